This design comes from an exercise in tuning for small area, a short achievable clock period and few clock cycles on the open sky130 flow, not from production work. In this exercise RTL edits were held to simulation tests only and were not proved equivalent to the original. The runs stand in the order in which they began. Some may have run side by side, so a run need not build on the results above it, and the first need not be the original design. Not every run is shown, and edits may drop behaviour that the tests do not exercise. Power and IR drop assume default switching activity.

**flow/design.v**
```verilog
module ysyx_23060025 (
	input				clock,
	input				reset,
	input				io_interrupt,
	input				io_master_awready,
	output				io_master_awvalid,
	output		[31:0]	io_master_awaddr,
	output		[3:0]	io_master_awid,
	output		[7:0]	io_master_awlen,
	output		[2:0]	io_master_awsize,
	output		[1:0]	io_master_awburst,
	input				io_master_wready,
	output				io_master_wvalid,
	output		[31:0]	io_master_wdata,
	output		[3:0]	io_master_wstrb,
	output				io_master_wlast,
	output				io_master_bready,
	input				io_master_bvalid,
	input		[1:0]	io_master_bresp,
	input		[3:0]	io_master_bid,
	input				io_master_arready,
	output				io_master_arvalid,
	output		[31:0]	io_master_araddr,
	output		[3:0]	io_master_arid,
	output		[7:0]	io_master_arlen,
	output		[2:0]	io_master_arsize,
	output		[1:0]	io_master_arburst,
	output				io_master_rready,
	input				io_master_rvalid,
	input		[1:0]	io_master_rresp,
	input		[31:0]	io_master_rdata,
	input				io_master_rlast,
	input		[3:0]	io_master_rid,
	output				io_slave_awready,
	input				io_slave_awvalid,
	input		[31:0]	io_slave_awaddr,
	input		[3:0]	io_slave_awid,
	input		[7:0]	io_slave_awlen,
	input		[2:0]	io_slave_awsize,
	input		[1:0]	io_slave_awburst,
	output				io_slave_wready,
	input				io_slave_wvalid,
	input		[31:0]	io_slave_wdata,
	input		[3:0]	io_slave_wstrb,
	input				io_slave_wlast,
	input				io_slave_bready,
	output				io_slave_bvalid,
	output		[1:0]	io_slave_bresp,
	output		[3:0]	io_slave_bid,
	output				io_slave_arready,
	input				io_slave_arvalid,
	input		[31:0]	io_slave_araddr,
	input		[3:0]	io_slave_arid,
	input		[7:0]	io_slave_arlen,
	input		[2:0]	io_slave_arsize,
	input		[1:0]	io_slave_arburst,
	input				io_slave_rready,
	output				io_slave_rvalid,
	output		[1:0]	io_slave_rresp,
	output		[31:0]	io_slave_rdata,
	output				io_slave_rlast,
	output		[3:0]	io_slave_rid
);
	assign io_slave_awready = 1'b0;
	assign io_slave_wready  = 1'b0;
	assign io_slave_bvalid  = 1'b0;
	assign io_slave_bresp   = 2'b0;
	assign io_slave_bid     = 4'b0;
	assign io_slave_arready = 1'b0;
	assign io_slave_rvalid  = 1'b0;
	assign io_slave_rresp   = 2'b0;
	assign io_slave_rdata   = 32'b0;
	assign io_slave_rlast   = 1'b0;
	assign io_slave_rid     = 4'b0;
	reg  [29:0] pc_f;		 
	reg  [29:0] pc_x;		 
	reg  [31:0] ir;
	reg         ir_v;
	reg  [1:0]  xs;			 
	reg  [63:0] mtime;
	reg  [31:0] rf [1:15];
	reg  [31:0] mtvec, mepc, mcause;
	localparam R_IDLE = 2'd0, R_FILL = 2'd1, R_LOAD = 2'd2;
	reg  [1:0]  rs;
	reg         arv;
	reg  [31:0] ara;
	reg  [1:0]  arl;
	reg  [1:0]  fidx;		 
	reg  [1:0]  fw;			 
	reg         awv, wv;
	reg  [29:0] awa;
	reg  [31:0] wd;
	reg  [3:0]  wst;
	reg  [31:0] ic_data [0:15];
	reg  [25:0] ic_tag  [0:3];
	reg  [3:0]  ic_wv   [0:3];
	assign io_master_arvalid = arv;
	assign io_master_araddr  = ara;
	assign io_master_arid    = 4'd0;
	assign io_master_arlen   = {6'd0, arl};
	assign io_master_arsize  = 3'b010;
	assign io_master_arburst = 2'b01;
	assign io_master_rready  = 1'b1;
	assign io_master_awvalid = awv;
	assign io_master_awaddr  = {awa, 2'b00};
	assign io_master_awid    = 4'd1;
	assign io_master_awlen   = 8'd0;
	assign io_master_awsize  = 3'b010;
	assign io_master_awburst = 2'b01;
	assign io_master_wvalid  = wv;
	assign io_master_wdata   = wd;
	assign io_master_wstrb   = wst;
	assign io_master_wlast   = 1'b1;
	assign io_master_bready  = 1'b1;
	wire [1:0]  f_idx  = pc_f[3:2];
	wire [1:0]  f_word = pc_f[1:0];
	wire        f_tag_ok = (ic_tag[f_idx] == pc_f[29:4]);
	wire        f_hit  = f_tag_ok & ic_wv[f_idx][f_word];
	wire [31:0] f_inst = ic_data[pc_f[3:0]];
	wire [4:0] opc = ir[6:2];
	wire [2:0] f3  = ir[14:12];
	wire is_lui   = (opc == 5'b01101);
	wire is_auipc = (opc == 5'b00101);
	wire is_jal   = (opc == 5'b11011);
	wire is_jalr  = (opc == 5'b11001);
	wire is_br    = (opc == 5'b11000);
	wire is_ld    = (opc == 5'b00000);
	wire is_st    = (opc == 5'b01000);
	wire is_opi   = (opc == 5'b00100);
	wire is_op    = (opc == 5'b01100);
	wire is_sys   = (opc == 5'b11100);
	wire is_csr   = is_sys & (f3 == 3'b001 | f3 == 3'b010);
	wire is_ecall = is_sys & (f3 == 3'b000) & ~ir[29] & ~ir[20];
	wire is_mret  = is_sys & (f3 == 3'b000) & ir[29];
	wire is_ctrl  = is_jal | is_jalr | is_br | is_ecall | is_mret;
	wire [3:0] ra1 = ir[18:15];
	wire [3:0] ra2 = ir[23:20];
	wire [3:0] rd  = ir[10:7];
	wire [31:0] rv1 = (ra1 == 4'd0) ? 32'd0 : rf[ra1];
	wire [31:0] rv2 = (ra2 == 4'd0) ? 32'd0 : rf[ra2];
	wire [31:0] imm_i = {{20{ir[31]}}, ir[31:20]};
	wire [31:0] imm_s = {{20{ir[31]}}, ir[31:25], ir[11:7]};
	wire [31:0] imm_b = {{20{ir[31]}}, ir[7], ir[30:25], ir[11:8], 1'b0};
	wire [31:0] imm_u = {ir[31:12], 12'd0};
	wire [31:0] imm_j = {{12{ir[31]}}, ir[19:12], ir[20], ir[30:21], 1'b0};
	wire use_rs2 = is_op | is_br;
	wire [31:0] opb = use_rs2 ? rv2 : (is_st ? imm_s : imm_i);
	wire do_sub = is_br | ((is_op | is_opi) & (f3 == 3'b010 | f3 == 3'b011)) | (is_op & (f3 == 3'b000) & ir[30]);
	wire [32:0] sum33 = {1'b0, rv1} + {1'b0, opb ^ {32{do_sub}}} + {32'd0, do_sub};
	wire [31:0] sum = sum33[31:0];
	wire ltu = ~sum33[32];
	wire lts = (rv1[31] == opb[31]) ? sum[31] : rv1[31];
	wire eq  = (rv1 == opb);
	wire br_cond = f3[2] ? (f3[1] ? ltu : lts) : eq;
	wire br_taken = br_cond ^ f3[0];
	wire [4:0]  shamt = opb[4:0];
	wire        sh_left = (f3 == 3'b001);
	wire [31:0] sh_in;
	genvar gi;
	generate for (gi = 0; gi < 32; gi = gi + 1) begin : g_rev
		assign sh_in[gi] = sh_left ? rv1[31-gi] : rv1[gi];
	end endgenerate
	wire        sh_fill = ir[30] & rv1[31] & ~sh_left;
	wire [31:0] sh_out = $signed({sh_fill, sh_in}) >>> shamt;
	wire [31:0] sh_res;
	generate for (gi = 0; gi < 32; gi = gi + 1) begin : g_rev2
		assign sh_res[gi] = sh_left ? sh_out[31-gi] : sh_out[gi];
	end endgenerate
	reg [31:0] alu_res;
	always @(*) begin
		case (f3)
			3'b000: alu_res = sum;
			3'b001: alu_res = sh_res;
			3'b010: alu_res = {31'd0, lts};
			3'b011: alu_res = {31'd0, ltu};
			3'b100: alu_res = rv1 ^ opb;
			3'b101: alu_res = sh_res;
			3'b110: alu_res = rv1 | opb;
			default: alu_res = rv1 & opb;
		endcase
	end
	wire [31:0] pc_imm = is_br ? imm_b : (is_jal ? imm_j : imm_u);
	wire [31:0] pc_add = {pc_x, 2'b00} + pc_imm;
	wire [11:0] csr_a = ir[31:20];
	reg  [31:0] csr_old;
	always @(*) begin
		case (csr_a)
			12'h300: csr_old = 32'h0000_1800;
			12'h305: csr_old = mtvec;
			12'h341: csr_old = mepc;
			12'h342: csr_old = mcause;
			12'hF11: csr_old = 32'h7973_7978;
			12'hF12: csr_old = 32'd23060025;
			default: csr_old = 32'd0;
		endcase
	end
	wire [31:0] csr_new = f3[1] ? (csr_old | rv1) : rv1;
	wire        ld_clint = (sum[31:16] == 16'h0200);
	wire        bus_idle = (rs == R_IDLE);
	wire        ld_issue = ir_v & is_ld & (xs == 2'd0) & bus_idle & ~wv;
	wire        ld_data_v = (rs == R_LOAD) & io_master_rvalid;
	wire [31:0] ld_word = (xs == 2'd3) ? (ara[2] ? mtime[63:32] : mtime[31:0]) : io_master_rdata;
	wire [31:0] ld_sh   = ld_word >> {ara[1:0], 3'b000};
	wire [31:0] ld_val  = f3[1] ? ld_sh :
	                      f3[0] ? {{16{~f3[2] & ld_sh[15]}}, ld_sh[15:0]} :
	                              {{24{~f3[2] & ld_sh[7]}}, ld_sh[7:0]};
	wire        ld_done = (xs == 2'd3) | ((xs == 2'd2) & ld_data_v);
	wire        st_ok = ~awv & ~wv;
	wire [3:0]  st_mask = f3[1] ? 4'b1111 : f3[0] ? (sum[1] ? 4'b1100 : 4'b0011) :
	                      (4'b0001 << sum[1:0]);
	wire [31:0] st_data = f3[1] ? rv2 : f3[0] ? {2{rv2[15:0]}} : {4{rv2[7:0]}};
	wire x_done = ir_v & (is_ld ? ld_done : is_st ? st_ok : 1'b1);
	wire redirect = ir_v & (is_jal | is_jalr | (is_br & br_taken) | is_ecall | is_mret);
	wire [31:0] target = is_jalr ? sum : is_ecall ? mtvec : is_mret ? mepc : pc_add;
	wire wr_rd = x_done & (is_lui | is_auipc | is_jal | is_jalr | is_ld | is_opi | is_op | is_csr) & (rd != 4'd0);
	wire [31:0] rd_val = is_ld ? ld_val :
	                     is_lui ? imm_u :
	                     is_auipc ? pc_add :
	                     (is_jal | is_jalr) ? {pc_f, 2'b00} :
	                     is_csr ? csr_old : alu_res;
	integer k;
	always @(posedge clock) begin
		if (wr_rd) rf[rd] <= rd_val;
	end
	always @(posedge clock) begin
		if (ir_v & is_csr & (csr_a == 12'h305)) mtvec <= csr_new;
		if (ir_v & is_ecall) mepc <= {pc_x, 2'b00};
		else if (ir_v & is_csr & (csr_a == 12'h341)) mepc <= csr_new;
		if (ir_v & is_ecall) mcause <= 32'd11;
		else if (ir_v & is_csr & (csr_a == 12'h342)) mcause <= csr_new;
	end
	always @(posedge clock) begin
		if (reset) mtime <= 64'd0;
		else mtime <= mtime + 64'd1;
	end
	wire take = f_hit & (~ir_v | x_done) & ~redirect;
	wire fill_start = bus_idle & ~f_hit & ~(ir_v & (is_ctrl | is_ld));
	always @(posedge clock) begin
		if (reset) begin
			pc_f <= 30'h0C00_0000;
			ir_v <= 1'b0;
		end else if (redirect) begin
			pc_f <= target[31:2];
			ir_v <= 1'b0;
		end else if (take) begin
			pc_f <= pc_f + 30'd1;
			ir_v <= 1'b1;
		end else if (x_done) begin
			ir_v <= 1'b0;
		end
	end
	always @(posedge clock) begin
		if (take) begin
			ir   <= f_inst;
			pc_x <= pc_f;
		end
	end
	always @(posedge clock) begin
		if (reset) xs <= 2'd0;
		else if (ld_issue) xs <= ld_clint ? 2'd3 : 2'd2;
		else if (ld_done) xs <= 2'd0;
	end
	always @(posedge clock) begin
		if (reset) begin
			rs  <= R_IDLE;
			arv <= 1'b0;
		end else begin
			if (arv & io_master_arready) arv <= 1'b0;
			case (rs)
				R_IDLE: begin
					if (ld_issue) begin
						if (~ld_clint) begin
							arv <= 1'b1;
							rs  <= R_LOAD;
						end
					end else if (fill_start) begin
						arv <= 1'b1;
						rs  <= R_FILL;
					end
				end
				default: begin
					if (io_master_rvalid & io_master_rlast) rs <= R_IDLE;
				end
			endcase
		end
	end
	always @(posedge clock) begin
		if (bus_idle) begin
			if (ld_issue) begin
				ara <= sum;
				arl <= 2'd0;
			end else begin
				ara <= {pc_f, 2'b00};
				arl <= ~pc_f[1:0];
				fidx <= pc_f[3:2];
				fw   <= pc_f[1:0];
			end
		end else if ((rs == R_FILL) & io_master_rvalid) begin
			fw <= fw + 2'd1;
		end
	end
	always @(posedge clock) begin
		if ((rs == R_FILL) & io_master_rvalid) ic_data[{fidx, fw}] <= io_master_rdata;
	end
	always @(posedge clock) begin
		if (bus_idle & ~ld_issue & fill_start & ~f_tag_ok) ic_tag[f_idx] <= pc_f[29:4];
	end
	always @(posedge clock) begin
		if (reset) begin
			for (k = 0; k < 4; k = k + 1) ic_wv[k] <= 4'd0;
		end else if ((rs == R_FILL) & io_master_rvalid) begin
			ic_wv[fidx][fw] <= 1'b1;
		end else if (bus_idle & ~ld_issue & fill_start & ~f_tag_ok) begin
			ic_wv[f_idx] <= 4'd0;
		end
	end
	wire st_go = ir_v & is_st & st_ok;
	always @(posedge clock) begin
		if (reset) begin
			awv <= 1'b0;
			wv  <= 1'b0;
		end else if (st_go) begin
			awv <= 1'b1;
			wv  <= 1'b1;
		end else begin
			if (io_master_awready) awv <= 1'b0;
			if (io_master_wready)  wv  <= 1'b0;
		end
	end
	always @(posedge clock) begin
		if (st_go) begin
			awa <= sum[31:2];
			wd  <= st_data;
			wst <= st_mask;
		end
	end
endmodule
```
**flow/run.sh**
```bash
#!/bin/bash
# synth_recipe.tcl (not shown) runs the flow's synth.tcl, then flattens the netlist and writes it again
# the make line also repeats each setting of config.mk as NAME=value (left out here)
make -C /OpenROAD-flow-scripts/flow DESIGN_CONFIG=/design/flow/config.mk WORK_HOME=/design/flow/orfs CLKGATE_MAP_FILE= SYNTH_SCRIPT=/design/flow/synth_recipe.tcl finish
```
**flow/config.mk**
```make
export PLATFORM = sky130hd
export DESIGN_NAME = ysyx_23060025
export DESIGN_NICKNAME = ysyx_23060025
export VERILOG_FILES = /design/flow/design.v
export SDC_FILE = /design/flow/constraint.sdc
export NUM_CORES = 4
export LEC_CHECK = 0
export CAP_MARGIN = 20
export CORE_MARGIN = 2
export CORE_UTILIZATION = 40
export SLEW_MARGIN = 20
```
**flow/constraint.sdc**
```tcl
create_clock -name core_clock -period 12.0 [get_ports {clock}]
set_input_delay 2.4000 -clock core_clock [delete_from_list [all_inputs] [get_ports {clock}]]
set_output_delay 2.4000 -clock core_clock [all_outputs]
set_load 0.01 [all_outputs]
```
==> results.yml, run 1 <==
clock_tree:
  hold_buffers: 0
  htree_num_levels: 4
  clk_latency_ps: 830
  cts_buffer_depth: 3
  clkTransAtPathRegs_ps: 60
  clkSinkCount: 1444
  cts_setup_buffers: 0
  cts_buffers: 155
  cts_root_buf: "clkbuf_16"
  cts-resized-gates: 0
  cts_tree: "done"
setup_path:
  startpoint_type: "flip-flop"
  crit_start: "ir[20]"
  r2r-start: "ir[20]"
  crit_chain: "buf_4, mux4_2, a22oi_1, nor3b_2, mux2i_4, buf_4, inv_2, xnor2_1, fa_1, a211oi_1, o21ai_0, nor2_1, nor4_1, o21ai_1, o21ai_0, a211oi_1, o31ai_2, xnor2_2, o21a_1, nor2_4, nor2_4, buf_4"
  crit_path_end_kind: "flip-flop"
  r2r_slack_ps: 2640
  cp.arrival_ps: 9780
  worst_path_max_delay_cell: "nor3b_2"
  crit_top_cell: "buf_4"
  r2r_cells: 22
  cp_num_buf_inv: 4
  crit_type: "reg -> reg"
  path_depth: 22
  critical_path_peak_fanout: 60
  r2r_end: "ir[22]"
  crit_path_end: "ir[22]"
  slowest_delay_ps: 850
  cp.required_ps: 12420
  crit_family: "compound AO/OA/AOI/OAI gates"
cells_and_area:
  layout-drive-gt1-share: 0.162
  utilization: 0.457
  nets: 6176
  syn2layout_area_growth_pct: 13.5
sta:
  tns_ps: 0
  period_needed_ps: 9360
  slew_headroom: 0.148
  rsz0062_at_grt: "false"
  max_slew.worst_pin.slew_ps: 1260
  hold_viol_final: 0
  setup_ws_ps: 2640
  drv_slew: 0
  clock.fmax_mhz: 107
  setup_viol: 0
  period_share: 0.780
  skew_ps: 47.5
hold_path:
  worstHoldPathType: "reg -> reg"
route:
  vias_per_cell: 6.27
  drc: 0
  ant_nets: 0
  drt-initial-drc-count: 7421
  drt-total-wl_um: 270000
  num_vias: 53000
  drtPass1Iterations: 6
  drt-wirelength-per-cell_um: 31.9
logic_synthesis:
  syn_avg_cell_area_um2: 12.9
  yosys.area.top_type: "edfxtp_1"
  yosys.area.top_type_share: 0.531
  ys.flop_type: "edfxtp_1"
  netlist_area_um2: 73800
  ys_warn_count: 1
  synthTopCellsByCount: "1,306 x edfxtp_1, 458 x nor2_1, 457 x nand2_1, 352 x mux4_2, 341 x a21oi_1"
  syn_inst: 5729
  ys_ff_latch: 1444
  synthTopCellsByArea: "edfxtp_1 53%, mux4_2 11%, dfxtp_1 3.7%, mux2i_1 3.5%, nor2_1 2.3%"
  ys_types: 99
  synth_edf_count: 1306
  ys_seq_area_frac: 0.569
  synth-async-reset-ratio: 0
  synth_most_common_cell: "edfxtp_1"
floorplanning:
  die-area_um2: 188000
  top_level_ports: 383
  die_y_um: 434
  core-area_um2: 183000
  start_util: 0.403
  die_width_um: 434
  fp-row-count: 157
power_and_ir_drop:
  leakage_uw: 0.0284
  vdd_drop_max_uv: 122
  power_density_nw_per_um2: 126
run_status:
  status: "finished clean"
placed_design:
  pre_cts_slack_ps: 2860
  place.gp.congestion: 1.04
  dpl.hpwl_um: 179000
  numPortBuffers: 141
grt:
  first_global_vias: 49800
  grt_usage: 0.283
  grt_max_degree: 130
  grt_pass1_wl_um: 377000
  grt_overflow_total: 0
  antenna_found_initial: 23
run:
  drv_cap: 0
stage by stage:
step           area [um2]  instances  total power (uW)  hold WS (ps)
3_3_place_gp        78400       8156              5800           437
2_1_floorplan       74100       5814              5720           424
4_1_cts             83700       8435             10700           465
5_1_grt             83700       8437             10900           484
6_report            83700       8446             10600           470
3_5_place_dp        78500       8157              5810           451
cells by family after synthesis:
group / synth area share
compound gates: 0.115
flops: 0.569
simple gates: 0.0840
fa+ha+maj: 0.0226
buf+inv: 0.0380
xor+xnor: 0.0231
mux: 0.148
other cells: 0.000102
worst register-to-register path, stage by stage, from the launching register on:
cell	delay (ps)
edfxtp_1	320
buf_4	560
mux4_2	620
a22oi_1	190
nor3b_2	850
mux2i_4	130
buf_4	300
inv_2	630
xnor2_1	280
fa_1	540
a211oi_1	380
o21ai_0	250
nor2_1	280
nor4_1	150
o21ai_1	240
o21ai_0	160
a211oi_1	460
o31ai_2	140
xnor2_2	520
o21a_1	670
nor2_4	290
nor2_4	150
buf_4	700
routing by layer:
layer / vias to the layer above / GRT usage / wire length (um)
li1: 22300 / - / -
met1: 26800 / 0.390 / 109000
met2: 3201 / 0.418 / 118000
met3: 637 / 0.0757 / 29700
met4: 18 / 0.125 / 13400
met5: - / 0 / 115
state kept, by name, summed over array words and instances (netlist names), 16 cells and up, named ones only:
name	cells
mtime	64
ara	32
ic_tag	104
rf	480
ir	30
mtvec	32
awa	30
mcause	32
mepc	32
ic_wv	16
pc_f	30
wd	32
ic_data	480
pc_x	30
area by class of cell:
class	count	area, um2
clock inverter	87	1140
multi-input combinational	3749	29800
antenna	10	25.0
tap	2464	3080
timing repair buffer	355	3090
inverter	146	549
sequential	1444	42000
fill	16300	99600
clock buffer	191	4080
where the power goes:
part           internal (uW)  total [uW]  switching (uW)  leakage [uW]
Sequential              5470        5490            11.4        0.0130
Combinational           67.8         216             148        0.0129
Clock                   2800        4890            2090       0.00251
worst min-delay path by stage:
stage | startpoint | endpoint | slack [ps] | depth (start not counted)
floorplan | pc_f[2] | fidx[0] | 420 | 0
global placement | mtime[0] | mtime[0] | 440 | 1
detailed placement | mtime[0] | mtime[0] | 450 | 1
CTS | mtime[0] | mtime[0] | 460 | 1
global route | mtime[0] | mtime[0] | 480 | 1
finish | mtime[0] | mtime[0] | 470 | 1
placed cells by master (no fill, tap or decap), drive strengths merged, types with 18 or more instances in the layout:
master,count
nor2b,24
inv,147
or3,23
xnor2,95
o221ai,34
nand2b,29
nor2,459
ha,130
clkinv,62
o21a,19
a211oi,137
a31oi,44
o22ai,74
nand3,135
dfxtp,138
and2,20
a21o,55
xor2,99
clkbuf,191
edfxtp,1306
o21ai,288
buf,215
nand4,44
mux2,36
nor3,81
nor4,24
mux4,352
mux2i,257
clkdlybuf4s50,140
o211ai,54
a21oi,341
nand2,457
and3,42
a221oi,18
conb,87
a22oi,57
o31ai,20
Testbench counts, summed over its fixed seeds: cycles 140,580.
==> run 2, diff against run 1 <==
--- a/flow/design.v
+++ b/flow/design.v
@@ -116,7 +116,10 @@
 	wire [1:0]  f_word = pc_f[1:0];
 	wire        f_tag_ok = (ic_tag[f_idx] == pc_f[29:4]);
 	wire        f_hit  = f_tag_ok & ic_wv[f_idx][f_word];
-	wire [31:0] f_inst = ic_data[pc_f[3:0]];
+	wire        fill_beat = (rs == R_FILL) & io_master_rvalid;
+	wire        f_byp  = fill_beat & f_tag_ok & (pc_f[3:0] == {fidx, fw});
+	wire        f_avail = f_hit | f_byp;
+	wire [31:0] f_inst = f_hit ? ic_data[pc_f[3:0]] : io_master_rdata;
 	wire [4:0] opc = ir[6:2];
 	wire [2:0] f3  = ir[14:12];
 	wire is_lui   = (opc == 5'b01101);
@@ -136,8 +139,7 @@
 	wire [3:0] ra1 = ir[18:15];
 	wire [3:0] ra2 = ir[23:20];
 	wire [3:0] rd  = ir[10:7];
-	wire [31:0] rv1 = (ra1 == 4'd0) ? 32'd0 : rf[ra1];
-	wire [31:0] rv2 = (ra2 == 4'd0) ? 32'd0 : rf[ra2];
+	reg  [31:0] rv1, rv2;		 
 	wire [31:0] imm_i = {{20{ir[31]}}, ir[31:20]};
 	wire [31:0] imm_s = {{20{ir[31]}}, ir[31:25], ir[11:7]};
 	wire [31:0] imm_b = {{20{ir[31]}}, ir[7], ir[30:25], ir[11:8], 1'b0};
@@ -233,7 +235,13 @@
 		if (reset) mtime <= 64'd0;
 		else mtime <= mtime + 64'd1;
 	end
-	wire take = f_hit & (~ir_v | x_done) & ~redirect;
+	wire take = f_avail & (~ir_v | x_done);
+	wire [3:0]  fa1 = f_inst[18:15];
+	wire [3:0]  fa2 = f_inst[23:20];
+	wire [31:0] frv1 = (fa1 == 4'd0) ? 32'd0 : rf[fa1];
+	wire [31:0] frv2 = (fa2 == 4'd0) ? 32'd0 : rf[fa2];
+	wire        fwd1 = wr_rd & (rd == fa1);
+	wire        fwd2 = wr_rd & (rd == fa2);
 	wire fill_start = bus_idle & ~f_hit & ~(ir_v & (is_ctrl | is_ld));
 	always @(posedge clock) begin
 		if (reset) begin
@@ -253,6 +261,8 @@
 		if (take) begin
 			ir   <= f_inst;
 			pc_x <= pc_f;
+			rv1  <= fwd1 ? rd_val : frv1;
+			rv2  <= fwd2 ? rd_val : frv2;
 		end
 	end
 	always @(posedge clock) begin
--- a/flow/config.mk
+++ b/flow/config.mk
@@ -5,7 +5,9 @@
 export SDC_FILE = /design/flow/constraint.sdc
 export NUM_CORES = 4
 export LEC_CHECK = 0
+export ABC_CLOCK_PERIOD_IN_PS = 4000
 export CAP_MARGIN = 20
 export CORE_MARGIN = 2
 export CORE_UTILIZATION = 40
+export SETUP_SLACK_MARGIN = 5
 export SLEW_MARGIN = 20
==> run 2 against run 1 <==
  * Sequential share of layout area rose by 0.098 points
  * Final cell count rose by 9.6%
  * Clock-buffer cell count rose by 25
  * Power rose by 4.8%
  * Clock power barely moved
  * Non-clock buffer count rose by 48
  * Core utilization fell by 0.21 points
==> results.yml, run 2 <==
run_status:
  status: "finished clean"
grt:
  antenna_found_initial: 15
  grt_usage: 0.293
  grt_pass1_wl_um: 413000
  first_global_vias: 54800
  grt_max_degree: 110
  grt_overflow_total: 0
floorplanning:
  fp-row-count: 161
  start_util: 0.403
  top_level_ports: 383
  die_y_um: 444
  die_width_um: 444
  core-area_um2: 192000
  die-area_um2: 197000
clock_tree:
  clkSinkCount: 1510
  cts_buffer_depth: 3
  cts_root_buf: "clkbuf_16"
  cts_tree: "done"
  cts_buffers: 161
  clkTransAtPathRegs_ps: 60
  clk_latency_ps: 840
  htree_num_levels: 4
cells_and_area:
  mostFrequentLayoutCell: "edfxtp_1"
  layout-drive-gt1-share: 0.123
  reg.largest.list: "ic_data x480, rf x480, ic_tag x104"
  utilization: 0.455
  layout_common_cells: "1,370 x edfxtp_1, 532 x nand2_1, 472 x mux2i_1"
  final_area_um2: 87500
  syn2layout_area_growth_pct: 12.9
  fill_cells: 17300
  nets: 6915
setup_path:
  path_depth: 12
  slowest_delay_ps: 930
  crit_chain: "mux2i_1, xnor2_1, or4_4, a2111oi_4, and4_1, nand2_4, a21oi_2, inv_2, buf_4, or3_1, nand2_2, o311ai_1"
  worst_path_max_delay_cell: "dfxtp_4"
  startpoint_type: "flip-flop"
  r2r_cells: 12
  critical_path_peak_fanout: 47
  crit_path_end_kind: "flip-flop"
  crit_type: "reg -> reg"
  cp.required_ps: 12480
  cp_num_buf_inv: 2
  crit_family: "simple AND/OR/NAND/NOR gates"
  cp.arrival_ps: 7270
logic_synthesis:
  yosys.area.top_type: "edfxtp_1"
  yosys.area.top_type_share: 0.531
  synth-simple-area-share: 0.101
  synth_mux_area_frac: 0.116
  synth_most_common_cell: "edfxtp_1"
  ys.flop_type: "edfxtp_1"
  syn_avg_cell_area_um2: 11.9
  synth-adder-area-share: 0.0215
  synth_compound_area_frac: 0.130
  synth_edf_count: 1370
  synthXorXnorAreaFrac: 0.0217
  ys_warn_count: 1
  synth-async-reset-ratio: 0
  ys_seq_area_frac: 0.567
  ys_ff_latch: 1510
  synthTopCellsByCount: "1,370 x edfxtp_1, 537 x nand2_1, 476 x mux2i_1, 421 x a21oi_1, 354 x nor2_1"
  synth_top_family_by_area: "compound AO/OA/AOI/OAI gates"
  syn_inst: 6485
  ys_types: 100
  netlist_area_um2: 77500
  synthTopCellsByArea: "edfxtp_1 53%, mux2i_1 6.2%, mux4_2 4.9%, dfxtp_1 3.6%, a21oi_1 2.7%"
route:
  drt-total-wl_um: 297000
  ant_nets: 0
  drt-initial-drc-count: 8143
  num_vias: 58700
  drtPass1Iterations: 8
  drt-wirelength-per-cell_um: 32.1
  drc: 0
  vias_per_cell: 6.35
run:
  drv_cap: 0
sta:
  max_slew.worst_pin.slew_ps: 1250
  period_needed_ps: 6800
  slew_headroom: 0.168
  hold_viol_final: 0
  drv_slew: 0
  setup_viol: 0
  tns_ps: 0
  clock.fmax_mhz: 147
  period_share: 0.566
  rsz0062_at_grt: "false"
  skew_ps: 37.6
placed_design:
  place.gp.congestion: 1.03
  placed_area_um2: 82100
  numPortBuffers: 141
  dpl.hpwl_um: 197000
power_and_ir_drop:
  power_density_nw_per_um2: 127
  power_uw: 11100
  leakage_uw: 0.0309
  vdd_drop_max_uv: 125
hold_path:
  worstHoldPathType: "reg -> reg"
  hold_depth: 1
[run 2: cell types whose count changed in the layout (fill, tap and decap cells not counted), sizes merged, moves of 84 or more]
| cell | previous run | this run |
|---|---|---|
| mux2i | 257 | 476 |
| mux4 | 352 | 175 |
| nand3 | 135 | 304 |
| o22ai | 74 | 215 |
| nor2 | 459 | 358 |
| nand2 | 457 | 541 |
[run 2: path summary, 6_finish.rpt]
path	slack (ps)	from	to
setup / recovery	5200	flip-flop	rv2[3]
hold / removal	460	mtime[0]	mtime[0]
setup reg to reg	5200	flip-flop	rv2[3]
hold reg to reg	460	mtime[0]	mtime[0]
[run 2: logic make-up after synthesis]
family | Yosys count
xor+xnor | 192
simple gates | 1658
buf+inv | 734
fa+ha+maj | 132
mux | 676
other cells | 2
flops | 1510
compound gates | 1581
[run 2: final cells by class]
| type | instances | area (um2) | share of cell area |
|---|---|---|---|
| Antenna cell | 11 | 27.5 | 0.000315 |
| Clock buffer | 216 | 4330 | 0.0495 |
| Clock inverter | 75 | 734 | 0.00840 |
| Inverter | 188 | 719 | 0.00822 |
| Multi-Input combinational cell | 4326 | 31100 | 0.356 |
| Sequential cell | 1510 | 44000 | 0.503 |
| Tap cell | 2526 | 3160 | 0.0361 |
| Timing Repair Buffer | 403 | 3410 | 0.0390 |
[run 2: repair_timing]
action,in CTS,in global routing
gates resized for setup,18,17
hold buffers,0,0
endpoints found under the hold margin,0,0
gates cloned,0,0
pin swaps,1,1
setup buffers,3,3
endpoints found under the setup margin,259,182
[run 2: per-layer routing]
metal  track usage  up-vias  wire (um)
li1              -    25000          -
met1         0.387    29400     115000
met5             0        -         80
met2         0.446     3598     132000
met3        0.0670      737      31400
met4         0.162       12      18900
[run 2: per-stage QoR]
stage | std cells | setup WS (ps) | hold slack, ps
5_1_grt | 9245 | 5010 | 481
6_report | 9255 | 5200 | 463
3_3_place_gp | 8947 | 4100 | 445
2_1_floorplan | 6570 | 5040 | 424
4_1_cts | 9241 | 5000 | 466
3_5_place_dp | 8947 | 4050 | 457
[run 2: power by group]
| group | total [uW] | switching [uW] | internal (uW) |
|---|---|---|---|
| logic | 499 | 338 | 161 |
| clock network | 4860 | 2150 | 2700 |
| registers | 5740 | 13.6 | 5730 |
| total | 11100 | 2500 | 8600 |
Testbench counts for the RTL of run 2, summed over its fixed seeds: cycles 137,174.
==> run 3, diff against run 2 <==
--- a/flow/design.v
+++ b/flow/design.v
@@ -73,10 +73,17 @@
 	assign io_slave_rlast   = 1'b0;
 	assign io_slave_rid     = 4'b0;
 	reg  [29:0] pc_f;		 
-	reg  [29:0] pc_x;		 
+	reg  [29:0] alt;		 
 	reg  [31:0] ir;
 	reg         ir_v;
+	reg         pred;		 
 	reg  [1:0]  xs;			 
+	reg  [3:0]  ld_off;		 
+	reg  [27:0] dtag;
+	reg  [3:0]  dvw;
+	reg  [31:0] dline [0:3];
+	reg  [1:0]  dpos;		 
+	reg         dfill;		 
 	reg  [63:0] mtime;
 	reg  [31:0] rf [1:15];
 	reg  [31:0] mtvec, mepc, mcause;
@@ -84,9 +91,8 @@
 	reg  [1:0]  rs;
 	reg         arv;
 	reg  [31:0] ara;
-	reg  [1:0]  arl;
-	reg  [1:0]  fidx;		 
-	reg  [1:0]  fw;			 
+	reg  [2:0]  arl;
+	reg  [3:0]  fpos;		 
 	reg         awv, wv;
 	reg  [29:0] awa;
 	reg  [31:0] wd;
@@ -97,7 +103,7 @@
 	assign io_master_arvalid = arv;
 	assign io_master_araddr  = ara;
 	assign io_master_arid    = 4'd0;
-	assign io_master_arlen   = {6'd0, arl};
+	assign io_master_arlen   = {5'd0, arl};
 	assign io_master_arsize  = 3'b010;
 	assign io_master_arburst = 2'b01;
 	assign io_master_rready  = 1'b1;
@@ -117,7 +123,11 @@
 	wire        f_tag_ok = (ic_tag[f_idx] == pc_f[29:4]);
 	wire        f_hit  = f_tag_ok & ic_wv[f_idx][f_word];
 	wire        fill_beat = (rs == R_FILL) & io_master_rvalid;
-	wire        f_byp  = fill_beat & f_tag_ok & (pc_f[3:0] == {fidx, fw});
+	wire        f_byp  = fill_beat & f_tag_ok & (pc_f[3:0] == fpos);
+	wire [27:0] n_line = pc_f[29:2] + 28'd1;
+	wire [1:0]  n_idx  = n_line[1:0];
+	wire        n_tag_ok = (ic_tag[n_idx] == n_line[27:2]);
+	wire        n_ext  = ~(n_tag_ok & (&ic_wv[n_idx]));
 	wire        f_avail = f_hit | f_byp;
 	wire [31:0] f_inst = f_hit ? ic_data[pc_f[3:0]] : io_master_rdata;
 	wire [4:0] opc = ir[6:2];
@@ -135,27 +145,28 @@
 	wire is_csr   = is_sys & (f3 == 3'b001 | f3 == 3'b010);
 	wire is_ecall = is_sys & (f3 == 3'b000) & ~ir[29] & ~ir[20];
 	wire is_mret  = is_sys & (f3 == 3'b000) & ir[29];
-	wire is_ctrl  = is_jal | is_jalr | is_br | is_ecall | is_mret;
+	wire is_ctrl  = is_jalr | is_br | is_ecall | is_mret;
 	wire [3:0] ra1 = ir[18:15];
 	wire [3:0] ra2 = ir[23:20];
 	wire [3:0] rd  = ir[10:7];
-	reg  [31:0] rv1, rv2;		 
+	reg  [31:0] rv1;		 
+	reg  [31:0] opb_r;		 
+	reg         sub_r;
+	reg  [31:0] rv2;		 
 	wire [31:0] imm_i = {{20{ir[31]}}, ir[31:20]};
 	wire [31:0] imm_s = {{20{ir[31]}}, ir[31:25], ir[11:7]};
 	wire [31:0] imm_b = {{20{ir[31]}}, ir[7], ir[30:25], ir[11:8], 1'b0};
 	wire [31:0] imm_u = {ir[31:12], 12'd0};
 	wire [31:0] imm_j = {{12{ir[31]}}, ir[19:12], ir[20], ir[30:21], 1'b0};
-	wire use_rs2 = is_op | is_br;
-	wire [31:0] opb = use_rs2 ? rv2 : (is_st ? imm_s : imm_i);
-	wire do_sub = is_br | ((is_op | is_opi) & (f3 == 3'b010 | f3 == 3'b011)) | (is_op & (f3 == 3'b000) & ir[30]);
-	wire [32:0] sum33 = {1'b0, rv1} + {1'b0, opb ^ {32{do_sub}}} + {32'd0, do_sub};
+	wire [31:0] opb = opb_r ^ {32{sub_r}};
+	wire [32:0] sum33 = {1'b0, rv1} + {1'b0, opb_r} + {32'd0, sub_r};
 	wire [31:0] sum = sum33[31:0];
 	wire ltu = ~sum33[32];
 	wire lts = (rv1[31] == opb[31]) ? sum[31] : rv1[31];
 	wire eq  = (rv1 == opb);
 	wire br_cond = f3[2] ? (f3[1] ? ltu : lts) : eq;
 	wire br_taken = br_cond ^ f3[0];
-	wire [4:0]  shamt = opb[4:0];
+	wire [4:0]  shamt = opb_r[4:0];
 	wire        sh_left = (f3 == 3'b001);
 	wire [31:0] sh_in;
 	genvar gi;
@@ -181,8 +192,6 @@
 			default: alu_res = rv1 & opb;
 		endcase
 	end
-	wire [31:0] pc_imm = is_br ? imm_b : (is_jal ? imm_j : imm_u);
-	wire [31:0] pc_add = {pc_x, 2'b00} + pc_imm;
 	wire [11:0] csr_a = ir[31:20];
 	reg  [31:0] csr_old;
 	always @(*) begin
@@ -198,27 +207,33 @@
 	end
 	wire [31:0] csr_new = f3[1] ? (csr_old | rv1) : rv1;
 	wire        ld_clint = (sum[31:16] == 16'h0200);
+	wire        ld_cable = (sum[31:29] == 3'b100);
+	wire        d_tag_ok = (dtag == sum[31:4]);
+	wire        d_hit    = ld_cable & d_tag_ok & dvw[sum[3:2]];
 	wire        bus_idle = (rs == R_IDLE);
-	wire        ld_issue = ir_v & is_ld & (xs == 2'd0) & bus_idle & ~wv;
+	wire        ld_x0    = ir_v & is_ld & (xs == 2'd0);
+	wire        ld_issue = ld_x0 & bus_idle & ~wv & ~d_hit & ~ld_clint;
 	wire        ld_data_v = (rs == R_LOAD) & io_master_rvalid;
-	wire [31:0] ld_word = (xs == 2'd3) ? (ara[2] ? mtime[63:32] : mtime[31:0]) : io_master_rdata;
-	wire [31:0] ld_sh   = ld_word >> {ara[1:0], 3'b000};
+	wire [31:0] ld_word = (xs == 2'd3) ? (ld_off[2] ? mtime[63:32] : mtime[31:0]) :
+	                      (xs == 2'd1) ? dline[ld_off[3:2]] : io_master_rdata;
+	wire [31:0] ld_sh   = ld_word >> {ld_off[1:0], 3'b000};
 	wire [31:0] ld_val  = f3[1] ? ld_sh :
 	                      f3[0] ? {{16{~f3[2] & ld_sh[15]}}, ld_sh[15:0]} :
 	                              {{24{~f3[2] & ld_sh[7]}}, ld_sh[7:0]};
-	wire        ld_done = (xs == 2'd3) | ((xs == 2'd2) & ld_data_v);
+	wire        ld_done = (xs == 2'd3) | (xs == 2'd1) | ((xs == 2'd2) & ld_data_v);
 	wire        st_ok = ~awv & ~wv;
 	wire [3:0]  st_mask = f3[1] ? 4'b1111 : f3[0] ? (sum[1] ? 4'b1100 : 4'b0011) :
 	                      (4'b0001 << sum[1:0]);
 	wire [31:0] st_data = f3[1] ? rv2 : f3[0] ? {2{rv2[15:0]}} : {4{rv2[7:0]}};
+	wire st_go = ir_v & is_st & st_ok;
 	wire x_done = ir_v & (is_ld ? ld_done : is_st ? st_ok : 1'b1);
-	wire redirect = ir_v & (is_jal | is_jalr | (is_br & br_taken) | is_ecall | is_mret);
-	wire [31:0] target = is_jalr ? sum : is_ecall ? mtvec : is_mret ? mepc : pc_add;
+	wire redirect = ir_v & (is_jalr | (is_br & (br_taken ^ pred)) | is_ecall | is_mret);
+	wire [31:0] target = is_jalr ? sum : is_ecall ? mtvec : is_mret ? mepc :
+	                     {alt, 2'b00};
 	wire wr_rd = x_done & (is_lui | is_auipc | is_jal | is_jalr | is_ld | is_opi | is_op | is_csr) & (rd != 4'd0);
 	wire [31:0] rd_val = is_ld ? ld_val :
-	                     is_lui ? imm_u :
-	                     is_auipc ? pc_add :
-	                     (is_jal | is_jalr) ? {pc_f, 2'b00} :
+	                     (is_lui | is_auipc) ? sum :
+	                     is_jal ? {alt, 2'b00} : is_jalr ? {pc_f, 2'b00} :
 	                     is_csr ? csr_old : alu_res;
 	integer k;
 	always @(posedge clock) begin
@@ -226,7 +241,7 @@
 	end
 	always @(posedge clock) begin
 		if (ir_v & is_csr & (csr_a == 12'h305)) mtvec <= csr_new;
-		if (ir_v & is_ecall) mepc <= {pc_x, 2'b00};
+		if (ir_v & is_ecall) mepc <= {pc_f, 2'b00};
 		else if (ir_v & is_csr & (csr_a == 12'h341)) mepc <= csr_new;
 		if (ir_v & is_ecall) mcause <= 32'd11;
 		else if (ir_v & is_csr & (csr_a == 12'h342)) mcause <= csr_new;
@@ -236,12 +251,34 @@
 		else mtime <= mtime + 64'd1;
 	end
 	wire take = f_avail & (~ir_v | x_done);
+	wire        f_is_jal = (f_inst[6:2] == 5'b11011);
+	wire        f_is_br  = (f_inst[6:2] == 5'b11000);
+	wire        f_pred   = f_is_jal | (f_is_br & f_inst[31]);
+	wire [29:0] f_off    = f_is_jal ? {{12{f_inst[31]}}, f_inst[19:12], f_inst[20], f_inst[30:22]}
+	                                : {{20{f_inst[31]}}, f_inst[7], f_inst[30:25], f_inst[11:9]};
+	wire [29:0] f_tinc   = pc_f + 30'd1;
+	wire [29:0] f_toff   = pc_f + f_off;
+	wire [29:0] f_next   = f_pred ? f_toff : f_tinc;
 	wire [3:0]  fa1 = f_inst[18:15];
 	wire [3:0]  fa2 = f_inst[23:20];
 	wire [31:0] frv1 = (fa1 == 4'd0) ? 32'd0 : rf[fa1];
 	wire [31:0] frv2 = (fa2 == 4'd0) ? 32'd0 : rf[fa2];
 	wire        fwd1 = wr_rd & (rd == fa1);
 	wire        fwd2 = wr_rd & (rd == fa2);
+	wire [31:0] fr1 = fwd1 ? rd_val : frv1;
+	wire [31:0] fr2 = fwd2 ? rd_val : frv2;
+	wire [2:0]  ff3     = f_inst[14:12];
+	wire        f_lui   = (f_inst[6:2] == 5'b01101);
+	wire        f_auipc = (f_inst[6:2] == 5'b00101);
+	wire        f_op    = (f_inst[6:2] == 5'b01100);
+	wire        f_opi   = (f_inst[6:2] == 5'b00100);
+	wire        f_st    = (f_inst[6:2] == 5'b01000);
+	wire        f_br    = (f_inst[6:2] == 5'b11000);
+	wire [31:0] f_imm   = (f_lui | f_auipc) ? {f_inst[31:12], 12'd0} :
+	                      f_st ? {{20{f_inst[31]}}, f_inst[31:25], f_inst[11:7]} :
+	                             {{20{f_inst[31]}}, f_inst[31:20]};
+	wire        f_sub   = f_br | ((f_op | f_opi) & (ff3 == 3'b010 | ff3 == 3'b011)) |
+	                      (f_op & (ff3 == 3'b000) & f_inst[30]);
 	wire fill_start = bus_idle & ~f_hit & ~(ir_v & (is_ctrl | is_ld));
 	always @(posedge clock) begin
 		if (reset) begin
@@ -251,7 +288,7 @@
 			pc_f <= target[31:2];
 			ir_v <= 1'b0;
 		end else if (take) begin
-			pc_f <= pc_f + 30'd1;
+			pc_f <= f_next;
 			ir_v <= 1'b1;
 		end else if (x_done) begin
 			ir_v <= 1'b0;
@@ -260,17 +297,48 @@
 	always @(posedge clock) begin
 		if (take) begin
 			ir   <= f_inst;
-			pc_x <= pc_f;
-			rv1  <= fwd1 ? rd_val : frv1;
-			rv2  <= fwd2 ? rd_val : frv2;
+			alt  <= f_pred ? f_tinc : f_toff;
+			rv2  <= fr2;
+			pred <= f_pred;
+			rv1   <= f_lui ? 32'd0 : f_auipc ? {pc_f, 2'b00} : fr1;
+			opb_r <= ((f_op | f_br) ? fr2 : f_imm) ^ {32{f_sub}};
+			sub_r <= f_sub;
 		end
 	end
 	always @(posedge clock) begin
 		if (reset) xs <= 2'd0;
-		else if (ld_issue) xs <= ld_clint ? 2'd3 : 2'd2;
+		else if (ld_x0 & ld_clint) xs <= 2'd3;
+		else if (ld_x0 & d_hit) xs <= 2'd1;
+		else if (ld_issue) xs <= 2'd2;
 		else if (ld_done) xs <= 2'd0;
 	end
 	always @(posedge clock) begin
+		if (xs == 2'd0) ld_off <= sum[3:0];
+	end
+	always @(posedge clock) begin
+		if (reset) begin
+			dvw   <= 4'd0;
+			dfill <= 1'b0;
+		end else if (st_go) begin
+			dvw   <= 4'd0;
+			dfill <= 1'b0;
+		end else if (ld_issue) begin
+			dfill <= ld_cable;
+			if (ld_cable & ~d_tag_ok) dvw <= 4'd0;
+		end else if (ld_data_v & dfill) begin
+			dvw[dpos] <= 1'b1;
+		end
+	end
+	always @(posedge clock) begin
+		if (ld_issue) begin
+			if (ld_cable & ~d_tag_ok) dtag <= sum[31:4];
+			dpos <= sum[3:2];
+		end else if (ld_data_v) begin
+			dpos <= dpos + 2'd1;
+		end
+		if (ld_data_v & dfill) dline[dpos] <= io_master_rdata;
+	end
+	always @(posedge clock) begin
 		if (reset) begin
 			rs  <= R_IDLE;
 			arv <= 1'b0;
@@ -279,10 +347,8 @@
 			case (rs)
 				R_IDLE: begin
 					if (ld_issue) begin
-						if (~ld_clint) begin
-							arv <= 1'b1;
-							rs  <= R_LOAD;
-						end
+						arv <= 1'b1;
+						rs  <= R_LOAD;
 					end else if (fill_start) begin
 						arv <= 1'b1;
 						rs  <= R_FILL;
@@ -296,35 +362,35 @@
 	end
 	always @(posedge clock) begin
 		if (bus_idle) begin
-			if (ld_issue) begin
+			if (ir_v & is_ld) begin
 				ara <= sum;
-				arl <= 2'd0;
+				arl <= ld_cable ? {1'b0, ~sum[3:2]} : 3'd0;
 			end else begin
 				ara <= {pc_f, 2'b00};
-				arl <= ~pc_f[1:0];
-				fidx <= pc_f[3:2];
-				fw   <= pc_f[1:0];
+				arl <= {n_ext, ~pc_f[1:0]};
+				fpos <= pc_f[3:0];
 			end
 		end else if ((rs == R_FILL) & io_master_rvalid) begin
-			fw <= fw + 2'd1;
+			fpos <= fpos + 4'd1;
 		end
 	end
 	always @(posedge clock) begin
-		if ((rs == R_FILL) & io_master_rvalid) ic_data[{fidx, fw}] <= io_master_rdata;
+		if ((rs == R_FILL) & io_master_rvalid) ic_data[fpos] <= io_master_rdata;
 	end
 	always @(posedge clock) begin
 		if (bus_idle & ~ld_issue & fill_start & ~f_tag_ok) ic_tag[f_idx] <= pc_f[29:4];
+		if (bus_idle & ~ld_issue & fill_start & n_ext & ~n_tag_ok) ic_tag[n_idx] <= n_line[27:2];
 	end
 	always @(posedge clock) begin
 		if (reset) begin
 			for (k = 0; k < 4; k = k + 1) ic_wv[k] <= 4'd0;
 		end else if ((rs == R_FILL) & io_master_rvalid) begin
-			ic_wv[fidx][fw] <= 1'b1;
-		end else if (bus_idle & ~ld_issue & fill_start & ~f_tag_ok) begin
-			ic_wv[f_idx] <= 4'd0;
+			ic_wv[fpos[3:2]][fpos[1:0]] <= 1'b1;
+		end else if (bus_idle & ~ld_issue & fill_start) begin
+			if (~f_tag_ok) ic_wv[f_idx] <= 4'd0;
+			if (n_ext & ~n_tag_ok) ic_wv[n_idx] <= 4'd0;
 		end
 	end
-	wire st_go = ir_v & is_st & st_ok;
 	always @(posedge clock) begin
 		if (reset) begin
 			awv <= 1'b0;
==> flow/flow/run.sh (new file) <==
#!/bin/bash
# The standard ORFS layout, unchanged except that timing repair aims for more setup
# slack than the 12 ns clock needs (the clock, constraints and all steps stay the same).
set -euo pipefail
bash standard.sh SETUP_SLACK_MARGIN=7 TNS_END_PERCENT=20 finish > standard_flow.log 2>&1
==> flow/standard.sh (new file) <==
#!/bin/bash
# synth_recipe.tcl (not shown) runs the flow's synth.tcl, then flattens the netlist and writes it again
# the make line also repeats each setting of config.mk as NAME=value (left out here)
make -C /OpenROAD-flow-scripts/flow DESIGN_CONFIG=/design/flow/config.mk WORK_HOME=/design/flow/orfs CLKGATE_MAP_FILE= SYNTH_SCRIPT=/design/flow/synth_recipe.tcl "${@:-finish}"
--- a/flow/config.mk
+++ b/flow/config.mk
@@ -9,5 +9,4 @@
 export CAP_MARGIN = 20
 export CORE_MARGIN = 2
 export CORE_UTILIZATION = 40
-export SETUP_SLACK_MARGIN = 5
 export SLEW_MARGIN = 20
removed: flow/run.sh
==> run 3 against run 2 <==
  * Clock-buffer cell count grew 21
  * Global-route usage grew 2.3 points
  * Still clean
  * Die area grew 17%
  * Critical path type unchanged
  * Highest routed layer unchanged
  * Critical endpoint is now pc_f[28]
  * First-iteration DRC count grew 32%
  * Maximum frequency grew 2.2%
  * Worst setup slack gained 150 ps
==> results.yml, run 3 <==
cells_and_area:
  layout-drive-gt1-share: 0.215
  layout_common_cells: "1,545 x edfxtp_1, 1,275 x nand2_1, 421 x buf_4"
  instances_no_fill: 11400
  utilization: 0.490
  nets: 8597
  final_area_um2: 110000
  syn2layout_area_growth_pct: 21.7
  mostFrequentLayoutCell: "edfxtp_1"
  reg.largest.list: "ic_data x480, rf x480, dline x128"
route:
  drc: 0
  drt-wirelength-per-cell_um: 32.8
  drt-total-wl_um: 375000
  drtPass1Iterations: 8
  vias_per_cell: 6.39
  ant_nets: 0
  drt-initial-drc-count: 10800
  num_vias: 72900
logic_synthesis:
  yosys.area.top_type_share: 0.513
  netlist_area_um2: 90400
  synth_most_common_cell: "edfxtp_1"
  ys_seq_area_frac: 0.549
  synth-async-reset-ratio: 0
  syn_avg_cell_area_um2: 11.5
  syn_inst: 7870
  yosys.area.top_type: "edfxtp_1"
  ys_warn_count: 1
  synth_edf_count: 1545
  ys_types: 92
  ys_ff_latch: 1708
  synthTopCellsByCount: "1,545 x edfxtp_1, 1,297 x nand2_1, 440 x a21oi_1, 424 x nor2_1, 423 x clkbuf_1"
  synthTopCellsByArea: "edfxtp_1 51%, mux4_2 7.2%, nand2_1 5.4%, dfxtp_1 3.6%, mux2i_1 2.8%"
  ys.flop_type: "edfxtp_1"
setup_path:
  crit_type: "reg -> reg"
  critical_path_peak_fanout: 5
  crit_path_end_kind: "flip-flop"
  cp.arrival_ps: 7460
  startpoint_type: "flip-flop"
  cp.required_ps: 12810
placed_design:
  placed_area_um2: 95900
  dpl.hpwl_um: 233000
  numPortBuffers: 142
  place.gp.congestion: 1.04
  placedCellCount: 10700
floorplanning:
  fp-row-count: 174
  start_util: 0.402
  die_width_um: 480
  top_level_ports: 383
  die_y_um: 480
  die-area_um2: 230000
  core-area_um2: 225000
clock_tree:
  clk_latency_ps: 930
  cts_buffer_depth: 3
  cts_root_buf: "clkbuf_16"
  clkTransAtPathRegs_ps: 60
  htree_num_levels: 4
  cts_buffers: 181
  cts_tree: "done"
  clkSinkCount: 1708
  hold_buffers: 0
grt:
  grt_busiest_layer: "met2"
  first_global_vias: 68400
  grt_max_degree: 98
  antenna_found_initial: 26
  grt_pass1_wl_um: 519000
  grt_usage: 0.316
  met3_usage: 0.0854
  gr-usage-met1: 0.408
  grt_use_met2: 0.468
  grt_overflow_total: 0
sta:
  rsz0062_at_grt: "true"
  drv_slew: 0
  slew_headroom: 0.193
  tns_ps: 0
  hold_viol_final: 0
  setup_viol: 0
  max_slew.worst_pin.slew_ps: 1200
  period_share: 0.554
  hold_ws_ps: 469
  period_needed_ps: 6650
  skew_ps: 95.1
  clock.fmax_mhz: 150
power_and_ir_drop:
  power_density_nw_per_um2: 121
  vdd_drop_max_uv: 128
  leakage_uw: 0.0386
run:
  drv_cap: 0
run_status:
  status: "finished clean"
hold_path:
  worstHoldPathType: "reg -> reg"
==> run 3: cell types whose count changed in the layout (fill, tap and decap cells not counted), moves of 121 or more <==
| cell | change |
|---|---|
| xnor2_1 | +148 |
| nand2_1 | +743 |
| buf_4 | +162 |
| nand3_1 | -130 |
| mux2i_1 | -245 |
| o22ai_1 | -142 |
| edfxtp_1 | +175 |
| mux4_2 | +121 |
==> run 3: final timing paths <==
check / startpoint / to / slack [ps] / cells after the start
max: flip-flop / pc_f[28] / 5350 / 25
min: mtime[0] / mtime[0] / 470 / 1
min reg2reg: mtime[0] / mtime[0] / 470 / 1
max reg2reg: flip-flop / pc_f[28] / 5350 / 25
==> run 3: per-layer routing <==
| layer | routed length (um) | part of all wire | up-vias |
|---|---|---|---|
| met1 | 138000 | 0.37 | 36200 |
| met5 | 69 | 0.00018 | - |
| met4 | 27800 | 0.074 | 12 |
| li1 | - | - | 30300 |
| met2 | 163000 | 0.43 | 5180 |
| met3 | 45700 | 0.12 | 1232 |
==> run 3: power by group <==
| group | switching, uW | internal [uW] |
|---|---|---|
| logic | 627 | 365 |
| registers | 21.3 | 6490 |
| clock network | 2520 | 3340 |
==> run 3: cells by family after synthesis <==
group           synth area share
mux                        0.107
simple gates               0.120
buf+inv                   0.0416
xor+xnor                  0.0392
other cells            0.0000830
flops                      0.549
compound gates             0.123
fa+ha+maj                 0.0203
==> run 3: stage by stage <==
step                      setup WS (ps)  power [uW]
after global routing               5180       13700
after CTS                          5340       13300
after floorplan                    5740        7040
after detailed placement           3430        7340
after global placement             3490        7330
final                              5350       13400
==> run 3: timing repair <==
| action | in CTS | in global routing |
|---|---|---|
| gates cloned | 40 | 1 |
| pin swaps | 157 | 127 |
| resized for setup | 736 | 180 |
| endpoints found under the setup margin | 1432 | 587 |
| buffers inserted | 250 | 55 |
| hold endpoints to repair | 0 | 0 |
==> run 3: layout make-up <==
type / instances / area (um2)
repair inverters: 3 / 33.8
inverters: 234 / 958
well taps: 2992 / 3740
flip-flops and latches: 1708 / 49700
clock inverters: 98 / 1380
clock buffers: 237 / 4810
repair buffers: 769 / 8290
fillers: 19400 / 115000
diodes: 19 / 47.5
multi-input cells: 5362 / 41200
==> run 3: critical path, cell delays in order (launching register included) <==
cell	delay, ps
dfxtp_4	410
buf_12	150
buf_4	120
mux4_2	550
xnor2_4	200
o2111ai_1	140
or4_4	550
nor4_4	310
buf_6	180
buf_12	120
buf_16	120
buf_4	120
buf_12	120
mux2i_2	350
buf_4	290
a21oi_1	150
ha_1	430
a211oi_1	410
a21oi_4	150
a221o_1	360
o41a_1	390
a221oi_2	300
xnor2_1	120
or3_1	310
o2111ai_1	90
o21ai_1	80
Testbench counts for the RTL of run 3, summed over its fixed seeds: cycles 113,554.
==> run 4, diff against run 3 <==
--- a/flow/design.v
+++ b/flow/design.v
@@ -1,3 +1,33 @@
+module ysyx_23060025_add #(parameter W = 32, L = 5) (
+	input  [W-1:0] a,
+	input  [W-1:0] b,
+	input          ci,
+	output [W-1:0] s,
+	output         co
+);
+	wire [W-1:0] p0 = a ^ b;
+	wire [W-1:0] g  [0:L];
+	wire [W-1:0] p  [0:L];
+	assign g[0] = {a[W-1:1] & b[W-1:1], (a[0] & b[0]) | (p0[0] & ci)};
+	assign p[0] = p0;
+	genvar l, i;
+	generate
+		for (l = 0; l < L; l = l + 1) begin : g_lvl
+			for (i = 0; i < W; i = i + 1) begin : g_bit
+				if ((i >> l) & 1) begin : g_comb
+					localparam integer J = ((i >> l) << l) - 1;
+					assign g[l+1][i] = g[l][i] | (p[l][i] & g[l][J]);
+					assign p[l+1][i] = p[l][i] & p[l][J];
+				end else begin : g_pass
+					assign g[l+1][i] = g[l][i];
+					assign p[l+1][i] = p[l][i];
+				end
+			end
+		end
+	endgenerate
+	assign s  = p0 ^ {g[L][W-2:0], ci};
+	assign co = g[L][W-1];
+endmodule
 module ysyx_23060025 (
 	input				clock,
 	input				reset,
@@ -122,14 +152,13 @@
 	wire [1:0]  f_word = pc_f[1:0];
 	wire        f_tag_ok = (ic_tag[f_idx] == pc_f[29:4]);
 	wire        f_hit  = f_tag_ok & ic_wv[f_idx][f_word];
-	wire        fill_beat = (rs == R_FILL) & io_master_rvalid;
-	wire        f_byp  = fill_beat & f_tag_ok & (pc_f[3:0] == fpos);
-	wire [27:0] n_line = pc_f[29:2] + 28'd1;
+	wire [27:0] n_line;
+	ysyx_23060025_add #(28) u_nline (.a(pc_f[29:2]), .b(28'd0), .ci(1'b1), .s(n_line), .co());
 	wire [1:0]  n_idx  = n_line[1:0];
 	wire        n_tag_ok = (ic_tag[n_idx] == n_line[27:2]);
 	wire        n_ext  = ~(n_tag_ok & (&ic_wv[n_idx]));
-	wire        f_avail = f_hit | f_byp;
-	wire [31:0] f_inst = f_hit ? ic_data[pc_f[3:0]] : io_master_rdata;
+	wire        f_avail = f_hit;
+	wire [31:0] f_inst = ic_data[pc_f[3:0]];
 	wire [4:0] opc = ir[6:2];
 	wire [2:0] f3  = ir[14:12];
 	wire is_lui   = (opc == 5'b01101);
@@ -159,7 +188,8 @@
 	wire [31:0] imm_u = {ir[31:12], 12'd0};
 	wire [31:0] imm_j = {{12{ir[31]}}, ir[19:12], ir[20], ir[30:21], 1'b0};
 	wire [31:0] opb = opb_r ^ {32{sub_r}};
-	wire [32:0] sum33 = {1'b0, rv1} + {1'b0, opb_r} + {32'd0, sub_r};
+	wire [32:0] sum33;
+	ysyx_23060025_add #(32) u_alu_add (.a(rv1), .b(opb_r), .ci(sub_r), .s(sum33[31:0]), .co(sum33[32]));
 	wire [31:0] sum = sum33[31:0];
 	wire ltu = ~sum33[32];
 	wire lts = (rv1[31] == opb[31]) ? sum[31] : rv1[31];
@@ -208,8 +238,11 @@
 	wire [31:0] csr_new = f3[1] ? (csr_old | rv1) : rv1;
 	wire        ld_clint = (sum[31:16] == 16'h0200);
 	wire        ld_cable = (sum[31:29] == 3'b100);
-	wire        d_tag_ok = (dtag == sum[31:4]);
-	wire        d_hit    = ld_cable & d_tag_ok & dvw[sum[3:2]];
+	wire [4:0]  lo4 = {1'b0, rv1[3:0]} + {1'b0, opb_r[3:0]};
+	wire [27:0] hx  = rv1[31:4] ^ opb_r[31:4];
+	wire [27:0] hc  = {(rv1[30:4] & opb_r[30:4]) | (hx[26:0] & ~dtag[26:0]), lo4[4]};
+	wire        d_tag_ok = ~|(hx ^ dtag ^ hc);
+	wire        d_hit    = d_tag_ok & dvw[lo4[3:2]];
 	wire        bus_idle = (rs == R_IDLE);
 	wire        ld_x0    = ir_v & is_ld & (xs == 2'd0);
 	wire        ld_issue = ld_x0 & bus_idle & ~wv & ~d_hit & ~ld_clint;
@@ -230,11 +263,12 @@
 	wire redirect = ir_v & (is_jalr | (is_br & (br_taken ^ pred)) | is_ecall | is_mret);
 	wire [31:0] target = is_jalr ? sum : is_ecall ? mtvec : is_mret ? mepc :
 	                     {alt, 2'b00};
-	wire wr_rd = x_done & (is_lui | is_auipc | is_jal | is_jalr | is_ld | is_opi | is_op | is_csr) & (rd != 4'd0);
-	wire [31:0] rd_val = is_ld ? ld_val :
-	                     (is_lui | is_auipc) ? sum :
+	wire wr_x  = ir_v & (is_lui | is_auipc | is_jal | is_jalr | is_opi | is_op | is_csr) & (rd != 4'd0);
+	wire wr_rd = wr_x | (ir_v & is_ld & ld_done & (rd != 4'd0));
+	wire [31:0] rd_x   = (is_lui | is_auipc) ? sum :
 	                     is_jal ? {alt, 2'b00} : is_jalr ? {pc_f, 2'b00} :
 	                     is_csr ? csr_old : alu_res;
+	wire [31:0] rd_val = is_ld ? ld_val : rd_x;
 	integer k;
 	always @(posedge clock) begin
 		if (wr_rd) rf[rd] <= rd_val;
@@ -246,27 +280,31 @@
 		if (ir_v & is_ecall) mcause <= 32'd11;
 		else if (ir_v & is_csr & (csr_a == 12'h342)) mcause <= csr_new;
 	end
+	wire [63:0] mtime_inc;
+	ysyx_23060025_add #(64, 6) u_mtime (.a(mtime), .b(64'd0), .ci(1'b1), .s(mtime_inc), .co());
 	always @(posedge clock) begin
 		if (reset) mtime <= 64'd0;
-		else mtime <= mtime + 64'd1;
+		else mtime <= mtime_inc;
 	end
-	wire take = f_avail & (~ir_v | x_done);
+	wire ld_hazard = ir_v & is_ld & (rd != 4'd0) & ((rd == f_inst[18:15]) | (rd == f_inst[23:20]));
+	wire take = f_avail & (~ir_v | x_done) & ~ld_hazard;
 	wire        f_is_jal = (f_inst[6:2] == 5'b11011);
 	wire        f_is_br  = (f_inst[6:2] == 5'b11000);
 	wire        f_pred   = f_is_jal | (f_is_br & f_inst[31]);
 	wire [29:0] f_off    = f_is_jal ? {{12{f_inst[31]}}, f_inst[19:12], f_inst[20], f_inst[30:22]}
 	                                : {{20{f_inst[31]}}, f_inst[7], f_inst[30:25], f_inst[11:9]};
-	wire [29:0] f_tinc   = pc_f + 30'd1;
-	wire [29:0] f_toff   = pc_f + f_off;
+	wire [29:0] f_tinc, f_toff;
+	ysyx_23060025_add #(30) u_finc (.a(pc_f), .b(30'd0), .ci(1'b1), .s(f_tinc), .co());
+	ysyx_23060025_add #(30) u_foff (.a(pc_f), .b(f_off), .ci(1'b0), .s(f_toff), .co());
 	wire [29:0] f_next   = f_pred ? f_toff : f_tinc;
 	wire [3:0]  fa1 = f_inst[18:15];
 	wire [3:0]  fa2 = f_inst[23:20];
 	wire [31:0] frv1 = (fa1 == 4'd0) ? 32'd0 : rf[fa1];
 	wire [31:0] frv2 = (fa2 == 4'd0) ? 32'd0 : rf[fa2];
-	wire        fwd1 = wr_rd & (rd == fa1);
-	wire        fwd2 = wr_rd & (rd == fa2);
-	wire [31:0] fr1 = fwd1 ? rd_val : frv1;
-	wire [31:0] fr2 = fwd2 ? rd_val : frv2;
+	wire        fwd1 = wr_x & (rd == fa1);
+	wire        fwd2 = wr_x & (rd == fa2);
+	wire [31:0] fr1 = fwd1 ? rd_x : frv1;
+	wire [31:0] fr2 = fwd2 ? rd_x : frv2;
 	wire [2:0]  ff3     = f_inst[14:12];
 	wire        f_lui   = (f_inst[6:2] == 5'b01101);
 	wire        f_auipc = (f_inst[6:2] == 5'b00101);
==> run 4 against run 3 <==
  * Clock power is 1% lower
  * Global-route usage shrank 3.6 points
  * Routed wire length fell by 14%
  * Flip-flop and latch count unchanged
  * Critical path type unchanged
  * Largest cell class unchanged
  * Largest power group unchanged
==> results.yml, run 4 <==
route:
  drt-total-wl_um: 322000
  drt-initial-drc-count: 8543
  drtPass1Iterations: 8
  vias_per_cell: 6.21
  ant_nets: 0
  drc: 0
  num_vias: 62200
  drt-wirelength-per-cell_um: 32.2
clock_tree:
  cts_buffers: 181
  cts_tree: "done"
  clk_latency_ps: 870
  hold_buffers: 0
  cts_buffer_depth: 3
  cts_root_buf: "clkbuf_16"
  clkSinkCount: 1708
  htree_num_levels: 4
  clkTransAtPathRegs_ps: 60
sta:
  period_needed_ps: 5410
  tns_ps: 0
  hold_viol_final: 0
  max_slew.worst_pin.slew_ps: 1100
  slew_headroom: 0.258
  clock.fmax_mhz: 185
  skew_ps: 79.5
  setup_viol: 0
  drv_slew: 0
  period_share: 0.451
  rsz0062_at_grt: "true"
cells_and_area:
  layout_common_cells: "1,545 x edfxtp_1, 589 x nand2_1, 488 x mux4_2"
  utilization: 0.463
  mostFrequentLayoutCell: "edfxtp_1"
  nets: 7283
  layout-drive-gt1-share: 0.194
  syn2layout_area_growth_pct: 14.9
  reg.largest.list: "ic_data x480, rf x480, dline x128"
  instances_no_fill: 10000
setup_path:
  crit_type: "reg -> reg"
  crit_path_end_kind: "flip-flop"
  r2r_slack_ps: 6590
  r2r-start: "opb_r[2]"
  cp.arrival_ps: 5860
  worst_path_max_delay_cell: "xor2_1"
  crit_top_cell: "inv_1"
  critical_path_peak_fanout: 35
  crit_chain: "buf_4, inv_1, fa_2, xor2_1, inv_1, a22oi_1, o211ai_1, a21oi_1, o21ai_0"
  startpoint_type: "flip-flop"
  cp.required_ps: 12450
  slowest_delay_ps: 780
  crit_start: "opb_r[2]"
logic_synthesis:
  synth_most_common_cell: "edfxtp_1"
  ys_warn_count: 5
  yosys.area.top_type_share: 0.524
  synth_edf_count: 1545
  syn_avg_cell_area_um2: 13.2
  synthTopCellsByCount: "1,545 x edfxtp_1, 595 x nand2_1, 488 x mux4_2, 440 x nor2_1, 332 x a21oi_1"
  ys.flop_type: "edfxtp_1"
  synth-async-reset-ratio: 0
  syn_inst: 6720
  netlist_area_um2: 88600
  ys_types: 102
  yosys.area.top_type: "edfxtp_1"
  ys_seq_area_frac: 0.561
  synthTopCellsByArea: "edfxtp_1 52%, mux4_2 12%, dfxtp_1 3.7%, nand2_1 2.5%, mux2i_1 2.5%"
  ys_ff_latch: 1708
hold_path:
  hp-start: "mcause[16]"
  worstHoldPathType: "reg -> reg"
power_and_ir_drop:
  power_density_nw_per_um2: 125
  leakage_uw: 0.0342
  power_uw: 12700
  vdd_drop_max_uv: 129
run:
  drv_cap: 0
floorplanning:
  start_util: 0.403
  core-area_um2: 220000
  top_level_ports: 383
  die-area_um2: 225000
  die_width_um: 475
  fp-row-count: 172
  die_y_um: 475
placed_design:
  place.gp.congestion: 0.998
  dpl.hpwl_um: 210000
  placedCellCount: 9570
  numPortBuffers: 142
run_status:
  status: "finished clean"
grt:
  grt_usage: 0.280
  first_global_vias: 59500
  antenna_found_initial: 14
  grt_overflow_total: 0
  grt_max_degree: 93
  grt_pass1_wl_um: 448000
==> run 4: changes by cell type after synthesis, sizes merged, moves of 40 or more <==
| cell | before | now |
|---|---|---|
| a21oi | 442 | 332 |
| a311oi | 129 | 8 |
| clkbuf | 423 | 292 |
| mux4 | 290 | 488 |
| nand2 | 1297 | 596 |
| xnor2 | 282 | 241 |
| and3 | 137 | 37 |
| a211oi | 129 | 169 |
| xor2 | 102 | 147 |
==> run 4: worst max-delay path, delay by kind of cell, from the launching register on <==
family / cells / cell delay, ps
XOR/XNOR: 1 / 780
buffers and inverters: 3 / 1550
adder cells (fa/ha/maj): 1 / 570
AO/OA/AOI/OAI: 4 / 1710
flip-flops: 1 / 340
==> run 4: timing repair <==
item                                    in CTS  in global routing
gates cloned                                 9                  5
setup buffers                               69                 17
resized for setup                          160                 62
endpoints found under the setup margin    1080               1211
pin swaps                                   42                 24
==> run 4: through the flow <==
step | hold WS [ps] | instance area, um2 | setup slack (ps)
floorplan | 417 | 89000 | 6570
global placement | 435 | 93600 | 4800
detailed placement | 443 | 93700 | 4700
CTS | 453 | 101000 | 6640
global route | 471 | 102000 | 6530
finish | 453 | 102000 | 6590
==> run 4: report_power, final <==
part | switching, uW | internal, uW | total, uW
combinational | 291 | 147 | 438
clock | 2470 | 3290 | 5770
sequential | 17.8 | 6480 | 6500
==> run 4: cell type report <==
class                   count  area, um2
repair buffers            466       4440
fillers                 19400     118000
clock inverters           101       1230
well taps                2958       3700
clock buffers             234       4860
flip-flops and latches   1708      49700
diodes                      4       10.0
inverters                 231        898
multi-input cells        4309      37000
==> run 4: cells by family (layout without fill, tap and decap cells) <==
group,count (synthesis),after routing,synth area share
compound gates,1292,1294,0.0933
xor+xnor,388,388,0.0384
fa+ha+maj,193,193,0.0305
buf+inv,791,1032,0.0396
flops,1708,1708,0.561
mux,772,774,0.157
other cells,2,90,0.0000848
simple gates,1574,1574,0.0805
==> run 4: layer usage <==
metal / part of all wire / vias up / global-route usage
li1: - / 26000 / -
met1: 0.38 / 31700 / 0.367
met2: 0.45 / 3737 / 0.429
met3: 0.10 / 796 / 0.0650
met4: 0.066 / 14 / 0.155
met5: 0.00029 / - / 0
==> run 4: final timing paths <==
path,to,cells past startpoint
worst max register to register,rv2[3],9
worst max-delay path,rv2[3],9
worst min-delay path,mcause[16],2
worst min register to register,mcause[16],2
Testbench counts for the RTL of run 4, summed over its fixed seeds: cycles 115,197.
==> run 5, diff against run 4 <==
--- a/flow/design.v
+++ b/flow/design.v
@@ -247,13 +247,14 @@
 	wire        ld_x0    = ir_v & is_ld & (xs == 2'd0);
 	wire        ld_issue = ld_x0 & bus_idle & ~wv & ~d_hit & ~ld_clint;
 	wire        ld_data_v = (rs == R_LOAD) & io_master_rvalid;
-	wire [31:0] ld_word = (xs == 2'd3) ? (ld_off[2] ? mtime[63:32] : mtime[31:0]) :
-	                      (xs == 2'd1) ? dline[ld_off[3:2]] : io_master_rdata;
-	wire [31:0] ld_sh   = ld_word >> {ld_off[1:0], 3'b000};
+	wire [31:0] ld_word = (xs == 2'd0) ? dline[lo4[3:2]] :
+	                      (xs == 2'd3) ? (ld_off[2] ? mtime[63:32] : mtime[31:0]) : io_master_rdata;
+	wire [1:0]  ld_b    = (xs == 2'd0) ? lo4[1:0] : ld_off[1:0];
+	wire [31:0] ld_sh   = ld_word >> {ld_b, 3'b000};
 	wire [31:0] ld_val  = f3[1] ? ld_sh :
 	                      f3[0] ? {{16{~f3[2] & ld_sh[15]}}, ld_sh[15:0]} :
 	                              {{24{~f3[2] & ld_sh[7]}}, ld_sh[7:0]};
-	wire        ld_done = (xs == 2'd3) | (xs == 2'd1) | ((xs == 2'd2) & ld_data_v);
+	wire        ld_done = (xs == 2'd3) | ((xs == 2'd0) & d_hit) | ((xs == 2'd2) & ld_data_v);
 	wire        st_ok = ~awv & ~wv;
 	wire [3:0]  st_mask = f3[1] ? 4'b1111 : f3[0] ? (sum[1] ? 4'b1100 : 4'b0011) :
 	                      (4'b0001 << sum[1:0]);
@@ -346,7 +347,6 @@
 	always @(posedge clock) begin
 		if (reset) xs <= 2'd0;
 		else if (ld_x0 & ld_clint) xs <= 2'd3;
-		else if (ld_x0 & d_hit) xs <= 2'd1;
 		else if (ld_issue) xs <= 2'd2;
 		else if (ld_done) xs <= 2'd0;
 	end
==> run 5 against run 4 <==
  * First-iteration DRC count rose by 16%
  * Core utilization rose by 0.32 points
  * Non-clock buffer count rose by 63
  * Maximum frequency rose by 4.7%
  * Critical endpoint is now rv2[5]
  * Largest cell class unchanged
==> results.yml, run 5 <==
cells_and_area:
  syn2layout_area_growth_pct: 15.9
  layout-drive-gt1-share: 0.183
  nets: 7887
  regArea_um2: 49600
  utilization: 0.466
  mostFrequentLayoutCell: "edfxtp_1"
  reg.largest.list: "ic_data x480, rf x480, dline x128"
  layout_common_cells: "1,544 x edfxtp_1, 742 x nand2_1, 417 x nor2_1"
  fill_cells: 19800
  multi_input_area_um2: 38700
grt:
  grt_use_met2: 0.434
  met3_usage: 0.0718
  gr-usage-met1: 0.381
  grt_usage: 0.288
  grt_overflow_total: 0
  antenna_found_initial: 18
  grt_max_degree: 92
  grt_pass1_wl_um: 476000
  grt_busiest_layer: "met2"
  first_global_vias: 64300
setup_path:
  worst_path_max_delay_cell: "o22ai_1"
  startpoint_type: "flip-flop"
  critical_path_peak_fanout: 53
  cp_num_buf_inv: 2
  crit_top_cell: "o221ai_1"
  crit_type: "reg -> reg"
  cp.required_ps: 12540
  crit_path_end_kind: "flip-flop"
  slowest_delay_ps: 600
  crit_family: "compound AO/OA/AOI/OAI gates"
  crit_chain: "buf_6, or3b_1, buf_4, nand3_1, nand2_1, o21ai_0, o221a_2, o221ai_1, o221ai_1, a21o_1, o22ai_1"
  cp.arrival_ps: 5710
clock_tree:
  cts_root_buf: "clkbuf_16"
  htree_num_levels: 4
  clkTransAtPathRegs_ps: 60
  cts_buffer_depth: 3
  clk_latency_ps: 900
  clkSinkCount: 1705
  hold_buffers: 0
  cts_buffers: 185
  cts_tree: "done"
route:
  drc: 0
  drt-initial-drc-count: 9878
  ant_nets: 0
  num_vias: 67400
  drtPass1Iterations: 6
  vias_per_cell: 6.33
  drt-total-wl_um: 339000
  drt-wirelength-per-cell_um: 31.8
floorplanning:
  die_y_um: 479
  fp-row-count: 174
  core-area_um2: 224000
  die-area_um2: 229000
  die_width_um: 479
  top_level_ports: 383
  start_util: 0.402
sta:
  setup_viol: 0
  rsz0062_at_grt: "true"
  hold_viol_final: 0
  period_share: 0.431
  slew_headroom: 0.162
  tns_ps: 0
  skew_ps: 90.4
  clock.fmax_mhz: 193
  period_needed_ps: 5170
  max_slew.worst_pin.slew_ps: 1240
  drv_slew: 0
run:
  drv_cap: 0
logic_synthesis:
  syn_avg_cell_area_um2: 12.3
  ys_seq_area_frac: 0.550
  synthTopCellsByCount: "1,544 x edfxtp_1, 755 x nand2_1, 449 x nor2_1, 402 x o21ai_0, 369 x mux4_2"
  synth-async-reset-ratio: 0
  syn_inst: 7334
  yosys.area.top_type: "edfxtp_1"
  ys_ff_latch: 1705
  yosys.area.top_type_share: 0.514
  synth_most_common_cell: "edfxtp_1"
  ys_warn_count: 5
  ys_types: 107
  synth_edf_count: 1544
  netlist_area_um2: 90200
  ys.flop_type: "edfxtp_1"
  synthTopCellsByArea: "edfxtp_1 51%, mux4_2 9.2%, dfxtp_1 3.6%, nand2_1 3.1%, mux2i_1 2.6%"
power_and_ir_drop:
  leakage_uw: 0.0358
  vdd_drop_max_uv: 132
  power_density_nw_per_um2: 122
placed_design:
  numPortBuffers: 142
  dpl.hpwl_um: 220000
  place.gp.congestion: 0.988
run_status:
  status: "finished clean"
hold_path:
  worstHoldPathType: "reg -> reg"
==> run 5: timing repair <==
item,4_1_cts,5_1_grt
buffers inserted,92,35
setup endpoints to repair,1558,1315
pin swaps,37,30
cloned,12,2
resized for setup,203,117
==> run 5: worst paths after layout <==
path,start,end,slack [ps],depth (start not counted)
hold reg to reg,mtime[0],mtime[0],460,1
setup reg to reg,ir[13],rv2[5],6830,11
setup / recovery,ir[13],rv2[5],6830,11
hold / removal,mtime[0],mtime[0],460,1
==> run 5: per-stage QoR <==
step	cells	hold WS (ps)	setup WS, ps	power [uW]	cell area [um2]
6_report	10700	456	6830	12800	105000
5_1_grt	10700	483	6780	13100	105000
4_1_cts	10600	458	6820	12900	104000
3_5_place_dp	10200	442	4650	7040	95300
3_3_place_gp	10200	427	4750	7030	95200
2_1_floorplan	7418	417	6650	6870	90700
==> run 5: cells by family (layout without fill, tap and decap cells) <==
kind of cell | count (synthesis) | count (layout) | share of synthesized area
buffers and inverters | 871 | 1107 | 0.0422
muxes | 661 | 662 | 0.125
adders and majority gates | 194 | 194 | 0.0301
and+or+nand+nor | 1922 | 1924 | 0.0975
xor gates and xnor gates | 373 | 373 | 0.0364
DFF | 1705 | 1705 | 0.550
other | 2 | 94 | 0.0000832
AOI/OAI and AO/OA | 1606 | 1607 | 0.119
==> run 5: final cells by class <==
class,instances,share of cell area
well taps,2992,0.0358
clock inverters,118,0.0136
flip-flops and latches,1705,0.474
multi-input cells,4846,0.370
diodes,8,0.000191
repair buffers,529,0.0511
clock buffers,227,0.0464
inverters,233,0.00871
==> run 5: metal layers <==
layer  vias up  wire [um]
met2      4167     150000
met1     34100     130000
li1      28200          -
met4        14      21600
met3       890      36600
met5         -        100
==> run 5: worst reg2reg max path, delay by kind of cell (launching register included) <==
family | cells | cell delay [ps]
AO/OA/AOI/OAI | 6 | 2470
buffers and inverters | 2 | 800
flip-flops | 1 | 440
AND/OR/NAND/NOR | 3 | 1140
==> run 5: power by group <==
part	internal, uW	switching (uW)
Sequential	6470	20.3
Combinational	146	305
Clock	3340	2530
Total	9960	2850
Testbench counts for the RTL of run 5, summed over its fixed seeds: cycles 110,559.
==> run 6, diff against run 5 <==
--- a/flow/design.v
+++ b/flow/design.v
@@ -155,7 +155,10 @@
 	wire [27:0] n_line;
 	ysyx_23060025_add #(28) u_nline (.a(pc_f[29:2]), .b(28'd0), .ci(1'b1), .s(n_line), .co());
 	wire [1:0]  n_idx  = n_line[1:0];
-	wire        n_tag_ok = (ic_tag[n_idx] == n_line[27:2]);
+	wire [25:0] n_k    = ic_tag[n_idx];
+	wire [25:0] n_t    = pc_f[29:4] ^ n_k;
+	wire [25:0] n_lc   = {pc_f[28:4] & ~n_k[24:0], &pc_f[3:2]};
+	wire        n_tag_ok = ~|(n_t ^ n_lc);
 	wire        n_ext  = ~(n_tag_ok & (&ic_wv[n_idx]));
 	wire        f_avail = f_hit;
 	wire [31:0] f_inst = ic_data[pc_f[3:0]];
@@ -174,7 +177,7 @@
 	wire is_csr   = is_sys & (f3 == 3'b001 | f3 == 3'b010);
 	wire is_ecall = is_sys & (f3 == 3'b000) & ~ir[29] & ~ir[20];
 	wire is_mret  = is_sys & (f3 == 3'b000) & ir[29];
-	wire is_ctrl  = is_jalr | is_br | is_ecall | is_mret;
+	wire is_ctrl  = is_jalr | (is_jal & ~pred) | is_br | is_ecall | is_mret;
 	wire [3:0] ra1 = ir[18:15];
 	wire [3:0] ra2 = ir[23:20];
 	wire [3:0] rd  = ir[10:7];
@@ -261,13 +264,13 @@
 	wire [31:0] st_data = f3[1] ? rv2 : f3[0] ? {2{rv2[15:0]}} : {4{rv2[7:0]}};
 	wire st_go = ir_v & is_st & st_ok;
 	wire x_done = ir_v & (is_ld ? ld_done : is_st ? st_ok : 1'b1);
-	wire redirect = ir_v & (is_jalr | (is_br & (br_taken ^ pred)) | is_ecall | is_mret);
-	wire [31:0] target = is_jalr ? sum : is_ecall ? mtvec : is_mret ? mepc :
+	wire redirect = ir_v & (is_jalr | (is_jal & ~pred) | (is_br & (br_taken ^ pred)) | is_ecall | is_mret);
+	wire [31:0] target = (is_jalr | is_jal) ? sum : is_ecall ? mtvec : is_mret ? mepc :
 	                     {alt, 2'b00};
 	wire wr_x  = ir_v & (is_lui | is_auipc | is_jal | is_jalr | is_opi | is_op | is_csr) & (rd != 4'd0);
 	wire wr_rd = wr_x | (ir_v & is_ld & ld_done & (rd != 4'd0));
 	wire [31:0] rd_x   = (is_lui | is_auipc) ? sum :
-	                     is_jal ? {alt, 2'b00} : is_jalr ? {pc_f, 2'b00} :
+	                     (is_jal | is_jalr) ? {alt, 2'b00} :
 	                     is_csr ? csr_old : alu_res;
 	wire [31:0] rd_val = is_ld ? ld_val : rd_x;
 	integer k;
@@ -291,12 +294,21 @@
 	wire take = f_avail & (~ir_v | x_done) & ~ld_hazard;
 	wire        f_is_jal = (f_inst[6:2] == 5'b11011);
 	wire        f_is_br  = (f_inst[6:2] == 5'b11000);
-	wire        f_pred   = f_is_jal | (f_is_br & f_inst[31]);
-	wire [29:0] f_off    = f_is_jal ? {{12{f_inst[31]}}, f_inst[19:12], f_inst[20], f_inst[30:22]}
-	                                : {{20{f_inst[31]}}, f_inst[7], f_inst[30:25], f_inst[11:9]};
-	wire [29:0] f_tinc, f_toff;
+	wire        f_sgn    = f_inst[31];
+	wire        f_jshort = (f_inst[19:12] == {8{f_sgn}});
+	wire        f_pred   = (f_is_jal & f_jshort) | (f_is_br & f_sgn);
+	wire [10:0] f_off    = f_is_jal ? {f_inst[12], f_inst[20], f_inst[30:22]}
+	                                : {f_sgn, f_inst[7], f_inst[30:25], f_inst[11:9]};
+	wire [29:0] f_tinc;
 	ysyx_23060025_add #(30) u_finc (.a(pc_f), .b(30'd0), .ci(1'b1), .s(f_tinc), .co());
-	ysyx_23060025_add #(30) u_foff (.a(pc_f), .b(f_off), .ci(1'b0), .s(f_toff), .co());
+	wire [10:0] f_lo;
+	wire        f_lo_c;
+	ysyx_23060025_add #(11, 4) u_flo (.a(pc_f[10:0]), .b(f_off), .ci(1'b0), .s(f_lo), .co(f_lo_c));
+	wire [18:0] f_upp, f_upm;
+	ysyx_23060025_add #(19) u_fupp (.a(pc_f[29:11]), .b(19'd0), .ci(1'b1), .s(f_upp), .co());
+	ysyx_23060025_add #(19) u_fupm (.a(pc_f[29:11]), .b({19{1'b1}}), .ci(1'b0), .s(f_upm), .co());
+	wire [18:0] f_up     = (f_lo_c == f_sgn) ? pc_f[29:11] : f_lo_c ? f_upp : f_upm;
+	wire [29:0] f_toff   = {f_up, f_lo};
 	wire [29:0] f_next   = f_pred ? f_toff : f_tinc;
 	wire [3:0]  fa1 = f_inst[18:15];
 	wire [3:0]  fa2 = f_inst[23:20];
@@ -314,6 +326,7 @@
 	wire        f_st    = (f_inst[6:2] == 5'b01000);
 	wire        f_br    = (f_inst[6:2] == 5'b11000);
 	wire [31:0] f_imm   = (f_lui | f_auipc) ? {f_inst[31:12], 12'd0} :
+	                      f_is_jal ? {{12{f_inst[31]}}, f_inst[19:12], f_inst[20], f_inst[30:21], 1'b0} :
 	                      f_st ? {{20{f_inst[31]}}, f_inst[31:25], f_inst[11:7]} :
 	                             {{20{f_inst[31]}}, f_inst[31:20]};
 	wire        f_sub   = f_br | ((f_op | f_opi) & (ff3 == 3'b010 | ff3 == 3'b011)) |
@@ -336,10 +349,10 @@
 	always @(posedge clock) begin
 		if (take) begin
 			ir   <= f_inst;
-			alt  <= f_pred ? f_tinc : f_toff;
+			alt  <= (f_is_br & ~f_pred) ? f_toff : f_tinc;
 			rv2  <= fr2;
 			pred <= f_pred;
-			rv1   <= f_lui ? 32'd0 : f_auipc ? {pc_f, 2'b00} : fr1;
+			rv1   <= f_lui ? 32'd0 : (f_auipc | f_is_jal) ? {pc_f, 2'b00} : fr1;
 			opb_r <= ((f_op | f_br) ? fr2 : f_imm) ^ {32{f_sub}};
 			sub_r <= f_sub;
 		end
--- a/flow/config.mk
+++ b/flow/config.mk
@@ -8,5 +8,6 @@
 export ABC_CLOCK_PERIOD_IN_PS = 4000
 export CAP_MARGIN = 20
 export CORE_MARGIN = 2
-export CORE_UTILIZATION = 40
+export CORE_UTILIZATION = 55
+export PLACE_DENSITY = 0.65
 export SLEW_MARGIN = 20
==> run 6 against run 5 <==
  * Still clean on timing, DRC and antenna
  * Combinational power increased by 4.9%
  * Routed wire length increased by 0.80%
  * Via count increased by 0.68%
  * First-iteration DRC count increased by 1.8%
  * Non-clock buffer count decreased by 55
  * Flip-flop and latch count unchanged
  * Sequential share of layout area increased by 1.0 points
  * Register-to-register slack got worse by 40 ps
  * Clock skew decreased by 20 ps
  * Core utilization increased by 16 points
  * Synthesized area increased by 0.23%
  * Largest cell class unchanged
  * Highest routed layer unchanged
==> results.yml, run 6 <==
power_and_ir_drop:
  leakage_uw: 0.0352
  power.internal_uw: 9830
  vdd_drop_max_uv: 163
  seqPwrFrac: 0.515
  swShare: 0.220
  power_density_nw_per_um2: 123
  combPwrFrac: 0.038
  pwr-share-clk: 0.447
  switching_power_uw: 2780
logic_synthesis:
  synth_most_common_cell: "edfxtp_1"
  netlist_area_um2: 90400
  syn_avg_cell_area_um2: 12.3
  ys_warn_count: 7
  synth-async-reset-ratio: 0
  synthTopCellsByCount: "1,544 x edfxtp_1, 894 x nand2_1, 401 x nor2_1, 366 x mux4_2, 355 x o21ai_0"
  ys_types: 106
  syn_inst: 7353
  yosys.area.top_type: "edfxtp_1"
  ys_seq_area_frac: 0.548
  ys.flop_type: "edfxtp_1"
  yosys.area.top_type_share: 0.513
  synthTopCellsByArea: "edfxtp_1 51%, mux4_2 9.1%, nand2_1 3.7%, dfxtp_1 3.6%, mux2i_1 2.6%"
  ys_ff_latch: 1705
  synth_edf_count: 1544
sta:
  rsz0062_at_grt: "true"
  tns_ps: 0
  clock.fmax_mhz: 192
  setup_viol: 0
  slew_headroom: 0.155
  max_slew.worst_pin.slew_ps: 1260
  hold_viol_final: 0
  period_share: 0.434
  period_needed_ps: 5210
  drv_slew: 0
  skew_ps: 69.9
setup_path:
  crit_family: "compound AO/OA/AOI/OAI gates"
  worst_path_max_delay_cell: "mux4_2"
  crit_path_end_kind: "flip-flop"
  cp.required_ps: 12750
  crit_top_cell: "mux4_2"
  cp.arrival_ps: 5960
  crit_type: "reg -> reg"
  critical_path_peak_fanout: 6
  cp_num_buf_inv: 2
  startpoint_type: "flip-flop"
  slowest_delay_ps: 590
  crit_chain: "buf_12, buf_16, mux4_2, mux4_2, and3_4, nand4_1, o21ai_2, ha_2, fa_2, a211oi_4, o21ai_1, a31o_2, a211o_4, nor4_2, nand2_1, nor4_1, nor4b_1, a2111oi_1"
clock_tree:
  clkSinkCount: 1705
  cts_tree: "done"
  cts_buffers: 179
  clkTransAtPathRegs_ps: 60
  cts_buffer_depth: 3
  hold_buffers: 0
  clk_latency_ps: 880
  cts_root_buf: "clkbuf_16"
  htree_num_levels: 4
grt:
  grt_max_degree: 85
  gr-usage-met1: 0.541
  grt_overflow_total: 0
  first_global_vias: 64000
  antenna_found_initial: 14
  met3_usage: 0.104
  grt_usage: 0.402
  grt_use_met2: 0.601
  grt_pass1_wl_um: 478000
  grt_busiest_layer: "met2"
floorplanning:
  core-area_um2: 163000
  top_level_ports: 383
  die_width_um: 409
  die-area_um2: 168000
  die_y_um: 409
  fp-row-count: 148
  start_util: 0.555
cells_and_area:
  syn2layout_area_growth_pct: 13.2
  mostFrequentLayoutCell: "edfxtp_1"
  utilization: 0.628
  layout-drive-gt1-share: 0.172
  reg.largest.list: "ic_data x480, rf x480, dline x128"
  nets: 7884
  layout_common_cells: "1,544 x edfxtp_1, 881 x nand2_1, 380 x nor2_1"
run:
  drv_cap: 0
route:
  drtPass1Iterations: 8
  drc: 0
  drt-initial-drc-count: 10100
  num_vias: 67900
  vias_per_cell: 6.92
  ant_nets: 0
  drt-wirelength-per-cell_um: 34.8
  drt-total-wl_um: 342000
placed_design:
  place.gp.congestion: 1.02
  numPortBuffers: 142
  dpl.hpwl_um: 223000
hold_path:
  worstHoldPathType: "reg -> reg"
run_status:
  status: "finished clean"
## run 6: changes by cell type after synthesis, moves of 37 or more
cell and delta:
nand2_1 +139, nand3_1 -90, a21oi_1 +55, a31oi_1 +55, nor2_1 -48, o21ai_0 -47, a211oi_1 -42, a311oi_1 -37
## run 6: per-stage QoR
step	hold WS, ps	setup WS (ps)	instance area (um2)	instances	total power, uW
after floorplan	417	4660	90800	7437	6880
after global placement	436	4800	94200	9394	7060
after detailed placement	436	4690	94200	9395	7070
after CTS	462	6820	102000	9795	12600
after global routing	497	6720	102000	9810	12900
final	466	6790	102000	9813	12600
## run 6: kinds of logic after synthesis
| group | count (synthesis) | share of synthesized area |
|---|---|---|
| XOR/XNOR | 356 | 0.0345 |
| AND/OR/NAND/NOR | 1954 | 0.0982 |
| AO/OA/AOI/OAI | 1599 | 0.117 |
| multiplexers | 678 | 0.127 |
| adder cells (fa/ha/maj) | 210 | 0.0322 |
| flip-flops | 1705 | 0.548 |
| buffers and inverters | 849 | 0.0429 |
| other | 2 | 0.0000830 |
## run 6: per-layer routing
layer | wire length, um | share of wire | up-vias
met4 | 21600 | 0.063 | 18
met3 | 41100 | 0.12 | 917
met2 | 151000 | 0.44 | 4593
met5 | 113 | 0.00033 | -
met1 | 127000 | 0.37 | 34200
li1 | - | - | 28200
## run 6: worst paths after layout
| path | startpoint | to | slack, ps | cells past startpoint |
|---|---|---|---|---|
| worst min register to register | mtime[0] | mtime[0] | 470 | 1 |
| worst max register to register | flip-flop | pc_f[26] | 6790 | 18 |
| worst max-delay path | flip-flop | pc_f[26] | 6790 | 18 |
| worst min-delay path | mtime[0] | mtime[0] | 470 | 1 |
## run 6: area by class of cell
type	count	area, um2
fill	12600	60600
antenna	4	10.0
tap	2175	2720
timing repair buffer	474	4590
clock buffer	229	4780
sequential	1705	49600
multi-input combinational	4884	38600
inverter	237	918
clock inverter	105	1140
## run 6: power groups by stage
stage / clock [uW] / combinational, uW / sequential (uW)
after global routing: 5890 / 496 / 6490
after CTS: 5670 / 455 / 6490
final: 5640 / 473 / 6490
after floorplan: 0 / 266 / 6620
after detailed placement: 0 / 447 / 6620
after global placement: 0 / 440 / 6620
## run 6: timing repair
item                                    4_1_cts  5_1_grt
pin swaps                                    40       37
hold endpoints to repair                      0        0
endpoints found under the setup margin     1526      960
gates cloned                                  9        1
resized for setup                           207       99
buffers inserted                             57       12
Testbench counts for the RTL of run 6, summed over its fixed seeds: cycles 110,559.
==> run 7, diff against run 6 <==
--- a/flow/design.v
+++ b/flow/design.v
@@ -121,19 +121,19 @@
 	reg  [1:0]  rs;
 	reg         arv;
 	reg  [31:0] ara;
-	reg  [2:0]  arl;
+	reg  [3:0]  arl;
 	reg  [3:0]  fpos;		 
 	reg         awv, wv;
 	reg  [29:0] awa;
 	reg  [31:0] wd;
 	reg  [3:0]  wst;
 	reg  [31:0] ic_data [0:15];
-	reg  [25:0] ic_tag  [0:3];
-	reg  [3:0]  ic_wv   [0:3];
+	reg  [25:0] ic_tag  [0:1];
+	reg  [7:0]  ic_wv   [0:1];
 	assign io_master_arvalid = arv;
 	assign io_master_araddr  = ara;
 	assign io_master_arid    = 4'd0;
-	assign io_master_arlen   = {5'd0, arl};
+	assign io_master_arlen   = {4'd0, arl};
 	assign io_master_arsize  = 3'b010;
 	assign io_master_arburst = 2'b01;
 	assign io_master_rready  = 1'b1;
@@ -148,16 +148,16 @@
 	assign io_master_wstrb   = wst;
 	assign io_master_wlast   = 1'b1;
 	assign io_master_bready  = 1'b1;
-	wire [1:0]  f_idx  = pc_f[3:2];
-	wire [1:0]  f_word = pc_f[1:0];
+	wire        f_idx  = pc_f[3];
+	wire [2:0]  f_word = pc_f[2:0];
 	wire        f_tag_ok = (ic_tag[f_idx] == pc_f[29:4]);
 	wire        f_hit  = f_tag_ok & ic_wv[f_idx][f_word];
-	wire [27:0] n_line;
-	ysyx_23060025_add #(28) u_nline (.a(pc_f[29:2]), .b(28'd0), .ci(1'b1), .s(n_line), .co());
-	wire [1:0]  n_idx  = n_line[1:0];
+	wire [26:0] n_line;
+	ysyx_23060025_add #(27) u_nline (.a(pc_f[29:3]), .b(27'd0), .ci(1'b1), .s(n_line), .co());
+	wire        n_idx  = n_line[0];
 	wire [25:0] n_k    = ic_tag[n_idx];
 	wire [25:0] n_t    = pc_f[29:4] ^ n_k;
-	wire [25:0] n_lc   = {pc_f[28:4] & ~n_k[24:0], &pc_f[3:2]};
+	wire [25:0] n_lc   = {pc_f[28:4] & ~n_k[24:0], pc_f[3]};
 	wire        n_tag_ok = ~|(n_t ^ n_lc);
 	wire        n_ext  = ~(n_tag_ok & (&ic_wv[n_idx]));
 	wire        f_avail = f_hit;
@@ -415,10 +415,10 @@
 		if (bus_idle) begin
 			if (ir_v & is_ld) begin
 				ara <= sum;
-				arl <= ld_cable ? {1'b0, ~sum[3:2]} : 3'd0;
+				arl <= ld_cable ? {2'b0, ~sum[3:2]} : 4'd0;
 			end else begin
 				ara <= {pc_f, 2'b00};
-				arl <= {n_ext, ~pc_f[1:0]};
+				arl <= {n_ext, ~pc_f[2:0]};
 				fpos <= pc_f[3:0];
 			end
 		end else if ((rs == R_FILL) & io_master_rvalid) begin
@@ -430,16 +430,16 @@
 	end
 	always @(posedge clock) begin
 		if (bus_idle & ~ld_issue & fill_start & ~f_tag_ok) ic_tag[f_idx] <= pc_f[29:4];
-		if (bus_idle & ~ld_issue & fill_start & n_ext & ~n_tag_ok) ic_tag[n_idx] <= n_line[27:2];
+		if (bus_idle & ~ld_issue & fill_start & n_ext & ~n_tag_ok) ic_tag[n_idx] <= n_line[26:1];
 	end
 	always @(posedge clock) begin
 		if (reset) begin
-			for (k = 0; k < 4; k = k + 1) ic_wv[k] <= 4'd0;
+			for (k = 0; k < 2; k = k + 1) ic_wv[k] <= 8'd0;
 		end else if ((rs == R_FILL) & io_master_rvalid) begin
-			ic_wv[fpos[3:2]][fpos[1:0]] <= 1'b1;
+			ic_wv[fpos[3]][fpos[2:0]] <= 1'b1;
 		end else if (bus_idle & ~ld_issue & fill_start) begin
-			if (~f_tag_ok) ic_wv[f_idx] <= 4'd0;
-			if (n_ext & ~n_tag_ok) ic_wv[n_idx] <= 4'd0;
+			if (~f_tag_ok) ic_wv[f_idx] <= 8'd0;
+			if (n_ext & ~n_tag_ok) ic_wv[n_idx] <= 8'd0;
 		end
 	end
 	always @(posedge clock) begin
==> run 7 against run 6 <==
  * Final cell count decreased by 3.8%
  * Synthesized area fell by 4.0%
  * Global-route usage decreased by 1.3 points
  * Combinational power fell by 13%
  * Still clean on timing, DRC and antenna
  * Register-to-register slack got worse by 60 ps
  * Largest cell class unchanged
  * Largest power group unchanged
  * Clock-buffer cell count shrank 5
  * Critical endpoint is now rv2[9]
  * Maximum frequency shrank 1.1%
  * Non-clock buffer count up 6
==> results.yml, run 7 <==
setup_path:
  r2r_cells: 13
  cp.required_ps: 12430
  critical_path_peak_fanout: 8
  cp.arrival_ps: 5700
  cp_num_buf_inv: 3
  worst_path_max_delay_cell: "o22ai_1"
  slowest_delay_ps: 680
  crit_chain: "inv_1, fa_2, nand3b_1, a21boi_1, buf_4, o21ai_0, fa_1, xor2_1, inv_1, a221oi_1, a31oi_1, o22ai_1, o21ai_0"
  r2r-start: "rv1[1]"
  r2r_slack_ps: 6730
  crit_family: "compound AO/OA/AOI/OAI gates"
  r2r_end: "rv2[9]"
  crit_path_end_kind: "flip-flop"
  crit_type: "reg -> reg"
  startpoint_type: "flip-flop"
logic_synthesis:
  synth-async-reset-ratio: 0
  ys_ff_latch: 1654
  ys.flop_type: "edfxtp_1"
  ys_warn_count: 7
  syn_inst: 7068
  syn_avg_cell_area_um2: 12.3
  yosys.area.top_type_share: 0.516
  netlist_area_um2: 86900
  yosys.area.top_type: "edfxtp_1"
  synth_most_common_cell: "edfxtp_1"
  synth_edf_count: 1493
  synthTopCellsByArea: "edfxtp_1 52%, mux4_2 8.6%, dfxtp_1 3.7%, nand2_1 3.6%, mux2i_1 2.8%"
  ys_types: 108
  ys_seq_area_frac: 0.553
  synthTopCellsByCount: "1,493 x edfxtp_1, 825 x nand2_1, 393 x a21oi_1, 392 x nor2_1, 348 x clkbuf_1"
placed_design:
  dpl.hpwl_um: 209000
  placed_area_um2: 90700
  place.gp.congestion: 1.05
  numPortBuffers: 143
sta:
  max_slew.worst_pin.slew_ps: 1270
  clock.fmax_mhz: 190
  hold_ws_ps: 451
  period_share: 0.439
  rsz0062_at_grt: "true"
  setup_viol: 0
  skew_ps: 36.2
  period_needed_ps: 5270
  tns_ps: 0
  slew_headroom: 0.142
  drv_slew: 0
  hold_viol_final: 0
route:
  drt-wirelength-per-cell_um: 33.9
  drt-total-wl_um: 320000
  ant_nets: 0
  drt-initial-drc-count: 10000
  drc: 0
  drtPass1Iterations: 11
  num_vias: 65700
  vias_per_cell: 6.96
grt:
  grt_usage: 0.390
  antenna_found_initial: 8
  grt_overflow_total: 0
  grt_max_degree: 108
  first_global_vias: 61600
  grt_pass1_wl_um: 450000
cells_and_area:
  syn2layout_area_growth_pct: 13.7
  reg.largest.list: "ic_data x480, rf x480, dline x128"
  layout-drive-gt1-share: 0.170
  nets: 7626
  mostFrequentLayoutCell: "edfxtp_1"
  layout_common_cells: "1,493 x edfxtp_1, 817 x nand2_1, 371 x a21oi_1"
  final_area_um2: 98700
floorplanning:
  die_y_um: 401
  top_level_ports: 383
  start_util: 0.555
  die-area_um2: 161000
  core-area_um2: 157000
  fp-row-count: 145
  die_width_um: 401
power_and_ir_drop:
  power_density_nw_per_um2: 122
  combPwrFrac: 0.034
  swShare: 0.220
  power.internal_uw: 9410
  pwr-share-clk: 0.445
  switching_power_uw: 2660
  vdd_drop_max_uv: 144
  seqPwrFrac: 0.521
  leakage_uw: 0.0337
clock_tree:
  htree_num_levels: 4
  cts_root_buf: "clkbuf_16"
  cts_buffer_depth: 3
  clkSinkCount: 1654
  cts_buffers: 175
  cts_tree: "done"
  clk_latency_ps: 820
  clkTransAtPathRegs_ps: 60
run_status:
  status: "finished clean"
hold_path:
  hp-start: "mtime[0]"
  worstHoldPathType: "reg -> reg"
  min_delay_worst_endpoint: "mtime[0]"
  hold_depth: 1
run:
  drv_cap: 0
-- run 7: cell types whose count changed in the layout (fill, tap and decap cells not counted), sizes merged, moves of 33 or more --
| cell | before | now |
|---|---|---|
| a211oi | 197 | 124 |
| a22oi | 46 | 79 |
| and3 | 127 | 53 |
| mux4 | 366 | 332 |
| a21oi | 352 | 395 |
| edfxtp | 1544 | 1493 |
| xnor2 | 228 | 194 |
| nand2 | 897 | 827 |
-- run 7: worst max path at each step --
stage,from,to,slack [ps],depth (start not counted)
floorplan,io_master_rvalid,rf[4][0],6090,8
global placement,flip-flop,pc_f[20],4660,20
detailed placement,flip-flop,pc_f[27],4620,20
CTS,ir[13],rf[10][6],6880,11
global route,flip-flop,pc_f[20],6720,23
finish,rv1[1],rv2[9],6730,13
-- run 7: timing repair --
item / 4_1_cts / 5_1_grt
resized for setup: 189 / 66
hold buffers: 0 / 0
cloned: 12 / 3
setup endpoints to repair: 1321 / 1110
hold endpoints to repair: 0 / 0
pin swaps: 36 / 30
buffers inserted: 67 / 24
-- run 7: power groups by stage --
stage	clock network [uW]	logic [uW]	registers, uW
after floorplan	0	229	6420
after global placement	0	382	6410
after detailed placement	0	388	6420
after CTS	5400	399	6290
after global routing	5620	430	6290
final	5370	411	6290
-- run 7: logic make-up after synthesis --
kind of cell,after synthesis,share of synthesized area
fa+ha+maj,207,0.0331
xor+xnor,321,0.0324
flops,1654,0.553
mux,635,0.122
other cells,2,0.0000865
simple gates,1837,0.0963
compound gates,1602,0.121
buf+inv,810,0.0415
-- run 7: metal layers --
| metal | routed length, um | global-route usage |
|---|---|---|
| met5 | 41 | 0 |
| met4 | 22600 | 0.232 |
| met3 | 38800 | 0.101 |
| met2 | 141000 | 0.578 |
| met1 | 118000 | 0.518 |
-- run 7: through the flow --
stage | instances | setup WS, ps | power [uW] | util
floorplan | 7151 | 6090 | 6640 | -
global placement | 9000 | 4660 | 6790 | 0.579
detailed placement | 9001 | 4620 | 6800 | 0.579
CTS | 9404 | 6880 | 12100 | 0.627
global route | 9431 | 6720 | 12300 | 0.630
finish | 9441 | 6730 | 12100 | 0.631
-- run 7: layout make-up --
class | count | area, um2
clock buffer | 224 | 4610
sequential | 1654 | 48100
timing repair buffer | 480 | 4690
fill | 12000 | 57800
tap | 2058 | 2570
clock inverter | 100 | 1040
antenna | 10 | 25.0
multi-input combinational | 4692 | 36800
inverter | 223 | 885
Testbench counts for the RTL of run 7, summed over its fixed seeds: cycles 110,999.
==> run 8, diff against run 7 <==
--- a/flow/design.v
+++ b/flow/design.v
@@ -120,25 +120,24 @@
 	localparam R_IDLE = 2'd0, R_FILL = 2'd1, R_LOAD = 2'd2;
 	reg  [1:0]  rs;
 	reg         arv;
-	reg  [31:0] ara;
+	reg  [31:0] maddr;		 
 	reg  [3:0]  arl;
 	reg  [3:0]  fpos;		 
 	reg         awv, wv;
-	reg  [29:0] awa;
 	reg  [31:0] wd;
 	reg  [3:0]  wst;
 	reg  [31:0] ic_data [0:15];
 	reg  [25:0] ic_tag  [0:1];
 	reg  [7:0]  ic_wv   [0:1];
 	assign io_master_arvalid = arv;
-	assign io_master_araddr  = ara;
+	assign io_master_araddr  = maddr;
 	assign io_master_arid    = 4'd0;
 	assign io_master_arlen   = {4'd0, arl};
 	assign io_master_arsize  = 3'b010;
 	assign io_master_arburst = 2'b01;
 	assign io_master_rready  = 1'b1;
 	assign io_master_awvalid = awv;
-	assign io_master_awaddr  = {awa, 2'b00};
+	assign io_master_awaddr  = {maddr[31:2], 2'b00};
 	assign io_master_awid    = 4'd1;
 	assign io_master_awlen   = 8'd0;
 	assign io_master_awsize  = 3'b010;
@@ -184,7 +183,6 @@
 	reg  [31:0] rv1;		 
 	reg  [31:0] opb_r;		 
 	reg         sub_r;
-	reg  [31:0] rv2;		 
 	wire [31:0] imm_i = {{20{ir[31]}}, ir[31:20]};
 	wire [31:0] imm_s = {{20{ir[31]}}, ir[31:25], ir[11:7]};
 	wire [31:0] imm_b = {{20{ir[31]}}, ir[7], ir[30:25], ir[11:8], 1'b0};
@@ -192,7 +190,8 @@
 	wire [31:0] imm_j = {{12{ir[31]}}, ir[19:12], ir[20], ir[30:21], 1'b0};
 	wire [31:0] opb = opb_r ^ {32{sub_r}};
 	wire [32:0] sum33;
-	ysyx_23060025_add #(32) u_alu_add (.a(rv1), .b(opb_r), .ci(sub_r), .s(sum33[31:0]), .co(sum33[32]));
+	wire [31:0] add_b = is_st ? imm_s : opb_r;
+	ysyx_23060025_add #(32) u_alu_add (.a(rv1), .b(add_b), .ci(sub_r), .s(sum33[31:0]), .co(sum33[32]));
 	wire [31:0] sum = sum33[31:0];
 	wire ltu = ~sum33[32];
 	wire lts = (rv1[31] == opb[31]) ? sum[31] : rv1[31];
@@ -258,10 +257,10 @@
 	                      f3[0] ? {{16{~f3[2] & ld_sh[15]}}, ld_sh[15:0]} :
 	                              {{24{~f3[2] & ld_sh[7]}}, ld_sh[7:0]};
 	wire        ld_done = (xs == 2'd3) | ((xs == 2'd0) & d_hit) | ((xs == 2'd2) & ld_data_v);
-	wire        st_ok = ~awv & ~wv;
+	wire        st_ok = ~awv & ~wv & ~arv;
 	wire [3:0]  st_mask = f3[1] ? 4'b1111 : f3[0] ? (sum[1] ? 4'b1100 : 4'b0011) :
 	                      (4'b0001 << sum[1:0]);
-	wire [31:0] st_data = f3[1] ? rv2 : f3[0] ? {2{rv2[15:0]}} : {4{rv2[7:0]}};
+	wire [31:0] st_data = f3[1] ? opb_r : f3[0] ? {2{opb_r[15:0]}} : {4{opb_r[7:0]}};
 	wire st_go = ir_v & is_st & st_ok;
 	wire x_done = ir_v & (is_ld ? ld_done : is_st ? st_ok : 1'b1);
 	wire redirect = ir_v & (is_jalr | (is_jal & ~pred) | (is_br & (br_taken ^ pred)) | is_ecall | is_mret);
@@ -331,7 +330,7 @@
 	                             {{20{f_inst[31]}}, f_inst[31:20]};
 	wire        f_sub   = f_br | ((f_op | f_opi) & (ff3 == 3'b010 | ff3 == 3'b011)) |
 	                      (f_op & (ff3 == 3'b000) & f_inst[30]);
-	wire fill_start = bus_idle & ~f_hit & ~(ir_v & (is_ctrl | is_ld));
+	wire fill_start = bus_idle & ~awv & ~f_hit & ~(ir_v & (is_ctrl | is_ld | is_st));
 	always @(posedge clock) begin
 		if (reset) begin
 			pc_f <= 30'h0C00_0000;
@@ -350,10 +349,9 @@
 		if (take) begin
 			ir   <= f_inst;
 			alt  <= (f_is_br & ~f_pred) ? f_toff : f_tinc;
-			rv2  <= fr2;
 			pred <= f_pred;
 			rv1   <= f_lui ? 32'd0 : (f_auipc | f_is_jal) ? {pc_f, 2'b00} : fr1;
-			opb_r <= ((f_op | f_br) ? fr2 : f_imm) ^ {32{f_sub}};
+			opb_r <= ((f_op | f_br | f_st) ? fr2 : f_imm) ^ {32{f_sub}};
 			sub_r <= f_sub;
 		end
 	end
@@ -367,22 +365,21 @@
 		if (xs == 2'd0) ld_off <= sum[3:0];
 	end
 	always @(posedge clock) begin
-		if (reset) begin
-			dvw   <= 4'd0;
-			dfill <= 1'b0;
-		end else if (st_go) begin
-			dvw   <= 4'd0;
-			dfill <= 1'b0;
-		end else if (ld_issue) begin
-			dfill <= ld_cable;
-			if (ld_cable & ~d_tag_ok) dvw <= 4'd0;
+		if (reset | st_go) dfill <= 1'b0;
+		else if (ld_issue) dfill <= ld_cable;
+	end
+	always @(posedge clock) begin
+		if (reset | st_go) begin
+			dvw <= 4'd0;
+		end else if (ld_x0 & bus_idle & ~wv & ~d_tag_ok) begin
+			dvw <= 4'd0;
 		end else if (ld_data_v & dfill) begin
 			dvw[dpos] <= 1'b1;
 		end
 	end
 	always @(posedge clock) begin
-		if (ld_issue) begin
-			if (ld_cable & ~d_tag_ok) dtag <= sum[31:4];
+		if (ld_x0 & bus_idle & ~wv & ~d_tag_ok) dtag <= sum[31:4];
+		if (ld_x0 & bus_idle) begin
 			dpos <= sum[3:2];
 		end else if (ld_data_v) begin
 			dpos <= dpos + 2'd1;
@@ -412,16 +409,19 @@
 		end
 	end
 	always @(posedge clock) begin
-		if (bus_idle) begin
+		if (st_go) begin
+			maddr <= sum;
+		end else if (bus_idle & ~awv) begin
 			if (ir_v & is_ld) begin
-				ara <= sum;
+				maddr <= sum;
 				arl <= ld_cable ? {2'b0, ~sum[3:2]} : 4'd0;
 			end else begin
-				ara <= {pc_f, 2'b00};
+				maddr <= {pc_f, 2'b00};
 				arl <= {n_ext, ~pc_f[2:0]};
 				fpos <= pc_f[3:0];
 			end
-		end else if ((rs == R_FILL) & io_master_rvalid) begin
+		end
+		if (~bus_idle & (rs == R_FILL) & io_master_rvalid) begin
 			fpos <= fpos + 4'd1;
 		end
 	end
@@ -429,15 +429,15 @@
 		if ((rs == R_FILL) & io_master_rvalid) ic_data[fpos] <= io_master_rdata;
 	end
 	always @(posedge clock) begin
-		if (bus_idle & ~ld_issue & fill_start & ~f_tag_ok) ic_tag[f_idx] <= pc_f[29:4];
-		if (bus_idle & ~ld_issue & fill_start & n_ext & ~n_tag_ok) ic_tag[n_idx] <= n_line[26:1];
+		if (bus_idle & fill_start & ~f_tag_ok) ic_tag[f_idx] <= pc_f[29:4];
+		if (bus_idle & fill_start & n_ext & ~n_tag_ok) ic_tag[n_idx] <= n_line[26:1];
 	end
 	always @(posedge clock) begin
 		if (reset) begin
 			for (k = 0; k < 2; k = k + 1) ic_wv[k] <= 8'd0;
 		end else if ((rs == R_FILL) & io_master_rvalid) begin
 			ic_wv[fpos[3]][fpos[2:0]] <= 1'b1;
-		end else if (bus_idle & ~ld_issue & fill_start) begin
+		end else if (bus_idle & fill_start) begin
 			if (~f_tag_ok) ic_wv[f_idx] <= 8'd0;
 			if (n_ext & ~n_tag_ok) ic_wv[n_idx] <= 8'd0;
 		end
@@ -456,7 +456,6 @@
 	end
 	always @(posedge clock) begin
 		if (st_go) begin
-			awa <= sum[31:2];
 			wd  <= st_data;
 			wst <= st_mask;
 		end
==> run 8 against run 7 <==
  * Clock skew is 33 ps higher
  * Non-clock buffer count grew 1
  * Via count shrank 7.1%
  * Sequential share of layout area decreased by 0.68 points
  * Critical endpoint is now rv1[13]
  * Maximum frequency is 0.45% higher
  * Hold slack lost 3.0 ps
  * Die area decreased by 3.0%
  * Clock-buffer cell count fell by 16
  * Flip-flop and latch count down 61
  * Design area is 2.4% lower
  * Clock power shrank 3%
==> results.yml, run 8 <==
logic_synthesis:
  syn_inst: 6547
  synth_edf_count: 1432
  syn_avg_cell_area_um2: 12.9
  synthXorXnorAreaFrac: 0.0338
  synthTopCellsByCount: "1,432 x edfxtp_1, 542 x nand2_1, 439 x nor2_1, 403 x mux4_2, 339 x a21oi_1"
  ys_types: 100
  ys_warn_count: 7
  yosys.area.top_type_share: 0.511
  yosys.area.top_type: "edfxtp_1"
  ys.flop_type: "edfxtp_1"
  ys_ff_latch: 1593
  synth_compound_area_frac: 0.104
  synth_mux_area_frac: 0.155
  synth_most_common_cell: "edfxtp_1"
  synth-adder-area-share: 0.0344
  netlist_area_um2: 84200
  synth-simple-area-share: 0.0816
  synth_top_family_by_area: "multiplexers"
  synth-async-reset-ratio: 0
  synthTopCellsByArea: "edfxtp_1 51%, mux4_2 11%, mux2i_1 3.9%, dfxtp_1 3.8%, ha_1 2.5%"
  ys_seq_area_frac: 0.549
power_and_ir_drop:
  switching_power_uw: 2580
  power_density_nw_per_um2: 121
  swShare: 0.221
  pwr-share-clk: 0.446
  vdd_drop_max_uv: 136
  combPwrFrac: 0.035
  seqPwrFrac: 0.519
  power.internal_uw: 9090
  leakage_uw: 0.0330
clock_tree:
  cts_tree: "done"
  cts_buffer_depth: 3
  cts_root_buf: "clkbuf_16"
  clk_latency_ps: 850
  htree_num_levels: 4
  clkTransAtPathRegs_ps: 60
  clkSinkCount: 1593
  cts_buffers: 170
cells_and_area:
  syn2layout_area_growth_pct: 14.4
  nets: 7127
  utilization: 0.634
  layout_common_cells: "1,432 x edfxtp_1, 535 x nand2_1, 416 x nor2_1"
  mostFrequentLayoutCell: "edfxtp_1"
  final_area_um2: 96300
  layout-drive-gt1-share: 0.197
  reg.largest.list: "ic_data x480, rf x480, dline x128"
placed_design:
  placed_area_um2: 87900
  pre_cts_slack_ps: 4910
  dpl.hpwl_um: 197000
  numPortBuffers: 143
  place.gp.congestion: 1.03
sta:
  drv_slew: 0
  tns_ps: 0
  hold_viol_final: 0
  setup_viol: 0
  max_slew.worst_pin.slew_ps: 1220
  period_needed_ps: 5240
  rsz0062_at_grt: "true"
  slew_headroom: 0.181
  clock.fmax_mhz: 191
  skew_ps: 69.5
  period_share: 0.437
  setup_ws_ps: 6760
setup_path:
  cp_num_buf_inv: 3
  crit_chain: "buf_4, buf_6, nor3b_4, buf_6, mux4_2, mux2i_1, mux2i_1, o31ai_1, o31ai_1, a22oi_2, o21ai_0, a31oi_2, nor2_1"
  slowest_delay_ps: 660
  crit_type: "reg -> reg"
  cp.arrival_ps: 5770
  startpoint_type: "flip-flop"
  crit_family: "compound AO/OA/AOI/OAI gates"
  critical_path_peak_fanout: 34
  cp.required_ps: 12520
  worst_path_max_delay_cell: "mux4_2"
  crit_path_end_kind: "flip-flop"
grt:
  grt_usage: 0.381
  first_global_vias: 57300
  grt_max_degree: 97
  antenna_found_initial: 24
  grt_overflow_total: 0
  grt_pass1_wl_um: 423000
route:
  num_vias: 61000
  met2_wirelength_um: 132000
  drt-initial-drc-count: 8715
  drt-wirelength-per-cell_um: 34.0
  ant_nets: 0
  dr.max_layer_used: "met5"
  wl_met3_um: 36600
  met1_length_um: 115000
  drc: 0
  drt-total-wl_um: 303000
  vias_per_cell: 6.85
  drtPass1Iterations: 7
floorplanning:
  die_width_um: 395
  start_util: 0.554
  top_level_ports: 383
  die_y_um: 395
  fp-row-count: 143
  die-area_um2: 156000
  core-area_um2: 152000
hold_path:
  worstHoldPathType: "reg -> reg"
run:
  drv_cap: 0
run_status:
  status: "finished clean"
==> run 8: worst register-to-register path, cell delays in order, from the launching register on <==
cell and delay (ps):
edfxtp_1 340, buf_4 280, buf_6 360, nor3b_4 300, buf_6 370, mux4_2 710
mux2i_1 380, mux2i_1 270, o31ai_1 450, o31ai_1 240, a22oi_2 460, o21ai_0 210
a31oi_2 470, nor2_1 120
==> run 8: layout make-up <==
class,count,area (um2)
clock buffer,208,4470
inverter,214,822
antenna,15,37.5
multi-input combinational,4264,36500
clock inverter,108,1100
fill,11400,55600
timing repair buffer,481,4640
sequential,1593,46200
tap,2030,2540
timing repair inverter,1,5.00
==> run 8: kinds of logic after synthesis <==
| logic type | Yosys count |
|---|---|
| fa+ha+maj | 209 |
| buf+inv | 775 |
| compound gates | 1348 |
| simple gates | 1504 |
| other cells | 2 |
| xor+xnor | 325 |
| mux | 791 |
| flops | 1593 |
==> run 8: routing by layer <==
layer | up-vias | global-route usage
li1 | 25300 | -
met1 | 30700 | 0.522
met2 | 4140 | 0.556
met3 | 874 | 0.100
met4 | 16 | 0.210
met5 | - | 0
==> run 8: power groups by stage <==
stage               Sequential [uW]  Combinational (uW)  Clock, uW
finish                         6060                 407       5210
global route                   6060                 431       5480
CTS                            6060                 397       5260
detailed placement             6170                 389          0
global placement               6170                 384          0
floorplan                      6170                 244          0
==> run 8: what timing repair did <==
action                                  CTS  global route
hold buffers                              0             0
gates resized for setup                 241            87
pin swaps                                43            46
endpoints found under the hold margin     0             0
buffers inserted                         78            28
setup endpoints to repair              1236           853
gates cloned                              9             1
==> run 8: stage by stage <==
step                std cells  hold slack (ps)  power, uW
floorplan                6630              417       6420
global placement         8464              435       6550
detailed placement       8466              441       6560
CTS                      8869              453      11700
global route             8902              491      12000
finish                   8914              448      11700
==> run 8: path summary, 6_finish.rpt <==
check	depth (start not counted)	startpoint	endpoint	slack, ps
max reg2reg	13	ir[12]	rv1[13]	6760
min	1	mtime[0]	mtime[0]	450
min reg2reg	1	mtime[0]	mtime[0]	450
max	13	ir[12]	rv1[13]	6760
Testbench counts for the RTL of run 8, summed over its fixed seeds: cycles 111,643.
==> run 9, diff against run 8 <==
==> flow/flow/run.sh (replaced) <==
#!/bin/bash
# The standard ORFS layout, with two changes to how it is made (the clock, constraints
# and all steps stay the same):
#  - timing repair aims for more setup slack than the 12 ns clock needs;
#  - the buffer that every input and output port gets is a buf_4 instead of the default
#    clkdlybuf4s50_1, which is slower and larger.
set -euo pipefail
bash standard.sh SETUP_SLACK_MARGIN=7 TNS_END_PERCENT=20 \
  "BUFFER_PORTS_ARGS=-buffer_cell sky130_fd_sc_hd__buf_4" finish > standard_flow.log 2>&1
==> run 9 against run 8 <==
  * Sequential share of layout area rose by 0.18 points
  * Clock skew is 5.0 ps higher
  * Register-to-register slack hardly changed
  * Synthesized area did not move
  * Hold slack improved by 2.0 ps
  * Power rose by 0.66%
  * Combinational power fell by 3%
  * Non-clock buffer count fell by 13
  * Die area did not move
  * Critical path type unchanged
  * Critical endpoint is now rf[2][2]
  * Largest cell class unchanged
  * Highest routed layer unchanged
==> results.yml, run 9 <==
logic_synthesis:
  synth-async-reset-ratio: 0
  ys_ff_latch: 1593
  synth_most_common_cell: "edfxtp_1"
  yosys.area.top_type_share: 0.511
  ys_types: 100
  syn_inst: 6547
  ys.flop_type: "edfxtp_1"
  ys_seq_area_frac: 0.549
  synthTopCellsByCount: "1,432 x edfxtp_1, 542 x nand2_1, 439 x nor2_1, 403 x mux4_2, 339 x a21oi_1"
  synthTopCellsByArea: "edfxtp_1 51%, mux4_2 11%, mux2i_1 3.9%, dfxtp_1 3.8%, ha_1 2.5%"
  syn_avg_cell_area_um2: 12.9
  yosys.area.top_type: "edfxtp_1"
  netlist_area_um2: 84200
  synth_edf_count: 1432
  ys_warn_count: 7
route:
  vias_per_cell: 6.86
  drc: 0
  drtPass1Iterations: 8
  num_vias: 61100
  drt-total-wl_um: 309000
  ant_nets: 0
  drt-initial-drc-count: 9262
  drt-wirelength-per-cell_um: 34.7
cells_and_area:
  fill_cells: 11600
  syn2layout_area_growth_pct: 13.9
  layout_common_cells: "1,432 x edfxtp_1, 532 x nand2_1, 415 x nor2_1"
  nets: 7114
  mostFrequentLayoutCell: "edfxtp_1"
  layout-drive-gt1-share: 0.214
  reg.largest.list: "ic_data x480, rf x480, dline x128"
sta:
  hold_viol_final: 0
  tns_ps: 0
  rsz0062_at_grt: "true"
  skew_ps: 74.5
  hold_ws_ps: 450
  period_share: 0.437
  setup_viol: 0
  clock.fmax_mhz: 191
  slew_headroom: 0.106
  period_needed_ps: 5240
  drv_slew: 0
  max_slew.worst_pin.slew_ps: 1340
setup_path:
  crit_family: "adder cells"
  cp.required_ps: 12550
  crit_type: "reg -> reg"
  crit_start: "ir[6]"
  cp_num_buf_inv: 4
  worst_path_max_delay_cell: "fa_2"
  startpoint_type: "flip-flop"
  slowest_delay_ps: 880
  crit_chain: "nor4_2, buf_4, nand2_8, buf_12, mux2i_2, fa_2, inv_1, fa_2, buf_4, fa_2, a22o_1, a31o_2, o221ai_1, a21oi_1, nand2_1, nand2_1"
  critical_path_peak_fanout: 15
  crit_top_cell: "fa_2"
  r2r-start: "ir[6]"
  crit_path_end_kind: "flip-flop"
  cp.arrival_ps: 5790
floorplanning:
  die-area_um2: 156000
  die_y_um: 395
  core-area_um2: 152000
  start_util: 0.554
  fp-row-count: 143
  die_width_um: 395
  top_level_ports: 383
hold_path:
  hp-start: "mtime[0]"
  worstHoldPathType: "reg -> reg"
grt:
  grt_max_degree: 148
  grt_pass1_wl_um: 428000
  first_global_vias: 57100
  antenna_found_initial: 17
  grt_overflow_total: 0
  grt_usage: 0.386
power_and_ir_drop:
  vdd_drop_max_uv: 132
  power_density_nw_per_um2: 123
  leakage_uw: 0.0331
placed_design:
  place.gp.congestion: 1.05
  numPortBuffers: 143
  dpl.hpwl_um: 199000
clock_tree:
  clkSinkCount: 1593
  hold_buffers: 0
  cts_tree: "done"
  cts_buffers: 169
  clk_latency_ps: 830
  htree_num_levels: 4
  cts_root_buf: "clkbuf_16"
  clkTransAtPathRegs_ps: 60
  cts_buffer_depth: 3
run_status:
  status: "finished clean"
run:
  drv_cap: 0
[run 9: cell families (layout without fill, tap and decap cells)]
kind of cell | after synthesis | count (layout) | synth area share
simple gates | 1504 | 1504 | 0.0816
buf+inv | 775 | 996 | 0.0428
flops | 1593 | 1593 | 0.549
mux | 791 | 792 | 0.155
other cells | 2 | 99 | 0.0000892
compound gates | 1348 | 1350 | 0.104
xor+xnor | 325 | 325 | 0.0338
fa+ha+maj | 209 | 209 | 0.0344
[run 9: routing by layer]
metal  routed length, um  share of wire  global-route usage  up-vias
li1                    -              -                   -    25300
met1              117000           0.38               0.538    30800
met2              136000           0.44               0.574     4078
met3               37900           0.12              0.0935      840
met4               18100          0.059               0.186        8
met5                  47        0.00015                   0        -
[run 9: report_power, final]
part / total (uW) / switching, uW / internal [uW]
combinational: 394 / 256 / 138
clock: 5300 / 2300 / 3000
sequential: 6050 / 16.3 / 6040
total: 11800 / 2570 / 9180
[run 9: timing repair]
action,4_1_cts,5_1_grt
setup endpoints to repair,1237,1042
gates cloned,12,5
setup buffers,66,26
resized for setup,224,102
pin swaps,47,31
[run 9: stage by stage]
step | area, um2 | setup WS, ps | power [uW] | std cells | utilization
6_report | 95900 | 6760 | 11800 | 8898 | 0.632
5_1_grt | 95900 | 6650 | 12000 | 8887 | 0.631
4_1_cts | 95100 | 6830 | 11800 | 8852 | 0.626
3_5_place_dp | 87500 | 4930 | 6550 | 8461 | 0.576
3_3_place_gp | 87500 | 4970 | 6540 | 8458 | 0.576
2_1_floorplan | 84700 | 6300 | 6420 | 6630 | -
[run 9: final cells by class]
type	count	area, um2	share of cell area
Antenna cell	14	35.0	0.000365
Clock buffer	213	4490	0.0468
Clock inverter	100	1110	0.0116
Inverter	214	833	0.00869
Multi-Input combinational cell	4265	36500	0.380
Sequential cell	1593	46200	0.482
Tap cell	2030	2540	0.0265
Timing Repair Buffer	468	4210	0.0439
Timing Repair inverter	1	7.51	0.0000783
[run 9: final timing paths]
kind | to | slack [ps] | cells past startpoint
setup / recovery | rf[2][2] | 6760 | 16
hold / removal | mtime[0] | 450 | 1
setup reg to reg | rf[2][2] | 6760 | 16
hold reg to reg | mtime[0] | 450 | 1
==> run 10, diff against run 9 <==
--- a/flow/design.v
+++ b/flow/design.v
@@ -114,6 +114,9 @@
 	reg  [31:0] dline [0:3];
 	reg  [1:0]  dpos;		 
 	reg         dfill;		 
+	reg         sw_pend;		 
+	reg         pf;			 
+	reg         sw_full;		 
 	reg  [63:0] mtime;
 	reg  [31:0] rf [1:15];
 	reg  [31:0] mtvec, mepc, mcause;
@@ -246,7 +249,7 @@
 	wire        d_tag_ok = ~|(hx ^ dtag ^ hc);
 	wire        d_hit    = d_tag_ok & dvw[lo4[3:2]];
 	wire        bus_idle = (rs == R_IDLE);
-	wire        ld_x0    = ir_v & is_ld & (xs == 2'd0);
+	wire        ld_x0    = ir_v & is_ld & (xs == 2'd0) & ~sw_pend;
 	wire        ld_issue = ld_x0 & bus_idle & ~wv & ~d_hit & ~ld_clint;
 	wire        ld_data_v = (rs == R_LOAD) & io_master_rvalid;
 	wire [31:0] ld_word = (xs == 2'd0) ? dline[lo4[3:2]] :
@@ -256,7 +259,7 @@
 	wire [31:0] ld_val  = f3[1] ? ld_sh :
 	                      f3[0] ? {{16{~f3[2] & ld_sh[15]}}, ld_sh[15:0]} :
 	                              {{24{~f3[2] & ld_sh[7]}}, ld_sh[7:0]};
-	wire        ld_done = (xs == 2'd3) | ((xs == 2'd0) & d_hit) | ((xs == 2'd2) & ld_data_v);
+	wire        ld_done = (xs == 2'd3) | (ld_x0 & d_hit) | ((xs == 2'd2) & ld_data_v);
 	wire        st_ok = ~awv & ~wv & ~arv;
 	wire [3:0]  st_mask = f3[1] ? 4'b1111 : f3[0] ? (sum[1] ? 4'b1100 : 4'b0011) :
 	                      (4'b0001 << sum[1:0]);
@@ -294,10 +297,8 @@
 	wire        f_is_jal = (f_inst[6:2] == 5'b11011);
 	wire        f_is_br  = (f_inst[6:2] == 5'b11000);
 	wire        f_sgn    = f_inst[31];
-	wire        f_jshort = (f_inst[19:12] == {8{f_sgn}});
-	wire        f_pred   = (f_is_jal & f_jshort) | (f_is_br & f_sgn);
-	wire [10:0] f_off    = f_is_jal ? {f_inst[12], f_inst[20], f_inst[30:22]}
-	                                : {f_sgn, f_inst[7], f_inst[30:25], f_inst[11:9]};
+	wire        f_pred   = f_is_br & f_sgn;
+	wire [10:0] f_off    = {f_sgn, f_inst[7], f_inst[30:25], f_inst[11:9]};
 	wire [29:0] f_tinc;
 	ysyx_23060025_add #(30) u_finc (.a(pc_f), .b(30'd0), .ci(1'b1), .s(f_tinc), .co());
 	wire [10:0] f_lo;
@@ -364,14 +365,37 @@
 	always @(posedge clock) begin
 		if (xs == 2'd0) ld_off <= sum[3:0];
 	end
+	wire [27:0] dtag_n;
+	ysyx_23060025_add #(28) u_dtagn (.a(dtag), .b(28'd0), .ci(1'b1), .s(dtag_n), .co());
+	wire        pf_issue = pf & bus_idle & ~awv & ~wv & ~(ir_v & (is_ld | is_st)) & ~fill_start &
+	                       ~sw_pend & (dtag_n[27:25] == 3'b100);
+	always @(posedge clock) begin
+		if (reset) pf <= 1'b0;
+		else if (ld_x0 & d_hit & (lo4[3:2] == 2'd3)) pf <= 1'b1;
+		else if (pf_issue | st_go | ld_issue) pf <= 1'b0;
+	end
 	always @(posedge clock) begin
 		if (reset | st_go) dfill <= 1'b0;
 		else if (ld_issue) dfill <= ld_cable;
+		else if (pf_issue) dfill <= 1'b1;
 	end
 	always @(posedge clock) begin
-		if (reset | st_go) begin
+		if (reset) sw_pend <= 1'b0;
+		else sw_pend <= st_go;
+		if (st_go) sw_full <= f3[1];
+	end
+	wire        sw_tag_ok = (dtag == maddr[31:4]);
+	wire        sw_cable  = (maddr[31:29] == 3'b100);
+	wire [1:0]  sw_w      = maddr[3:2];
+	wire        sw_alloc  = sw_pend & sw_full & sw_cable & ~sw_tag_ok;
+	wire        sw_wr     = sw_pend & sw_full & sw_cable;
+	always @(posedge clock) begin
+		if (reset) begin
 			dvw <= 4'd0;
-		end else if (ld_x0 & bus_idle & ~wv & ~d_tag_ok) begin
+		end else if (sw_pend) begin
+			if (sw_tag_ok) dvw[sw_w] <= sw_full & sw_cable;
+			else if (sw_alloc) dvw <= 4'b0001 << sw_w;
+		end else if ((ld_x0 & bus_idle & ~wv & ~d_tag_ok) | pf_issue) begin
 			dvw <= 4'd0;
 		end else if (ld_data_v & dfill) begin
 			dvw[dpos] <= 1'b1;
@@ -379,12 +403,17 @@
 	end
 	always @(posedge clock) begin
 		if (ld_x0 & bus_idle & ~wv & ~d_tag_ok) dtag <= sum[31:4];
-		if (ld_x0 & bus_idle) begin
+		else if (sw_alloc) dtag <= maddr[31:4];
+		else if (pf_issue) dtag <= dtag_n;
+		if (pf_issue) begin
+			dpos <= 2'd0;
+		end else if (ld_x0 & bus_idle) begin
 			dpos <= sum[3:2];
 		end else if (ld_data_v) begin
 			dpos <= dpos + 2'd1;
 		end
-		if (ld_data_v & dfill) dline[dpos] <= io_master_rdata;
+		if (sw_wr) dline[sw_w] <= wd;
+		else if (ld_data_v & dfill) dline[dpos] <= io_master_rdata;
 	end
 	always @(posedge clock) begin
 		if (reset) begin
@@ -400,6 +429,9 @@
 					end else if (fill_start) begin
 						arv <= 1'b1;
 						rs  <= R_FILL;
+					end else if (pf_issue) begin
+						arv <= 1'b1;
+						rs  <= R_LOAD;
 					end
 				end
 				default: begin
@@ -416,8 +448,13 @@
 				maddr <= sum;
 				arl <= ld_cable ? {2'b0, ~sum[3:2]} : 4'd0;
 			end else begin
-				maddr <= {pc_f, 2'b00};
-				arl <= {n_ext, ~pc_f[2:0]};
+				if (pf_issue) begin
+					maddr <= {dtag_n, 4'd0};
+					arl <= 4'd3;
+				end else begin
+					maddr <= {pc_f, 2'b00};
+					arl <= {n_ext, ~pc_f[2:0]};
+				end
 				fpos <= pc_f[3:0];
 			end
 		end
==> run 10 against run 9 <==
  * Highest routed layer unchanged
  * Largest power group unchanged
  * Sequential share of layout area is 0.96 points lower
  * Clock-buffer cell count fell by 2
  * Global-route usage is 2.6 points higher
  * Core utilization fell by 0.64 points
  * Critical endpoint is now rv1[22]
  * First-iteration DRC count rose by 14%
  * Critical path type unchanged
  * Largest cell class unchanged
==> results.yml, run 10 <==
clock_tree:
  clkTransAtPathRegs_ps: 60
  htree_num_levels: 4
  clkSinkCount: 1596
  hold_buffers: 0
  cts_buffers: 169
  clk_latency_ps: 820
  cts_root_buf: "clkbuf_16"
  cts_buffer_depth: 3
  cts_tree: "done"
sta:
  hold_viol_final: 0
  period_share: 0.425
  tns_ps: 0
  skew_ps: 75.1
  period_needed_ps: 5100
  clock.fmax_mhz: 196
  hold_ws_ps: 452
  rsz0062_at_grt: "true"
  slew_headroom: 0.187
  max_slew.worst_pin.slew_ps: 1210
  setup_viol: 0
  drv_slew: 0
power_and_ir_drop:
  power_uw: 11700
  power_density_nw_per_um2: 119
  swShare: 0.224
  pwr-share-clk: 0.443
  vdd_drop_max_uv: 139
  seqPwrFrac: 0.520
  switching_power_uw: 2620
  leakage_uw: 0.0344
  combPwrFrac: 0.037
  power.internal_uw: 9060
cells_and_area:
  layout-drive-gt1-share: 0.179
  reg.largest.list: "ic_data x480, rf x480, dline x128"
  nets: 7880
  instances_no_fill: 9678
  layout_common_cells: "1,431 x edfxtp_1, 895 x nand2_1, 423 x nor2_1"
  syn2layout_area_growth_pct: 12.6
  fill_cells: 12200
  mostFrequentLayoutCell: "edfxtp_1"
  utilization: 0.625
setup_path:
  cp.required_ps: 12460
  crit_path_end_kind: "flip-flop"
  crit_type: "reg -> reg"
  startpoint_type: "flip-flop"
  cp.arrival_ps: 5550
  critical_path_peak_fanout: 43
floorplanning:
  start_util: 0.555
  core-area_um2: 157000
  die_y_um: 402
  die_width_um: 402
  top_level_ports: 383
  die-area_um2: 161000
  fp-row-count: 145
logic_synthesis:
  ys_types: 104
  ys_ff_latch: 1596
  synthTopCellsByCount: "1,431 x edfxtp_1, 898 x nand2_1, 444 x nor2_1, 358 x a21oi_1, 347 x clkbuf_1"
  syn_inst: 7361
  synth-async-reset-ratio: 0
  synthTopCellsByArea: "edfxtp_1 49%, mux4_2 7.7%, nand2_1 3.9%, mux2i_1 3.8%, dfxtp_1 3.8%"
  synth_most_common_cell: "edfxtp_1"
  yosys.area.top_type_share: 0.494
  synth_edf_count: 1431
  netlist_area_um2: 87000
  ys_warn_count: 8
  ys.flop_type: "edfxtp_1"
  syn_avg_cell_area_um2: 11.8
  ys_seq_area_frac: 0.532
  yosys.area.top_type: "edfxtp_1"
route:
  drc: 0
  drt-wirelength-per-cell_um: 35.1
  num_vias: 67500
  vias_per_cell: 6.97
  drt-initial-drc-count: 10500
  drtPass1Iterations: 7
  drt-total-wl_um: 340000
  ant_nets: 0
placed_design:
  place.gp.congestion: 1.04
  dpl.hpwl_um: 228000
  numPortBuffers: 143
  placedCellCount: 9259
run:
  drv_cap: 0
grt:
  first_global_vias: 62800
  grt_usage: 0.412
  grt_overflow_total: 0
  antenna_found_initial: 17
  grt_max_degree: 122
  grt_pass1_wl_um: 473000
hold_path:
  worstHoldPathType: "reg -> reg"
run_status:
  status: "finished clean"
==> run 10: logic make-up (layout without fill, tap and decap cells) <==
| logic type | after synthesis | after routing | synth area share |
|---|---|---|---|
| AND/OR/NAND/NOR | 2002 | 2005 | 0.103 |
| multiplexers | 714 | 714 | 0.126 |
| XOR/XNOR | 375 | 375 | 0.0377 |
| flip-flops | 1596 | 1596 | 0.532 |
| adder cells (fa/ha/maj) | 216 | 216 | 0.0343 |
| other | 2 | 94 | 0.0000863 |
| AO/OA/AOI/OAI | 1623 | 1623 | 0.123 |
| buffers and inverters | 833 | 997 | 0.0438 |
==> run 10: area by class of cell <==
type / instances / area, um2 / area share
clock buffer: 211 / 4460 / 0.0455
sequential: 1596 / 46300 / 0.472
tap: 2058 / 2570 / 0.0263
antenna: 9 / 22.5 / 0.000230
multi-input combinational: 5018 / 38600 / 0.394
clock inverter: 100 / 1010 / 0.0103
timing repair buffer: 479 / 4210 / 0.0430
inverter: 207 / 805 / 0.00821
==> run 10: final timing paths <==
path                                from        to  slack [ps]  cells after the start
worst max-delay path              ir[12]   rv1[22]        6900                     12
worst min-delay path            mtime[0]  mtime[0]         450                      1
worst max register to register    ir[12]   rv1[22]        6900                     12
worst min register to register  mtime[0]  mtime[0]         450                      1
==> run 10: power by group through the flow <==
stage	sequential (uW)	clock, uW	combinational, uW
4_1_cts	6070	5210	419
6_report	6070	5180	434
2_1_floorplan	6180	0	259
5_1_grt	6070	5430	453
3_5_place_dp	6190	0	414
3_3_place_gp	6180	0	408
==> run 10: metal layers <==
| layer | track usage | vias to the layer above | part of all wire |
|---|---|---|---|
| met3 | 0.114 | 923 | 0.13 |
| li1 | - | 28000 | - |
| met4 | 0.229 | 10 | 0.066 |
| met5 | 0 | - | 0.00044 |
| met2 | 0.595 | 4894 | 0.43 |
| met1 | 0.566 | 33700 | 0.38 |
==> run 10: timing repair <==
item                                    in CTS  in global routing
resized for setup                          170                 69
endpoints found under the setup margin    1422               1057
pin swaps                                   21                 14
buffers inserted                            40                 52
cloned                                       7                  0
==> run 10: through the flow <==
step	instance area, um2	worst slack, ps
6_report	98000	6900
3_5_place_dp	90200	4240
4_1_cts	97200	6870
3_3_place_gp	90200	4190
2_1_floorplan	87400	6520
5_1_grt	98000	6880
==> run 10: critical path, cell delays in order (launching register included) <==
cell,delay [ps]
edfxtp_1,680
buf_6,410
nor3b_4,290
buf_4,330
xnor2_1,180
mux2i_4,280
a22o_1,260
a2111oi_1,940
a21oi_1,190
nor3_2,420
o221a_2,460
nand2b_1,150
a31oi_1,140
Testbench counts for the RTL of run 10, summed over its fixed seeds: cycles 101,153.
==> run 11, diff against run 10 <==
--- a/flow/design.v
+++ b/flow/design.v
@@ -103,6 +103,11 @@
 	assign io_slave_rlast   = 1'b0;
 	assign io_slave_rid     = 4'b0;
 	reg  [29:0] pc_f;		 
+	reg  [31:0] ir_d;
+	reg  [29:0] pc_d;
+	reg  [29:0] alt_d;
+	reg         pred_d;
+	reg         d_v;
 	reg  [29:0] alt;		 
 	reg  [31:0] ir;
 	reg         ir_v;
@@ -281,7 +286,7 @@
 	end
 	always @(posedge clock) begin
 		if (ir_v & is_csr & (csr_a == 12'h305)) mtvec <= csr_new;
-		if (ir_v & is_ecall) mepc <= {pc_f, 2'b00};
+		if (ir_v & is_ecall) mepc <= {alt, 2'b00};
 		else if (ir_v & is_csr & (csr_a == 12'h341)) mepc <= csr_new;
 		if (ir_v & is_ecall) mcause <= 32'd11;
 		else if (ir_v & is_csr & (csr_a == 12'h342)) mcause <= csr_new;
@@ -292,9 +297,6 @@
 		if (reset) mtime <= 64'd0;
 		else mtime <= mtime_inc;
 	end
-	wire ld_hazard = ir_v & is_ld & (rd != 4'd0) & ((rd == f_inst[18:15]) | (rd == f_inst[23:20]));
-	wire take = f_avail & (~ir_v | x_done) & ~ld_hazard;
-	wire        f_is_jal = (f_inst[6:2] == 5'b11011);
 	wire        f_is_br  = (f_inst[6:2] == 5'b11000);
 	wire        f_sgn    = f_inst[31];
 	wire        f_pred   = f_is_br & f_sgn;
@@ -310,50 +312,66 @@
 	wire [18:0] f_up     = (f_lo_c == f_sgn) ? pc_f[29:11] : f_lo_c ? f_upp : f_upm;
 	wire [29:0] f_toff   = {f_up, f_lo};
 	wire [29:0] f_next   = f_pred ? f_toff : f_tinc;
-	wire [3:0]  fa1 = f_inst[18:15];
-	wire [3:0]  fa2 = f_inst[23:20];
-	wire [31:0] frv1 = (fa1 == 4'd0) ? 32'd0 : rf[fa1];
-	wire [31:0] frv2 = (fa2 == 4'd0) ? 32'd0 : rf[fa2];
-	wire        fwd1 = wr_x & (rd == fa1);
-	wire        fwd2 = wr_x & (rd == fa2);
-	wire [31:0] fr1 = fwd1 ? rd_x : frv1;
-	wire [31:0] fr2 = fwd2 ? rd_x : frv2;
-	wire [2:0]  ff3     = f_inst[14:12];
-	wire        f_lui   = (f_inst[6:2] == 5'b01101);
-	wire        f_auipc = (f_inst[6:2] == 5'b00101);
-	wire        f_op    = (f_inst[6:2] == 5'b01100);
-	wire        f_opi   = (f_inst[6:2] == 5'b00100);
-	wire        f_st    = (f_inst[6:2] == 5'b01000);
-	wire        f_br    = (f_inst[6:2] == 5'b11000);
-	wire [31:0] f_imm   = (f_lui | f_auipc) ? {f_inst[31:12], 12'd0} :
-	                      f_is_jal ? {{12{f_inst[31]}}, f_inst[19:12], f_inst[20], f_inst[30:21], 1'b0} :
-	                      f_st ? {{20{f_inst[31]}}, f_inst[31:25], f_inst[11:7]} :
-	                             {{20{f_inst[31]}}, f_inst[31:20]};
-	wire        f_sub   = f_br | ((f_op | f_opi) & (ff3 == 3'b010 | ff3 == 3'b011)) |
-	                      (f_op & (ff3 == 3'b000) & f_inst[30]);
-	wire fill_start = bus_idle & ~awv & ~f_hit & ~(ir_v & (is_ctrl | is_ld | is_st));
+	wire [3:0]  da1 = ir_d[18:15];
+	wire [3:0]  da2 = ir_d[23:20];
+	wire [31:0] drv1 = (da1 == 4'd0) ? 32'd0 : rf[da1];
+	wire [31:0] drv2 = (da2 == 4'd0) ? 32'd0 : rf[da2];
+	wire        fwd1 = wr_x & (rd == da1);
+	wire        fwd2 = wr_x & (rd == da2);
+	wire [31:0] dr1 = fwd1 ? rd_x : drv1;
+	wire [31:0] dr2 = fwd2 ? rd_x : drv2;
+	wire [2:0]  df3     = ir_d[14:12];
+	wire        d_lui   = (ir_d[6:2] == 5'b01101);
+	wire        d_auipc = (ir_d[6:2] == 5'b00101);
+	wire        d_jal   = (ir_d[6:2] == 5'b11011);
+	wire        d_jalr  = (ir_d[6:2] == 5'b11001);
+	wire        d_sys   = (ir_d[6:2] == 5'b11100);
+	wire        d_op    = (ir_d[6:2] == 5'b01100);
+	wire        d_opi   = (ir_d[6:2] == 5'b00100);
+	wire        d_st    = (ir_d[6:2] == 5'b01000);
+	wire        d_br    = (ir_d[6:2] == 5'b11000);
+	wire [31:0] d_imm   = (d_lui | d_auipc) ? {ir_d[31:12], 12'd0} :
+	                      d_jal ? {{12{ir_d[31]}}, ir_d[19:12], ir_d[20], ir_d[30:21], 1'b0} :
+	                      d_st ? {{20{ir_d[31]}}, ir_d[31:25], ir_d[11:7]} :
+	                             {{20{ir_d[31]}}, ir_d[31:20]};
+	wire        d_sub   = d_br | ((d_op | d_opi) & (df3 == 3'b010 | df3 == 3'b011)) |
+	                      (d_op & (df3 == 3'b000) & ir_d[30]);
+	wire ld_hazard = ir_v & is_ld & (rd != 4'd0) & ((rd == da1) | (rd == da2));
+	wire d_adv  = d_v & (~ir_v | x_done) & ~ld_hazard;
+	wire take   = f_avail & (~d_v | d_adv);
+	wire fill_start = bus_idle & ~awv & ~f_hit & ~(ir_v & (is_ctrl | is_ld | is_st)) &
+	                  ~(d_v & (d_jal | d_jalr | d_sys));
 	always @(posedge clock) begin
 		if (reset) begin
 			pc_f <= 30'h0C00_0000;
+			d_v  <= 1'b0;
 			ir_v <= 1'b0;
 		end else if (redirect) begin
 			pc_f <= target[31:2];
+			d_v  <= 1'b0;
 			ir_v <= 1'b0;
-		end else if (take) begin
-			pc_f <= f_next;
-			ir_v <= 1'b1;
-		end else if (x_done) begin
-			ir_v <= 1'b0;
+		end else begin
+			if (take) pc_f <= f_next;
+			d_v  <= take | (d_v & ~d_adv);
+			ir_v <= d_adv | (ir_v & ~x_done);
 		end
 	end
 	always @(posedge clock) begin
 		if (take) begin
-			ir   <= f_inst;
-			alt  <= (f_is_br & ~f_pred) ? f_toff : f_tinc;
-			pred <= f_pred;
-			rv1   <= f_lui ? 32'd0 : (f_auipc | f_is_jal) ? {pc_f, 2'b00} : fr1;
-			opb_r <= ((f_op | f_br | f_st) ? fr2 : f_imm) ^ {32{f_sub}};
-			sub_r <= f_sub;
+			ir_d   <= f_inst;
+			pc_d   <= pc_f;
+			pred_d <= f_pred;
+			alt_d  <= (f_is_br & ~f_pred) ? f_toff : f_tinc;
+		end
+	end
+	always @(posedge clock) begin
+		if (d_adv) begin
+			ir    <= ir_d;
+			alt   <= alt_d;
+			pred  <= pred_d;
+			rv1   <= d_lui ? 32'd0 : (d_auipc | d_jal) ? {pc_d, 2'b00} : dr1;
+			opb_r <= ((d_op | d_br | d_st) ? dr2 : d_imm) ^ {32{d_sub}};
+			sub_r <= d_sub;
 		end
 	end
 	always @(posedge clock) begin
--- a/flow/flow/run.sh
+++ b/flow/flow/run.sh
@@ -5,5 +5,5 @@
 #  - the buffer that every input and output port gets is a buf_4 instead of the default
 #    clkdlybuf4s50_1, which is slower and larger.
 set -euo pipefail
-bash standard.sh SETUP_SLACK_MARGIN=7 TNS_END_PERCENT=20 \
+bash standard.sh SETUP_SLACK_MARGIN=8 TNS_END_PERCENT=20 \
   "BUFFER_PORTS_ARGS=-buffer_cell sky130_fd_sc_hd__buf_4" finish > standard_flow.log 2>&1
==> run 11 against run 10 <==
  * Design area is 7.8% higher
  * Still clean
  * Critical path type unchanged
  * Synthesized cell count is 4.8% lower
  * Hold slack worse by 36 ps
  * Via count is 0.62% higher
  * Routed wire length is 4.6% higher
==> results.yml, run 11 <==
run_status:
  status: "finished clean"
setup_path:
  crit_type: "reg -> reg"
  cp.arrival_ps: 5700
  crit_path_end_kind: "flip-flop"
  crit_top_cell: "buf_4"
  worst_path_max_delay_cell: "a221oi_2"
  slowest_delay_ps: 530
  critical_path_peak_fanout: 6
  crit_chain: "nor4_2, buf_4, nand2_8, buf_12, buf_6, mux2_4, fa_2, a211oi_4, buf_6, buf_4, o21ai_4, a21o_1, buf_4, xnor2_2, o221ai_1, a211oi_4, nor2_1, a221oi_2, nor2_1"
  r2r_slack_ps: 6890
  startpoint_type: "flip-flop"
  cp.required_ps: 12590
route:
  drt-total-wl_um: 356000
  vias_per_cell: 7.02
  drc: 0
  drtPass1Iterations: 9
  num_vias: 67900
  ant_nets: 0
  drt-initial-drc-count: 11000
  drt-wirelength-per-cell_um: 36.8
run:
  drv_cap: 0
logic_synthesis:
  ys.flop_type: "edfxtp_1"
  synth-async-reset-ratio: 0
  synth-simple-area-share: 0.0849
  yosys.area.top_type: "edfxtp_1"
  synth-adder-area-share: 0.0330
  syn_inst: 7011
  synthTopCellsByArea: "edfxtp_1 50%, mux4_2 12%, dfxtp_1 3.8%, mux2i_1 3.5%, ha_1 2.5%"
  ys_ff_latch: 1696
  ys_seq_area_frac: 0.542
  synthTopCellsByCount: "1,522 x edfxtp_1, 571 x nand2_1, 463 x mux4_2, 459 x nor2_1, 434 x a21oi_1"
  ys_types: 115
  synth_edf_count: 1522
  ys_warn_count: 8
  netlist_area_um2: 90700
  synthXorXnorAreaFrac: 0.0328
  synth_most_common_cell: "edfxtp_1"
  synth_compound_area_frac: 0.105
  synth_top_family_by_area: "multiplexers"
  syn_avg_cell_area_um2: 12.9
  synth_mux_area_frac: 0.161
  yosys.area.top_type_share: 0.504
sta:
  drv_slew: 0
  setup_viol: 0
  period_share: 0.426
  slew_headroom: 0.136
  hold_ws_ps: 416
  rsz0062_at_grt: "true"
  period_needed_ps: 5110
  skew_ps: 69.2
  hold_viol_final: 0
  setup_ws_ps: 6890
  max_slew.worst_pin.slew_ps: 1300
  clock.fmax_mhz: 196
  tns_ps: 0
cells_and_area:
  reg.largest.list: "ic_data x480, rf x480, dline x128"
  layout-drive-gt1-share: 0.249
  nets: 7733
  syn2layout_area_growth_pct: 16.5
  fill_cells: 12300
  mostFrequentLayoutCell: "edfxtp_1"
  final_area_um2: 106000
  layout_common_cells: "1,522 x edfxtp_1, 559 x nand2_1, 501 x buf_4"
grt:
  grt_usage: 0.413
  grt_max_degree: 98
  grt_overflow_total: 0
  first_global_vias: 62300
  antenna_found_initial: 25
  grt_pass1_wl_um: 487000
clock_tree:
  cts_root_buf: "clkbuf_16"
  cts_buffer_depth: 3
  clkTransAtPathRegs_ps: 70
  cts_tree: "done"
  cts_buffers: 174
  hold_buffers: 0
  clkSinkCount: 1696
  htree_num_levels: 4
  clk_latency_ps: 870
power_and_ir_drop:
  power_uw: 12200
  vdd_drop_max_uv: 175
  power_density_nw_per_um2: 116
  leakage_uw: 0.0370
placed_design:
  placed_area_um2: 94500
  dpl.hpwl_um: 234000
  pre_cts_slack_ps: 4800
  place.gp.congestion: 1.08
  numPortBuffers: 143
floorplanning:
  die_y_um: 410
  core-area_um2: 164000
  die-area_um2: 168000
  die_width_um: 410
  fp-row-count: 149
  start_util: 0.551
  top_level_ports: 383
hold_path:
  worstHoldPathType: "reg -> reg"
run 11: through the flow:
| step | std cells | utilization |
|---|---|---|
| after detailed placement | 9095 | 0.575 |
| final | 9673 | 0.642 |
| after global routing | 9660 | 0.642 |
| after floorplan | 7094 | - |
| after global placement | 9093 | 0.575 |
| after CTS | 9570 | 0.630 |
run 11: critical path, delay by kind of cell, from the launching register on:
family	cells	cell delay, ps
AOI/OAI and AO/OA	6	1730
xor gates and xnor gates	1	440
adders and majority gates	1	430
buffers and inverters	6	900
DFF	1	420
muxes	1	300
and+or+nand+nor	4	610
run 11: layout make-up:
type                            count  area [um2]  area share
Clock inverter                    101        1180      0.0111
Antenna cell                       15        37.5    0.000355
Clock buffer                      220        4590      0.0435
Timing Repair Buffer              632        5950      0.0563
Sequential cell                  1696       49200       0.466
Inverter                          214         828     0.00784
Multi-Input combinational cell   4606       41100       0.389
Tap cell                         2189        2740      0.0259
run 11: power by group:
| group | internal, uW | switching [uW] | total, uW |
|---|---|---|---|
| Combinational | 72.9 | 160 | 233 |
| Clock | 3160 | 2390 | 5550 |
| Sequential | 6410 | 28.5 | 6440 |
run 11: what timing repair did:
action,4_1_cts,5_1_grt
endpoints found under the setup margin,1579,1554
pin swaps,96,103
buffers inserted,139,76
gates resized for setup,346,214
gates cloned,15,11
run 11: cell families after synthesis:
| logic type | count (synthesis) |
|---|---|
| AO/OA/AOI/OAI | 1445 |
| XOR/XNOR | 340 |
| adder cells (fa/ha/maj) | 216 |
| buffers and inverters | 799 |
| flip-flops | 1696 |
| multiplexers | 866 |
| other | 2 |
| AND/OR/NAND/NOR | 1647 |
run 11: path summary, 6_finish.rpt:
| kind | start | endpoint | cells after the start |
|---|---|---|---|
| worst min register to register | alt_d[7] | alt[7] | 0 |
| worst max register to register | ir[3] | rv1[7] | 19 |
| worst max-delay path | ir[3] | rv1[7] | 19 |
| worst min-delay path | alt_d[7] | alt[7] | 0 |
run 11: per-layer routing:
metal	track usage	up-vias	share of wire
met1	0.571	34100	0.37
met4	0.253	14	0.075
met5	0	-	0.00052
met3	0.109	1048	0.13
li1	-	27600	-
met2	0.586	5162	0.43
Testbench counts for the RTL of run 11, summed over its fixed seeds: cycles 102,705.

-- separate check: timing with driven ports --
No port has a modelled driver above. Below, the same layouts with a new extraction and two added sets of constraints. Step 1: set_driving_cell puts a clkbuf_16 on clock and a buf_2 on each other input, an assumption about the parent block. Step 2 times the ports against the registers' clock, not the clock port: input delays grow and output delays shrink by t, the midpoint of the rising clock arrivals with the driver on. Slacks: no drivers / after step 1 / after step 2; pairs: no drivers / after step 1.
| run | t (ns) | setup WS [ns] | worst setup path after step 2 | slew at the worst register clock pin (ns) | cell pins on the clock port's net |
|---|---|---|---|---|---|
| run 1 | 0.893 | 2.643 / 2.643 / 2.643 | register to register | 0.08 / 0.08 | 1 |
| run 2 | 0.913 | 5.203 / 5.203 / 4.562 | input to register | 0.07 / 0.07 | 1 |
| run 3 | 0.964 | 5.348 / 5.348 / 4.906 | input to register | 0.07 / 0.07 | 1 |
| run 4 | 0.924 | 6.587 / 6.587 / 5.919 | input to register | 0.07 / 0.07 | 1 |
| run 5 | 0.962 | 6.830 / 6.830 / 5.966 | input to register | 0.07 / 0.07 | 1 |
| run 6 | 0.936 | 6.789 / 6.789 / 6.040 | input to register | 0.07 / 0.07 | 1 |
| run 7 | 0.888 | 6.732 / 6.732 / 6.191 | input to register | 0.07 / 0.07 | 1 |
| run 8 | 0.893 | 6.755 / 6.755 / 6.088 | input to register | 0.07 / 0.07 | 1 |
| run 9 | 0.875 | 6.756 / 6.756 / 6.588 | input to register | 0.07 / 0.07 | 1 |
| run 10 | 0.865 | 6.901 / 6.901 / 6.525 | input to register | 0.07 / 0.07 | 1 |
| run 11 | 0.917 | 6.886 / 6.886 / 6.881 | input to register | 0.07 / 0.07 | 1 |
After both steps every run listed still meets setup and hold. The setup slack of run 5, which loses most, moves by 0.000 ns with the drivers and by -0.864 ns with both steps.
